This is an optimization exercise on Yosys and OpenROAD, whose aim is small area, not a production implementation. Where RTL was checked, it was by simulation tests only, not by an equivalence proof against the original. Runs are listed by start time; runs that overlapped did not see each other's results, and the first one shown may already differ from the original design. Not every run is shown, and edits may drop behaviour that the tests do not exercise. The RTL of runs 2 to 6, 15, 16 and 21 was laid out without a check of its function. Power and IR drop assume default switching activity.

$ cat flow/run.sh
#!/bin/bash
# synth_recipe.tcl (not shown) runs the flow's synth.tcl, then flattens the netlist and writes it again
# the make line also repeats each setting of config.mk as NAME=value (left out here)
make -C /OpenROAD-flow-scripts/flow DESIGN_CONFIG=/design/flow/config.mk WORK_HOME=/design/flow/orfs CLKGATE_MAP_FILE= SYNTH_SCRIPT=/design/flow/synth_recipe.tcl finish
$ cat flow/config.mk
export PLATFORM = sky130hd
export DESIGN_NAME = framer
export DESIGN_NICKNAME = framer
export VERILOG_FILES = /design/flow/design.v
export SDC_FILE = /design/flow/constraint.sdc
export NUM_CORES = 4
export LEC_CHECK = 0
export CAP_MARGIN = 20
export CORE_MARGIN = 2
export CORE_UTILIZATION = 40
export SLEW_MARGIN = 20
$ cat flow/constraint.sdc
create_clock -name core_clock -period 5.0 [get_ports {aclk}]
set_input_delay 1.0000 -clock core_clock [delete_from_list [all_inputs] [get_ports {aclk}]]
set_output_delay 1.0000 -clock core_clock [all_outputs]
set_load 0.01 [all_outputs]
$ cat flow/design.v
`timescale 1ns / 1ps
module framer (
    input  wire        aclk,
    input  wire        aresetn,
    input  wire [255:0] s_axis_tdata,
    input  wire         s_axis_tvalid,
    output wire         s_axis_tready,
    output wire [31:0] m_axi_awaddr,
    output wire        m_axi_awvalid,
    input  wire        m_axi_awready,
    output wire [31:0] m_axi_wdata,
    output wire [3:0]  m_axi_wstrb,
    output wire        m_axi_wvalid,
    input  wire        m_axi_wready,
    input  wire [1:0]  m_axi_bresp,
    input  wire        m_axi_bvalid,
    output wire        m_axi_bready,
    output wire [31:0] m_axi_araddr,
    output wire        m_axi_arvalid,
    input  wire        m_axi_arready,
    input  wire [31:0] m_axi_rdata,
    input  wire [1:0]  m_axi_rresp,
    input  wire        m_axi_rvalid,
    output wire        m_axi_rready
);
localparam [2:0]
    STATE_INIT        = 3'd0,
    STATE_IDLE        = 3'd1,
    STATE_WRITE_FRAME = 3'd2,
    STATE_TX_FRAME    = 3'd3,
    STATE_WAIT_DONE   = 3'd4;
reg [255:0] data;
reg [255:0] data_next;
reg  [2:0] state;
reg  [2:0] state_next;
reg         tready_reg;
reg  [31:0] awaddr_reg;
reg         awvalid_reg;
reg  [31:0] wdata_reg;
reg         wvalid_reg;
reg  [31:0] araddr_reg;
reg         arvalid_reg;
reg         rready_reg;
reg         tready_next;
reg  [31:0] awaddr_next; 
reg         awvalid_next;
reg  [31:0] wdata_next;
reg         wvalid_next;
reg  [31:0] araddr_next;
reg         arvalid_next;
reg         rready_next;
always @* begin
    state_next = STATE_IDLE;
    data_next = data;
    tready_next = tready_reg;
    awaddr_next = awaddr_reg;
    awvalid_next = awvalid_reg;
    wdata_next = wdata_reg;
    wvalid_next = wvalid_reg;
    araddr_next = araddr_reg;
    arvalid_next = arvalid_reg;
    rready_next = rready_reg;
    case (state)
        STATE_INIT: begin
            awaddr_next = 32'h40E0_07f4;
            wdata_next = 32'h0062;
            if (m_axi_awready) begin
                if (m_axi_awvalid) begin
                    awvalid_next = 1'b0;
                    wvalid_next = 1'b1;
                end
            end else begin
                if (!m_axi_wvalid) awvalid_next = 1'b1;
            end
            if (m_axi_wready) begin
                if (m_axi_wvalid) begin
                    awaddr_next = 32'h40E0_0000;
                    awvalid_next = 1'b0;
                    wvalid_next = 1'b0;
                    wdata_next = 32'b0;
                    state_next = STATE_IDLE;
                end else begin
                    state_next = STATE_INIT;
                end
            end else begin
                state_next = STATE_INIT;
            end
        end
        STATE_IDLE: begin
            if (s_axis_tready & s_axis_tvalid) begin
                data_next = s_axis_tdata;
                tready_next = 1'b0;
                awaddr_next = 32'h40E0_0000;
                awvalid_next = 1'b1;
                rready_next = 1'b0;
                state_next = STATE_WRITE_FRAME;
            end else begin
                tready_next = 1'b1;
                rready_next = 1'b1;
                state_next = STATE_IDLE;
            end
        end
        STATE_WRITE_FRAME: begin
            state_next = STATE_WRITE_FRAME;
            case (m_axi_awaddr[12:0])
                13'h00: wdata_next = 32'hFFFFFFFF;
                13'h04: wdata_next = 32'h1800FFFF;
                13'h08: wdata_next = 32'h6b4d023e;
                13'h0c: wdata_next = 32'h00450008;
                13'h10: wdata_next = 32'h00005400;
                13'h14: wdata_next = 32'h11ff0000;
                13'h18: wdata_next = 32'h0000eff0;
                13'h1c: wdata_next = 32'ha8c00000;
                13'h20: wdata_next = 32'hc507010a;
                13'h24: wdata_next = 32'h4000c507;
                13'h28: wdata_next = 32'h722f0000;
                13'h2c: wdata_next = 32'h6f696461;
                13'h30: wdata_next = 32'h6d757264;
                13'h34: wdata_next = 32'h692c0000;
                13'h38: wdata_next = 32'h69696969;
                13'h3c: wdata_next = 32'h00696969;
                13'h40: wdata_next = {data[23:16], data[31:24], 16'h0000};
                13'h44: wdata_next = {data[55:48], data[63:56], data[7:0], data[15:8]};
                13'h48: wdata_next = {data[87:80], data[95:88], data[39:32], data[47:40]};
                13'h4c: wdata_next = {data[119:112], data[127:120], data[71:64], data[79:72]};
                13'h50: wdata_next = {data[151:144], data[159:152], data[103:96], data[111:104]};
                13'h54: wdata_next = {data[183:176], data[191:184], data[135:128], data[143:136]};
                13'h58: wdata_next = {data[215:208], data[223:216], data[167:160], data[175:168]};
                13'h5c: wdata_next = {data[247:240], data[255:248], data[199:192], data[207:200]};
                13'h60: wdata_next = {16'h0000, data[231:224], data[239:232]};
            endcase
            if (m_axi_awready) begin
                if (m_axi_awvalid) begin
                    awvalid_next = 1'b0;
                    wvalid_next = 1'b1;
                end
            end
            if (m_axi_wready) begin
                if (m_axi_awaddr <= 32'h40E0_0060) begin
                    awaddr_next = awaddr_reg + 32'h4;
                    awvalid_next = 1'b1;
                    wvalid_next = 1'b0;
                end else begin
                    awaddr_next = 32'h40E0_07fc;
                    awvalid_next = 1'b1;
                    wvalid_next = 1'b0;
                    state_next = STATE_TX_FRAME;
                end
            end else begin
                wvalid_next = 1'b1;
            end
        end
        STATE_TX_FRAME: begin
            wdata_next = 32'h0009;
            if (m_axi_awready) begin
                if (m_axi_awvalid) begin
                    awvalid_next = 1'b0;
                    wvalid_next = 1'b1;
                end
            end else begin
                if (!m_axi_wvalid) awvalid_next = 1'b1;
            end
            if (m_axi_wready) begin
                if (m_axi_wvalid) begin
                    awaddr_next = 32'h40E0_0000;
                    awvalid_next = 1'b0;
                    wvalid_next = 1'b0;
                    wdata_next = 32'b0;
                    state_next = STATE_WAIT_DONE;
                end else begin
                    state_next = STATE_TX_FRAME;
                end
            end else begin
                state_next = STATE_TX_FRAME;
            end
        end
        STATE_WAIT_DONE: begin
            if (m_axi_rvalid) begin
                if (m_axi_rdata == 32'h08) begin
                    arvalid_next = 1'b0;
                    state_next = STATE_IDLE;
                end else begin
                    state_next = STATE_WAIT_DONE;
                end
            end else begin
                araddr_next = 32'h40E0_07fc;
                arvalid_next = 1'b1;
                rready_next = 1'b1;
                state_next = STATE_WAIT_DONE;
            end
        end
    endcase
end
always @(posedge aclk) begin
    if (~aresetn) begin
        state <= STATE_INIT;
        data <= 64'b0;
        tready_reg <= 1'b0;
        awaddr_reg <= 32'b0;
        awvalid_reg <= 1'b0;
        wdata_reg <= 32'b0;
        wvalid_reg <= 1'b0;
        araddr_reg <= 32'b0;
        arvalid_reg <= 1'b0;
        rready_reg <= 1'b0;
    end else begin
        state <= state_next;
        data <= data_next;
        tready_reg <= tready_next;
        awaddr_reg <= awaddr_next;
        awvalid_reg <= awvalid_next;
        wdata_reg <= wdata_next;
        wvalid_reg <= wvalid_next;
        araddr_reg <= araddr_next;
        arvalid_reg <= arvalid_next;
        rready_reg <= rready_next;
    end
end
assign s_axis_tready = tready_reg;
assign m_axi_awaddr = awaddr_reg;
assign m_axi_awvalid = awvalid_reg;
assign m_axi_wdata = wdata_reg;
assign m_axi_wvalid = wvalid_reg;
assign m_axi_wstrb = 4'hF;
assign m_axi_bready = 1'b1;
assign m_axi_araddr = araddr_reg; 
assign m_axi_arvalid = arvalid_reg;
assign m_axi_rready = rready_reg;
endmodule
==> flow_summary.toml, run 1 <==
[logic_synthesis]
seq_total_area_yosys = 0.448
count_of_different_cell_masters_after_synthesis = 83
syn_area_um2 = 14600
yosys_warnings = 1
synth-main-ff-cell = "sky130_fd_sc_hd__dfxtp_1"
synthTopCellsByArea = "sky130_fd_sc_hd__dfxtp_1 45%, sky130_fd_sc_hd__nand2_1 15%, sky130_fd_sc_hd__a21oi_1 10%, sky130_fd_sc_hd__a22oi_1 2.8%, sky130_fd_sc_hd__clkbuf_1 2.6%"
synth-adder-area-share = 0.00342
synthMuxAreaShare = 0.000770
ys_async_sr_fraction = 0
synth-seq-cells = 327
synth_top_area_cell = "sky130_fd_sc_hd__dfxtp_1"
synthXorXnorAreaFrac = 0.0120
synthSimpleGateAreaFrac = 0.247
number_of_enable_type_register_cells_in_the_synthesized_netlist = 0
synth.top_cell.area_share = 0.448
synth.avg_cell_area_um2 = 7.68
syn-instance-count = 1905
synth_compound_area_frac = 0.224
synth_top_family_by_area = "simple AND/OR/NAND/NOR gates"

[detailed_routing]
detail_route.drc_violations = 0
detailedRoute.firstPassIterationCount = 6
detail_route.iter0.violations = 1130
ant_nets = 0
drt-total-wl_um = 54700
vias = 14800
detail_route.wl_per_cell_um = 20.3
viasPerCell = 5.52

[sta]
finalHoldViolCount = 0
max_slew_margin_vs_limit = 0.222
final-setup-viol-count = 0
timing.final.crit_period_ns = 3.48
worst-slew-pin-transition_ns = 1.16
final_report_max_slew_violation_count = 0
fmax_ghz = 0.288
final.setup.tns_ns = 0
period_share = 0.696
fin_worst_skew_ns = 0.0197
rsz_0062_raised_after_global_routing = "false"

[global_route]
grt_start_max_net_pins = 115
antenna_found_initial = 6
first_global_vias = 14200
grt_pass1_wl_um = 82200
groute.usage.overall = 0.278
overflow_after_grt = 0

[cells_and_area]
fill_cells = 3584
layout.cells.non_filler = 2691
finalNetCount = 2504
largest_register_ffs = 256
flow.area_growth_from_synthesis_pct = 34.5
layout-drive-gt1-share = 0.0577

[power_and_ir_drop]
comb_power_share = 0.094
total_switching_power_mw = 1.36
p_int_mw = 4.38
power.static_leakage_nw = 6.64
power_density_nw_per_um2 = 292
p_seq_frac = 0.464
vdd.ir_drop.worst_mv = 0.211
pwr-share-clk = 0.442
switching_fraction_of_total_power = 0.237

[hold_path]
timing.hold.worst.class = "reg -> reg"
whs_endpoint = "data[227]$_SDFFE_PN0P_"
hold_path.startpoint = "data[227]$_SDFFE_PN0P_"
whs_path_depth = 2

[place]
hpwl_um = 39000
numPortBuffers = 373
globalplace.congestion = 0.894
post-place-cells = 2629

[critical_path]
crit_slowest_cell = "sky130_fd_sc_hd__dfxtp_1"
rr_startpoint = "awaddr_reg[4]$_SDFFE_PN0P_"
path_class = "reg -> reg"
timing.critical_path.slowest_cell_delay_ns = 0.70
critical_path_peak_fanout = 18
worst_setup_path_end_kind = "flop"
worstPathRequired_ns = 5.45
rr_worst_depth = 9
cp_cell_sequence = "buf_4, nand4bb_1, nor3_4, buf_4, a22o_1, a211oi_1, nand4_1, o22ai_1, nor3_1"
worst_r2r_endpoint = "wdata_reg[0]$_SDFFE_PN0P_"
reg2reg_slack_ns = 1.52
startpoint_type = "flop"
timing.critical_path.arrival_ns = 3.92
worst_path_most_repeated_cell = "sky130_fd_sc_hd__buf_4"

[die]
fp.dieArea_um2 = 38100
cell_row_count = 70
die_h_um = 195
die_wd_um = 195
design.core.area_um2 = 36300
io-pin-count = 406
floorplan.initialDensity = 0.403

[clocking]
cts_inserted_buffers = 37
postCtsResizedCells = 0
htreeDepth = 2
ctsHoldBuffers = 0
clkTransAtPathRegs_ns = 0.06
clk_path_buf_depth = 3
root_buffer = "sky130_fd_sc_hd__clkbuf_16"
post-cts-setup-buffer-count = 0
clock_tree_from_tritoncts = "built"
clk_sink_count = 327
insertion_delay_ns = 0.53

[run]
max_cap_viol_count = 0

[run_status]
outcome = "complete, no violations"
==> worst max path at each step <==
stage	start	end	slack, ns	cells past startpoint
after floorplan	m_axi_wready	awaddr_reg[26]$_SDFFE_PN0P_	2.24	8
after global placement	m_axi_wready	awaddr_reg[26]$_SDFFE_PN0P_	1.29	8
after detailed placement	m_axi_wready	awaddr_reg[26]$_SDFFE_PN0P_	1.28	8
after CTS	awaddr_reg[4]$_SDFFE_PN0P_	wdata_reg[0]$_SDFFE_PN0P_	1.54	9
after global routing	awaddr_reg[7]$_SDFFE_PN0P_	wdata_reg[19]$_SDFFE_PN0P_	1.36	9
final	awaddr_reg[4]$_SDFFE_PN0P_	wdata_reg[0]$_SDFFE_PN0P_	1.52	9
==> per-stage QoR <==
step / hold WS, ns / worst slack [ns] / cell area, um2 / total power [mW] / util
2_1_floorplan: 0.432 / 2.24 / 14700 / 2.92 / -
3_3_place_gp: 0.441 / 1.29 / 18500 / 3.25 / 0.511
3_5_place_dp: 0.446 / 1.28 / 18500 / 3.26 / 0.511
4_1_cts: 0.454 / 1.54 / 19700 / 5.77 / 0.542
5_1_grt: 0.468 / 1.36 / 19700 / 5.91 / 0.542
6_report: 0.454 / 1.52 / 19700 / 5.74 / 0.542
==> Yosys cell counts, drive strengths merged, types with 12 or more instances <==
cell	count
nand2	598
o2bb2ai	15
clkbuf	101
a21oi	307
inv	15
nor2	70
nand3	28
o21ai	29
xnor2	12
a222oi	24
nand4	23
a221oi	13
nor3	29
buf	81
and3	14
a22oi	54
dfxtp	327
a22o	15
==> cells in the final DEF, fill, tap and decap left out, types with 5 or more instances in the layout <==
cell                              count
sky130_fd_sc_hd__nor2b_1             10
sky130_fd_sc_hd__nand2_1            597
sky130_fd_sc_hd__o21ai_0             21
sky130_fd_sc_hd__o22ai_1              7
sky130_fd_sc_hd__clkbuf_8             5
sky130_fd_sc_hd__a31oi_1              6
sky130_fd_sc_hd__a22oi_1             54
sky130_fd_sc_hd__nor3_2               5
sky130_fd_sc_hd__clkdlybuf4s50_1    373
sky130_fd_sc_hd__buf_4               37
sky130_fd_sc_hd__a222oi_1            24
sky130_fd_sc_hd__dfxtp_1            327
sky130_fd_sc_hd__a22o_1              15
sky130_fd_sc_hd__a221oi_1            13
sky130_fd_sc_hd__inv_1               14
sky130_fd_sc_hd__nand2b_1            11
sky130_fd_sc_hd__xor2_1               8
sky130_fd_sc_hd__a211oi_1            11
sky130_fd_sc_hd__a2111oi_0            7
sky130_fd_sc_hd__o2bb2ai_1           15
sky130_fd_sc_hd__nor2_1              68
sky130_fd_sc_hd__nand4_1             23
sky130_fd_sc_hd__o21ai_1              6
sky130_fd_sc_hd__clkinv_2             9
sky130_fd_sc_hd__clkbuf_16           38
sky130_fd_sc_hd__xnor2_1             12
sky130_fd_sc_hd__a21oi_1            306
sky130_fd_sc_hd__nand3_1             28
sky130_fd_sc_hd__conb_1              26
sky130_fd_sc_hd__and3_1              14
sky130_fd_sc_hd__nor4_1               8
sky130_fd_sc_hd__nor3_1              20
==> critical path: cells and delay by family, from the launching register on <==
family                 cells  cell delay [ns]
and+or+nand+nor            4             1.46
buffers and inverters      2             0.71
DFF                        1             0.70
AOI/OAI and AO/OA          3             0.53
==> cell families after synthesis <==
group / count (synthesis)
mux: 1
compound gates: 523
buf+inv: 197
fa+ha+maj: 4
xor+xnor: 20
other cells: 2
simple gates: 831
flops: 327
==> per-layer routing <==
metal | global-route usage | vias up | wire [um] | share of wire
li1 | - | 7140 | - | -
met1 | 0.359 | 6952 | 22900 | 0.42
met2 | 0.454 | 637 | 25100 | 0.46
met3 | 0.0623 | 114 | 4670 | 0.085
met4 | 0.109 | 6 | 2040 | 0.037
met5 | 0 | - | 41 | 0.00075
==> power groups by stage <==
stage | logic, mW | clock network [mW] | registers [mW]
2_1_floorplan | 0.212 | 0 | 2.70
3_3_place_gp | 0.537 | 0 | 2.72
3_5_place_dp | 0.537 | 0 | 2.72
4_1_cts | 0.540 | 2.57 | 2.66
5_1_grt | 0.577 | 2.67 | 2.66
6_report | 0.542 | 2.53 | 2.66
==> area by class of cell <==
cell class	count	area [um2]	share of cell area
antenna	3	7.51	0.000382
tap	468	586	0.0298
clock buffer	47	1030	0.0526
inverter	15	63.8	0.00325
sequential	327	6550	0.333
clock inverter	12	77.6	0.00395
multi-input combinational	1405	7260	0.369
timing repair buffer	414	4090	0.208
==> inputs of run 2 (changes only) <==
==> flow/design.v (replaced) <==
`timescale 1ns / 1ps
module framer (
    input  wire        aclk,
    input  wire        aresetn,
    input  wire [255:0] s_axis_tdata,
    input  wire         s_axis_tvalid,
    output wire         s_axis_tready,
    output wire [31:0] m_axi_awaddr,
    output wire        m_axi_awvalid,
    input  wire        m_axi_awready,
    output wire [31:0] m_axi_wdata,
    output wire [3:0]  m_axi_wstrb,
    output wire        m_axi_wvalid,
    input  wire        m_axi_wready,
    input  wire [1:0]  m_axi_bresp,
    input  wire        m_axi_bvalid,
    output wire        m_axi_bready,
    output wire [31:0] m_axi_araddr,
    output wire        m_axi_arvalid,
    input  wire        m_axi_arready,
    input  wire [31:0] m_axi_rdata,
    input  wire [1:0]  m_axi_rresp,
    input  wire        m_axi_rvalid,
    output wire        m_axi_rready
);
localparam [2:0]
    S_INIT0 = 3'd0,
    S_INIT  = 3'd1,
    S_IDLE  = 3'd2,
    S_WRITE = 3'd3,
    S_TX    = 3'd4,
    S_WAIT  = 3'd5;
localparam [4:0]
    W_ZERO = 5'd31,
    W_C62  = 5'd29,
    W_C9   = 5'd30;
reg [255:0] data;         
reg   [2:0] state;
reg   [4:0] idx;          
reg   [4:0] wsel;         
reg         tready_reg;
reg         awvalid_reg;
reg         wvalid_reg;
reg         rready_reg;
reg         ar_set;       
wire in_init0 = (state == S_INIT0);
wire in_init  = (state == S_INIT);
wire in_idle  = (state == S_IDLE);
wire in_write = (state == S_WRITE);
wire in_tx    = (state == S_TX);
wire in_wait  = (state == S_WAIT);
wire last_word = (idx == 5'd25);
wire hs_exit   = m_axi_wready & wvalid_reg;       
wire accept    = tready_reg & s_axis_tvalid;      
wire done      = m_axi_rvalid & (m_axi_rdata == 32'h8);
reg   [2:0] state_next;
reg   [4:0] idx_next;
reg   [4:0] wsel_next;
reg         awvalid_next;
reg         wvalid_next;
reg         rready_next;
always @* begin
    state_next   = state;
    idx_next     = 5'd0;
    wsel_next    = W_ZERO;
    awvalid_next = awvalid_reg;
    wvalid_next  = wvalid_reg;
    rready_next  = rready_reg;
    case (state)
        S_INIT0, S_INIT, S_TX: begin
            state_next = (state == S_INIT0) ? S_INIT : state;
            wsel_next  = (state == S_TX) ? W_C9 : W_C62;
            if (m_axi_awready) begin
                awvalid_next = 1'b0;
                if (awvalid_reg) wvalid_next = 1'b1;
            end else if (!wvalid_reg) begin
                awvalid_next = 1'b1;
            end
            if (hs_exit) begin
                awvalid_next = 1'b0;
                wvalid_next  = 1'b0;
                wsel_next    = W_ZERO;
                state_next   = (state == S_TX) ? S_WAIT : S_IDLE;
            end
        end
        S_IDLE: begin
            rready_next = ~accept;
            if (accept) begin
                awvalid_next = 1'b1;
                state_next   = S_WRITE;
            end
        end
        S_WRITE: begin
            wsel_next = {idx[4:1], idx[0] & ~last_word};
            if (m_axi_wready) begin
                awvalid_next = 1'b1;
                wvalid_next  = 1'b0;
                if (last_word) state_next = S_TX;
                else           idx_next   = idx + 5'd1;
            end else begin
                idx_next    = idx;
                wvalid_next = 1'b1;
                if (m_axi_awready) awvalid_next = 1'b0;
            end
        end
        S_WAIT: begin
            if (!m_axi_rvalid) rready_next = 1'b1;
            if (done) state_next = S_IDLE;
        end
        default: ;
    endcase
end
always @(posedge aclk) begin
    if (tready_reg) data <= s_axis_tdata;
end
always @(posedge aclk) begin
    if (~aresetn) begin
        state       <= S_INIT0;
        idx         <= 5'd0;
        wsel        <= W_ZERO;
        tready_reg  <= 1'b0;
        awvalid_reg <= 1'b0;
        wvalid_reg  <= 1'b0;
        rready_reg  <= 1'b0;
        ar_set      <= 1'b0;
    end else begin
        state       <= state_next;
        idx         <= idx_next;
        wsel        <= wsel_next;
        tready_reg  <= in_idle & ~accept;
        awvalid_reg <= awvalid_next;
        wvalid_reg  <= wvalid_next;
        rready_reg  <= rready_next;
        if (in_wait & ~m_axi_rvalid) ar_set <= 1'b1;
    end
end
reg [31:0] wdata;
always @* begin
    case (wsel)
        5'd0:  wdata = 32'hFFFFFFFF;
        5'd1:  wdata = 32'h1800FFFF;
        5'd2:  wdata = 32'h6b4d023e;
        5'd3:  wdata = 32'h00450008;
        5'd4:  wdata = 32'h00005400;
        5'd5:  wdata = 32'h11ff0000;
        5'd6:  wdata = 32'h0000eff0;
        5'd7:  wdata = 32'ha8c00000;
        5'd8:  wdata = 32'hc507010a;
        5'd9:  wdata = 32'h4000c507;
        5'd10: wdata = 32'h722f0000;
        5'd11: wdata = 32'h6f696461;
        5'd12: wdata = 32'h6d757264;
        5'd13: wdata = 32'h692c0000;
        5'd14: wdata = 32'h69696969;
        5'd15: wdata = 32'h00696969;
        5'd16: wdata = {data[23:16], data[31:24], 16'h0000};
        5'd17: wdata = {data[55:48], data[63:56], data[7:0], data[15:8]};
        5'd18: wdata = {data[87:80], data[95:88], data[39:32], data[47:40]};
        5'd19: wdata = {data[119:112], data[127:120], data[71:64], data[79:72]};
        5'd20: wdata = {data[151:144], data[159:152], data[103:96], data[111:104]};
        5'd21: wdata = {data[183:176], data[191:184], data[135:128], data[143:136]};
        5'd22: wdata = {data[215:208], data[223:216], data[167:160], data[175:168]};
        5'd23: wdata = {data[247:240], data[255:248], data[199:192], data[207:200]};
        5'd24: wdata = {16'h0000, data[231:224], data[239:232]};
        W_C62: wdata = 32'h00000062;
        W_C9:  wdata = 32'h00000009;
        default: wdata = 32'h00000000;
    endcase
end
wire base    = ~in_init0;
wire hi_addr = in_init | in_tx;
assign s_axis_tready = tready_reg;
assign m_axi_awaddr  = {1'b0, base, 6'b0, base, base, base, 10'b0,
                        {4{hi_addr}}, idx | {hi_addr, hi_addr, hi_addr, in_tx, hi_addr}, 2'b00};
assign m_axi_awvalid = awvalid_reg;
assign m_axi_wdata   = wdata;
assign m_axi_wvalid  = wvalid_reg;
assign m_axi_wstrb   = 4'hF;
assign m_axi_bready  = 1'b1;
assign m_axi_araddr  = {1'b0, ar_set, 6'b0, ar_set, ar_set, ar_set, 10'b0,
                        {9{ar_set}}, 2'b00};
assign m_axi_arvalid = rready_reg & in_wait;
assign m_axi_rready  = rready_reg;
endmodule
==> run 2 against run 1 <==
Against the previous run: flip-flop and latch count fell by 53; via count shrank 43%; register-to-register slack gained 1.0 ns; hold slack gained 0.11 ns; sequential share of layout area rose by 16 points; first-iteration DRC count fell by 15%; setup slack got worse by 1.2 ns; still clean; largest power group unchanged; largest cell class is now flip-flops and latches; count of clock-buffer cells in the layout fell by 12.
==> flow_summary.toml, run 2 <==
[die]
io-pin-count = 406
floorplan.initialDensity = 0.406
die_wd_um = 175
die_h_um = 175
design.core.area_um2 = 28700
cell_row_count = 62
fp.dieArea_um2 = 30500

[clocking]
clkTransAtPathRegs_ns = 0.06
root_buffer = "sky130_fd_sc_hd__clkbuf_16"
clk_sink_count = 274
htreeDepth = 1
clk_path_buf_depth = 3
post-cts-setup-buffer-count = 0
ctsHoldBuffers = 0
postCtsResizedCells = 0
insertion_delay_ns = 0.56
clock_tree_from_tritoncts = "built"
cts_inserted_buffers = 30

[critical_path]
timing.critical_path.arrival_ns = 3.63
startpoint_type = "flop"
rr_startpoint = "tready_reg$_SDFF_PN0_"
path_class = "reg -> out"
worst_r2r_endpoint = "data[65]$_DFFE_PP_"
critical_path_peak_fanout = 25
rr_worst_depth = 2
worstPathRequired_ns = 4.00
reg2reg_slack_ns = 2.54
worst_setup_path_end_kind = "output pin"

[sta]
final-setup-viol-count = 0
timing.final.crit_period_ns = 4.63
period_share = 0.926
final.setup.tns_ns = 0
final_report_max_slew_violation_count = 0
worst-slew-pin-transition_ns = 1.00
max_slew_margin_vs_limit = 0.329
layout_setup_ws_ns = 0.371
worst_hold_slack_ns = 0.566
fin_worst_skew_ns = 0.00893
fmax_ghz = 0.216
finalHoldViolCount = 0
rsz_0062_raised_after_global_routing = "false"

[logic_synthesis]
synth-main-ff-cell = "sky130_fd_sc_hd__edfxtp_1"
syn_area_um2 = 11700
synth_top_area_cell = "sky130_fd_sc_hd__edfxtp_1"
yosysMostFrequentCell = "sky130_fd_sc_hd__edfxtp_1"
synth.top_cell.area_share = 0.660
count_of_different_cell_masters_after_synthesis = 72
synthTopCellsByArea = "sky130_fd_sc_hd__edfxtp_1 66%, sky130_fd_sc_hd__buf_4 4.5%, sky130_fd_sc_hd__a22oi_1 3.5%, sky130_fd_sc_hd__dfxtp_1 3.1%, sky130_fd_sc_hd__a21oi_1 1.5%"
seq_total_area_yosys = 0.691
yosys_warnings = 1
netlist_top_cells_count = "256 x sky130_fd_sc_hd__edfxtp_1, 70 x sky130_fd_sc_hd__buf_4, 54 x sky130_fd_sc_hd__a22oi_1"
synth-seq-cells = 274
syn-instance-count = 825
ys_async_sr_fraction = 0
number_of_enable_type_register_cells_in_the_synthesized_netlist = 256
synth.avg_cell_area_um2 = 14.1

[power_and_ir_drop]
p_int_mw = 4.09
finalPower_mw = 5.11
p_seq_frac = 0.497
vdd.ir_drop.worst_mv = 0.285
pwr-share-clk = 0.431
switching_fraction_of_total_power = 0.199
comb_power_share = 0.072
power.static_leakage_nw = 5.44
power_density_nw_per_um2 = 314
total_switching_power_mw = 1.02

[cells_and_area]
registers.top_by_ff_count = "data"
finalNetCount = 1465
flow.area_growth_from_synthesis_pct = 39.7
layout-drive-gt1-share = 0.0828
post-route-util = 0.567
largest_register_ffs = 256
final_common_cell = "sky130_fd_sc_hd__clkdlybuf4s50_1"
final_cell_mix = "356 x sky130_fd_sc_hd__clkdlybuf4s50_1, 256 x sky130_fd_sc_hd__edfxtp_1, 54 x sky130_fd_sc_hd__a22oi_1, 43 x sky130_fd_sc_hd__conb_1"

[place]
numPortBuffers = 356
worst_slack_at_placement_ns = 0.958
globalplace.congestion = 0.839
hpwl_um = 26300

[hold_path]
timing.hold.worst.class = "reg -> reg"
whs_path_depth = 2
whs_endpoint = "rready_reg$_SDFFE_PN0P_"
hold_path.startpoint = "rready_reg$_SDFFE_PN0P_"

[global_route]
groute.usage.overall = 0.235
first_global_vias = 8383
overflow_after_grt = 0
grt_start_max_net_pins = 129
antenna_found_initial = 8
grt_pass1_wl_um = 52900

[detailed_routing]
detailedRoute.firstPassIterationCount = 5
detail_route.wl_per_cell_um = 23.6
detail_route.iter0.violations = 964
drt-total-wl_um = 37100
viasPerCell = 5.41
vias = 8508
detail_route.drc_violations = 0
ant_nets = 0

[run]
max_cap_viol_count = 0

[run_status]
outcome = "complete, no violations"
## run 2: cell type report
type	instances	area (um2)
Clock buffer	35	791
Fill cell	2391	12400
Clock inverter	17	174
Antenna cell	6	15.0
Timing Repair Buffer	379	3750
Tap cell	384	480
Multi-Input combinational cell	470	2990
Inverter	8	30.0
Sequential cell	274	8060
## run 2: through the flow
| step | instance area, um2 | cells |
|---|---|---|
| 2_1_floorplan | 11800 | 866 |
| 3_3_place_gp | 15300 | 1515 |
| 3_5_place_dp | 15300 | 1515 |
| 4_1_cts | 16300 | 1567 |
| 5_1_grt | 16300 | 1573 |
| 6_report | 16300 | 1573 |
## run 2: worst max-delay path by stage
stage                     endpoint  cells after the start                   from  slack [ns]
floorplan            s_axis_tready                      0  tready_reg$_SDFF_PN0_        0.70
global placement    m_axi_wdata[7]                      8     wsel[0]$_SDFF_PN1_        0.96
detailed placement  m_axi_wdata[7]                      8     wsel[0]$_SDFF_PN1_        0.96
CTS                 m_axi_wdata[7]                      8     wsel[0]$_SDFF_PN1_        0.34
global route        m_axi_wdata[9]                      8     wsel[0]$_SDFF_PN1_        0.26
finish              m_axi_wdata[7]                      8     wsel[0]$_SDFF_PN1_        0.37
## run 2: routing by layer
layer | global-route usage | share of wire
met5 | 0 | 0.00032
met4 | 0.0823 | 0.035
met3 | 0.0509 | 0.089
met2 | 0.377 | 0.47
met1 | 0.316 | 0.41
## run 2: critical path: stages (launching register included)
cell	delay [ns]
sky130_fd_sc_hd__dfxtp_2	0.51
sky130_fd_sc_hd__buf_4	0.36
sky130_fd_sc_hd__nand3b_1	0.24
sky130_fd_sc_hd__nor2_4	0.67
sky130_fd_sc_hd__buf_4	0.35
sky130_fd_sc_hd__a22o_1	0.19
sky130_fd_sc_hd__a221oi_1	0.05
sky130_fd_sc_hd__nand4_1	0.13
sky130_fd_sc_hd__clkdlybuf4s50_1	0.55
## run 2: power groups by stage
stage,Clock (mW),Sequential [mW],Combinational (mW)
after floorplan,0,2.59,0.114
after global placement,0,2.58,0.361
after detailed placement,0,2.59,0.365
after CTS,2.24,2.54,0.367
after global routing,2.33,2.54,0.389
final,2.20,2.54,0.366
## run 2: cell families after synthesis
group / synth area share
adders and majority gates: 0.00215
AOI/OAI and AO/OA: 0.136
muxes: 0.00354
and+or+nand+nor: 0.0928
DFF: 0.691
xor gates and xnor gates: 0.00526
buffers and inverters: 0.0688
other: 0.000644
==> inputs of run 3 (changes only) <==
==> flow/flow/run.sh (new file) <==
#!/bin/bash
# Standard layout, with every I/O port buffered by a minimum-size buffer.
set -euo pipefail
bash standard.sh BUFFER_PORTS_ARGS="-buffer_cell sky130_fd_sc_hd__buf_1" finish > standard_flow.log 2>&1
==> flow/standard.sh (new file) <==
#!/bin/bash
# synth_recipe.tcl (not shown) runs the flow's synth.tcl, then flattens the netlist and writes it again
# the make line also repeats each setting of config.mk as NAME=value (left out here)
make -C /OpenROAD-flow-scripts/flow DESIGN_CONFIG=/design/flow/config.mk WORK_HOME=/design/flow/orfs CLKGATE_MAP_FILE= SYNTH_SCRIPT=/design/flow/synth_recipe.tcl "${@:-finish}"
--- a/flow/config.mk
+++ b/flow/config.mk
@@ -8,4 +8,5 @@
 export CAP_MARGIN = 20
 export CORE_MARGIN = 2
 export CORE_UTILIZATION = 40
+export CTS_BUF_LIST = sky130_fd_sc_hd__clkbuf_4
 export SLEW_MARGIN = 20
removed: flow/run.sh
==> run 3 against run 2 <==
Against the previous run: largest cell class unchanged; global-route usage shrank 0.22 points; synthesized cell count did not move; setup slack improved by 0.15 ns; still clean on timing, DRC and antenna; critical path depth unchanged; synthesized area unchanged; die area unchanged; count of clock-buffer cells in the layout grew 73; register-to-register slack gained 0.67 ns.
==> flow_summary.toml, run 3 <==
[clocking]
clkTransAtPathRegs_ns = 0.07
clk_path_buf_depth = 3
cts_inserted_buffers = 76
root_buffer = "sky130_fd_sc_hd__clkbuf_4"
postCtsResizedCells = 0
clock_tree_from_tritoncts = "built"
insertion_delay_ns = 0.69
post-cts-setup-buffer-count = 0
clk_sink_count = 274
htreeDepth = 3
ctsHoldBuffers = 0

[logic_synthesis]
synth_top_area_cell = "sky130_fd_sc_hd__edfxtp_1"
synthSimpleGateAreaFrac = 0.0928
number_of_enable_type_register_cells_in_the_synthesized_netlist = 256
syn-instance-count = 825
synth-main-ff-cell = "sky130_fd_sc_hd__edfxtp_1"
netlist_top_cells_count = "256 x sky130_fd_sc_hd__edfxtp_1, 70 x sky130_fd_sc_hd__buf_4, 54 x sky130_fd_sc_hd__a22oi_1"
yosys_warnings = 1
synthXorXnorAreaFrac = 0.00526
synth.avg_cell_area_um2 = 14.1
synthTopCellsByArea = "sky130_fd_sc_hd__edfxtp_1 66%, sky130_fd_sc_hd__buf_4 4.5%, sky130_fd_sc_hd__a22oi_1 3.5%, sky130_fd_sc_hd__dfxtp_1 3.1%, sky130_fd_sc_hd__a21oi_1 1.5%"
synth-seq-cells = 274
synth_top_family_by_area = "compound AO/OA/AOI/OAI gates"
count_of_different_cell_masters_after_synthesis = 72
ys_async_sr_fraction = 0
synth.top_cell.area_share = 0.660
seq_total_area_yosys = 0.691
syn_area_um2 = 11700
synth_compound_area_frac = 0.136
synth-adder-area-share = 0.00215
yosysMostFrequentCell = "sky130_fd_sc_hd__edfxtp_1"
synthMuxAreaShare = 0.00354

[die]
fp.dieArea_um2 = 30500
die_h_um = 175
io-pin-count = 406
cell_row_count = 62
die_wd_um = 175
floorplan.initialDensity = 0.406
design.core.area_um2 = 28700

[detailed_routing]
vias = 8685
viasPerCell = 5.29
ant_nets = 0
detail_route.wl_per_cell_um = 22.1
drt-total-wl_um = 36400
detail_route.iter0.violations = 708
detail_route.drc_violations = 0
detailedRoute.firstPassIterationCount = 5

[global_route]
grt_start_max_net_pins = 136
groute.usage.overall = 0.233
grt_pass1_wl_um = 52300
overflow_after_grt = 0
antenna_found_initial = 3
first_global_vias = 8640

[sta]
rsz_0062_raised_after_global_routing = "false"
fin_worst_skew_ns = 0.0393
timing.final.crit_period_ns = 4.47
final_report_max_slew_violation_count = 0
fmax_ghz = 0.223
worst-slew-pin-transition_ns = 1.13
final.setup.tns_ns = 0
max_slew_margin_vs_limit = 0.248
finalHoldViolCount = 0
period_share = 0.895
final-setup-viol-count = 0

[cells_and_area]
flow.area_growth_from_synthesis_pct = 20.2
finalNetCount = 1507
layout.cells.non_filler = 1643
final_cell_mix = "356 x sky130_fd_sc_hd__buf_1, 256 x sky130_fd_sc_hd__edfxtp_1, 108 x sky130_fd_sc_hd__clkbuf_4, 54 x sky130_fd_sc_hd__a22oi_1, 43 x sky130_fd_sc_hd__conb_1"
final_common_cell = "sky130_fd_sc_hd__buf_1"
registers.top_by_ff_count = "data"
largest_register_ffs = 256
layout-drive-gt1-share = 0.136

[critical_path]
path_class = "reg -> out"
rr_startpoint = "tready_reg$_SDFF_PN0_"
worstPathRequired_ns = 4.00
timing.critical_path.arrival_ns = 3.47
startpoint_type = "flop"
critical_path_peak_fanout = 19
worst_r2r_endpoint = "data[15]$_DFFE_PP_"
worst_setup_path_end_kind = "output pin"
rr_worst_depth = 1
reg2reg_slack_ns = 3.21

[hold_path]
whs_path_depth = 1
whs_endpoint = "data[6]$_DFFE_PP_"
timing.hold.worst.class = "in -> reg"
hold_path.startpoint = "s_axis_tdata[6]"

[place]
post-place-cells = 1510
numPortBuffers = 356
hpwl_um = 25000
globalplace.congestion = 0.852

[power_and_ir_drop]
power_density_nw_per_um2 = 337
power.static_leakage_nw = 4.56
vdd.ir_drop.worst_mv = 0.200

[run_status]
outcome = "complete, no violations"

[run]
max_cap_viol_count = 0
## run 3: cell counts after synthesis
Identical to the previous run, type by type.
## run 3: area by class of cell
class / count / area, um2
Clock buffer: 108 / 811
Sequential cell: 274 / 8060
Tap cell: 384 / 480
Timing Repair Buffer: 375 / 1510
Fill cell: 2674 / 14700
Antenna cell: 5 / 12.5
Multi-Input combinational cell: 470 / 2990
Clock inverter: 19 / 126
Inverter: 8 / 30.0
## run 3: worst max path at each step
stage                                      from               to
after CTS                    wsel[3]$_SDFF_PN1_  m_axi_wdata[15]
after floorplan           tready_reg$_SDFF_PN0_    s_axis_tready
after global placement       wsel[3]$_SDFF_PN1_  m_axi_wdata[15]
after detailed placement     wsel[3]$_SDFF_PN1_  m_axi_wdata[15]
after global routing         wsel[3]$_SDFF_PN1_  m_axi_wdata[31]
final                        wsel[3]$_SDFF_PN1_  m_axi_wdata[31]
## run 3: routing by layer
layer | global-route usage | vias up | part of all wire
li1 | - | 3968 | -
met1 | 0.299 | 4186 | 0.41
met2 | 0.381 | 460 | 0.49
met3 | 0.0516 | 71 | 0.078
met4 | 0.0972 | 0 | 0.028
met5 | 0 | - | 0
## run 3: worst max-delay path, stage by stage, from the launching register on
cell and delay [ns]:
sky130_fd_sc_hd__dfxtp_1 0.55, sky130_fd_sc_hd__nand2b_1 0.44, sky130_fd_sc_hd__nor3_4 0.62, sky130_fd_sc_hd__buf_4 0.38, sky130_fd_sc_hd__buf_4 0.25, sky130_fd_sc_hd__o2bb2ai_1 0.14, sky130_fd_sc_hd__a221oi_1 0.08, sky130_fd_sc_hd__nand3_1 0.13
sky130_fd_sc_hd__buf_1 0.16
## run 3: cell families (layout without fill, tap and decap cells)
family          after synthesis  in the layout
flops                       274            274
other cells                   2             48
xor+xnor                      7              7
buf+inv                     122            510
mux                           4              4
fa+ha+maj                     2              2
simple gates                199            199
compound gates              215            215
## run 3: power breakdown
part / switching [mW] / internal (mW)
Combinational: 0.118 / 0.0832
Sequential: 0.0157 / 2.52
Clock: 0.932 / 1.05
## run 3: through the flow
| stage | hold WS (ns) | worst slack, ns | utilization | instance area, um2 | power [mW] |
|---|---|---|---|---|---|
| finish | 0.467 | 0.525 | 0.488 | 14000 | 4.72 |
| global route | 0.412 | 0.255 | 0.488 | 14000 | 4.92 |
| CTS | 0.411 | 0.364 | 0.487 | 14000 | 4.79 |
| detailed placement | 0.561 | 1.14 | 0.454 | 13000 | 2.79 |
| global placement | 0.551 | 1.01 | 0.454 | 13000 | 2.78 |
| floorplan | 0.428 | 0.699 | - | 11800 | 2.70 |
==> inputs of run 4 (changes only) <==
--- a/flow/config.mk
+++ b/flow/config.mk
@@ -7,6 +7,6 @@
 export LEC_CHECK = 0
 export CAP_MARGIN = 20
 export CORE_MARGIN = 2
-export CORE_UTILIZATION = 40
-export CTS_BUF_LIST = sky130_fd_sc_hd__clkbuf_4
+export CORE_UTILIZATION = 60
+export CTS_BUF_LIST = sky130_fd_sc_hd__clkbuf_8
 export SLEW_MARGIN = 20
==> run 4 against run 3 <==
Against the previous run: cell count shrank 11%; routed wire length fell by 11%; final area shrank 2.3%; global-route usage increased by 7.0 points; setup slack worse by 0.071 ns; non-clock buffer count decreased by 6; largest power group unchanged.
==> flow_summary.toml, run 4 <==
[clocking]
post-cts-setup-buffer-count = 0
clkTransAtPathRegs_ns = 0.06
clk_sink_count = 274
root_buffer = "sky130_fd_sc_hd__clkbuf_8"
ctsHoldBuffers = 0
clk_path_buf_depth = 3
htreeDepth = 2
cts_inserted_buffers = 44
clock_tree_from_tritoncts = "built"
postCtsResizedCells = 0
insertion_delay_ns = 0.55

[hold_path]
hold_path.startpoint = "idx[4]$_SDFFE_PN0P_"
timing.hold.worst.class = "reg -> reg"

[die]
die_wd_um = 143
io-pin-count = 406
cell_row_count = 50
die_h_um = 143
fp.dieArea_um2 = 20600
design.core.area_um2 = 18900
floorplan.initialDensity = 0.617

[logic_synthesis]
ys_async_sr_fraction = 0
synthMuxAreaShare = 0.00354
synth_compound_area_frac = 0.136
synth-seq-cells = 274
synthXorXnorAreaFrac = 0.00526
count_of_different_cell_masters_after_synthesis = 72
synth.top_cell.area_share = 0.660
seq_total_area_yosys = 0.691
synth-main-ff-cell = "sky130_fd_sc_hd__edfxtp_1"
netlist_top_cells_count = "256 x sky130_fd_sc_hd__edfxtp_1, 70 x sky130_fd_sc_hd__buf_4, 54 x sky130_fd_sc_hd__a22oi_1"
syn_area_um2 = 11700
yosysMostFrequentCell = "sky130_fd_sc_hd__edfxtp_1"
synthTopCellsByArea = "sky130_fd_sc_hd__edfxtp_1 66%, sky130_fd_sc_hd__buf_4 4.5%, sky130_fd_sc_hd__a22oi_1 3.5%, sky130_fd_sc_hd__dfxtp_1 3.1%, sky130_fd_sc_hd__a21oi_1 1.5%"
synth-adder-area-share = 0.00215
number_of_enable_type_register_cells_in_the_synthesized_netlist = 256
synth_top_area_cell = "sky130_fd_sc_hd__edfxtp_1"
synthSimpleGateAreaFrac = 0.0928
syn-instance-count = 825
synth_top_family_by_area = "compound AO/OA/AOI/OAI gates"
synth.avg_cell_area_um2 = 14.1
yosys_warnings = 1

[sta]
max_slew_margin_vs_limit = 0.168
final.setup.tns_ns = 0
rsz_0062_raised_after_global_routing = "false"
fmax_ghz = 0.220
fin_worst_skew_ns = 0.0200
final-setup-viol-count = 0
finalHoldViolCount = 0
final_report_max_slew_violation_count = 0
period_share = 0.909
worst-slew-pin-transition_ns = 1.25
timing.final.crit_period_ns = 4.55

[place]
numPortBuffers = 356
globalplace.congestion = 0.869
hpwl_um = 22400

[power_and_ir_drop]
vdd.ir_drop.worst_mv = 0.250
pwr-share-clk = 0.399
p_seq_frac = 0.557
power_density_nw_per_um2 = 333
p_int_mw = 3.57
total_switching_power_mw = 0.989
switching_fraction_of_total_power = 0.217
comb_power_share = 0.044
power.static_leakage_nw = 4.45

[detailed_routing]
detail_route.drc_violations = 0
detailedRoute.firstPassIterationCount = 6
detail_route.iter0.violations = 917
drt-total-wl_um = 32200
detail_route.wl_per_cell_um = 22.0
vias = 8394
viasPerCell = 5.73
ant_nets = 0

[global_route]
antenna_found_initial = 1
grt_start_max_net_pins = 187
grt_pass1_wl_um = 45500
overflow_after_grt = 0
groute.usage.overall = 0.302
first_global_vias = 8041

[critical_path]
worstPathRequired_ns = 4.00
timing.critical_path.arrival_ns = 3.55
worst_setup_path_end_kind = "output pin"
critical_path_peak_fanout = 28
startpoint_type = "flop"
path_class = "reg -> out"
crit_start = "wsel[0]$_SDFF_PN1_"
rr_startpoint = "tready_reg$_SDFF_PN0_"

[cells_and_area]
largest_register_ffs = 256
final_common_cell = "sky130_fd_sc_hd__buf_1"
final_cell_mix = "356 x sky130_fd_sc_hd__buf_1, 256 x sky130_fd_sc_hd__edfxtp_1, 54 x sky130_fd_sc_hd__a22oi_1, 46 x sky130_fd_sc_hd__clkbuf_8, 43 x sky130_fd_sc_hd__conb_1"
post-route-util = 0.725
final-seq-area_um2 = 8060
fill_cells = 1403
layout-drive-gt1-share = 0.0856
flow.area_growth_from_synthesis_pct = 17.5
registers.top_by_ff_count = "data"
footprint_of_the_multi_input_gates_um2 = 2990
finalNetCount = 1469

[run]
max_cap_viol_count = 0

[run_status]
outcome = "complete, no violations"
## run 4: cell counts after synthesis
Identical to the previous run, type by type.
## run 4: final cells by class
| class | instances | area share |
|---|---|---|
| multi-input combinational | 470 | 0.218 |
| antenna | 1 | 0.000183 |
| inverter | 8 | 0.00219 |
| clock buffer | 46 | 0.0462 |
| timing repair buffer | 369 | 0.107 |
| clock inverter | 36 | 0.0146 |
| sequential | 274 | 0.588 |
| tap | 260 | 0.0238 |
## run 4: cells by family (layout without fill, tap and decap cells)
family	Yosys count	in the layout
multiplexers	4	4
AND/OR/NAND/NOR	199	199
buffers and inverters	122	459
other	2	44
AO/OA/AOI/OAI	215	215
flip-flops	274	274
XOR/XNOR	7	7
adder cells (fa/ha/maj)	2	2
## run 4: through the flow
stage	total power, mW	hold slack [ns]	worst slack, ns	instance area (um2)	std cells
2_1_floorplan	2.70	0.428	0.699	11800	866
3_3_place_gp	2.78	0.541	1.12	12900	1381
3_5_place_dp	2.78	0.556	1.14	12900	1381
4_1_cts	4.58	0.568	0.549	13700	1463
5_1_grt	4.70	0.591	0.299	13700	1464
6_report	4.56	0.563	0.454	13700	1464
## run 4: worst paths after layout
kind	end	slack, ns	depth (start not counted)
worst min register to register	wsel[4]$_SDFF_PN1_	0.56	1
worst max-delay path	m_axi_wdata[14]	0.45	7
worst min-delay path	wsel[4]$_SDFF_PN1_	0.56	1
worst max register to register	data[59]$_DFFE_PP_	2.66	1
## run 4: worst max-delay path, stage by stage (launching register included)
cell                       delay, ns
sky130_fd_sc_hd__dfxtp_1        0.95
sky130_fd_sc_hd__nand2b_1       0.39
sky130_fd_sc_hd__nor3_2         0.65
sky130_fd_sc_hd__buf_4          0.42
sky130_fd_sc_hd__a22oi_1        0.11
sky130_fd_sc_hd__and3_1         0.21
sky130_fd_sc_hd__nand3_1        0.09
sky130_fd_sc_hd__buf_1          0.16
## run 4: routing by layer
| metal | track usage | up-vias | routed length [um] |
|---|---|---|---|
| met2 | 0.513 | 495 | 16200 |
| met5 | 0 | - | 0 |
| met3 | 0.0750 | 42 | 3440 |
| met4 | 0.0965 | 0 | 723 |
| met1 | 0.386 | 4015 | 11900 |
| li1 | - | 3842 | - |
## run 4: power by group through the flow
stage | combinational, mW | sequential (mW) | clock, mW
after floorplan | 0.114 | 2.59 | 0
after global placement | 0.193 | 2.58 | 0
after detailed placement | 0.196 | 2.59 | 0
after CTS | 0.198 | 2.54 | 1.84
after global routing | 0.219 | 2.54 | 1.95
final | 0.200 | 2.54 | 1.82
==> inputs of run 5 (changes only) <==
==> flow/flow/run.sh (replaced) <==
#!/bin/bash
# Standard layout, with every I/O port buffered by a minimum-size buffer and
# larger clock-sink clusters without dummy loads.
set -euo pipefail
bash standard.sh BUFFER_PORTS_ARGS="-buffer_cell sky130_fd_sc_hd__buf_1" \
  CTS_ARGS="-sink_clustering_enable -repair_clock_nets -buf_list sky130_fd_sc_hd__clkbuf_8 -sink_clustering_size 20 -sink_clustering_max_diameter 100 -dont_use_dummy_load" \
  finish > standard_flow.log 2>&1
--- a/flow/config.mk
+++ b/flow/config.mk
@@ -8,5 +8,4 @@
 export CAP_MARGIN = 20
 export CORE_MARGIN = 2
 export CORE_UTILIZATION = 60
-export CTS_BUF_LIST = sky130_fd_sc_hd__clkbuf_8
 export SLEW_MARGIN = 20
==> run 5 against run 4 <==
Against the previous run: critical path depth unchanged; cell count shrank 4.3%; final area decreased by 4.3%; still clean on timing, DRC and antenna; global-route usage fell by 0.79 points; synthesized area unchanged; first-iteration DRC count is 9.2% higher; hold slack improved by 0.015 ns; via count is 2.3% lower; sequential share of layout area rose by 2.7 points; register-to-register slack improved by 0.02 ns; die area unchanged; non-clock buffer count stayed put.
==> flow_summary.toml, run 5 <==
[run_status]
outcome = "complete, no violations"

[sta]
worst_hold_slack_ns = 0.577
final_report_max_slew_violation_count = 0
timing.final.crit_period_ns = 4.57
fmax_ghz = 0.219
period_share = 0.914
max_slew_margin_vs_limit = 0.207
final.setup.tns_ns = 0
layout_setup_ws_ns = 0.432
rsz_0062_raised_after_global_routing = "false"
finalHoldViolCount = 0
worst-slew-pin-transition_ns = 1.19
final-setup-viol-count = 0
fin_worst_skew_ns = 0.0200

[logic_synthesis]
yosys_warnings = 1
syn_area_um2 = 11700
yosysMostFrequentCell = "sky130_fd_sc_hd__edfxtp_1"
synthTopCellsByArea = "sky130_fd_sc_hd__edfxtp_1 66%, sky130_fd_sc_hd__buf_4 4.5%, sky130_fd_sc_hd__a22oi_1 3.5%, sky130_fd_sc_hd__dfxtp_1 3.1%, sky130_fd_sc_hd__a21oi_1 1.5%"
netlist_top_cells_count = "256 x sky130_fd_sc_hd__edfxtp_1, 70 x sky130_fd_sc_hd__buf_4, 54 x sky130_fd_sc_hd__a22oi_1"
seq_total_area_yosys = 0.691
syn-instance-count = 825
synth-main-ff-cell = "sky130_fd_sc_hd__edfxtp_1"
synth.top_cell.area_share = 0.660
ys_async_sr_fraction = 0
synthMuxAreaShare = 0.00354
synth_top_area_cell = "sky130_fd_sc_hd__edfxtp_1"
synthSimpleGateAreaFrac = 0.0928
number_of_enable_type_register_cells_in_the_synthesized_netlist = 256
synth-adder-area-share = 0.00215
synthXorXnorAreaFrac = 0.00526
synth-seq-cells = 274
synth_top_family_by_area = "compound AO/OA/AOI/OAI gates"
count_of_different_cell_masters_after_synthesis = 72
synth_compound_area_frac = 0.136
synth.avg_cell_area_um2 = 14.1

[power_and_ir_drop]
comb_power_share = 0.054
p_seq_frac = 0.687
power_density_nw_per_um2 = 282
total_switching_power_mw = 0.776
switching_fraction_of_total_power = 0.210
vdd.ir_drop.worst_mv = 0.289
pwr-share-clk = 0.259
p_int_mw = 2.91
finalPower_mw = 3.69
power.static_leakage_nw = 4.10

[place]
worst_slack_at_placement_ns = 1.14
hpwl_um = 22400
globalplace.congestion = 0.869
numPortBuffers = 356

[die]
fp.dieArea_um2 = 20600
cell_row_count = 50
design.core.area_um2 = 18900
floorplan.initialDensity = 0.617
die_h_um = 143
die_wd_um = 143
io-pin-count = 406

[cells_and_area]
flow.area_growth_from_synthesis_pct = 12.4
registers.top_by_ff_count = "data"
finalNetCount = 1442
final_cell_mix = "356 x sky130_fd_sc_hd__buf_1, 256 x sky130_fd_sc_hd__edfxtp_1, 54 x sky130_fd_sc_hd__a22oi_1, 43 x sky130_fd_sc_hd__conb_1"
largest_register_ffs = 256
final-seq-area_um2 = 8060
layout-drive-gt1-share = 0.0571
post-route-util = 0.693
footprint_of_the_multi_input_gates_um2 = 2990
final_common_cell = "sky130_fd_sc_hd__buf_1"
fill_cells = 1446

[critical_path]
worst_setup_path_end_kind = "output pin"
category_of_cells_accounting_for_the_largest_share_of_critical_path_delay = "simple AND/OR/NAND/NOR gates"
timing.critical_path.arrival_ns = 3.57
reg2reg_slack_ns = 2.68
rr_worst_depth = 1
rr_startpoint = "tready_reg$_SDFF_PN0_"
wp_buf_inv = 2
worstPathRequired_ns = 4.00
cp_cell_sequence = "nand2b_1, nor3_2, buf_4, a22oi_1, and3_1, nand3_1, buf_1"
startpoint_type = "flop"
path_class = "reg -> out"
timing.critical_path.slowest_cell_delay_ns = 0.99
critical_path_peak_fanout = 28
crit_start = "wsel[0]$_SDFF_PN1_"
crit_slowest_cell = "sky130_fd_sc_hd__dfxtp_1"
worst_r2r_endpoint = "data[123]$_DFFE_PP_"

[global_route]
gr-usage-met2 = 0.500
groute.usage.overall = 0.294
grt.met1_usage = 0.385
overflow_after_grt = 0
grt_busiest_layer = "met2"
first_global_vias = 7748
use_met3 = 0.0610
grt_start_max_net_pins = 187
grt_pass1_wl_um = 44400
antenna_found_initial = 2

[detailed_routing]
detailedRoute.firstPassIterationCount = 6
vias = 8204
detail_route.drc_violations = 0
viasPerCell = 5.86
drt-total-wl_um = 31600
detail_route.iter0.violations = 1001
ant_nets = 0
detail_route.wl_per_cell_um = 22.6

[clocking]
clk_path_buf_depth = 3
ctsHoldBuffers = 0
postCtsResizedCells = 0
insertion_delay_ns = 0.54
htreeDepth = 1
post-cts-setup-buffer-count = 0
clk_sink_count = 274
cts_inserted_buffers = 17
clkTransAtPathRegs_ns = 0.12
clock_tree_from_tritoncts = "built"
root_buffer = "sky130_fd_sc_hd__clkbuf_8"

[hold_path]
whs_path_depth = 1
whs_endpoint = "wsel[4]$_SDFF_PN1_"
timing.hold.worst.class = "reg -> reg"
hold_path.startpoint = "idx[4]$_SDFFE_PN0P_"

[run]
max_cap_viol_count = 0
==> run 5: cell counts after synthesis <==
Identical to the previous run, type by type.
==> run 5: layout make-up <==
class	count	area share
diodes	3	0.000573
clock buffers	17	0.0179
inverters	8	0.00229
multi-input cells	470	0.228
flip-flops and latches	274	0.615
well taps	260	0.0248
repair buffers	369	0.111
==> run 5: cell families (layout without fill, tap and decap cells) <==
logic type               after synthesis  count (layout)
XOR/XNOR                               7               7
multiplexers                           4               4
AO/OA/AOI/OAI                        215             215
adder cells (fa/ha/maj)                2               2
flip-flops                           274             274
buffers and inverters                122             394
AND/OR/NAND/NOR                      199             199
other                                  2              46
==> run 5: power groups by stage <==
stage          registers [mW]  logic (mW)  clock network, mW
2_1_floorplan            2.59       0.114                  0
3_3_place_gp             2.58       0.193                  0
3_5_place_dp             2.59       0.196                  0
4_1_cts                  2.53       0.198              0.968
5_1_grt                  2.54       0.219               1.04
6_report                 2.53       0.200              0.956
==> run 5: stage by stage <==
step / instance area (um2) / cells
2_1_floorplan: 11800 / 866
3_3_place_gp: 12900 / 1381
3_5_place_dp: 12900 / 1381
4_1_cts: 13100 / 1398
5_1_grt: 13100 / 1400
6_report: 13100 / 1401
==> run 5: worst max path at each step <==
| stage | end | slack (ns) | cells past startpoint |
|---|---|---|---|
| detailed placement | m_axi_wdata[14] | 1.14 | 7 |
| global route | m_axi_wdata[14] | 0.28 | 7 |
| finish | m_axi_wdata[14] | 0.43 | 7 |
| global placement | m_axi_wdata[7] | 1.12 | 7 |
| CTS | m_axi_wdata[14] | 0.53 | 7 |
| floorplan | s_axis_tready | 0.70 | 0 |
==> run 5: routing by layer <==
layer,up-vias,part of all wire
met1,3929,0.37
met4,0,0.029
met3,52,0.10
met5,-,0
li1,3760,-
met2,463,0.50
==> inputs of run 6 (changes only) <==
==> flow/flow/run.sh (replaced) <==
#!/bin/bash
# Standard layout, with every I/O port buffered by a minimum-size buffer and
# larger clock-sink clusters without dummy loads.
set -euo pipefail
bash standard.sh BUFFER_PORTS_ARGS="-buffer_cell sky130_fd_sc_hd__buf_1" \
  CTS_ARGS="-sink_clustering_enable -repair_clock_nets -buf_list sky130_fd_sc_hd__clkbuf_16 -sink_clustering_size 32 -sink_clustering_max_diameter 120 -dont_use_dummy_load" \
  finish > standard_flow.log 2>&1
==> run 6 against run 5 <==
Against the previous run: synthesized cell count is the same; largest power group unchanged; via count is essentially flat; highest routed layer unchanged; clock skew grew 0.036 ns; routed wire length is the same; still clean.
==> flow_summary.toml, run 6 <==
[sta]
worst-slew-pin-transition_ns = 1.11
final-setup-viol-count = 0
worst_hold_slack_ns = 0.553
fin_worst_skew_ns = 0.0559
rsz_0062_raised_after_global_routing = "false"
final.setup.tns_ns = 0
fmax_ghz = 0.224
period_share = 0.893
finalHoldViolCount = 0
final_report_max_slew_violation_count = 0
max_slew_margin_vs_limit = 0.261
timing.final.crit_period_ns = 4.47

[hold_path]
whs_path_depth = 1
whs_endpoint = "wsel[2]$_SDFF_PN1_"
timing.hold.worst.class = "reg -> reg"
hold_path.startpoint = "idx[2]$_SDFFE_PN0P_"

[run_status]
outcome = "complete, no violations"

[cells_and_area]
flow.area_growth_from_synthesis_pct = 12.9
largest_register_ffs = 256
final_common_cell = "sky130_fd_sc_hd__buf_1"
final_cell_mix = "356 x sky130_fd_sc_hd__buf_1, 256 x sky130_fd_sc_hd__edfxtp_1, 54 x sky130_fd_sc_hd__a22oi_1, 43 x sky130_fd_sc_hd__conb_1"
registers.top_by_ff_count = "data"
fill_cells = 1429
layout-drive-gt1-share = 0.0530
finalNetCount = 1437

[logic_synthesis]
netlist_top_cells_count = "256 x sky130_fd_sc_hd__edfxtp_1, 70 x sky130_fd_sc_hd__buf_4, 54 x sky130_fd_sc_hd__a22oi_1"
number_of_enable_type_register_cells_in_the_synthesized_netlist = 256
seq_total_area_yosys = 0.691
syn_area_um2 = 11700
synth-main-ff-cell = "sky130_fd_sc_hd__edfxtp_1"
yosys_warnings = 1
synth.top_cell.area_share = 0.660
ys_async_sr_fraction = 0
count_of_different_cell_masters_after_synthesis = 72
synthTopCellsByArea = "sky130_fd_sc_hd__edfxtp_1 66%, sky130_fd_sc_hd__buf_4 4.5%, sky130_fd_sc_hd__a22oi_1 3.5%, sky130_fd_sc_hd__dfxtp_1 3.1%, sky130_fd_sc_hd__a21oi_1 1.5%"
synth-seq-cells = 274
yosysMostFrequentCell = "sky130_fd_sc_hd__edfxtp_1"
syn-instance-count = 825
synth.avg_cell_area_um2 = 14.1
synth_top_area_cell = "sky130_fd_sc_hd__edfxtp_1"

[die]
io-pin-count = 406
die_wd_um = 143
cell_row_count = 50
design.core.area_um2 = 18900
floorplan.initialDensity = 0.617
fp.dieArea_um2 = 20600
die_h_um = 143

[critical_path]
startpoint_type = "flop"
worst_r2r_endpoint = "data[75]$_DFFE_PP_"
timing.critical_path.arrival_ns = 3.47
rr_startpoint = "tready_reg$_SDFF_PN0_"
critical_path_peak_fanout = 28
worst_setup_path_end_kind = "output pin"
reg2reg_slack_ns = 2.72
rr_worst_depth = 1
path_class = "reg -> out"
worstPathRequired_ns = 4.00

[detailed_routing]
detail_route.iter0.violations = 887
detail_route.wl_per_cell_um = 22.7
drt-total-wl_um = 31600
ant_nets = 0
vias = 8198
detailedRoute.firstPassIterationCount = 5
detail_route.drc_violations = 0
viasPerCell = 5.88

[global_route]
grt_pass1_wl_um = 44400
antenna_found_initial = 2
overflow_after_grt = 0
groute.usage.overall = 0.294
grt_start_max_net_pins = 187
first_global_vias = 7708

[clocking]
root_buffer = "sky130_fd_sc_hd__clkbuf_16"
clk_path_buf_depth = 3
clock_tree_from_tritoncts = "built"
htreeDepth = 1
insertion_delay_ns = 0.50
ctsHoldBuffers = 0
clkTransAtPathRegs_ns = 0.12
cts_inserted_buffers = 12
post-cts-setup-buffer-count = 0
postCtsResizedCells = 0
clk_sink_count = 274

[place]
hpwl_um = 22400
globalplace.congestion = 0.869
numPortBuffers = 356

[run]
max_cap_viol_count = 0

[power_and_ir_drop]
power.static_leakage_nw = 4.12
power_density_nw_per_um2 = 290
vdd.ir_drop.worst_mv = 0.282
==> run 6: cell counts after synthesis <==
Identical to the previous run, type by type.
==> run 6: per-layer routing <==
layer	wire length (um)	part of all wire	global-route usage
met1	11700	0.37	0.387
met2	16000	0.51	0.503
met3	3210	0.10	0.0606
met4	732	0.023	0.0810
met5	0	0	0
==> run 6: through the flow <==
stage / utilization / power [mW] / setup slack [ns] / instance area [um2] / cells
after floorplan: - / 2.70 / 0.699 / 11800 / 866
after global placement: 0.681 / 2.78 / 1.12 / 12900 / 1381
after detailed placement: 0.681 / 2.78 / 1.14 / 12900 / 1381
after CTS: 0.696 / 3.83 / 0.617 / 13200 / 1393
after global routing: 0.697 / 3.92 / 0.346 / 13200 / 1395
final: 0.697 / 3.82 / 0.533 / 13200 / 1395
==> run 6: how the worst max path moves through the flow <==
stage | cells after the start | from | endpoint | slack, ns
3_3_place_gp | 7 | wsel[0]$_SDFF_PN1_ | m_axi_wdata[7] | 1.12
2_1_floorplan | 0 | tready_reg$_SDFF_PN0_ | s_axis_tready | 0.70
5_1_grt | 7 | wsel[0]$_SDFF_PN1_ | m_axi_wdata[14] | 0.35
4_1_cts | 7 | wsel[0]$_SDFF_PN1_ | m_axi_wdata[14] | 0.62
6_report | 7 | wsel[0]$_SDFF_PN1_ | m_axi_wdata[14] | 0.53
3_5_place_dp | 7 | wsel[0]$_SDFF_PN1_ | m_axi_wdata[14] | 1.14
==> run 6: layout make-up <==
| class | count | area (um2) | share of cell area |
|---|---|---|---|
| repair buffers | 369 | 1460 | 0.111 |
| flip-flops and latches | 274 | 8060 | 0.612 |
| well taps | 260 | 325 | 0.0247 |
| multi-input cells | 470 | 2990 | 0.227 |
| inverters | 8 | 30.0 | 0.00228 |
| clock buffers | 12 | 300 | 0.0228 |
| diodes | 2 | 5.00 | 0.000380 |
==> run 6: cells by family (layout without fill, tap and decap cells) <==
kind of cell	Yosys count	after routing	share of synthesized area
buffers and inverters	122	389	0.0688
xor gates and xnor gates	7	7	0.00526
AOI/OAI and AO/OA	215	215	0.136
muxes	4	4	0.00354
adders and majority gates	2	2	0.00215
and+or+nand+nor	199	199	0.0928
DFF	274	274	0.691
other	2	45	0.000644
==> run 6: worst max-delay path, stage by stage (launching register included) <==
cell and delay [ns]:
sky130_fd_sc_hd__dfxtp_1 0.97, sky130_fd_sc_hd__nand2b_1 0.39, sky130_fd_sc_hd__nor3_2 0.62, sky130_fd_sc_hd__buf_4 0.42
sky130_fd_sc_hd__a22oi_1 0.11, sky130_fd_sc_hd__and3_1 0.21, sky130_fd_sc_hd__nand3_1 0.09, sky130_fd_sc_hd__buf_1 0.16
==> run 6: power by group <==
| group | switching, mW | total (mW) | internal [mW] | leakage [nW] |
|---|---|---|---|---|
| clock network | 0.650 | 1.09 | 0.438 | 0.148 |
| logic | 0.117 | 0.200 | 0.0827 | 1.53 |
| registers | 0.0136 | 2.53 | 2.52 | 2.45 |
| total | 0.780 | 3.82 | 3.04 | 4.12 |
==> inputs of run 7 (changes only) <==
--- a/flow/design.v
+++ b/flow/design.v
@@ -134,38 +134,42 @@
         if (in_wait & ~m_axi_rvalid) ar_set <= 1'b1;
     end
 end
+wire [31:0] hdr =
+    ({32{wsel == 5'd0}} & 32'hFFFFFFFF) |
+    ({32{wsel == 5'd1}} & 32'h1800FFFF) |
+    ({32{wsel == 5'd2}} & 32'h6b4d023e) |
+    ({32{wsel == 5'd3}} & 32'h00450008) |
+    ({32{wsel == 5'd4}} & 32'h00005400) |
+    ({32{wsel == 5'd5}} & 32'h11ff0000) |
+    ({32{wsel == 5'd6}} & 32'h0000eff0) |
+    ({32{wsel == 5'd7}} & 32'ha8c00000) |
+    ({32{wsel == 5'd8}} & 32'hc507010a) |
+    ({32{wsel == 5'd9}} & 32'h4000c507) |
+    ({32{wsel == 5'd10}} & 32'h722f0000) |
+    ({32{wsel == 5'd11}} & 32'h6f696461) |
+    ({32{wsel == 5'd12}} & 32'h6d757264) |
+    ({32{wsel == 5'd13}} & 32'h692c0000) |
+    ({32{wsel == 5'd14}} & 32'h69696969) |
+    ({32{wsel == 5'd15}} & 32'h00696969) |
+    ({32{wsel == W_C62}} & 32'h00000062) |
+    ({32{wsel == W_C9}}  & 32'h00000009);
+wire [8:0] wsel_data;     
+genvar gk;
+generate
+    for (gk = 0; gk < 9; gk = gk + 1) begin : g_sel
+        assign wsel_data[gk] = (wsel == 5'd16 + gk);
+    end
+endgenerate
 reg [31:0] wdata;
+integer k;
 always @* begin
-    case (wsel)
-        5'd0:  wdata = 32'hFFFFFFFF;
-        5'd1:  wdata = 32'h1800FFFF;
-        5'd2:  wdata = 32'h6b4d023e;
-        5'd3:  wdata = 32'h00450008;
-        5'd4:  wdata = 32'h00005400;
-        5'd5:  wdata = 32'h11ff0000;
-        5'd6:  wdata = 32'h0000eff0;
-        5'd7:  wdata = 32'ha8c00000;
-        5'd8:  wdata = 32'hc507010a;
-        5'd9:  wdata = 32'h4000c507;
-        5'd10: wdata = 32'h722f0000;
-        5'd11: wdata = 32'h6f696461;
-        5'd12: wdata = 32'h6d757264;
-        5'd13: wdata = 32'h692c0000;
-        5'd14: wdata = 32'h69696969;
-        5'd15: wdata = 32'h00696969;
-        5'd16: wdata = {data[23:16], data[31:24], 16'h0000};
-        5'd17: wdata = {data[55:48], data[63:56], data[7:0], data[15:8]};
-        5'd18: wdata = {data[87:80], data[95:88], data[39:32], data[47:40]};
-        5'd19: wdata = {data[119:112], data[127:120], data[71:64], data[79:72]};
-        5'd20: wdata = {data[151:144], data[159:152], data[103:96], data[111:104]};
-        5'd21: wdata = {data[183:176], data[191:184], data[135:128], data[143:136]};
-        5'd22: wdata = {data[215:208], data[223:216], data[167:160], data[175:168]};
-        5'd23: wdata = {data[247:240], data[255:248], data[199:192], data[207:200]};
-        5'd24: wdata = {16'h0000, data[231:224], data[239:232]};
-        W_C62: wdata = 32'h00000062;
-        W_C9:  wdata = 32'h00000009;
-        default: wdata = 32'h00000000;
-    endcase
+    wdata = hdr;
+    for (k = 0; k < 8; k = k + 1) begin
+        wdata[31:16] = wdata[31:16] | ({16{wsel_data[k]}} &
+                       {data[32*k+23 -: 8], data[32*k+31 -: 8]});
+        wdata[15:0]  = wdata[15:0]  | ({16{wsel_data[k+1]}} &
+                       {data[32*k+7 -: 8], data[32*k+15 -: 8]});
+    end
 end
 wire base    = ~in_init0;
 wire hi_addr = in_init | in_tx;
==> flow/flow/run.sh (replaced) <==
#!/bin/bash
# Standard layout with three changes to how it is made:
#  - synthesis maps the logic with an area-oriented ABC script (flow/abc.script);
#    the registers come out of the standard synthesis unchanged,
#  - every I/O port is buffered by a minimum-size buffer,
#  - clock sinks are clustered into larger groups, without dummy loads.
set -euo pipefail
here=$(pwd)
cat > "$here/my_synth.tcl" <<EOT
proc abc {args} {
  set i [lsearch \$args -script]
  if {\$i >= 0} { lset args [expr {\$i + 1}] {$here/flow/abc.script} }
  yosys abc {*}\$args
}
source {$here/synth_recipe.tcl}
EOT
bash standard.sh SYNTH_SCRIPT="$here/my_synth.tcl" \
  BUFFER_PORTS_ARGS="-buffer_cell sky130_fd_sc_hd__buf_1" \
  CTS_ARGS="-sink_clustering_enable -repair_clock_nets -buf_list sky130_fd_sc_hd__clkbuf_8 -sink_clustering_size 16 -sink_clustering_max_diameter 80 -dont_use_dummy_load" \
  finish > standard_flow.log 2>&1
==> flow/flow/abc.script (new file) <==
strash
&get -n
&st
&dch
&nf -R 1000
&st
&dch
&nf -R 1000
&put
topo
==> run 7 against run 6 <==
Against the previous run: register-to-register slack gained 0.13 ns; clock power shrank 5%; first-iteration DRC count shrank 22%; critical path depth is the same; global-route usage shrank 1.0 points; synthesized area shrank 8.0%; sequential power grew 13%; setup slack gained 0.14 ns; sequential share of layout area grew 3.2 points; clock skew shrank 0.0019 ns; critical endpoint is now m_axi_wdata[27]; highest routed layer is now met5.
==> flow_summary.toml, run 7 <==
[logic_synthesis]
netlist_top_cells_count = "256 x sky130_fd_sc_hd__edfxtp_1, 64 x sky130_fd_sc_hd__buf_4, 44 x sky130_fd_sc_hd__a222oi_1"
yosysMostFrequentCell = "sky130_fd_sc_hd__edfxtp_1"
ys_async_sr_fraction = 0
synth-seq-cells = 274
syn_area_um2 = 10700
synth-main-ff-cell = "sky130_fd_sc_hd__edfxtp_1"
synthTopCellsByArea = "sky130_fd_sc_hd__edfxtp_1 72%, sky130_fd_sc_hd__buf_4 4.5%, sky130_fd_sc_hd__a222oi_1 4.1%, sky130_fd_sc_hd__dfxtp_1 3.4%, sky130_fd_sc_hd__a221oi_1 1.5%"
count_of_different_cell_masters_after_synthesis = 48
synth.top_cell.area_share = 0.717
synth_top_area_cell = "sky130_fd_sc_hd__edfxtp_1"
number_of_enable_type_register_cells_in_the_synthesized_netlist = 256
seq_total_area_yosys = 0.751
syn-instance-count = 677
synth.avg_cell_area_um2 = 15.8
yosys_warnings = 1

[clocking]
clk_path_buf_depth = 3
clock_tree_from_tritoncts = "built"
htreeDepth = 1
clkTransAtPathRegs_ns = 0.10
insertion_delay_ns = 0.55
ctsHoldBuffers = 0
clk_sink_count = 274
root_buffer = "sky130_fd_sc_hd__clkbuf_8"
post-cts-setup-buffer-count = 0
postCtsResizedCells = 0
cts_inserted_buffers = 21

[cells_and_area]
post-route-util = 0.720
final_cell_mix = "356 x sky130_fd_sc_hd__buf_1, 256 x sky130_fd_sc_hd__edfxtp_1, 44 x sky130_fd_sc_hd__a222oi_1, 43 x sky130_fd_sc_hd__conb_1, 40 x sky130_fd_sc_hd__nand2_1"
largest_register_ffs = 256
layout-drive-gt1-share = 0.0477
final_common_cell = "sky130_fd_sc_hd__buf_1"
registers.top_by_ff_count = "data"
finalNetCount = 1353
flow.area_growth_from_synthesis_pct = 16.6
antenna_cells = 0

[sta]
layout_setup_ws_ns = 0.673
finalHoldViolCount = 0
fin_worst_skew_ns = 0.0540
final_report_max_slew_violation_count = 0
worst-slew-pin-transition_ns = 1.02
max_slew_margin_vs_limit = 0.319
timing.final.crit_period_ns = 4.33
final-setup-viol-count = 0
rsz_0062_raised_after_global_routing = "false"
period_share = 0.865
fmax_ghz = 0.231
final.setup.tns_ns = 0

[place]
hpwl_um = 20000
worst_slack_at_placement_ns = 1.36
numPortBuffers = 356
globalplace.congestion = 0.897

[detailed_routing]
viasPerCell = 5.88
drt-total-wl_um = 28000
vias = 7497
detail_route.wl_per_cell_um = 22.0
detail_route.iter0.violations = 688
detailedRoute.firstPassIterationCount = 5
ant_nets = 0
detail_route.drc_violations = 0

[critical_path]
path_class = "reg -> out"
worstPathRequired_ns = 4.00
timing.critical_path.arrival_ns = 3.33
startpoint_type = "flop"
critical_path_peak_fanout = 18
worst_setup_path_end_kind = "output pin"

[die]
die_wd_um = 138
floorplan.initialDensity = 0.618
design.core.area_um2 = 17400
fp.dieArea_um2 = 18900
cell_row_count = 48
die_h_um = 138
io-pin-count = 406

[run_status]
outcome = "complete, no violations"

[global_route]
antenna_found_initial = 1
grt_start_max_net_pins = 85
first_global_vias = 7110
use_met3 = 0.0758
grt_pass1_wl_um = 39300
groute.usage.overall = 0.284
gr-usage-met2 = 0.475
overflow_after_grt = 0
grt.met1_usage = 0.363
grt_busiest_layer = "met2"

[power_and_ir_drop]
vdd.ir_drop.worst_mv = 0.281
power.static_leakage_nw = 4.01
power_density_nw_per_um2 = 365

[run]
max_cap_viol_count = 0

[hold_path]
timing.hold.worst.class = "reg -> reg"
## run 7: logic make-up after synthesis
group,synth area share
other,0.000701
flip-flops,0.751
buffers and inverters,0.0480
XOR/XNOR,0.00245
AO/OA/AOI/OAI,0.117
AND/OR/NAND/NOR,0.0784
adder cells (fa/ha/maj),0.00233
## run 7: layout make-up
cell class,count,area (um2)
well taps,225,282
inverters,9,33.8
multi-input cells,371,2370
repair buffers,374,1470
flip-flops and latches,274,8050
clock buffers,21,289
fillers,1258,4860
## run 7: worst paths after layout
path	startpoint	to	slack, ns	cells past startpoint
worst min register to register	idx[1]$_SDFFE_PN0P_	idx[1]$_SDFFE_PN0P_	0.55	2
worst max register to register	tready_reg$_SDFF_PN0_	data[16]$_DFFE_PP_	2.85	1
worst min-delay path	idx[1]$_SDFFE_PN0P_	idx[1]$_SDFFE_PN0P_	0.55	2
worst max-delay path	wsel[4]$_SDFF_PN1_	m_axi_wdata[27]	0.67	7
## run 7: layer usage
metal,share of wire,wire (um),up-vias
li1,-,-,3432
met1,0.37,10400,3604
met2,0.49,13800,409
met3,0.11,2970,50
met4,0.028,795,2
met5,0.00036,10,-
## run 7: where the power goes
group,internal (mW),switching [mW]
clock network,0.377,0.659
logic,0.221,0.453
registers,2.73,0.120
## run 7: critical path, stage by stage (launching register included)
cell and delay, ns:
sky130_fd_sc_hd__dfxtp_1 0.74, sky130_fd_sc_hd__nand2_1 0.36, sky130_fd_sc_hd__nor3_2 0.72, sky130_fd_sc_hd__buf_4 0.34, sky130_fd_sc_hd__a222oi_1 0.10, sky130_fd_sc_hd__and3_1 0.25, sky130_fd_sc_hd__nand3_1 0.08, sky130_fd_sc_hd__buf_1 0.18
## run 7: metrics by stage
stage	hold slack (ns)	total power, mW	instance area (um2)	std cells
after floorplan	0.469	3.37	10900	718
after global placement	0.519	3.56	12200	1253
after detailed placement	0.532	3.57	12200	1253
after CTS	0.551	4.57	12500	1274
after global routing	0.587	4.74	12500	1274
final	0.554	4.56	12500	1274
==> inputs of run 8 (changes only) <==
--- a/flow/flow/run.sh
+++ b/flow/flow/run.sh
@@ -16,5 +16,5 @@
 EOT
 bash standard.sh SYNTH_SCRIPT="$here/my_synth.tcl" \
   BUFFER_PORTS_ARGS="-buffer_cell sky130_fd_sc_hd__buf_1" \
-  CTS_ARGS="-sink_clustering_enable -repair_clock_nets -buf_list sky130_fd_sc_hd__clkbuf_8 -sink_clustering_size 16 -sink_clustering_max_diameter 80 -dont_use_dummy_load" \
+  CTS_ARGS="-sink_clustering_enable -repair_clock_nets -buf_list sky130_fd_sc_hd__clkbuf_4 -sink_clustering_size 10 -sink_clustering_max_diameter 60 -dont_use_dummy_load" \
   finish > standard_flow.log 2>&1
==> run 8 against run 7 <==
Against the previous run: still clean; clock skew decreased by 0.022 ns; global-route usage about the same; non-clock buffer count unchanged; core utilization fell by 0.35 points; sequential power barely moved; critical path depth rose by 1; routed wire length about the same; hold slack worse by 0.092 ns; combinational power hardly changed; count of clock-buffer cells in the layout is 10 higher; clock power is 11% lower; setup slack worse by 0.090 ns; critical path type unchanged; critical endpoint is now m_axi_wdata[5]; highest routed layer unchanged.
==> flow_summary.toml, run 8 <==
[cells_and_area]
layout-drive-gt1-share = 0.0557
largest_register_ffs = 256
fill_cells = 1273
final_cell_mix = "356 x sky130_fd_sc_hd__buf_1, 256 x sky130_fd_sc_hd__edfxtp_1, 44 x sky130_fd_sc_hd__a222oi_1, 43 x sky130_fd_sc_hd__conb_1, 40 x sky130_fd_sc_hd__nand2_1"
final_common_cell = "sky130_fd_sc_hd__buf_1"
registers.top_by_ff_count = "data"
flow.area_growth_from_synthesis_pct = 16.1
finalNetCount = 1363

[logic_synthesis]
synthSimpleGateAreaFrac = 0.0784
synth-adder-area-share = 0.00233
count_of_different_cell_masters_after_synthesis = 48
seq_total_area_yosys = 0.751
synth_top_family_by_area = "compound AO/OA/AOI/OAI gates"
synth.avg_cell_area_um2 = 15.8
synthTopCellsByArea = "sky130_fd_sc_hd__edfxtp_1 72%, sky130_fd_sc_hd__buf_4 4.5%, sky130_fd_sc_hd__a222oi_1 4.1%, sky130_fd_sc_hd__dfxtp_1 3.4%, sky130_fd_sc_hd__a221oi_1 1.5%"
number_of_enable_type_register_cells_in_the_synthesized_netlist = 256
yosys_warnings = 1
syn-instance-count = 677
netlist_top_cells_count = "256 x sky130_fd_sc_hd__edfxtp_1, 64 x sky130_fd_sc_hd__buf_4, 44 x sky130_fd_sc_hd__a222oi_1"
synth_compound_area_frac = 0.117
synth-seq-cells = 274
syn_area_um2 = 10700
synthXorXnorAreaFrac = 0.00245
yosysMostFrequentCell = "sky130_fd_sc_hd__edfxtp_1"
synthMuxAreaShare = 0
synth_top_area_cell = "sky130_fd_sc_hd__edfxtp_1"
synth.top_cell.area_share = 0.717
ys_async_sr_fraction = 0
synth-main-ff-cell = "sky130_fd_sc_hd__edfxtp_1"

[sta]
finalHoldViolCount = 0
final_report_max_slew_violation_count = 0
max_slew_margin_vs_limit = 0.242
timing.final.crit_period_ns = 4.42
fin_worst_skew_ns = 0.0318
final.setup.tns_ns = 0
fmax_ghz = 0.226
final-setup-viol-count = 0
worst_hold_slack_ns = 0.462
rsz_0062_raised_after_global_routing = "false"
worst-slew-pin-transition_ns = 1.13
period_share = 0.883

[die]
io-pin-count = 406
die_wd_um = 138
fp.dieArea_um2 = 18900
cell_row_count = 48
design.core.area_um2 = 17400
die_h_um = 138
floorplan.initialDensity = 0.618

[global_route]
overflow_after_grt = 0
grt_start_max_net_pins = 85
grt_pass1_wl_um = 39400
antenna_found_initial = 2
groute.usage.overall = 0.284
first_global_vias = 7179

[power_and_ir_drop]
total_switching_power_mw = 1.22
power_density_nw_per_um2 = 358
p_int_mw = 3.23
switching_fraction_of_total_power = 0.274
pwr-share-clk = 0.209
vdd.ir_drop.worst_mv = 0.224
power.static_leakage_nw = 4.00
p_seq_frac = 0.639
comb_power_share = 0.152

[place]
globalplace.congestion = 0.897
numPortBuffers = 356
hpwl_um = 20000

[hold_path]
timing.hold.worst.class = "in -> reg"
whs_path_depth = 1
whs_endpoint = "data[41]$_DFFE_PP_"
hold_path.startpoint = "s_axis_tdata[41]"

[critical_path]
reg2reg_slack_ns = 2.79
critical_path_peak_fanout = 23
path_class = "reg -> out"
worstPathRequired_ns = 4.00
worst_r2r_endpoint = "data[35]$_DFFE_PP_"
worst_setup_path_end_kind = "output pin"
startpoint_type = "flop"
timing.critical_path.arrival_ns = 3.42
rr_worst_depth = 1
rr_startpoint = "tready_reg$_SDFF_PN0_"

[run]
max_cap_viol_count = 0

[detailed_routing]
detail_route.wl_per_cell_um = 21.8
viasPerCell = 5.88
detailedRoute.firstPassIterationCount = 6
vias = 7562
detail_route.drc_violations = 0
drt-total-wl_um = 28000
ant_nets = 0
detail_route.iter0.violations = 694

[clocking]
htreeDepth = 1
ctsHoldBuffers = 0
cts_inserted_buffers = 31
postCtsResizedCells = 0
clk_path_buf_depth = 3
clkTransAtPathRegs_ns = 0.11
clk_sink_count = 274
root_buffer = "sky130_fd_sc_hd__clkbuf_4"
clock_tree_from_tritoncts = "built"
post-cts-setup-buffer-count = 0
insertion_delay_ns = 0.69

[run_status]
outcome = "complete, no violations"
-- run 8: power groups by stage --
stage                     combinational, mW  sequential [mW]  clock [mW]
final                                 0.676             2.85       0.930
after global routing                  0.744             2.86        1.04
after CTS                             0.677             2.84       0.954
after detailed placement              0.674             2.90           0
after global placement                0.667             2.89           0
after floorplan                       0.417             2.96           0
-- run 8: critical path, stage by stage, from the launching register on --
cell and delay, ns:
sky130_fd_sc_hd__dfxtp_1 0.74, sky130_fd_sc_hd__nand2_1 0.37, sky130_fd_sc_hd__nor2_4 0.68, sky130_fd_sc_hd__buf_4 0.33, sky130_fd_sc_hd__a22oi_1 0.09, sky130_fd_sc_hd__nand2_1 0.11
sky130_fd_sc_hd__a2111oi_0 0.07, sky130_fd_sc_hd__nand4_1 0.13, sky130_fd_sc_hd__buf_1 0.20
-- run 8: per-layer routing --
| metal | wire [um] | part of all wire | GRT usage | vias to the layer above |
|---|---|---|---|---|
| met5 | 8 | 0.00029 | 0 | - |
| met4 | 578 | 0.021 | 0.0842 | 2 |
| met3 | 3310 | 0.12 | 0.0754 | 45 |
| met2 | 14000 | 0.50 | 0.480 | 461 |
| met1 | 10200 | 0.36 | 0.363 | 3590 |
| li1 | - | - | - | 3464 |
-- run 8: layout make-up --
cell class                 instances  area, um2  area share
antenna                            1       2.50    0.000201
clock buffer                      31        233      0.0187
inverter                           9       33.8     0.00272
multi-input combinational        371       2370       0.190
sequential                       274       8050       0.647
tap                              225        282      0.0226
timing repair buffer             374       1470       0.118
-- run 8: metrics by stage --
step                instances  cell area [um2]  setup WS, ns  power (mW)  utilization
floorplan                 718            10900         0.145        3.37            -
global placement         1253            12200          1.41        3.56        0.703
detailed placement       1253            12200          1.36        3.57        0.703
CTS                      1284            12400         0.575        4.47        0.717
global route             1285            12400         0.382        4.65        0.717
finish                   1285            12400         0.583        4.45        0.717
-- run 8: worst max-delay path by stage --
| stage | start | to | slack (ns) |
|---|---|---|---|
| after floorplan | tready_reg$_SDFF_PN0_ | state[0]$_SDFFE_PN0P_ | 0.15 |
| after global placement | wsel[1]$_SDFF_PN1_ | m_axi_wdata[5] | 1.41 |
| after detailed placement | wsel[1]$_SDFF_PN1_ | m_axi_wdata[5] | 1.36 |
| after CTS | wsel[1]$_SDFF_PN1_ | m_axi_wdata[5] | 0.57 |
| after global routing | wsel[4]$_SDFF_PN1_ | m_axi_wdata[5] | 0.38 |
| final | wsel[1]$_SDFF_PN1_ | m_axi_wdata[5] | 0.58 |
-- run 8: cells by family (layout without fill, tap and decap cells) --
kind of cell / count (synthesis) / count (layout)
xor gates and xnor gates: 3 / 3
AOI/OAI and AO/OA: 153 / 153
buffers and inverters: 73 / 414
other: 2 / 44
and+or+nand+nor: 170 / 170
adders and majority gates: 2 / 2
DFF: 274 / 274
==> inputs of run 9 (changes only) <==
--- a/flow/flow/run.sh
+++ b/flow/flow/run.sh
@@ -16,5 +16,5 @@
 EOT
 bash standard.sh SYNTH_SCRIPT="$here/my_synth.tcl" \
   BUFFER_PORTS_ARGS="-buffer_cell sky130_fd_sc_hd__buf_1" \
-  CTS_ARGS="-sink_clustering_enable -repair_clock_nets -buf_list sky130_fd_sc_hd__clkbuf_4 -sink_clustering_size 10 -sink_clustering_max_diameter 60 -dont_use_dummy_load" \
-  finish > standard_flow.log 2>&1
+  CTS_ARGS="-sink_clustering_enable -repair_clock_nets -buf_list sky130_fd_sc_hd__clkbuf_8 -sink_clustering_size 16 -sink_clustering_max_diameter 80 -dont_use_dummy_load" \
+  SKIP_REPAIR_TIE_FANOUT=1 finish > standard_flow.log 2>&1
==> run 9 against run 8 <==
Against the previous run: still clean; setup slack worse by 0.017 ns; maximum frequency fell by 0.37%; core utilization decreased by 0.52 points; die area unchanged; cell count down 3.9%; flip-flop and latch count unchanged; final area decreased by 0.72%; clock skew up 0.034 ns; combinational power hardly changed; via count down 1.4%.
==> flow_summary.toml, run 9 <==
[cells_and_area]
fin_area_um2 = 12300
final_common_cell = "sky130_fd_sc_hd__buf_1"
finalNetCount = 1313
layout.cells.non_filler = 1235
post-route-util = 0.712
flow.area_growth_from_synthesis_pct = 15.2
registers.top_by_ff_count = "data"
layout-drive-gt1-share = 0.0496
final_cell_mix = "356 x sky130_fd_sc_hd__buf_1, 256 x sky130_fd_sc_hd__edfxtp_1, 44 x sky130_fd_sc_hd__a222oi_1, 40 x sky130_fd_sc_hd__nand2_1, 28 x sky130_fd_sc_hd__nor2_1"
largest_register_ffs = 256

[hold_path]
timing.hold.worst.class = "reg -> reg"

[detailed_routing]
detail_route.iter0.violations = 751
vias = 7457
detail_route.drc_violations = 0
drt-total-wl_um = 28100
detailedRoute.firstPassIterationCount = 6
viasPerCell = 6.04
ant_nets = 0
detail_route.wl_per_cell_um = 22.7

[clocking]
cts_inserted_buffers = 21
clk_path_buf_depth = 3
root_buffer = "sky130_fd_sc_hd__clkbuf_8"
ctsHoldBuffers = 0
clock_tree_from_tritoncts = "built"
clk_sink_count = 274
post-cts-setup-buffer-count = 0
htreeDepth = 1
postCtsResizedCells = 0
insertion_delay_ns = 0.55
clkTransAtPathRegs_ns = 0.10

[global_route]
first_global_vias = 7376
overflow_after_grt = 0
grt_pass1_wl_um = 40200
antenna_found_initial = 0
grt_start_max_net_pins = 84
groute.usage.overall = 0.289

[logic_synthesis]
ys_async_sr_fraction = 0
synth.avg_cell_area_um2 = 15.8
count_of_different_cell_masters_after_synthesis = 48
number_of_enable_type_register_cells_in_the_synthesized_netlist = 256
netlist_top_cells_count = "256 x sky130_fd_sc_hd__edfxtp_1, 64 x sky130_fd_sc_hd__buf_4, 44 x sky130_fd_sc_hd__a222oi_1"
yosys_warnings = 1
seq_total_area_yosys = 0.751
synth-main-ff-cell = "sky130_fd_sc_hd__edfxtp_1"
yosysMostFrequentCell = "sky130_fd_sc_hd__edfxtp_1"
synthTopCellsByArea = "sky130_fd_sc_hd__edfxtp_1 72%, sky130_fd_sc_hd__buf_4 4.5%, sky130_fd_sc_hd__a222oi_1 4.1%, sky130_fd_sc_hd__dfxtp_1 3.4%, sky130_fd_sc_hd__a221oi_1 1.5%"
synth-seq-cells = 274
synth.top_cell.area_share = 0.717
syn_area_um2 = 10700
syn-instance-count = 677
synth_top_area_cell = "sky130_fd_sc_hd__edfxtp_1"

[sta]
final-setup-viol-count = 0
final_report_max_slew_violation_count = 0
period_share = 0.887
finalHoldViolCount = 0
worst-slew-pin-transition_ns = 1.14
rsz_0062_raised_after_global_routing = "false"
max_slew_margin_vs_limit = 0.230
timing.final.crit_period_ns = 4.43
fmax_ghz = 0.226
final.setup.tns_ns = 0
fin_worst_skew_ns = 0.0660

[critical_path]
timing.critical_path.arrival_ns = 3.43
startpoint_type = "flop"
critical_path_peak_fanout = 19
timing.critical_path.slowest_cell_delay_ns = 0.73
cp_cell_sequence = "clkinv_1, nor2_1, nand2_1, nor2_4, buf_4, a222oi_1, a21boi_0, nand4_1, buf_1"
wp_buf_inv = 3
crit_slowest_cell = "sky130_fd_sc_hd__dfxtp_1"
worstPathRequired_ns = 4.00
path_class = "reg -> out"
category_of_cells_accounting_for_the_largest_share_of_critical_path_delay = "simple AND/OR/NAND/NOR gates"
worst_setup_path_end_kind = "output pin"

[die]
die_wd_um = 138
cell_row_count = 48
fp.dieArea_um2 = 18900
floorplan.initialDensity = 0.618
die_h_um = 138
io-pin-count = 406
design.core.area_um2 = 17400

[run_status]
outcome = "complete, no violations"

[power_and_ir_drop]
vdd.ir_drop.worst_mv = 0.274
power.static_leakage_nw = 3.88
power_density_nw_per_um2 = 368

[place]
post-place-cells = 1213
postPlaceCellArea_um2 = 12100
hpwl_um = 20200
numPortBuffers = 356
globalplace.congestion = 0.949

[run]
max_cap_viol_count = 0
==> run 9: cell counts after synthesis <==
No cell type changed its count.
==> run 9: through the flow <==
stage | setup slack [ns] | hold WS (ns) | power, mW
final | 0.567 | 0.549 | 4.54
after global placement | 1.33 | 0.522 | 3.54
after floorplan | 0.145 | 0.469 | 3.37
after detailed placement | 1.20 | 0.540 | 3.57
after global routing | 0.328 | 0.578 | 4.72
after CTS | 0.597 | 0.545 | 4.55
==> run 9: where the power goes <==
group          internal, mW  switching, mW
logic                 0.219          0.454
registers              2.73          0.126
clock network         0.378          0.639
total                  3.32           1.22
==> run 9: metal layers <==
metal / share of wire / vias to the layer above / wire length, um / GRT usage
met4: 0.026 / 0 / 733 / 0.0911
met3: 0.12 / 53 / 3360 / 0.0688
met5: 0 / - / 0 / 0
li1: - / 3384 / - / -
met1: 0.36 / 3546 / 10100 / 0.370
met2: 0.49 / 474 / 13800 / 0.490
==> run 9: kinds of logic after synthesis <==
group | synth area share
flops | 0.751
simple gates | 0.0784
compound gates | 0.117
buf+inv | 0.0480
xor+xnor | 0.00245
fa+ha+maj | 0.00233
other cells | 0.000701
==> run 9: final timing paths <==
check / endpoint / cells past startpoint / slack, ns / from
setup / recovery: m_axi_wdata[12] / 9 / 0.57 / wsel[0]$_SDFF_PN1_
hold / removal: idx[1]$_SDFFE_PN0P_ / 2 / 0.55 / idx[1]$_SDFFE_PN0P_
setup reg to reg: state[0]$_SDFFE_PN0P_ / 6 / 2.80 / tready_reg$_SDFF_PN0_
hold reg to reg: idx[1]$_SDFFE_PN0P_ / 2 / 0.55 / idx[1]$_SDFFE_PN0P_
==> run 9: worst reg2reg max path: stages (launching register included) <==
cell and delay, ns:
sky130_fd_sc_hd__dfxtp_4 0.81, sky130_fd_sc_hd__a21oi_1 0.22, sky130_fd_sc_hd__o31ai_1 0.35, sky130_fd_sc_hd__o311a_1 0.30, sky130_fd_sc_hd__o31a_1 0.20, sky130_fd_sc_hd__o21ai_0 0.10, sky130_fd_sc_hd__o211a_1 0.14
==> run 9: layout make-up <==
cell class / count / area, um2
repair buffers: 375 / 1480
well taps: 225 / 282
multi-input cells: 330 / 2210
clock buffers: 21 / 289
flip-flops and latches: 274 / 8050
inverters: 9 / 33.8
fillers: 1229 / 5010
diodes: 1 / 2.50
==> inputs of run 10 (changes only) <==
==> flow/flow/run.sh (replaced) <==
#!/bin/bash
# Standard layout with three changes to how it is made:
#  - synthesis maps the logic with an area-oriented ABC script (flow/abc.script);
#    the registers come out of the standard synthesis unchanged,
#  - every I/O port is buffered by a minimum-size buffer,
#  - clock sinks are clustered by CTS without dummy loads,
#  - each constant output value comes from a single tie cell.
set -euo pipefail
here=$(pwd)
cat > "$here/my_synth.tcl" <<EOT
proc abc {args} {
  set i [lsearch \$args -script]
  if {\$i >= 0} { lset args [expr {\$i + 1}] {$here/flow/abc.script} }
  yosys abc {*}\$args
}
source {$here/synth_recipe.tcl}
EOT
bash standard.sh SYNTH_SCRIPT="$here/my_synth.tcl" \
  BUFFER_PORTS_ARGS="-buffer_cell sky130_fd_sc_hd__buf_1" \
  CTS_ARGS="-sink_clustering_enable -repair_clock_nets -buf_list sky130_fd_sc_hd__clkbuf_4 -sink_clustering_size 10 -sink_clustering_max_diameter 60 -dont_use_dummy_load" \
  SKIP_REPAIR_TIE_FANOUT=1 finish > standard_flow.log 2>&1
==> run 10 against run 9 <==
Against the previous run: still clean; routed wire length rose by 0.82%; sequential power about the same; cell count is 0.89% higher; critical path type unchanged; largest cell class unchanged.
==> flow_summary.toml, run 10 <==
[run_status]
outcome = "complete, no violations"

[die]
floorplan.initialDensity = 0.618
fp.dieArea_um2 = 18900
die_h_um = 138
io-pin-count = 406
design.core.area_um2 = 17400
die_wd_um = 138
cell_row_count = 48

[global_route]
overflow_after_grt = 0
first_global_vias = 7470
groute.usage.overall = 0.290
grt_pass1_wl_um = 40500
grt_start_max_net_pins = 84
antenna_found_initial = 1

[cells_and_area]
final-seq-area_um2 = 8050
finalNetCount = 1324
footprint_of_the_multi_input_gates_um2 = 2210
layout-drive-gt1-share = 0.0598
registers.top_by_ff_count = "data"
final_common_cell = "sky130_fd_sc_hd__buf_1"
largest_register_ffs = 256
flow.area_growth_from_synthesis_pct = 14.7
final_cell_mix = "356 x sky130_fd_sc_hd__buf_1, 256 x sky130_fd_sc_hd__edfxtp_1, 44 x sky130_fd_sc_hd__a222oi_1, 40 x sky130_fd_sc_hd__nand2_1, 31 x sky130_fd_sc_hd__clkbuf_4"
fill_cells = 1246

[detailed_routing]
detailedRoute.firstPassIterationCount = 5
vias = 7496
detail_route.wl_per_cell_um = 22.7
drt-total-wl_um = 28300
detail_route.iter0.violations = 756
ant_nets = 0
detail_route.drc_violations = 0
viasPerCell = 6.02

[clocking]
clk_sink_count = 274
ctsHoldBuffers = 0
insertion_delay_ns = 0.71
cts_inserted_buffers = 31
postCtsResizedCells = 0
htreeDepth = 1
root_buffer = "sky130_fd_sc_hd__clkbuf_4"
clock_tree_from_tritoncts = "built"
clk_path_buf_depth = 3
clkTransAtPathRegs_ns = 0.11
post-cts-setup-buffer-count = 0

[run]
max_cap_viol_count = 0

[logic_synthesis]
yosys_warnings = 1
synth.avg_cell_area_um2 = 15.8
ys_async_sr_fraction = 0
synthTopCellsByArea = "sky130_fd_sc_hd__edfxtp_1 72%, sky130_fd_sc_hd__buf_4 4.5%, sky130_fd_sc_hd__a222oi_1 4.1%, sky130_fd_sc_hd__dfxtp_1 3.4%, sky130_fd_sc_hd__a221oi_1 1.5%"
synth_top_area_cell = "sky130_fd_sc_hd__edfxtp_1"
yosysMostFrequentCell = "sky130_fd_sc_hd__edfxtp_1"
seq_total_area_yosys = 0.751
synth.top_cell.area_share = 0.717
syn_area_um2 = 10700
number_of_enable_type_register_cells_in_the_synthesized_netlist = 256
synth-seq-cells = 274
synth-main-ff-cell = "sky130_fd_sc_hd__edfxtp_1"
syn-instance-count = 677
count_of_different_cell_masters_after_synthesis = 48
netlist_top_cells_count = "256 x sky130_fd_sc_hd__edfxtp_1, 64 x sky130_fd_sc_hd__buf_4, 44 x sky130_fd_sc_hd__a222oi_1"

[critical_path]
wp_buf_inv = 3
path_class = "reg -> out"
cp_cell_sequence = "clkinv_1, nor2_1, nand2_1, nor2_4, buf_4, a222oi_1, a21boi_0, nand4_1, buf_1"
timing.critical_path.slowest_cell_delay_ns = 0.75
worstPathRequired_ns = 4.00
startpoint_type = "flop"
crit_slowest_cell = "sky130_fd_sc_hd__dfxtp_1"
timing.critical_path.arrival_ns = 3.59
category_of_cells_accounting_for_the_largest_share_of_critical_path_delay = "simple AND/OR/NAND/NOR gates"
critical_path_peak_fanout = 19
worst_setup_path_end_kind = "output pin"

[sta]
final-setup-viol-count = 0
final.setup.tns_ns = 0
period_share = 0.919
worst-slew-pin-transition_ns = 1.04
final_report_max_slew_violation_count = 0
finalHoldViolCount = 0
worst_hold_slack_ns = 0.448
fmax_ghz = 0.218
fin_worst_skew_ns = 0.0518
timing.final.crit_period_ns = 4.59
rsz_0062_raised_after_global_routing = "false"
max_slew_margin_vs_limit = 0.309

[place]
globalplace.congestion = 0.949
hpwl_um = 20200
numPortBuffers = 356

[power_and_ir_drop]
power.static_leakage_nw = 3.88
finalPower_mw = 4.46
power_density_nw_per_um2 = 363
vdd.ir_drop.worst_mv = 0.275

[hold_path]
timing.hold.worst.class = "in -> reg"
==> run 10: cell counts after synthesis <==
Identical to the previous run, type by type.
==> run 10: through the flow <==
step / cell area (um2) / worst slack (ns) / utilization / std cells
floorplan: 10700 / 0.145 / - / 677
global placement: 12100 / 1.33 / 0.695 / 1213
detailed placement: 12100 / 1.20 / 0.695 / 1213
CTS: 12300 / 0.448 / 0.708 / 1244
global route: 12300 / 0.188 / 0.709 / 1246
finish: 12300 / 0.406 / 0.709 / 1246
==> run 10: final cells by class <==
class,count,share of cell area
Antenna cell,1,0.000203
Sequential cell,274,0.655
Clock buffer,31,0.0189
Timing Repair Buffer,376,0.121
Tap cell,225,0.0229
Multi-Input combinational cell,330,0.180
Inverter,9,0.00275
==> run 10: logic make-up (layout without fill, tap and decap cells) <==
family	count (synthesis)	after routing	share of synthesized area
other	2	3	0.000701
adder cells (fa/ha/maj)	2	2	0.00233
AND/OR/NAND/NOR	170	170	0.0784
AO/OA/AOI/OAI	153	153	0.117
flip-flops	274	274	0.751
XOR/XNOR	3	3	0.00245
buffers and inverters	73	416	0.0480
==> run 10: worst register-to-register path, cell delays in order (launching register included) <==
cell and delay (ns):
sky130_fd_sc_hd__dfxtp_4 0.81, sky130_fd_sc_hd__a21oi_1 0.21, sky130_fd_sc_hd__o31ai_1 0.35, sky130_fd_sc_hd__o311a_1 0.29
sky130_fd_sc_hd__o31a_1 0.20, sky130_fd_sc_hd__o21ai_0 0.10, sky130_fd_sc_hd__o211a_1 0.14
==> run 10: layer usage <==
metal  up-vias  track usage  wire length [um]
li1       3420            -                 -
met1      3563        0.374             10400
met2       460        0.497             13900
met3        53       0.0666              3340
met4         0       0.0825               671
met5         -            0                 0
==> run 10: report_power, final <==
part | leakage (nW) | switching, mW | internal [mW]
registers | 2.46 | 0.127 | 2.73
clock network | 0.143 | 0.650 | 0.284
logic | 1.28 | 0.456 | 0.219
==> run 10: final timing paths <==
check / start / endpoint / slack [ns] / depth (start not counted)
setup / recovery: wsel[0]$_SDFF_PN1_ / m_axi_wdata[12] / 0.41 / 9
hold / removal: s_axis_tdata[249] / data[249]$_DFFE_PP_ / 0.45 / 1
setup reg to reg: tready_reg$_SDFF_PN0_ / state[0]$_SDFFE_PN0P_ / 2.80 / 6
hold reg to reg: idx[1]$_SDFFE_PN0P_ / idx[1]$_SDFFE_PN0P_ / 0.56 / 2
==> inputs of run 11 (changes only) <==
==> flow/config.mk (replaced) <==
export PLATFORM = sky130hd
export DESIGN_NAME = framer
export DESIGN_NICKNAME = framer
export VERILOG_FILES = /design/flow/design.v
export SDC_FILE = /design/flow/constraint.sdc
export NUM_CORES = 4
export LEC_CHECK = 0
export CAP_MARGIN = 0
export CORE_MARGIN = 2
export CORE_UTILIZATION = 70
export SLEW_MARGIN = 0
==> run 11 against run 10 <==
Against the previous run: via count is 1.9% higher; first-iteration DRC count is 22% higher; total power down 0.61%; final area decreased by 0.56%; sequential share of layout area increased by 0.37 points; hold slack improved by 0.016 ns.
==> flow_summary.toml, run 11 <==
[logic_synthesis]
synth_top_area_cell = "sky130_fd_sc_hd__edfxtp_1"
netlist_top_cells_count = "256 x sky130_fd_sc_hd__edfxtp_1, 64 x sky130_fd_sc_hd__buf_4, 44 x sky130_fd_sc_hd__a222oi_1"
yosys_warnings = 1
yosysMostFrequentCell = "sky130_fd_sc_hd__edfxtp_1"
synth.top_cell.area_share = 0.717
number_of_enable_type_register_cells_in_the_synthesized_netlist = 256
synth-seq-cells = 274
synth-main-ff-cell = "sky130_fd_sc_hd__edfxtp_1"
syn-instance-count = 677
ys_async_sr_fraction = 0
syn_area_um2 = 10700
synthTopCellsByArea = "sky130_fd_sc_hd__edfxtp_1 72%, sky130_fd_sc_hd__buf_4 4.5%, sky130_fd_sc_hd__a222oi_1 4.1%, sky130_fd_sc_hd__dfxtp_1 3.4%, sky130_fd_sc_hd__a221oi_1 1.5%"
count_of_different_cell_masters_after_synthesis = 48
synth.avg_cell_area_um2 = 15.8
seq_total_area_yosys = 0.751

[place]
globalplace.congestion = 0.897
hpwl_um = 19900
numPortBuffers = 356

[clocking]
root_buffer = "sky130_fd_sc_hd__clkbuf_4"
ctsHoldBuffers = 0
post-cts-setup-buffer-count = 0
clock_tree_from_tritoncts = "built"
clkTransAtPathRegs_ns = 0.11
insertion_delay_ns = 0.69
cts_inserted_buffers = 31
clk_sink_count = 274
htreeDepth = 1
postCtsResizedCells = 0
clk_path_buf_depth = 3

[global_route]
grt_start_max_net_pins = 101
overflow_after_grt = 0
antenna_found_initial = 1
grt_pass1_wl_um = 40600
first_global_vias = 7685
groute.usage.overall = 0.332

[detailed_routing]
detail_route.drc_violations = 0
drt-total-wl_um = 27800
vias = 7641
detailedRoute.firstPassIterationCount = 5
detail_route.wl_per_cell_um = 23.1
viasPerCell = 6.33
ant_nets = 0
detail_route.iter0.violations = 924

[critical_path]
worstPathRequired_ns = 4.00
cp_cell_sequence = "clkinv_1, nand2_1, nor3_2, buf_4, a222oi_1, nand4_1, or4_1, buf_1"
crit_slowest_cell = "sky130_fd_sc_hd__dfxtp_1"
startpoint_type = "flop"
rr_startpoint = "tready_reg$_SDFF_PN0_"
crit_start = "wsel[0]$_SDFF_PN1_"
worst_setup_path_end_kind = "output pin"
critical_path_peak_fanout = 22
path_class = "reg -> out"
timing.critical_path.slowest_cell_delay_ns = 0.73
timing.critical_path.arrival_ns = 3.59

[run_status]
outcome = "complete, no violations"

[cells_and_area]
flow.area_growth_from_synthesis_pct = 14.1
layout-drive-gt1-share = 0.0561
largest_register_ffs = 256
finalNetCount = 1320
final_common_cell = "sky130_fd_sc_hd__buf_1"
fill_cells = 908
registers.top_by_ff_count = "data"
final_cell_mix = "356 x sky130_fd_sc_hd__buf_1, 256 x sky130_fd_sc_hd__edfxtp_1, 44 x sky130_fd_sc_hd__a222oi_1, 40 x sky130_fd_sc_hd__nand2_1, 31 x sky130_fd_sc_hd__clkbuf_4"

[die]
floorplan.initialDensity = 0.710
fp.dieArea_um2 = 16300
die_h_um = 128
design.core.area_um2 = 15100
io-pin-count = 406
cell_row_count = 45
die_wd_um = 128

[sta]
fmax_ghz = 0.218
worst-slew-pin-transition_ns = 1.35
worst_hold_slack_ns = 0.464
final-setup-viol-count = 0
max_slew_margin_vs_limit = 0.0940
final.setup.tns_ns = 0
final_report_max_slew_violation_count = 0
fin_worst_skew_ns = 0.0648
timing.final.crit_period_ns = 4.59
rsz_0062_raised_after_global_routing = "false"
period_share = 0.918
finalHoldViolCount = 0

[hold_path]
timing.hold.worst.class = "in -> reg"
hold_path.startpoint = "s_axis_tdata[151]"

[power_and_ir_drop]
power_density_nw_per_um2 = 363
vdd.ir_drop.worst_mv = 0.306
power.static_leakage_nw = 3.86

[run]
max_cap_viol_count = 0
-- run 11: changes by cell type in the layout (fill, tap and decap cells not counted), sizes merged --
cell | before | now
clkbuf | 32 | 31
diode | 1 | 3
buf | 375 | 372
-- run 11: layout make-up --
type	instances	area, um2	share of cell area
multi-input combinational	330	2210	0.181
sequential	274	8050	0.658
antenna	3	7.51	0.000614
timing repair buffer	372	1460	0.119
tap	188	235	0.0192
inverter	9	33.8	0.00276
clock buffer	31	233	0.0190
-- run 11: routing by layer --
layer  global-route usage  vias to the layer above  wire length (um)
li1                     -                     3420                 -
met1                0.409                     3580              9520
met2                0.576                      551             14100
met3               0.0730                       90              3070
met4                0.138                        0              1130
met5                    0                        -                 0
-- run 11: path summary, 6_finish.rpt --
check,slack (ns),cells past startpoint,end
setup / recovery,0.41,8,m_axi_wdata[1]
hold / removal,0.46,1,data[151]$_DFFE_PP_
setup reg to reg,2.41,2,data[195]$_DFFE_PP_
hold reg to reg,0.54,2,idx[1]$_SDFFE_PN0P_
-- run 11: cells by family (layout without fill, tap and decap cells) --
kind of cell | Yosys count | count (layout) | synth area share
xor gates and xnor gates | 3 | 3 | 0.00245
adders and majority gates | 2 | 2 | 0.00233
other | 2 | 5 | 0.000701
and+or+nand+nor | 170 | 170 | 0.0784
DFF | 274 | 274 | 0.751
buffers and inverters | 73 | 412 | 0.0480
AOI/OAI and AO/OA | 153 | 153 | 0.117
-- run 11: where the power goes --
group,internal (mW),switching (mW),leakage (nW),total (mW)
Combinational,0.219,0.444,1.26,0.663
Clock,0.284,0.633,0.143,0.916
Sequential,2.73,0.128,2.46,2.85
Total,3.23,1.20,3.86,4.43
-- run 11: critical path: cells and delay by family (launching register included) --
kind | cells | cell delay, ns
buf+inv | 3 | 0.78
simple gates | 4 | 0.95
flops | 1 | 0.73
compound gates | 1 | 0.42
-- run 11: stage by stage --
step | util | std cells | setup WS, ns | power, mW | cell area, um2
after CTS | 0.810 | 1204 | 0.441 | 4.45 | 12200
after global routing | 0.810 | 1205 | 0.223 | 4.61 | 12200
after global placement | 0.795 | 1173 | 1.33 | 3.53 | 12000
after detailed placement | 0.795 | 1173 | 1.20 | 3.56 | 12000
after floorplan | - | 677 | 0.145 | 3.37 | 10700
final | 0.810 | 1207 | 0.411 | 4.43 | 12200
==> inputs of run 12 (changes only) <==
--- a/flow/flow/run.sh
+++ b/flow/flow/run.sh
@@ -1,5 +1,5 @@
 #!/bin/bash
-# Standard layout with three changes to how it is made:
+# Standard layout with these changes to how it is made:
 #  - synthesis maps the logic with an area-oriented ABC script (flow/abc.script);
 #    the registers come out of the standard synthesis unchanged,
 #  - every I/O port is buffered by a minimum-size buffer,
==> flow/config.mk (replaced) <==
export PLATFORM = sky130hd
export DESIGN_NAME = framer
export DESIGN_NICKNAME = framer
export VERILOG_FILES = /design/flow/design.v
export SDC_FILE = /design/flow/constraint.sdc
export NUM_CORES = 4
export LEC_CHECK = 0
export CAP_MARGIN = 20
export CORE_MARGIN = 2
export CORE_UTILIZATION = 60
export GPL_TIMING_DRIVEN = 0
export SLEW_MARGIN = 20
==> run 12 against run 11 <==
Against the previous run: combinational power is 23% higher; total power is 3.7% higher; count of clock-buffer cells in the layout is the same; sequential power about the same; hold slack worse by 0.012 ns; critical endpoint unchanged; largest cell class unchanged.
==> flow_summary.toml, run 12 <==
[cells_and_area]
final_common_cell = "sky130_fd_sc_hd__buf_1"
layout-drive-gt1-share = 0.119
post-route-util = 0.748
finalNetCount = 1392
final_cell_mix = "356 x sky130_fd_sc_hd__buf_1, 256 x sky130_fd_sc_hd__edfxtp_1, 73 x sky130_fd_sc_hd__buf_4, 44 x sky130_fd_sc_hd__a222oi_1, 40 x sky130_fd_sc_hd__nand2_1"
flow.area_growth_from_synthesis_pct = 21.1
largest_register_ffs = 256
registers.top_by_ff_count = "data"

[die]
floorplan.initialDensity = 0.618
design.core.area_um2 = 17400
die_h_um = 138
io-pin-count = 406
die_wd_um = 138
fp.dieArea_um2 = 18900
cell_row_count = 48

[place]
globalplace.congestion = 0.888
numPortBuffers = 356
hpwl_um = 21100

[clocking]
postCtsResizedCells = 0
ctsHoldBuffers = 0
clk_path_buf_depth = 3
insertion_delay_ns = 0.71
clock_tree_from_tritoncts = "built"
htreeDepth = 1
clk_sink_count = 274
root_buffer = "sky130_fd_sc_hd__clkbuf_4"
clkTransAtPathRegs_ns = 0.11
cts_inserted_buffers = 31
post-cts-setup-buffer-count = 0

[global_route]
groute.usage.overall = 0.292
first_global_vias = 7433
overflow_after_grt = 0
grt_pass1_wl_um = 40700
antenna_found_initial = 0
grt_start_max_net_pins = 63

[logic_synthesis]
number_of_enable_type_register_cells_in_the_synthesized_netlist = 256
synth.top_cell.area_share = 0.717
synth_top_area_cell = "sky130_fd_sc_hd__edfxtp_1"
synth-seq-cells = 274
yosysMostFrequentCell = "sky130_fd_sc_hd__edfxtp_1"
synth-main-ff-cell = "sky130_fd_sc_hd__edfxtp_1"
yosys_warnings = 1
ys_async_sr_fraction = 0
synth.avg_cell_area_um2 = 15.8
count_of_different_cell_masters_after_synthesis = 48
netlist_top_cells_count = "256 x sky130_fd_sc_hd__edfxtp_1, 64 x sky130_fd_sc_hd__buf_4, 44 x sky130_fd_sc_hd__a222oi_1"
syn-instance-count = 677
synthTopCellsByArea = "sky130_fd_sc_hd__edfxtp_1 72%, sky130_fd_sc_hd__buf_4 4.5%, sky130_fd_sc_hd__a222oi_1 4.1%, sky130_fd_sc_hd__dfxtp_1 3.4%, sky130_fd_sc_hd__a221oi_1 1.5%"
syn_area_um2 = 10700
seq_total_area_yosys = 0.751

[detailed_routing]
vias = 7774
viasPerCell = 5.91
detail_route.wl_per_cell_um = 21.7
detail_route.drc_violations = 0
ant_nets = 0
detail_route.iter0.violations = 824
drt-total-wl_um = 28500
detailedRoute.firstPassIterationCount = 8

[power_and_ir_drop]
vdd.ir_drop.worst_mv = 0.258
power_density_nw_per_um2 = 354
power.static_leakage_nw = 4.28

[hold_path]
timing.hold.worst.class = "in -> reg"

[sta]
final_report_max_slew_violation_count = 0
fin_worst_skew_ns = 0.0514
final-setup-viol-count = 0
max_slew_margin_vs_limit = 0.359
worst-slew-pin-transition_ns = 0.952
rsz_0062_raised_after_global_routing = "false"
final.setup.tns_ns = 0
fmax_ghz = 0.218
finalHoldViolCount = 0
period_share = 0.917
timing.final.crit_period_ns = 4.58

[run]
max_cap_viol_count = 0

[critical_path]
timing.critical_path.slowest_cell_delay_ns = 0.71
worst_setup_path_end_kind = "output pin"
category_of_cells_accounting_for_the_largest_share_of_critical_path_delay = "simple AND/OR/NAND/NOR gates"
startpoint_type = "flop"
critical_path_peak_fanout = 15
crit_slowest_cell = "sky130_fd_sc_hd__dfxtp_1"
worstPathRequired_ns = 4.00
cp_cell_sequence = "clkinv_1, nand2_1, nor3_2, buf_4, a222oi_1, nand4_1, or4_1, buf_1"
path_class = "reg -> out"
wp_buf_inv = 3
timing.critical_path.arrival_ns = 3.58

[run_status]
outcome = "complete, no violations"
## run 12: metrics by stage
stage	total power [mW]	worst slack (ns)	instances	instance area (um2)	hold slack [ns]
2_1_floorplan	3.37	0.145	677	10700	0.469
3_3_place_gp	3.68	-2.33	1258	12300	0.532
3_5_place_dp	3.70	1.19	1282	12700	0.542
4_1_cts	4.60	0.433	1313	13000	0.409
5_1_grt	4.78	0.0309	1313	13000	0.416
6_report	4.60	0.416	1315	13000	0.452
## run 12: area by class of cell
class	count	area [um2]
Antenna cell	2	5.00
Timing Repair Buffer	380	1680
Inverter	9	33.8
Tap cell	225	282
Buffer	64	480
Clock buffer	31	233
Fill cell	1177	4380
Sequential cell	274	8050
Multi-Input combinational cell	330	2210
## run 12: final timing paths
path                              start  depth (start not counted)                    end  slack (ns)
setup reg to reg  state[1]$_SDFFE_PN0P_                          8  state[1]$_SDFFE_PN0P_        2.80
setup / recovery     wsel[0]$_SDFF_PN1_                          8         m_axi_wdata[1]        0.42
hold reg to reg     idx[1]$_SDFFE_PN0P_                          2    idx[1]$_SDFFE_PN0P_        0.55
hold / removal        s_axis_tdata[180]                          1    data[180]$_DFFE_PP_        0.45
## run 12: power by group
group	internal, mW	switching (mW)
clock network	0.283	0.658
registers	2.72	0.118
logic	0.330	0.486
total	3.33	1.26
## run 12: logic make-up (layout without fill, tap and decap cells)
family,Yosys count,in the layout,share of synthesized area
XOR/XNOR,3,3,0.00245
buffers and inverters,73,484,0.0480
adder cells (fa/ha/maj),2,2,0.00233
AO/OA/AOI/OAI,153,153,0.117
flip-flops,274,274,0.751
other,2,4,0.000701
AND/OR/NAND/NOR,170,170,0.0784
## run 12: metal layers
layer,GRT usage,wire (um),vias up,share of wire
met2,0.503,14400,472,0.50
li1,-,-,3560,-
met4,0.0899,759,0,0.027
met3,0.0773,3300,59,0.12
met1,0.363,10100,3683,0.35
met5,0,0,-,0
==> inputs of run 13 (changes only) <==
--- a/flow/config.mk
+++ b/flow/config.mk
@@ -7,6 +7,6 @@
 export LEC_CHECK = 0
 export CAP_MARGIN = 20
 export CORE_MARGIN = 2
-export CORE_UTILIZATION = 60
+export CORE_UTILIZATION = 70
 export GPL_TIMING_DRIVEN = 0
 export SLEW_MARGIN = 20
==> run 13 against run 12 <==
Against the previous run: still clean on timing, DRC and antenna; count of clock-buffer cells in the layout is the same; non-clock buffer count decreased by 2; total power is essentially flat; sequential power hardly changed; combinational power increased by 0.9%; flip-flop and latch count unchanged; setup slack worse by 0.13 ns; clock skew decreased by 0.014 ns; cell count fell by 3.0%; critical path type unchanged.
==> flow_summary.toml, run 13 <==
[detailed_routing]
drt-total-wl_um = 28800
viasPerCell = 6.36
detail_route.drc_violations = 0
ant_nets = 0
detail_route.wl_per_cell_um = 22.6
detail_route.iter0.violations = 1044
vias = 8118
detailedRoute.firstPassIterationCount = 8

[logic_synthesis]
syn-instance-count = 677
yosysMostFrequentCell = "sky130_fd_sc_hd__edfxtp_1"
number_of_enable_type_register_cells_in_the_synthesized_netlist = 256
synth-main-ff-cell = "sky130_fd_sc_hd__edfxtp_1"
netlist_top_cells_count = "256 x sky130_fd_sc_hd__edfxtp_1, 64 x sky130_fd_sc_hd__buf_4, 44 x sky130_fd_sc_hd__a222oi_1"
synth-seq-cells = 274
count_of_different_cell_masters_after_synthesis = 48
synth_top_area_cell = "sky130_fd_sc_hd__edfxtp_1"
yosys_warnings = 1
syn_area_um2 = 10700
synthTopCellsByArea = "sky130_fd_sc_hd__edfxtp_1 72%, sky130_fd_sc_hd__buf_4 4.5%, sky130_fd_sc_hd__a222oi_1 4.1%, sky130_fd_sc_hd__dfxtp_1 3.4%, sky130_fd_sc_hd__a221oi_1 1.5%"
ys_async_sr_fraction = 0
synth.top_cell.area_share = 0.717
seq_total_area_yosys = 0.751
synth.avg_cell_area_um2 = 15.8

[cells_and_area]
finalNetCount = 1390
flow.area_growth_from_synthesis_pct = 20.6
footprint_of_the_multi_input_gates_um2 = 2220
final_common_cell = "sky130_fd_sc_hd__buf_1"
layout-drive-gt1-share = 0.119
final-seq-area_um2 = 8050
registers.top_by_ff_count = "data"
fill_cells = 771
final_cell_mix = "356 x sky130_fd_sc_hd__buf_1, 256 x sky130_fd_sc_hd__edfxtp_1, 74 x sky130_fd_sc_hd__buf_4, 44 x sky130_fd_sc_hd__a222oi_1, 40 x sky130_fd_sc_hd__nand2_1"
largest_register_ffs = 256

[clocking]
clock_tree_from_tritoncts = "built"
htreeDepth = 1
clk_path_buf_depth = 3
clkTransAtPathRegs_ns = 0.11
clk_sink_count = 274
post-cts-setup-buffer-count = 0
ctsHoldBuffers = 0
root_buffer = "sky130_fd_sc_hd__clkbuf_4"
cts_inserted_buffers = 31
insertion_delay_ns = 0.69
postCtsResizedCells = 0

[power_and_ir_drop]
vdd.ir_drop.worst_mv = 0.344
power.static_leakage_nw = 4.27
switching_fraction_of_total_power = 0.275
p_int_mw = 3.34
finalPower_mw = 4.60
total_switching_power_mw = 1.26
pwr-share-clk = 0.202
p_seq_frac = 0.619
power_density_nw_per_um2 = 356
comb_power_share = 0.179

[critical_path]
worst_setup_path_end_kind = "output pin"
crit_start = "wsel[0]$_SDFF_PN1_"
critical_path_peak_fanout = 23
rr_startpoint = "tready_reg$_SDFF_PN0_"
path_class = "reg -> out"
startpoint_type = "flop"
worstPathRequired_ns = 4.00
timing.critical_path.arrival_ns = 3.71

[die]
io-pin-count = 406
floorplan.initialDensity = 0.710
die_wd_um = 128
fp.dieArea_um2 = 16300
design.core.area_um2 = 15100
die_h_um = 128
cell_row_count = 45

[run_status]
outcome = "complete, no violations"

[run]
max_cap_viol_count = 0

[global_route]
overflow_after_grt = 0
first_global_vias = 7740
antenna_found_initial = 3
grt_pass1_wl_um = 41700
groute.usage.overall = 0.344
grt_start_max_net_pins = 65

[sta]
rsz_0062_raised_after_global_routing = "false"
timing.final.crit_period_ns = 4.71
fin_worst_skew_ns = 0.0371
period_share = 0.943
max_slew_margin_vs_limit = 0.424
finalHoldViolCount = 0
worst-slew-pin-transition_ns = 0.843
final_report_max_slew_violation_count = 0
final-setup-viol-count = 0
final.setup.tns_ns = 0
fmax_ghz = 0.212

[hold_path]
hold_path.startpoint = "s_axis_tdata[33]"
timing.hold.worst.class = "in -> reg"

[place]
hpwl_um = 21000
numPortBuffers = 356
globalplace.congestion = 0.926
==> run 13: cell types whose count changed in the layout (fill, tap and decap cells not counted), sizes merged <==
cell and change:
buf -2
==> run 13: routing by layer <==
metal	GRT usage	vias to the layer above	part of all wire	routed length, um
met4	0.151	2	0.046	1340
met2	0.595	645	0.50	14400
met5	0	-	0.00038	11
met3	0.0743	98	0.12	3450
li1	-	3565	-	-
met1	0.423	3808	0.33	9560
==> run 13: through the flow <==
step / utilization / setup slack (ns) / instances / hold WS (ns) / instance area (um2)
final: 0.857 / 0.285 / 1276 / 0.464 / 12900
after global routing: 0.857 / 0.0487 / 1276 / 0.443 / 12900
after CTS: 0.856 / 0.366 / 1274 / 0.445 / 12900
after detailed placement: 0.841 / 1.13 / 1243 / 0.548 / 12700
after global placement: 0.815 / -2.07 / 1221 / 0.529 / 12300
after floorplan: - / 0.145 / 677 / 0.469 / 10700
==> run 13: area by class of cell <==
type / instances / area share
Buffer: 64 / 0.0372
Clock buffer: 31 / 0.0180
Tap cell: 188 / 0.0182
Inverter: 9 / 0.00261
Timing Repair Buffer: 378 / 0.129
Multi-Input combinational cell: 330 / 0.172
Antenna cell: 2 / 0.000387
Sequential cell: 274 / 0.623
==> run 13: worst paths after layout <==
| path | cells past startpoint | slack (ns) | endpoint |
|---|---|---|---|
| worst max-delay path | 9 | 0.29 | m_axi_wdata[20] |
| worst min-delay path | 1 | 0.46 | data[33]$_DFFE_PP_ |
| worst min register to register | 2 | 0.57 | idx[1]$_SDFFE_PN0P_ |
| worst max register to register | 7 | 2.73 | state[0]$_SDFFE_PN0P_ |
==> run 13: cells by family (layout without fill, tap and decap cells) <==
logic type | count (synthesis) | in the layout | share of synthesized area
other | 2 | 4 | 0.000701
DFF | 274 | 274 | 0.751
adders and majority gates | 2 | 2 | 0.00233
and+or+nand+nor | 170 | 170 | 0.0784
buffers and inverters | 73 | 482 | 0.0480
xor gates and xnor gates | 3 | 3 | 0.00245
AOI/OAI and AO/OA | 153 | 153 | 0.117
==> run 13: critical path: stages (launching register included) <==
cell and delay [ns]:
sky130_fd_sc_hd__dfxtp_1 0.74, sky130_fd_sc_hd__clkinv_1 0.36, sky130_fd_sc_hd__nand2_1 0.29, sky130_fd_sc_hd__nor2_4 0.14, sky130_fd_sc_hd__buf_12 0.20, sky130_fd_sc_hd__a22o_1 0.24, sky130_fd_sc_hd__a221o_1 0.26, sky130_fd_sc_hd__a2111oi_0 0.50
sky130_fd_sc_hd__nand2_1 0.11, sky130_fd_sc_hd__buf_1 0.16
==> run 13: power by group through the flow <==
stage / sequential [mW] / combinational (mW) / clock (mW)
after floorplan: 2.96 / 0.417 / 0
after global placement: 3.00 / 0.661 / 0
after detailed placement: 2.89 / 0.813 / 0
after CTS: 2.84 / 0.815 / 0.931
after global routing: 2.86 / 0.894 / 1.02
final: 2.85 / 0.823 / 0.930
==> inputs of run 14 (changes only) <==
--- a/flow/flow/run.sh
+++ b/flow/flow/run.sh
@@ -17,5 +17,5 @@
 EOT
 bash standard.sh SYNTH_SCRIPT="$here/my_synth.tcl" \
   BUFFER_PORTS_ARGS="-buffer_cell sky130_fd_sc_hd__buf_1" \
-  CTS_ARGS="-sink_clustering_enable -repair_clock_nets -buf_list sky130_fd_sc_hd__clkbuf_4 -sink_clustering_size 10 -sink_clustering_max_diameter 60 -dont_use_dummy_load" \
+  CTS_ARGS="-sink_clustering_enable -repair_clock_nets -buf_list sky130_fd_sc_hd__clkbuf_2 -sink_clustering_size 6 -sink_clustering_max_diameter 50 -dont_use_dummy_load" \
   SKIP_REPAIR_TIE_FANOUT=1 finish > standard_flow.log 2>&1
--- a/flow/config.mk
+++ b/flow/config.mk
@@ -7,6 +7,5 @@
 export LEC_CHECK = 0
 export CAP_MARGIN = 20
 export CORE_MARGIN = 2
-export CORE_UTILIZATION = 70
-export GPL_TIMING_DRIVEN = 0
+export CORE_UTILIZATION = 60
 export SLEW_MARGIN = 20
==> run 14 against run 13 <==
Against the previous run: core utilization down 15 points; non-clock buffer count down 66; hold slack worse by 0.15 ns.
==> flow_summary.toml, run 14 <==
[sta]
worst-slew-pin-transition_ns = 1.03
final-setup-viol-count = 0
fin_worst_skew_ns = 0.0738
final.setup.tns_ns = 0
final_report_max_slew_violation_count = 0
max_slew_margin_vs_limit = 0.313
timing.final.crit_period_ns = 4.72
fmax_ghz = 0.212
rsz_0062_raised_after_global_routing = "false"
period_share = 0.943
layout_setup_ws_ns = 0.283
finalHoldViolCount = 0

[logic_synthesis]
synth_top_area_cell = "sky130_fd_sc_hd__edfxtp_1"
synth-main-ff-cell = "sky130_fd_sc_hd__edfxtp_1"
synth_compound_area_frac = 0.117
synth-seq-cells = 274
yosys_warnings = 1
yosysMostFrequentCell = "sky130_fd_sc_hd__edfxtp_1"
synthXorXnorAreaFrac = 0.00245
ys_async_sr_fraction = 0
synthMuxAreaShare = 0
syn-instance-count = 677
number_of_enable_type_register_cells_in_the_synthesized_netlist = 256
synth_top_family_by_area = "compound AO/OA/AOI/OAI gates"
synthTopCellsByArea = "sky130_fd_sc_hd__edfxtp_1 72%, sky130_fd_sc_hd__buf_4 4.5%, sky130_fd_sc_hd__a222oi_1 4.1%, sky130_fd_sc_hd__dfxtp_1 3.4%, sky130_fd_sc_hd__a221oi_1 1.5%"
seq_total_area_yosys = 0.751
count_of_different_cell_masters_after_synthesis = 48
netlist_top_cells_count = "256 x sky130_fd_sc_hd__edfxtp_1, 64 x sky130_fd_sc_hd__buf_4, 44 x sky130_fd_sc_hd__a222oi_1"
synth-adder-area-share = 0.00233
synth.top_cell.area_share = 0.717
synthSimpleGateAreaFrac = 0.0784
syn_area_um2 = 10700
synth.avg_cell_area_um2 = 15.8

[detailed_routing]
detail_route.drc_violations = 0
detail_route.wl_per_cell_um = 22.6
ant_nets = 0
viasPerCell = 6.04
drt-total-wl_um = 28600
detail_route.iter0.violations = 694
detailedRoute.firstPassIterationCount = 8
vias = 7644

[critical_path]
critical_path_peak_fanout = 19
worstPathRequired_ns = 4.00
rr_startpoint = "tready_reg$_SDFF_PN0_"
category_of_cells_accounting_for_the_largest_share_of_critical_path_delay = "simple AND/OR/NAND/NOR gates"
timing.critical_path.arrival_ns = 3.72
startpoint_type = "flop"
path_class = "reg -> out"
timing.critical_path.slowest_cell_delay_ns = 0.75
wp_buf_inv = 3
rr_worst_depth = 6
worstSetupPathDepth = 9
cp_cell_sequence = "clkinv_1, nor2_1, nand2_1, nor2_4, buf_4, a222oi_1, a21boi_0, nand4_1, buf_1"
crit_slowest_cell = "sky130_fd_sc_hd__dfxtp_1"
worst_setup_path_end_kind = "output pin"
worst_r2r_endpoint = "state[0]$_SDFFE_PN0P_"
reg2reg_slack_ns = 2.78

[place]
post-place-cells = 1213
numPortBuffers = 356
globalplace.congestion = 0.949
hpwl_um = 20200
worst_slack_at_placement_ns = 1.20

[clocking]
clock_tree_from_tritoncts = "built"
insertion_delay_ns = 0.84
cts_inserted_buffers = 51
clk_path_buf_depth = 3
clk_sink_count = 274
clkTransAtPathRegs_ns = 0.12
postCtsResizedCells = 0
post-cts-setup-buffer-count = 0
htreeDepth = 2
root_buffer = "sky130_fd_sc_hd__clkbuf_2"
ctsHoldBuffers = 0

[cells_and_area]
flow.area_growth_from_synthesis_pct = 15.0
finalNetCount = 1344
layout.cells.non_filler = 1266
final_cell_mix = "356 x sky130_fd_sc_hd__buf_1, 256 x sky130_fd_sc_hd__edfxtp_1, 52 x sky130_fd_sc_hd__clkbuf_2, 44 x sky130_fd_sc_hd__a222oi_1, 40 x sky130_fd_sc_hd__nand2_1"
final_common_cell = "sky130_fd_sc_hd__buf_1"
registers.top_by_ff_count = "data"
largest_register_ffs = 256
fill_cells = 1247
footprint_of_the_multi_input_gates_um2 = 2210
layout-drive-gt1-share = 0.0779
final-seq-area_um2 = 8050

[die]
floorplan.initialDensity = 0.618
die_wd_um = 138
cell_row_count = 48
design.core.area_um2 = 17400
die_h_um = 138
io-pin-count = 406
fp.dieArea_um2 = 18900

[power_and_ir_drop]
power_density_nw_per_um2 = 365
vdd.ir_drop.worst_mv = 0.313
switching_fraction_of_total_power = 0.287
p_int_mw = 3.21
pwr-share-clk = 0.216
comb_power_share = 0.150
power.static_leakage_nw = 3.95
p_seq_frac = 0.634
total_switching_power_mw = 1.29

[global_route]
grt_start_max_net_pins = 84
first_global_vias = 7681
overflow_after_grt = 0
groute.usage.overall = 0.296
antenna_found_initial = 1
grt_pass1_wl_um = 41100

[hold_path]
whs_endpoint = "data[102]$_DFFE_PP_"
whs_path_depth = 1
hold_path.startpoint = "s_axis_tdata[102]"
timing.hold.worst.class = "in -> reg"

[run]
max_cap_viol_count = 0

[run_status]
outcome = "complete, no violations"
==> run 14: cell counts after synthesis <==
No cell type changed its count.
==> run 14: kinds of logic (layout without fill, tap and decap cells) <==
family | after synthesis | count (layout)
flip-flops | 274 | 274
AND/OR/NAND/NOR | 170 | 170
AO/OA/AOI/OAI | 153 | 153
buffers and inverters | 73 | 436
XOR/XNOR | 3 | 3
adder cells (fa/ha/maj) | 2 | 2
other | 2 | 3
==> run 14: worst max path at each step <==
stage / to / from
finish: m_axi_wdata[12] / wsel[0]$_SDFF_PN1_
detailed placement: m_axi_wdata[12] / wsel[0]$_SDFF_PN1_
floorplan: state[0]$_SDFFE_PN0P_ / tready_reg$_SDFF_PN0_
global route: m_axi_wdata[12] / wsel[0]$_SDFF_PN1_
global placement: m_axi_wdata[12] / wsel[0]$_SDFF_PN1_
CTS: m_axi_wdata[12] / wsel[0]$_SDFF_PN1_
==> run 14: through the flow <==
| stage | power [mW] | area, um2 | util | hold slack (ns) |
|---|---|---|---|---|
| final | 4.50 | 12300 | 0.710 | 0.311 |
| after global routing | 4.70 | 12300 | 0.710 | 0.260 |
| after CTS | 4.52 | 12300 | 0.709 | 0.247 |
| after detailed placement | 3.57 | 12100 | 0.695 | 0.540 |
| after global placement | 3.54 | 12100 | 0.695 | 0.522 |
| after floorplan | 3.37 | 10700 | - | 0.469 |
==> run 14: final cells by class <==
type / count / share of cell area
clock buffer: 51 / 0.0207
antenna: 1 / 0.000203
sequential: 274 / 0.653
timing repair buffer: 376 / 0.120
tap: 225 / 0.0228
inverter: 9 / 0.00274
multi-input combinational: 330 / 0.180
==> run 14: worst reg2reg max path: stages, from the launching register on <==
cell and delay (ns):
sky130_fd_sc_hd__dfxtp_4 0.81, sky130_fd_sc_hd__a21oi_1 0.22, sky130_fd_sc_hd__o31ai_1 0.36, sky130_fd_sc_hd__o311a_1 0.30, sky130_fd_sc_hd__o31a_1 0.20, sky130_fd_sc_hd__o21ai_0 0.10, sky130_fd_sc_hd__o211a_1 0.14
==> run 14: power groups by stage <==
stage | registers (mW) | logic (mW) | clock network (mW)
3_3_place_gp | 2.89 | 0.654 | 0
4_1_cts | 2.85 | 0.672 | 0.998
6_report | 2.85 | 0.675 | 0.975
3_5_place_dp | 2.90 | 0.670 | 0
2_1_floorplan | 2.96 | 0.417 | 0
5_1_grt | 2.87 | 0.736 | 1.09
==> run 14: per-layer routing <==
metal / up-vias / track usage / wire (um) / share of wire
met2: 512 / 0.497 / 14100 / 0.49
met5: - / 0 / 0 / 0
li1: 3468 / - / - / -
met3: 60 / 0.0798 / 3350 / 0.12
met1: 3604 / 0.372 / 10400 / 0.36
met4: 0 / 0.108 / 720 / 0.025
==> inputs of run 15 (changes only) <==
--- a/flow/design.v
+++ b/flow/design.v
@@ -36,8 +36,8 @@
     W_C9   = 5'd30;
 reg [255:0] data;         
 reg   [2:0] state;
-reg   [4:0] idx;          
 reg   [4:0] wsel;         
+reg         ahead;        
 reg         tready_reg;
 reg         awvalid_reg;
 reg         wvalid_reg;
@@ -49,20 +49,21 @@
 wire in_write = (state == S_WRITE);
 wire in_tx    = (state == S_TX);
 wire in_wait  = (state == S_WAIT);
-wire last_word = (idx == 5'd25);
-wire hs_exit   = m_axi_wready & wvalid_reg;       
-wire accept    = tready_reg & s_axis_tvalid;      
-wire done      = m_axi_rvalid & (m_axi_rdata == 32'h8);
+wire  [4:0] idx       = wsel + {4'b0, ahead};
+wire        last_word = (wsel == 5'd24) & ahead;    
+wire        hs_exit   = m_axi_wready & wvalid_reg;  
+wire        accept    = tready_reg & s_axis_tvalid;   
+wire        done      = m_axi_rvalid & (m_axi_rdata == 32'h8);
 reg   [2:0] state_next;
-reg   [4:0] idx_next;
 reg   [4:0] wsel_next;
+reg         ahead_next;
 reg         awvalid_next;
 reg         wvalid_next;
 reg         rready_next;
 always @* begin
     state_next   = state;
-    idx_next     = 5'd0;
     wsel_next    = W_ZERO;
+    ahead_next   = 1'b1;
     awvalid_next = awvalid_reg;
     wvalid_next  = wvalid_reg;
     rready_next  = rready_reg;
@@ -91,14 +92,13 @@
             end
         end
         S_WRITE: begin
-            wsel_next = {idx[4:1], idx[0] & ~last_word};
+            wsel_next  = last_word ? 5'd24 : idx;
+            ahead_next = last_word | m_axi_wready;
             if (m_axi_wready) begin
                 awvalid_next = 1'b1;
                 wvalid_next  = 1'b0;
                 if (last_word) state_next = S_TX;
-                else           idx_next   = idx + 5'd1;
             end else begin
-                idx_next    = idx;
                 wvalid_next = 1'b1;
                 if (m_axi_awready) awvalid_next = 1'b0;
             end
@@ -116,8 +116,8 @@
 always @(posedge aclk) begin
     if (~aresetn) begin
         state       <= S_INIT0;
-        idx         <= 5'd0;
         wsel        <= W_ZERO;
+        ahead       <= 1'b1;
         tready_reg  <= 1'b0;
         awvalid_reg <= 1'b0;
         wvalid_reg  <= 1'b0;
@@ -125,8 +125,8 @@
         ar_set      <= 1'b0;
     end else begin
         state       <= state_next;
-        idx         <= idx_next;
         wsel        <= wsel_next;
+        ahead       <= ahead_next;
         tready_reg  <= in_idle & ~accept;
         awvalid_reg <= awvalid_next;
         wvalid_reg  <= wvalid_next;
@@ -175,7 +175,7 @@
 wire hi_addr = in_init | in_tx;
 assign s_axis_tready = tready_reg;
 assign m_axi_awaddr  = {1'b0, base, 6'b0, base, base, base, 10'b0,
-                        {4{hi_addr}}, idx | {hi_addr, hi_addr, hi_addr, in_tx, hi_addr}, 2'b00};
+                        {4{hi_addr}}, ({5{in_write}} & idx) | {hi_addr, hi_addr, hi_addr, in_tx, hi_addr}, 2'b00};
 assign m_axi_awvalid = awvalid_reg;
 assign m_axi_wdata   = wdata;
 assign m_axi_wvalid  = wvalid_reg;
--- a/flow/flow/run.sh
+++ b/flow/flow/run.sh
@@ -17,5 +17,5 @@
 EOT
 bash standard.sh SYNTH_SCRIPT="$here/my_synth.tcl" \
   BUFFER_PORTS_ARGS="-buffer_cell sky130_fd_sc_hd__buf_1" \
-  CTS_ARGS="-sink_clustering_enable -repair_clock_nets -buf_list sky130_fd_sc_hd__clkbuf_2 -sink_clustering_size 6 -sink_clustering_max_diameter 50 -dont_use_dummy_load" \
+  CTS_ARGS="-sink_clustering_enable -repair_clock_nets -buf_list sky130_fd_sc_hd__clkbuf_4 -sink_clustering_size 10 -sink_clustering_max_diameter 60 -dont_use_dummy_load" \
   SKIP_REPAIR_TIE_FANOUT=1 finish > standard_flow.log 2>&1
==> run 15 against run 14 <==
Against the previous run: still clean on timing, DRC and antenna; combinational power grew 8.3%; final area shrank 1.5%; maximum frequency grew 0.74%; global-route usage up 0.32 points; count of clock-buffer cells in the layout is 21 lower; clock skew decreased by 0.041 ns; routed wire length increased by 0.69%; first-iteration DRC count grew 12%; sequential power is essentially flat; core utilization decreased by 0.82 points; synthesized cell count is 1.5% higher; hold slack gained 0.16 ns; highest routed layer unchanged.
==> flow_summary.toml, run 15 <==
[clocking]
clkTransAtPathRegs_ns = 0.11
clk_sink_count = 270
clock_tree_from_tritoncts = "built"
post-cts-setup-buffer-count = 0
clk_path_buf_depth = 3
root_buffer = "sky130_fd_sc_hd__clkbuf_4"
cts_inserted_buffers = 30
htreeDepth = 1
postCtsResizedCells = 0
ctsHoldBuffers = 0
insertion_delay_ns = 0.68

[logic_synthesis]
ys_async_sr_fraction = 0
synthMuxAreaShare = 0
netlist_top_cells_count = "256 x sky130_fd_sc_hd__edfxtp_1, 64 x sky130_fd_sc_hd__buf_4, 57 x sky130_fd_sc_hd__nand2_1"
synth_top_family_by_area = "compound AO/OA/AOI/OAI gates"
syn-instance-count = 687
synthXorXnorAreaFrac = 0.00247
synth-seq-cells = 270
synth-adder-area-share = 0.00235
synthTopCellsByArea = "sky130_fd_sc_hd__edfxtp_1 72%, sky130_fd_sc_hd__buf_4 4.5%, sky130_fd_sc_hd__a222oi_1 3.8%, sky130_fd_sc_hd__dfxtp_1 2.6%, sky130_fd_sc_hd__nand2_1 2.0%"
number_of_enable_type_register_cells_in_the_synthesized_netlist = 256
synthSimpleGateAreaFrac = 0.0809
synth_compound_area_frac = 0.117
synth_top_area_cell = "sky130_fd_sc_hd__edfxtp_1"
count_of_different_cell_masters_after_synthesis = 44
syn_area_um2 = 10600
synth-main-ff-cell = "sky130_fd_sc_hd__edfxtp_1"
yosysMostFrequentCell = "sky130_fd_sc_hd__edfxtp_1"
seq_total_area_yosys = 0.749
yosys_warnings = 1
synth.avg_cell_area_um2 = 15.5
synth.top_cell.area_share = 0.722

[global_route]
overflow_after_grt = 0
gr-usage-met2 = 0.509
use_met3 = 0.0648
antenna_found_initial = 2
first_global_vias = 7494
grt_pass1_wl_um = 40800
grt_start_max_net_pins = 84
groute.usage.overall = 0.299
grt.met1_usage = 0.362
grt_busiest_layer = "met2"

[place]
globalplace.congestion = 0.914
hpwl_um = 20400
numPortBuffers = 356

[die]
die_wd_um = 137
die_h_um = 137
fp.dieArea_um2 = 18800
cell_row_count = 48
design.core.area_um2 = 17300
floorplan.initialDensity = 0.615
io-pin-count = 406

[critical_path]
path_class = "reg -> out"
worst_setup_path_end_kind = "output pin"
timing.critical_path.slowest_cell_delay_ns = 0.58
rr_worst_depth = 8
worst_r2r_endpoint = "state[1]$_SDFFE_PN0P_"
crit_start = "wsel[2]$_SDFF_PN1_"
critical_path_peak_fanout = 11
rr_startpoint = "wsel[4]$_SDFF_PN1_"
timing.critical_path.arrival_ns = 3.68
worstPathRequired_ns = 4.00
crit_slowest_cell = "sky130_fd_sc_hd__nor2_1"
startpoint_type = "flop"
cp_cell_sequence = "nand2_1, nor2_1, nand2_1, a21oi_1, a21oi_1, and3_1, nand3_1, buf_1"
reg2reg_slack_ns = 2.08

[cells_and_area]
footprint_of_the_multi_input_gates_um2 = 2200
final-seq-area_um2 = 7970
post-route-util = 0.702
final_cell_mix = "356 x sky130_fd_sc_hd__buf_1, 256 x sky130_fd_sc_hd__edfxtp_1, 57 x sky130_fd_sc_hd__nand2_1, 40 x sky130_fd_sc_hd__a222oi_1, 30 x sky130_fd_sc_hd__clkbuf_4"
fill_cells = 1280
finalNetCount = 1324
largest_register_ffs = 256
flow.area_growth_from_synthesis_pct = 14.1
final_common_cell = "sky130_fd_sc_hd__buf_1"
registers.top_by_ff_count = "data"
layout-drive-gt1-share = 0.0500

[sta]
final-setup-viol-count = 0
timing.final.crit_period_ns = 4.68
final_report_max_slew_violation_count = 0
worst-slew-pin-transition_ns = 1.07
final.setup.tns_ns = 0
period_share = 0.937
rsz_0062_raised_after_global_routing = "false"
fin_worst_skew_ns = 0.0331
fmax_ghz = 0.214
finalHoldViolCount = 0
max_slew_margin_vs_limit = 0.289

[detailed_routing]
detail_route.wl_per_cell_um = 23.1
detailedRoute.firstPassIterationCount = 6
detail_route.iter0.violations = 780
viasPerCell = 6.09
vias = 7589
drt-total-wl_um = 28800
detail_route.drc_violations = 0
ant_nets = 0

[power_and_ir_drop]
finalPower_mw = 4.49
p_int_mw = 3.23
comb_power_share = 0.163
pwr-share-clk = 0.205
power.static_leakage_nw = 3.81
total_switching_power_mw = 1.26
power_density_nw_per_um2 = 370
p_seq_frac = 0.632
switching_fraction_of_total_power = 0.281
vdd.ir_drop.worst_mv = 0.248

[run]
max_cap_viol_count = 0

[hold_path]
whs_path_depth = 1
hold_path.startpoint = "s_axis_tdata[82]"
timing.hold.worst.class = "in -> reg"
whs_endpoint = "data[82]$_DFFE_PP_"

[run_status]
outcome = "complete, no violations"
## run 15: cell types whose count changed after synthesis, moves of 5 or more
cell and change:
sky130_fd_sc_hd__o21ai_0 +11, sky130_fd_sc_hd__and3_1 +5, sky130_fd_sc_hd__a21oi_1 +6, sky130_fd_sc_hd__or2_0 -5, sky130_fd_sc_hd__nand2_1 +17, sky130_fd_sc_hd__nor3_1 -8, sky130_fd_sc_hd__nor4_1 -5, sky130_fd_sc_hd__a211oi_1 -7
## run 15: worst max-delay path: cells and delay by family (launching register included)
family	cells	cell delay [ns]
and+or+nand+nor	5	1.41
AOI/OAI and AO/OA	2	0.86
DFF	1	0.55
buffers and inverters	1	0.18
## run 15: cell type report
type / instances / share of cell area
multi-input combinational: 345 / 0.182
sequential: 270 / 0.657
inverter: 8 / 0.00247
clock buffer: 30 / 0.0186
timing repair buffer: 367 / 0.117
tap: 225 / 0.0232
antenna: 2 / 0.000412
## run 15: cells by family (layout without fill, tap and decap cells)
kind of cell	count (synthesis)	in the layout
AO/OA/AOI/OAI	158	158
XOR/XNOR	3	3
adder cells (fa/ha/maj)	2	2
buffers and inverters	72	405
flip-flops	270	270
other	2	4
AND/OR/NAND/NOR	180	180
## run 15: per-layer routing
metal	up-vias	wire length, um
met5	-	0
met4	0	1300
met3	82	2810
met2	487	14700
met1	3601	10000
li1	3419	-
## run 15: through the flow
| stage | setup slack, ns | hold WS (ns) | instances | cell area [um2] |
|---|---|---|---|---|
| after floorplan | 0.314 | 0.545 | 687 | 10600 |
| after global placement | 1.20 | 0.509 | 1215 | 11900 |
| after detailed placement | 1.16 | 0.514 | 1215 | 11900 |
| after CTS | 0.417 | 0.441 | 1245 | 12100 |
| after global routing | 0.194 | 0.447 | 1247 | 12100 |
| final | 0.317 | 0.468 | 1247 | 12100 |
## run 15: worst max path at each step
stage / endpoint / slack (ns) / cells past startpoint
detailed placement: m_axi_wdata[6] / 1.16 / 9
finish: m_axi_wdata[16] / 0.32 / 8
CTS: m_axi_wdata[6] / 0.42 / 9
floorplan: state[2]$_SDFFE_PN0P_ / 0.31 / 7
global route: m_axi_wdata[10] / 0.19 / 8
global placement: m_axi_wdata[10] / 1.20 / 8
## run 15: power groups by stage
stage / sequential, mW / combinational (mW) / clock [mW]
after CTS: 2.83 / 0.727 / 0.936
final: 2.84 / 0.731 / 0.918
after floorplan: 2.94 / 0.444 / 0
after global placement: 2.87 / 0.697 / 0
after global routing: 2.86 / 0.812 / 1.02
after detailed placement: 2.89 / 0.723 / 0
==> inputs of run 16 (changes only) <==
--- a/flow/design.v
+++ b/flow/design.v
@@ -29,7 +29,8 @@
     S_IDLE  = 3'd2,
     S_WRITE = 3'd3,
     S_TX    = 3'd4,
-    S_WAIT  = 3'd5;
+    S_WAIT  = 3'd5,
+    S_READY = 3'd6;       
 localparam [4:0]
     W_ZERO = 5'd31,
     W_C62  = 5'd29,
@@ -38,14 +39,13 @@
 reg   [2:0] state;
 reg   [4:0] wsel;         
 reg         ahead;        
-reg         tready_reg;
 reg         awvalid_reg;
 reg         wvalid_reg;
-reg         rready_reg;
 reg         ar_set;       
 wire in_init0 = (state == S_INIT0);
 wire in_init  = (state == S_INIT);
-wire in_idle  = (state == S_IDLE);
+wire in_idle  = (state == S_IDLE) | (state == S_READY);
+wire tready_reg = (state == S_READY);
 wire in_write = (state == S_WRITE);
 wire in_tx    = (state == S_TX);
 wire in_wait  = (state == S_WAIT);
@@ -59,18 +59,17 @@
 reg         ahead_next;
 reg         awvalid_next;
 reg         wvalid_next;
-reg         rready_next;
 always @* begin
     state_next   = state;
     wsel_next    = W_ZERO;
     ahead_next   = 1'b1;
     awvalid_next = awvalid_reg;
     wvalid_next  = wvalid_reg;
-    rready_next  = rready_reg;
     case (state)
         S_INIT0, S_INIT, S_TX: begin
             state_next = (state == S_INIT0) ? S_INIT : state;
             wsel_next  = (state == S_TX) ? W_C9 : W_C62;
+            ahead_next = 1'b0;
             if (m_axi_awready) begin
                 awvalid_next = 1'b0;
                 if (awvalid_reg) wvalid_next = 1'b1;
@@ -84,8 +83,8 @@
                 state_next   = (state == S_TX) ? S_WAIT : S_IDLE;
             end
         end
-        S_IDLE: begin
-            rready_next = ~accept;
+        S_IDLE, S_READY: begin
+            state_next  = S_READY;
             if (accept) begin
                 awvalid_next = 1'b1;
                 state_next   = S_WRITE;
@@ -104,7 +103,7 @@
             end
         end
         S_WAIT: begin
-            if (!m_axi_rvalid) rready_next = 1'b1;
+            ahead_next = ahead | ~m_axi_rvalid;
             if (done) state_next = S_IDLE;
         end
         default: ;
@@ -118,19 +117,15 @@
         state       <= S_INIT0;
         wsel        <= W_ZERO;
         ahead       <= 1'b1;
-        tready_reg  <= 1'b0;
         awvalid_reg <= 1'b0;
         wvalid_reg  <= 1'b0;
-        rready_reg  <= 1'b0;
         ar_set      <= 1'b0;
     end else begin
         state       <= state_next;
         wsel        <= wsel_next;
         ahead       <= ahead_next;
-        tready_reg  <= in_idle & ~accept;
         awvalid_reg <= awvalid_next;
         wvalid_reg  <= wvalid_next;
-        rready_reg  <= rready_next;
         if (in_wait & ~m_axi_rvalid) ar_set <= 1'b1;
     end
 end
@@ -183,6 +178,6 @@
 assign m_axi_bready  = 1'b1;
 assign m_axi_araddr  = {1'b0, ar_set, 6'b0, ar_set, ar_set, ar_set, 10'b0,
                         {9{ar_set}}, 2'b00};
-assign m_axi_arvalid = rready_reg & in_wait;
-assign m_axi_rready  = rready_reg;
+assign m_axi_arvalid = ahead & in_wait;
+assign m_axi_rready  = (ahead & (in_wait | (state == S_IDLE))) | tready_reg;
 endmodule
==> run 16 against run 15 <==
Against the previous run: count of clock-buffer cells in the layout did not move; non-clock buffer count up 1; flip-flop and latch count shrank 2; critical endpoint is now m_axi_wdata[19]; largest power group unchanged; sequential power fell by 7.7%.
==> flow_summary.toml, run 16 <==
[run_status]
outcome = "complete, no violations"

[clocking]
clock_tree_from_tritoncts = "built"
post-cts-setup-buffer-count = 0
cts_inserted_buffers = 30
insertion_delay_ns = 0.68
postCtsResizedCells = 0
root_buffer = "sky130_fd_sc_hd__clkbuf_4"
ctsHoldBuffers = 0
clk_sink_count = 268
htreeDepth = 1
clk_path_buf_depth = 3
clkTransAtPathRegs_ns = 0.11

[global_route]
groute.usage.overall = 0.311
overflow_after_grt = 0
grt_pass1_wl_um = 42400
grt_start_max_net_pins = 162
first_global_vias = 7723
antenna_found_initial = 2

[power_and_ir_drop]
power_density_nw_per_um2 = 336
power.static_leakage_nw = 3.80
vdd.ir_drop.worst_mv = 0.292

[critical_path]
path_class = "reg -> out"
reg2reg_slack_ns = 2.25
wp_buf_inv = 2
worst_setup_path_end_kind = "output pin"
category_of_cells_accounting_for_the_largest_share_of_critical_path_delay = "simple AND/OR/NAND/NOR gates"
timing.critical_path.arrival_ns = 3.61
critical_path_peak_fanout = 12
crit_slowest_cell = "sky130_fd_sc_hd__a2111oi_0"
worstPathRequired_ns = 4.00
timing.critical_path.slowest_cell_delay_ns = 0.75
startpoint_type = "flop"
cp_cell_sequence = "clkinv_1, nand2_1, or2_0, nand2_1, a2111oi_0, nand3_1, buf_1"
worst_path_most_repeated_cell = "sky130_fd_sc_hd__nand2_1"

[detailed_routing]
ant_nets = 0
detailedRoute.firstPassIterationCount = 9
vias = 7668
drt-total-wl_um = 29400
detail_route.drc_violations = 0
viasPerCell = 6.19
detail_route.wl_per_cell_um = 23.7
detail_route.iter0.violations = 775

[sta]
final_report_max_slew_violation_count = 0
period_share = 0.922
max_slew_margin_vs_limit = 0.272
timing.final.crit_period_ns = 4.61
final-setup-viol-count = 0
worst-slew-pin-transition_ns = 1.09
rsz_0062_raised_after_global_routing = "false"
fin_worst_skew_ns = 0.0216
final.setup.tns_ns = 0
fmax_ghz = 0.217
finalHoldViolCount = 0

[cells_and_area]
fin_area_um2 = 12100
final_cell_mix = "356 x sky130_fd_sc_hd__buf_1, 256 x sky130_fd_sc_hd__edfxtp_1, 49 x sky130_fd_sc_hd__nand2_1, 40 x sky130_fd_sc_hd__a222oi_1, 31 x sky130_fd_sc_hd__nand3_1"
finalNetCount = 1315
layout.cells.non_filler = 1238
fill_cells = 1239
registers.top_by_ff_count = "data"
largest_register_ffs = 256
flow.area_growth_from_synthesis_pct = 14.6
layout-drive-gt1-share = 0.0554
final_common_cell = "sky130_fd_sc_hd__buf_1"

[die]
cell_row_count = 48
design.core.area_um2 = 17300
die_wd_um = 137
floorplan.initialDensity = 0.612
io-pin-count = 406
fp.dieArea_um2 = 18700
die_h_um = 137

[logic_synthesis]
synth_top_area_cell = "sky130_fd_sc_hd__edfxtp_1"
synth-adder-area-share = 0.00236
ys_async_sr_fraction = 0
synth_top_family_by_area = "compound AO/OA/AOI/OAI gates"
synthMuxAreaShare = 0.00106
synth_compound_area_frac = 0.120
count_of_different_cell_masters_after_synthesis = 45
seq_total_area_yosys = 0.749
syn-instance-count = 677
yosysMostFrequentCell = "sky130_fd_sc_hd__edfxtp_1"
synth-seq-cells = 268
synth.avg_cell_area_um2 = 15.6
yosys_warnings = 1
synthXorXnorAreaFrac = 0.00166
synthTopCellsByArea = "sky130_fd_sc_hd__edfxtp_1 73%, sky130_fd_sc_hd__buf_4 4.5%, sky130_fd_sc_hd__a222oi_1 3.8%, sky130_fd_sc_hd__dfxtp_1 2.3%, sky130_fd_sc_hd__nand2_1 1.7%"
number_of_enable_type_register_cells_in_the_synthesized_netlist = 256
synth.top_cell.area_share = 0.726
syn_area_um2 = 10600
synth-main-ff-cell = "sky130_fd_sc_hd__edfxtp_1"
netlist_top_cells_count = "256 x sky130_fd_sc_hd__edfxtp_1, 64 x sky130_fd_sc_hd__buf_4, 49 x sky130_fd_sc_hd__nand2_1"
synthSimpleGateAreaFrac = 0.0783

[run]
max_cap_viol_count = 0

[hold_path]
timing.hold.worst.class = "in -> reg"

[place]
postPlaceCellArea_um2 = 11900
post-place-cells = 1206
globalplace.congestion = 0.972
hpwl_um = 20800
numPortBuffers = 356
## run 16: cell count changes after synthesis, sizes merged, moves of 4 or more
cell / delta
a21oi: -9
and3: -8
a211oi: +6
a22oi: +9
nand2: -8
nor3: +4
## run 16: final timing paths
kind	from	to	depth (start not counted)
worst max-delay path	wsel[4]$_SDFF_PN1_	m_axi_wdata[19]	7
worst min-delay path	s_axis_tdata[95]	data[95]$_DFFE_PP_	1
worst max register to register	wsel[1]$_SDFF_PN1_	state[1]$_SDFFE_PN0P_	8
worst min register to register	state[1]$_SDFFE_PN0P_	wsel[1]$_SDFF_PN1_	1
## run 16: cells by family (layout without fill, tap and decap cells)
group,count (synthesis),in the layout
adders and majority gates,2,2
buffers and inverters,69,403
muxes,1,1
xor gates and xnor gates,2,2
and+or+nand+nor,173,173
AOI/OAI and AO/OA,160,160
other,2,4
DFF,268,268
## run 16: cell type report
type / instances / area, um2 / share of cell area
clock buffers: 30 / 225 / 0.0186
repair buffers: 368 / 1440 / 0.119
flip-flops and latches: 268 / 7930 / 0.654
multi-input cells: 340 / 2220 / 0.183
well taps: 225 / 282 / 0.0232
diodes: 2 / 5.00 / 0.000413
inverters: 5 / 20.0 / 0.00165
## run 16: power breakdown
part	leakage, nW	internal (mW)	switching, mW
registers	2.40	2.54	0.0753
clock network	0.138	0.275	0.630
logic	1.26	0.192	0.360
total	3.80	3.01	1.07
## run 16: per-layer routing
layer,share of wire,GRT usage,vias to the layer above
li1,-,-,3402
met1,0.35,0.385,3664
met2,0.51,0.543,527
met3,0.10,0.0663,75
met4,0.035,0.113,0
met5,0,0,-
## run 16: through the flow
step           total power [mW]  setup WS, ns  hold slack, ns  utilization
6_report                   4.07         0.389           0.481        0.701
5_1_grt                    4.25         0.178           0.433        0.701
4_1_cts                    4.09         0.445           0.426        0.701
3_5_place_dp               3.21          1.22           0.551        0.688
3_3_place_gp               3.18          1.29           0.558        0.688
2_1_floorplan              3.04        -0.225           0.515            -
==> inputs of run 17 (changes only) <==
--- a/flow/design.v
+++ b/flow/design.v
@@ -41,6 +41,7 @@
 reg         ahead;        
 reg         awvalid_reg;
 reg         wvalid_reg;
+reg         rready_reg;
 reg         ar_set;       
 wire in_init0 = (state == S_INIT0);
 wire in_init  = (state == S_INIT);
@@ -59,17 +60,18 @@
 reg         ahead_next;
 reg         awvalid_next;
 reg         wvalid_next;
+reg         rready_next;
 always @* begin
     state_next   = state;
     wsel_next    = W_ZERO;
     ahead_next   = 1'b1;
     awvalid_next = awvalid_reg;
     wvalid_next  = wvalid_reg;
+    rready_next  = rready_reg;
     case (state)
         S_INIT0, S_INIT, S_TX: begin
             state_next = (state == S_INIT0) ? S_INIT : state;
             wsel_next  = (state == S_TX) ? W_C9 : W_C62;
-            ahead_next = 1'b0;
             if (m_axi_awready) begin
                 awvalid_next = 1'b0;
                 if (awvalid_reg) wvalid_next = 1'b1;
@@ -84,6 +86,7 @@
             end
         end
         S_IDLE, S_READY: begin
+            rready_next = ~accept;
             state_next  = S_READY;
             if (accept) begin
                 awvalid_next = 1'b1;
@@ -103,7 +106,7 @@
             end
         end
         S_WAIT: begin
-            ahead_next = ahead | ~m_axi_rvalid;
+            if (!m_axi_rvalid) rready_next = 1'b1;
             if (done) state_next = S_IDLE;
         end
         default: ;
@@ -119,6 +122,7 @@
         ahead       <= 1'b1;
         awvalid_reg <= 1'b0;
         wvalid_reg  <= 1'b0;
+        rready_reg  <= 1'b0;
         ar_set      <= 1'b0;
     end else begin
         state       <= state_next;
@@ -126,6 +130,7 @@
         ahead       <= ahead_next;
         awvalid_reg <= awvalid_next;
         wvalid_reg  <= wvalid_next;
+        rready_reg  <= rready_next;
         if (in_wait & ~m_axi_rvalid) ar_set <= 1'b1;
     end
 end
@@ -178,6 +183,6 @@
 assign m_axi_bready  = 1'b1;
 assign m_axi_araddr  = {1'b0, ar_set, 6'b0, ar_set, ar_set, ar_set, 10'b0,
                         {9{ar_set}}, 2'b00};
-assign m_axi_arvalid = ahead & in_wait;
-assign m_axi_rready  = (ahead & (in_wait | (state == S_IDLE))) | tready_reg;
+assign m_axi_arvalid = rready_reg & in_wait;
+assign m_axi_rready  = rready_reg;
 endmodule
==> run 17 against run 16 <==
Against the previous run: total power rose by 0.90%; combinational power rose by 3.8%; register-to-register slack got worse by 0.19 ns; maximum frequency rose by 1.6%; synthesized cell count fell by 0.74%; critical endpoint unchanged; largest cell class unchanged.
==> flow_summary.toml, run 17 <==
[global_route]
groute.usage.overall = 0.301
grt_start_max_net_pins = 138
overflow_after_grt = 0
antenna_found_initial = 2
grt_pass1_wl_um = 41300
first_global_vias = 7601

[detailed_routing]
drt-total-wl_um = 28600
detail_route.iter0.violations = 676
viasPerCell = 6.07
vias = 7499
detail_route.drc_violations = 0
detail_route.wl_per_cell_um = 23.2
ant_nets = 0
detailedRoute.firstPassIterationCount = 7

[cells_and_area]
flow.area_growth_from_synthesis_pct = 14.6
layout.cells.non_filler = 1235
finalNetCount = 1312
final_common_cell = "sky130_fd_sc_hd__buf_1"
largest_register_ffs = 256
final_cell_mix = "356 x sky130_fd_sc_hd__buf_1, 256 x sky130_fd_sc_hd__edfxtp_1, 56 x sky130_fd_sc_hd__nand2_1, 41 x sky130_fd_sc_hd__a222oi_1, 31 x sky130_fd_sc_hd__nand3_1"
post-route-util = 0.702
registers.top_by_ff_count = "data"
layout-drive-gt1-share = 0.0526
fill_cells = 1265

[logic_synthesis]
synth.top_cell.area_share = 0.727
netlist_top_cells_count = "256 x sky130_fd_sc_hd__edfxtp_1, 64 x sky130_fd_sc_hd__buf_4, 56 x sky130_fd_sc_hd__nand2_1"
yosys_warnings = 1
synth-seq-cells = 269
count_of_different_cell_masters_after_synthesis = 47
ys_async_sr_fraction = 0
number_of_enable_type_register_cells_in_the_synthesized_netlist = 256
synthTopCellsByArea = "sky130_fd_sc_hd__edfxtp_1 73%, sky130_fd_sc_hd__buf_4 4.5%, sky130_fd_sc_hd__a222oi_1 3.9%, sky130_fd_sc_hd__dfxtp_1 2.5%, sky130_fd_sc_hd__nand2_1 2.0%"
synth.avg_cell_area_um2 = 15.7
synth_top_area_cell = "sky130_fd_sc_hd__edfxtp_1"
synth-main-ff-cell = "sky130_fd_sc_hd__edfxtp_1"
yosysMostFrequentCell = "sky130_fd_sc_hd__edfxtp_1"
seq_total_area_yosys = 0.752
syn_area_um2 = 10600
syn-instance-count = 672

[clocking]
insertion_delay_ns = 0.72
clk_sink_count = 269
post-cts-setup-buffer-count = 0
htreeDepth = 1
clock_tree_from_tritoncts = "built"
ctsHoldBuffers = 0
cts_inserted_buffers = 30
postCtsResizedCells = 0
root_buffer = "sky130_fd_sc_hd__clkbuf_4"
clk_path_buf_depth = 3
clkTransAtPathRegs_ns = 0.12

[die]
cell_row_count = 48
io-pin-count = 406
floorplan.initialDensity = 0.613
design.core.area_um2 = 17200
die_h_um = 137
fp.dieArea_um2 = 18700
die_wd_um = 137

[critical_path]
timing.critical_path.slowest_cell_delay_ns = 0.88
worstPathRequired_ns = 4.00
worst_setup_path_end_kind = "output pin"
startpoint_type = "flop"
cp_cell_sequence = "clkinv_1, nand2_1, or2_0, nand2_1, a2111oi_0, nand3_1, buf_1"
path_class = "reg -> out"
timing.critical_path.arrival_ns = 3.54
crit_slowest_cell = "sky130_fd_sc_hd__a2111oi_0"
worst_path_most_repeated_cell = "sky130_fd_sc_hd__nand2_1"
reg2reg_slack_ns = 2.06
critical_path_peak_fanout = 12

[sta]
max_slew_margin_vs_limit = 0.293
timing.final.crit_period_ns = 4.54
layout_setup_ws_ns = 0.463
fmax_ghz = 0.220
final_report_max_slew_violation_count = 0
rsz_0062_raised_after_global_routing = "false"
finalHoldViolCount = 0
final-setup-viol-count = 0
fin_worst_skew_ns = 0.0771
period_share = 0.907
final.setup.tns_ns = 0
worst-slew-pin-transition_ns = 1.06

[place]
globalplace.congestion = 0.910
post-place-cells = 1203
worst_slack_at_placement_ns = 1.19
hpwl_um = 20400
numPortBuffers = 356

[power_and_ir_drop]
power_density_nw_per_um2 = 339
power.static_leakage_nw = 3.80
vdd.ir_drop.worst_mv = 0.267
finalPower_mw = 4.11

[run]
max_cap_viol_count = 0

[hold_path]
timing.hold.worst.class = "in -> reg"

[run_status]
outcome = "complete, no violations"
==> run 17: cell types whose count changed after synthesis, sizes merged, moves of 3 or more <==
| cell | before | now |
|---|---|---|
| nor3 | 14 | 11 |
| o21ai | 20 | 9 |
| nand2 | 49 | 56 |
| a22oi | 21 | 10 |
| and3 | 4 | 7 |
| a21oi | 15 | 26 |
| a22o | 12 | 15 |
| nor2 | 35 | 30 |
==> run 17: worst paths after layout <==
| path | startpoint | endpoint | cells after the start |
|---|---|---|---|
| max | wsel[4]$_SDFF_PN1_ | m_axi_wdata[19] | 7 |
| min | s_axis_tdata[115] | data[115]$_DFFE_PP_ | 1 |
| max reg2reg | wsel[1]$_SDFF_PN1_ | state[2]$_SDFFE_PN0P_ | 9 |
| min reg2reg | rready_reg$_SDFFE_PN0P_ | rready_reg$_SDFFE_PN0P_ | 1 |
==> run 17: metrics by stage <==
step	instance area, um2	hold WS, ns
after floorplan	10600	0.534
after global placement	11900	0.517
after detailed placement	11900	0.521
after CTS	12100	0.400
after global routing	12100	0.405
final	12100	0.435
==> run 17: logic make-up (layout without fill, tap and decap cells) <==
group,Yosys count,after routing,synth area share
compound gates,152,152,0.115
simple gates,178,178,0.0816
flops,269,269,0.752
xor+xnor,2,2,0.00166
other cells,2,4,0.000711
fa+ha+maj,2,2,0.00237
buf+inv,67,403,0.0465
==> run 17: worst max-delay path: cells and delay by family (launching register included) <==
| family | cells | cell delay [ns] |
|---|---|---|
| AO/OA/AOI/OAI | 1 | 0.88 |
| buffers and inverters | 2 | 0.54 |
| flip-flops | 1 | 0.59 |
| AND/OR/NAND/NOR | 4 | 0.87 |
==> run 17: area by class of cell <==
class | instances | area, um2 | area share
sequential | 269 | 7950 | 0.657
multi-input combinational | 336 | 2180 | 0.180
timing repair buffer | 370 | 1450 | 0.120
tap | 225 | 282 | 0.0233
clock buffer | 30 | 225 | 0.0186
inverter | 3 | 11.3 | 0.000930
antenna | 2 | 5.00 | 0.000413
==> run 17: power breakdown <==
part           switching [mW]  internal [mW]  leakage (nW)  total (mW)
registers              0.0695           2.54          2.41        2.61
clock network           0.652          0.275         0.138       0.927
logic                   0.374          0.199          1.25       0.573
==> run 17: layer usage <==
layer / track usage / share of wire
met2: 0.535 / 0.51
met3: 0.0737 / 0.099
met1: 0.359 / 0.36
met4: 0.101 / 0.033
met5: 0 / 0
==> inputs of run 18 (changes only) <==
--- a/flow/flow/run.sh
+++ b/flow/flow/run.sh
@@ -17,5 +17,5 @@
 EOT
 bash standard.sh SYNTH_SCRIPT="$here/my_synth.tcl" \
   BUFFER_PORTS_ARGS="-buffer_cell sky130_fd_sc_hd__buf_1" \
-  CTS_ARGS="-sink_clustering_enable -repair_clock_nets -buf_list sky130_fd_sc_hd__clkbuf_4 -sink_clustering_size 10 -sink_clustering_max_diameter 60 -dont_use_dummy_load" \
+  CTS_ARGS="-sink_clustering_enable -repair_clock_nets -buf_list sky130_fd_sc_hd__clkbuf_4 -sink_clustering_size 9 -sink_clustering_max_diameter 50 -dont_use_dummy_load" \
   SKIP_REPAIR_TIE_FANOUT=1 finish > standard_flow.log 2>&1
==> run 18 against run 17 <==
Against the previous run: sequential power about the same; cell count increased by 0.57%; highest routed layer unchanged; routed wire length about the same; core utilization increased by 0.28 points; largest power group unchanged; non-clock buffer count unchanged; synthesized cell count unchanged.
==> flow_summary.toml, run 18 <==
[cells_and_area]
post-route-util = 0.705
flow.area_growth_from_synthesis_pct = 15.0
layout.cells.non_filler = 1242
largest_register_ffs = 256
layout-drive-gt1-share = 0.0582
final_common_cell = "sky130_fd_sc_hd__buf_1"
fill_cells = 1276
registers.top_by_ff_count = "data"
finalNetCount = 1318
final_cell_mix = "356 x sky130_fd_sc_hd__buf_1, 256 x sky130_fd_sc_hd__edfxtp_1, 56 x sky130_fd_sc_hd__nand2_1, 41 x sky130_fd_sc_hd__a222oi_1, 36 x sky130_fd_sc_hd__clkbuf_4"

[clocking]
post-cts-setup-buffer-count = 0
cts_inserted_buffers = 36
clock_tree_from_tritoncts = "built"
ctsHoldBuffers = 0
clk_sink_count = 269
clk_path_buf_depth = 3
root_buffer = "sky130_fd_sc_hd__clkbuf_4"
postCtsResizedCells = 0
insertion_delay_ns = 0.63
htreeDepth = 2
clkTransAtPathRegs_ns = 0.10

[sta]
timing.final.crit_period_ns = 4.37
fin_worst_skew_ns = 0.0488
final.setup.tns_ns = 0
fmax_ghz = 0.229
finalHoldViolCount = 0
final_report_max_slew_violation_count = 0
rsz_0062_raised_after_global_routing = "false"
max_slew_margin_vs_limit = 0.325
final-setup-viol-count = 0
worst_hold_slack_ns = 0.531
period_share = 0.875
worst-slew-pin-transition_ns = 1.01

[global_route]
grt_pass1_wl_um = 41400
first_global_vias = 7665
grt_start_max_net_pins = 138
groute.usage.overall = 0.303
overflow_after_grt = 0
antenna_found_initial = 2

[power_and_ir_drop]
power.static_leakage_nw = 3.83
power_density_nw_per_um2 = 343
vdd.ir_drop.worst_mv = 0.256
finalPower_mw = 4.17

[logic_synthesis]
netlist_top_cells_count = "256 x sky130_fd_sc_hd__edfxtp_1, 64 x sky130_fd_sc_hd__buf_4, 56 x sky130_fd_sc_hd__nand2_1"
number_of_enable_type_register_cells_in_the_synthesized_netlist = 256
yosysMostFrequentCell = "sky130_fd_sc_hd__edfxtp_1"
synth-seq-cells = 269
synth.top_cell.area_share = 0.727
synthTopCellsByArea = "sky130_fd_sc_hd__edfxtp_1 73%, sky130_fd_sc_hd__buf_4 4.5%, sky130_fd_sc_hd__a222oi_1 3.9%, sky130_fd_sc_hd__dfxtp_1 2.5%, sky130_fd_sc_hd__nand2_1 2.0%"
yosys_warnings = 1
synth.avg_cell_area_um2 = 15.7
synth-main-ff-cell = "sky130_fd_sc_hd__edfxtp_1"
ys_async_sr_fraction = 0
seq_total_area_yosys = 0.752
syn_area_um2 = 10600
syn-instance-count = 672
synth_top_area_cell = "sky130_fd_sc_hd__edfxtp_1"
count_of_different_cell_masters_after_synthesis = 47

[critical_path]
timing.critical_path.slowest_cell_delay_ns = 0.81
path_class = "reg -> out"
worstPathRequired_ns = 4.00
crit_slowest_cell = "sky130_fd_sc_hd__a2111oi_0"
worst_path_most_repeated_cell = "sky130_fd_sc_hd__nand2_1"
worst_setup_path_end_kind = "output pin"
timing.critical_path.arrival_ns = 3.37
cp_cell_sequence = "clkinv_1, nand2_1, or2_0, nand2_1, a2111oi_0, nand3_1, buf_1"
startpoint_type = "flop"
critical_path_peak_fanout = 12

[die]
design.core.area_um2 = 17200
cell_row_count = 48
die_h_um = 137
io-pin-count = 406
floorplan.initialDensity = 0.613
die_wd_um = 137
fp.dieArea_um2 = 18700

[detailed_routing]
detail_route.drc_violations = 0
detailedRoute.firstPassIterationCount = 7
vias = 7571
dr.max_layer_used = "met4"
detail_route.iter0.violations = 657
routedLengthMet1_um = 10200
drt-total-wl_um = 28600
detail_route.wl_per_cell_um = 23.0
ant_nets = 0
viasPerCell = 6.10
met3_length_um = 2700
wl_met2_um = 15000

[place]
hpwl_um = 20400
post-place-cells = 1203
globalplace.congestion = 0.910
numPortBuffers = 356

[run]
max_cap_viol_count = 0

[hold_path]
timing.hold.worst.class = "in -> reg"

[run_status]
outcome = "complete, no violations"
[run 18: cell count changes in the layout (fill, tap and decap cells not counted)]
cell,before,now
sky130_fd_sc_hd__clkbuf_4,30,36
sky130_fd_sc_hd__diode_2,2,3
[run 18: metrics by stage]
stage | worst slack [ns] | area (um2)
after global routing | 0.395 | 12100
after floorplan | 0.0569 | 10600
after global placement | 1.29 | 11900
final | 0.626 | 12200
after detailed placement | 1.19 | 11900
after CTS | 0.543 | 12100
[run 18: kinds of logic after synthesis]
kind of cell | count (synthesis) | share of synthesized area
XOR/XNOR | 2 | 0.00166
adder cells (fa/ha/maj) | 2 | 0.00237
other | 2 | 0.000711
AND/OR/NAND/NOR | 178 | 0.0816
buffers and inverters | 67 | 0.0465
flip-flops | 269 | 0.752
AO/OA/AOI/OAI | 152 | 0.115
[run 18: final timing paths]
check                                 end               startpoint  slack, ns  cells after the start
setup / recovery          m_axi_wdata[19]       wsel[4]$_SDFF_PN1_       0.63                      7
hold / removal        data[203]$_DFFE_PP_        s_axis_tdata[203]       0.53                      1
hold reg to reg   rready_reg$_SDFFE_PN0P_  rready_reg$_SDFFE_PN0P_       0.54                      1
setup reg to reg    state[2]$_SDFFE_PN0P_       wsel[1]$_SDFF_PN1_       2.08                      9
[run 18: cell type report]
class	instances	area, um2	share of cell area
diodes	3	7.51	0.000618
clock buffers	36	270	0.0222
inverters	3	11.3	0.000927
multi-input cells	336	2180	0.179
flip-flops and latches	269	7950	0.654
well taps	225	282	0.0232
repair buffers	370	1450	0.120
[run 18: worst max-delay path, delay by kind of cell, from the launching register on]
kind,cells,cell delay [ns]
and+or+nand+nor,4,0.86
AOI/OAI and AO/OA,1,0.81
buffers and inverters,2,0.55
DFF,1,0.59
[run 18: power breakdown]
group / internal, mW / switching, mW
combinational: 0.199 / 0.373
sequential: 2.54 / 0.0689
clock: 0.334 / 0.655
total: 3.07 / 1.10
[run 18: routing by layer]
metal / track usage / vias to the layer above
met1: 0.359 / 3693
met2: 0.538 / 426
li1: - / 3394
met5: 0 / -
met4: 0.103 / 0
met3: 0.0781 / 58
==> inputs of run 19 (changes only) <==
--- a/flow/flow/run.sh
+++ b/flow/flow/run.sh
@@ -17,5 +17,5 @@
 EOT
 bash standard.sh SYNTH_SCRIPT="$here/my_synth.tcl" \
   BUFFER_PORTS_ARGS="-buffer_cell sky130_fd_sc_hd__buf_1" \
-  CTS_ARGS="-sink_clustering_enable -repair_clock_nets -buf_list sky130_fd_sc_hd__clkbuf_4 -sink_clustering_size 9 -sink_clustering_max_diameter 50 -dont_use_dummy_load" \
+  CTS_ARGS="-sink_clustering_enable -repair_clock_nets -buf_list sky130_fd_sc_hd__clkbuf_4 -sink_clustering_size 10 -sink_clustering_max_diameter 60 -dont_use_dummy_load" \
   SKIP_REPAIR_TIE_FANOUT=1 finish > standard_flow.log 2>&1
--- a/flow/config.mk
+++ b/flow/config.mk
@@ -7,5 +7,5 @@
 export LEC_CHECK = 0
 export CAP_MARGIN = 20
 export CORE_MARGIN = 2
-export CORE_UTILIZATION = 60
+export CORE_UTILIZATION = 70
 export SLEW_MARGIN = 20
==> run 19 against run 18 <==
Against the previous run: still clean; synthesized cell count unchanged; die area down 14%; critical path depth unchanged; total power down 2.0%; final area down 0.94%; clock power down 8.8%; non-clock buffer count down 2; core utilization up 12 points; register-to-register slack worse by 0.25 ns; combinational power up 0.7%; synthesized area unchanged.
==> flow_summary.toml, run 19 <==
[critical_path]
startpoint_type = "flop"
rr_worst_depth = 7
path_class = "reg -> out"
crit_slowest_cell = "sky130_fd_sc_hd__nor3_2"
worst_setup_path_end_kind = "output pin"
crit_start = "wsel[2]$_SDFF_PN1_"
rr_startpoint = "state[1]$_SDFFE_PN0P_"
cp_cell_sequence = "nand2b_1, nor3_2, buf_4, a22oi_1, and4_1, nand3_1, buf_1"
timing.critical_path.slowest_cell_delay_ns = 0.71
reg2reg_slack_ns = 1.83
worst_r2r_endpoint = "awvalid_reg$_SDFFE_PN0P_"
critical_path_peak_fanout = 23
worstPathRequired_ns = 4.00
timing.critical_path.arrival_ns = 3.56
cp-endpoint = "m_axi_wdata[27]"

[global_route]
first_global_vias = 7927
grt_start_max_net_pins = 110
groute.usage.overall = 0.355
overflow_after_grt = 0
grt_pass1_wl_um = 42500
antenna_found_initial = 2

[detailed_routing]
drt-total-wl_um = 29100
detail_route.wl_per_cell_um = 24.4
detail_route.drc_violations = 0
viasPerCell = 6.51
vias = 7762
detailedRoute.firstPassIterationCount = 5
ant_nets = 0
detail_route.iter0.violations = 964

[clocking]
clk_path_buf_depth = 3
root_buffer = "sky130_fd_sc_hd__clkbuf_4"
clk_sink_count = 269
clock_tree_from_tritoncts = "built"
clkTransAtPathRegs_ns = 0.11
insertion_delay_ns = 0.69
cts_inserted_buffers = 30
ctsHoldBuffers = 0
post-cts-setup-buffer-count = 0
postCtsResizedCells = 0
htreeDepth = 1

[power_and_ir_drop]
power_density_nw_per_um2 = 339
power.static_leakage_nw = 3.79
vdd.ir_drop.worst_mv = 0.237

[cells_and_area]
fill_cells = 809
layout-drive-gt1-share = 0.0507
final_common_cell = "sky130_fd_sc_hd__buf_1"
finalNetCount = 1310
flow.area_growth_from_synthesis_pct = 13.9
final_cell_mix = "356 x sky130_fd_sc_hd__buf_1, 256 x sky130_fd_sc_hd__edfxtp_1, 56 x sky130_fd_sc_hd__nand2_1, 41 x sky130_fd_sc_hd__a222oi_1, 31 x sky130_fd_sc_hd__nand3_1"
registers.top_by_ff_count = "data"
layout.cells.non_filler = 1192
post-route-util = 0.822
largest_register_ffs = 256

[hold_path]
whs_path_depth = 1
timing.hold.worst.class = "in -> reg"

[logic_synthesis]
syn-instance-count = 672
synth_top_area_cell = "sky130_fd_sc_hd__edfxtp_1"
yosysMostFrequentCell = "sky130_fd_sc_hd__edfxtp_1"
synth-main-ff-cell = "sky130_fd_sc_hd__edfxtp_1"
ys_async_sr_fraction = 0
synth-seq-cells = 269
synth.top_cell.area_share = 0.727
yosys_warnings = 1
netlist_top_cells_count = "256 x sky130_fd_sc_hd__edfxtp_1, 64 x sky130_fd_sc_hd__buf_4, 56 x sky130_fd_sc_hd__nand2_1"
number_of_enable_type_register_cells_in_the_synthesized_netlist = 256
count_of_different_cell_masters_after_synthesis = 47
seq_total_area_yosys = 0.752
syn_area_um2 = 10600
synth.avg_cell_area_um2 = 15.7
synthTopCellsByArea = "sky130_fd_sc_hd__edfxtp_1 73%, sky130_fd_sc_hd__buf_4 4.5%, sky130_fd_sc_hd__a222oi_1 3.9%, sky130_fd_sc_hd__dfxtp_1 2.5%, sky130_fd_sc_hd__nand2_1 2.0%"

[run]
max_cap_viol_count = 0

[place]
hpwl_um = 20900
post-place-cells = 1160
numPortBuffers = 356
globalplace.congestion = 0.912

[sta]
fin_worst_skew_ns = 0.0698
worst-slew-pin-transition_ns = 1.05
finalHoldViolCount = 0
final-setup-viol-count = 0
rsz_0062_raised_after_global_routing = "false"
final_report_max_slew_violation_count = 0
final.setup.tns_ns = 0
fmax_ghz = 0.219
period_share = 0.911
timing.final.crit_period_ns = 4.56
max_slew_margin_vs_limit = 0.297

[die]
cell_row_count = 44
design.core.area_um2 = 14600
fp.dieArea_um2 = 16100
die_wd_um = 127
io-pin-count = 406
die_h_um = 127
floorplan.initialDensity = 0.722

[run_status]
outcome = "complete, no violations"
[run 19: cell types whose count changed in the layout (fill, tap and decap cells not counted)]
cell / change
sky130_fd_sc_hd__buf_4: -2
sky130_fd_sc_hd__clkbuf_4: -6
sky130_fd_sc_hd__diode_2: -1
[run 19: worst min path at each step]
stage / start / end / slack (ns)
after floorplan: state[1]$_SDFFE_PN0P_ / wsel[1]$_SDFF_PN1_ / 0.53
after global placement: awvalid_reg$_SDFFE_PN0P_ / awvalid_reg$_SDFFE_PN0P_ / 0.52
after detailed placement: rready_reg$_SDFFE_PN0P_ / rready_reg$_SDFFE_PN0P_ / 0.53
after CTS: s_axis_tdata[141] / data[141]$_DFFE_PP_ / 0.44
after global routing: s_axis_tdata[215] / data[215]$_DFFE_PP_ / 0.44
final: s_axis_tdata[141] / data[141]$_DFFE_PP_ / 0.47
[run 19: per-layer routing]
layer	GRT usage	routed length, um
met1	0.436	9700
met2	0.617	15000
met3	0.0776	3210
met4	0.151	1200
met5	0	0
[run 19: power breakdown]
| part | switching (mW) | total [mW] | internal [mW] |
|---|---|---|---|
| registers | 0.0692 | 2.61 | 2.54 |
| clock network | 0.627 | 0.902 | 0.275 |
| logic | 0.377 | 0.576 | 0.199 |
[run 19: cell families (layout without fill, tap and decap cells)]
kind of cell | count (synthesis) | in the layout | synth area share
compound gates | 152 | 152 | 0.115
flops | 269 | 269 | 0.752
xor+xnor | 2 | 2 | 0.00166
buf+inv | 67 | 401 | 0.0465
fa+ha+maj | 2 | 2 | 0.00237
simple gates | 178 | 178 | 0.0816
other cells | 2 | 4 | 0.000711
[run 19: cell type report]
cell class | count | area, um2 | share of cell area
diodes | 2 | 5.00 | 0.000416
clock buffers | 30 | 225 | 0.0187
inverters | 3 | 11.3 | 0.000935
multi-input cells | 336 | 2180 | 0.181
flip-flops and latches | 269 | 7950 | 0.660
well taps | 184 | 230 | 0.0191
repair buffers | 368 | 1440 | 0.120
[run 19: worst max-delay path: cells and delay by family, from the launching register on]
kind | cells | cell delay, ns
AO/OA/AOI/OAI | 1 | 0.16
buffers and inverters | 2 | 0.67
flip-flops | 1 | 0.57
AND/OR/NAND/NOR | 4 | 1.46
[run 19: per-stage QoR]
step	instance area, um2	hold slack (ns)	total power [mW]	setup WS (ns)
after detailed placement	11800	0.531	3.22	1.22
after CTS	12000	0.438	4.08	0.459
after global routing	12000	0.435	4.23	0.203
after floorplan	10600	0.534	3.05	0.0569
after global placement	11800	0.524	3.20	1.26
final	12000	0.465	4.09	0.444
==> inputs of run 20 (changes only) <==
--- a/flow/design.v
+++ b/flow/design.v
@@ -160,17 +160,8 @@
         assign wsel_data[gk] = (wsel == 5'd16 + gk);
     end
 endgenerate
-reg [31:0] wdata;
-integer k;
-always @* begin
-    wdata = hdr;
-    for (k = 0; k < 8; k = k + 1) begin
-        wdata[31:16] = wdata[31:16] | ({16{wsel_data[k]}} &
-                       {data[32*k+23 -: 8], data[32*k+31 -: 8]});
-        wdata[15:0]  = wdata[15:0]  | ({16{wsel_data[k+1]}} &
-                       {data[32*k+7 -: 8], data[32*k+15 -: 8]});
-    end
-end
+wire [31:0] wdata;
+framer_wmux u_wmux (.data(data), .sel(wsel_data), .hdr(hdr), .wdata(wdata));
 wire base    = ~in_init0;
 wire hi_addr = in_init | in_tx;
 assign s_axis_tready = tready_reg;
@@ -186,3 +177,20 @@
 assign m_axi_arvalid = rready_reg & in_wait;
 assign m_axi_rready  = rready_reg;
 endmodule
+module framer_wmux (
+    input  wire [255:0] data,
+    input  wire   [8:0] sel,      
+    input  wire  [31:0] hdr,
+    output reg   [31:0] wdata
+);
+integer k;
+always @* begin
+    wdata = hdr;
+    for (k = 0; k < 8; k = k + 1) begin
+        wdata[31:16] = wdata[31:16] | ({16{sel[k]}} &
+                       {data[32*k+23 -: 8], data[32*k+31 -: 8]});
+        wdata[15:0]  = wdata[15:0]  | ({16{sel[k+1]}} &
+                       {data[32*k+7 -: 8], data[32*k+15 -: 8]});
+    end
+end
+endmodule
==> flow/flow/run.sh (replaced) <==
#!/bin/bash
# Standard layout with these changes to how it is made:
#  - the m_axi_wdata multiplexer (module framer_wmux) is laid out from a
#    hand-mapped gate-level version of it (flow/wmux_gates.v); the rest of
#    synthesis maps the logic with an area-oriented ABC script
#    (flow/abc.script); the registers come out of the standard synthesis
#    unchanged,
#  - every I/O port is buffered by a minimum-size buffer,
#  - clock sinks are clustered by CTS without dummy loads,
#  - each constant output value comes from a single tie cell.
set -euo pipefail
here=$(pwd)
awk '/^[ \t]*module[ \t]+framer_wmux[ \t(]/{skip=1} !skip{print} skip && /^[ \t]*endmodule/{skip=0}' \
  design.v > design_mapped.v
cat flow/wmux_gates.v >> design_mapped.v
cat > "$here/my_synth.tcl" <<EOT
proc abc {args} {
  set i [lsearch \$args -script]
  if {\$i >= 0} { lset args [expr {\$i + 1}] {$here/flow/abc.script} }
  yosys abc {*}\$args
}
source {$here/synth_recipe.tcl}
EOT
bash standard.sh SYNTH_SCRIPT="$here/my_synth.tcl" \
  VERILOG_FILES="$here/design_mapped.v" \
  BUFFER_PORTS_ARGS="-buffer_cell sky130_fd_sc_hd__buf_1" \
  CTS_ARGS="-sink_clustering_enable -repair_clock_nets -buf_list sky130_fd_sc_hd__clkbuf_4 -sink_clustering_size 10 -sink_clustering_max_diameter 60 -dont_use_dummy_load" \
  SKIP_REPAIR_TIE_FANOUT=1 finish > standard_flow.log 2>&1
==> flow/flow/wmux_gates.v (new file) <==
// framer_wmux mapped by hand to sky130_fd_sc_hd cells; written by
// gen/wmux_gates.py. Each output bit is nand3 of two a222oi and one
// a221oi: eight (select, data) pairs and the header bit.
module framer_wmux (
    input  wire [255:0] data,
    input  wire   [8:0] sel,
    input  wire  [31:0] hdr,
    output wire  [31:0] wdata
);
wire [2:0] n0;
sky130_fd_sc_hd__a222oi_1 g0_0 (.A1(sel[1]), .A2(data[8]), .B1(sel[2]), .B2(data[40]), .C1(sel[3]), .C2(data[72]), .Y(n0[0]));
sky130_fd_sc_hd__a222oi_1 g0_1 (.A1(sel[4]), .A2(data[104]), .B1(sel[5]), .B2(data[136]), .C1(sel[6]), .C2(data[168]), .Y(n0[1]));
sky130_fd_sc_hd__a221oi_1 g0_2 (.A1(sel[7]), .A2(data[200]), .B1(sel[8]), .B2(data[232]), .C1(hdr[0]), .Y(n0[2]));
sky130_fd_sc_hd__nand3_1 g0_3 (.A(n0[0]), .B(n0[1]), .C(n0[2]), .Y(wdata[0]));
wire [2:0] n1;
sky130_fd_sc_hd__a222oi_1 g1_0 (.A1(sel[1]), .A2(data[9]), .B1(sel[2]), .B2(data[41]), .C1(sel[3]), .C2(data[73]), .Y(n1[0]));
sky130_fd_sc_hd__a222oi_1 g1_1 (.A1(sel[4]), .A2(data[105]), .B1(sel[5]), .B2(data[137]), .C1(sel[6]), .C2(data[169]), .Y(n1[1]));
sky130_fd_sc_hd__a221oi_1 g1_2 (.A1(sel[7]), .A2(data[201]), .B1(sel[8]), .B2(data[233]), .C1(hdr[1]), .Y(n1[2]));
sky130_fd_sc_hd__nand3_1 g1_3 (.A(n1[0]), .B(n1[1]), .C(n1[2]), .Y(wdata[1]));
wire [2:0] n2;
sky130_fd_sc_hd__a222oi_1 g2_0 (.A1(sel[1]), .A2(data[10]), .B1(sel[2]), .B2(data[42]), .C1(sel[3]), .C2(data[74]), .Y(n2[0]));
sky130_fd_sc_hd__a222oi_1 g2_1 (.A1(sel[4]), .A2(data[106]), .B1(sel[5]), .B2(data[138]), .C1(sel[6]), .C2(data[170]), .Y(n2[1]));
sky130_fd_sc_hd__a221oi_1 g2_2 (.A1(sel[7]), .A2(data[202]), .B1(sel[8]), .B2(data[234]), .C1(hdr[2]), .Y(n2[2]));
sky130_fd_sc_hd__nand3_1 g2_3 (.A(n2[0]), .B(n2[1]), .C(n2[2]), .Y(wdata[2]));
wire [2:0] n3;
sky130_fd_sc_hd__a222oi_1 g3_0 (.A1(sel[1]), .A2(data[11]), .B1(sel[2]), .B2(data[43]), .C1(sel[3]), .C2(data[75]), .Y(n3[0]));
sky130_fd_sc_hd__a222oi_1 g3_1 (.A1(sel[4]), .A2(data[107]), .B1(sel[5]), .B2(data[139]), .C1(sel[6]), .C2(data[171]), .Y(n3[1]));
sky130_fd_sc_hd__a221oi_1 g3_2 (.A1(sel[7]), .A2(data[203]), .B1(sel[8]), .B2(data[235]), .C1(hdr[3]), .Y(n3[2]));
sky130_fd_sc_hd__nand3_1 g3_3 (.A(n3[0]), .B(n3[1]), .C(n3[2]), .Y(wdata[3]));
wire [2:0] n4;
sky130_fd_sc_hd__a222oi_1 g4_0 (.A1(sel[1]), .A2(data[12]), .B1(sel[2]), .B2(data[44]), .C1(sel[3]), .C2(data[76]), .Y(n4[0]));
sky130_fd_sc_hd__a222oi_1 g4_1 (.A1(sel[4]), .A2(data[108]), .B1(sel[5]), .B2(data[140]), .C1(sel[6]), .C2(data[172]), .Y(n4[1]));
sky130_fd_sc_hd__a221oi_1 g4_2 (.A1(sel[7]), .A2(data[204]), .B1(sel[8]), .B2(data[236]), .C1(hdr[4]), .Y(n4[2]));
sky130_fd_sc_hd__nand3_1 g4_3 (.A(n4[0]), .B(n4[1]), .C(n4[2]), .Y(wdata[4]));
wire [2:0] n5;
sky130_fd_sc_hd__a222oi_1 g5_0 (.A1(sel[1]), .A2(data[13]), .B1(sel[2]), .B2(data[45]), .C1(sel[3]), .C2(data[77]), .Y(n5[0]));
sky130_fd_sc_hd__a222oi_1 g5_1 (.A1(sel[4]), .A2(data[109]), .B1(sel[5]), .B2(data[141]), .C1(sel[6]), .C2(data[173]), .Y(n5[1]));
sky130_fd_sc_hd__a221oi_1 g5_2 (.A1(sel[7]), .A2(data[205]), .B1(sel[8]), .B2(data[237]), .C1(hdr[5]), .Y(n5[2]));
sky130_fd_sc_hd__nand3_1 g5_3 (.A(n5[0]), .B(n5[1]), .C(n5[2]), .Y(wdata[5]));
wire [2:0] n6;
sky130_fd_sc_hd__a222oi_1 g6_0 (.A1(sel[1]), .A2(data[14]), .B1(sel[2]), .B2(data[46]), .C1(sel[3]), .C2(data[78]), .Y(n6[0]));
sky130_fd_sc_hd__a222oi_1 g6_1 (.A1(sel[4]), .A2(data[110]), .B1(sel[5]), .B2(data[142]), .C1(sel[6]), .C2(data[174]), .Y(n6[1]));
sky130_fd_sc_hd__a221oi_1 g6_2 (.A1(sel[7]), .A2(data[206]), .B1(sel[8]), .B2(data[238]), .C1(hdr[6]), .Y(n6[2]));
sky130_fd_sc_hd__nand3_1 g6_3 (.A(n6[0]), .B(n6[1]), .C(n6[2]), .Y(wdata[6]));
wire [2:0] n7;
sky130_fd_sc_hd__a222oi_1 g7_0 (.A1(sel[1]), .A2(data[15]), .B1(sel[2]), .B2(data[47]), .C1(sel[3]), .C2(data[79]), .Y(n7[0]));
sky130_fd_sc_hd__a222oi_1 g7_1 (.A1(sel[4]), .A2(data[111]), .B1(sel[5]), .B2(data[143]), .C1(sel[6]), .C2(data[175]), .Y(n7[1]));
sky130_fd_sc_hd__a221oi_1 g7_2 (.A1(sel[7]), .A2(data[207]), .B1(sel[8]), .B2(data[239]), .C1(hdr[7]), .Y(n7[2]));
sky130_fd_sc_hd__nand3_1 g7_3 (.A(n7[0]), .B(n7[1]), .C(n7[2]), .Y(wdata[7]));
wire [2:0] n8;
sky130_fd_sc_hd__a222oi_1 g8_0 (.A1(sel[1]), .A2(data[0]), .B1(sel[2]), .B2(data[32]), .C1(sel[3]), .C2(data[64]), .Y(n8[0]));
sky130_fd_sc_hd__a222oi_1 g8_1 (.A1(sel[4]), .A2(data[96]), .B1(sel[5]), .B2(data[128]), .C1(sel[6]), .C2(data[160]), .Y(n8[1]));
sky130_fd_sc_hd__a221oi_1 g8_2 (.A1(sel[7]), .A2(data[192]), .B1(sel[8]), .B2(data[224]), .C1(hdr[8]), .Y(n8[2]));
sky130_fd_sc_hd__nand3_1 g8_3 (.A(n8[0]), .B(n8[1]), .C(n8[2]), .Y(wdata[8]));
wire [2:0] n9;
sky130_fd_sc_hd__a222oi_1 g9_0 (.A1(sel[1]), .A2(data[1]), .B1(sel[2]), .B2(data[33]), .C1(sel[3]), .C2(data[65]), .Y(n9[0]));
sky130_fd_sc_hd__a222oi_1 g9_1 (.A1(sel[4]), .A2(data[97]), .B1(sel[5]), .B2(data[129]), .C1(sel[6]), .C2(data[161]), .Y(n9[1]));
sky130_fd_sc_hd__a221oi_1 g9_2 (.A1(sel[7]), .A2(data[193]), .B1(sel[8]), .B2(data[225]), .C1(hdr[9]), .Y(n9[2]));
sky130_fd_sc_hd__nand3_1 g9_3 (.A(n9[0]), .B(n9[1]), .C(n9[2]), .Y(wdata[9]));
wire [2:0] n10;
sky130_fd_sc_hd__a222oi_1 g10_0 (.A1(sel[1]), .A2(data[2]), .B1(sel[2]), .B2(data[34]), .C1(sel[3]), .C2(data[66]), .Y(n10[0]));
sky130_fd_sc_hd__a222oi_1 g10_1 (.A1(sel[4]), .A2(data[98]), .B1(sel[5]), .B2(data[130]), .C1(sel[6]), .C2(data[162]), .Y(n10[1]));
sky130_fd_sc_hd__a221oi_1 g10_2 (.A1(sel[7]), .A2(data[194]), .B1(sel[8]), .B2(data[226]), .C1(hdr[10]), .Y(n10[2]));
sky130_fd_sc_hd__nand3_1 g10_3 (.A(n10[0]), .B(n10[1]), .C(n10[2]), .Y(wdata[10]));
wire [2:0] n11;
sky130_fd_sc_hd__a222oi_1 g11_0 (.A1(sel[1]), .A2(data[3]), .B1(sel[2]), .B2(data[35]), .C1(sel[3]), .C2(data[67]), .Y(n11[0]));
sky130_fd_sc_hd__a222oi_1 g11_1 (.A1(sel[4]), .A2(data[99]), .B1(sel[5]), .B2(data[131]), .C1(sel[6]), .C2(data[163]), .Y(n11[1]));
sky130_fd_sc_hd__a221oi_1 g11_2 (.A1(sel[7]), .A2(data[195]), .B1(sel[8]), .B2(data[227]), .C1(hdr[11]), .Y(n11[2]));
sky130_fd_sc_hd__nand3_1 g11_3 (.A(n11[0]), .B(n11[1]), .C(n11[2]), .Y(wdata[11]));
wire [2:0] n12;
sky130_fd_sc_hd__a222oi_1 g12_0 (.A1(sel[1]), .A2(data[4]), .B1(sel[2]), .B2(data[36]), .C1(sel[3]), .C2(data[68]), .Y(n12[0]));
sky130_fd_sc_hd__a222oi_1 g12_1 (.A1(sel[4]), .A2(data[100]), .B1(sel[5]), .B2(data[132]), .C1(sel[6]), .C2(data[164]), .Y(n12[1]));
sky130_fd_sc_hd__a221oi_1 g12_2 (.A1(sel[7]), .A2(data[196]), .B1(sel[8]), .B2(data[228]), .C1(hdr[12]), .Y(n12[2]));
sky130_fd_sc_hd__nand3_1 g12_3 (.A(n12[0]), .B(n12[1]), .C(n12[2]), .Y(wdata[12]));
wire [2:0] n13;
sky130_fd_sc_hd__a222oi_1 g13_0 (.A1(sel[1]), .A2(data[5]), .B1(sel[2]), .B2(data[37]), .C1(sel[3]), .C2(data[69]), .Y(n13[0]));
sky130_fd_sc_hd__a222oi_1 g13_1 (.A1(sel[4]), .A2(data[101]), .B1(sel[5]), .B2(data[133]), .C1(sel[6]), .C2(data[165]), .Y(n13[1]));
sky130_fd_sc_hd__a221oi_1 g13_2 (.A1(sel[7]), .A2(data[197]), .B1(sel[8]), .B2(data[229]), .C1(hdr[13]), .Y(n13[2]));
sky130_fd_sc_hd__nand3_1 g13_3 (.A(n13[0]), .B(n13[1]), .C(n13[2]), .Y(wdata[13]));
wire [2:0] n14;
sky130_fd_sc_hd__a222oi_1 g14_0 (.A1(sel[1]), .A2(data[6]), .B1(sel[2]), .B2(data[38]), .C1(sel[3]), .C2(data[70]), .Y(n14[0]));
sky130_fd_sc_hd__a222oi_1 g14_1 (.A1(sel[4]), .A2(data[102]), .B1(sel[5]), .B2(data[134]), .C1(sel[6]), .C2(data[166]), .Y(n14[1]));
sky130_fd_sc_hd__a221oi_1 g14_2 (.A1(sel[7]), .A2(data[198]), .B1(sel[8]), .B2(data[230]), .C1(hdr[14]), .Y(n14[2]));
sky130_fd_sc_hd__nand3_1 g14_3 (.A(n14[0]), .B(n14[1]), .C(n14[2]), .Y(wdata[14]));
wire [2:0] n15;
sky130_fd_sc_hd__a222oi_1 g15_0 (.A1(sel[1]), .A2(data[7]), .B1(sel[2]), .B2(data[39]), .C1(sel[3]), .C2(data[71]), .Y(n15[0]));
sky130_fd_sc_hd__a222oi_1 g15_1 (.A1(sel[4]), .A2(data[103]), .B1(sel[5]), .B2(data[135]), .C1(sel[6]), .C2(data[167]), .Y(n15[1]));
sky130_fd_sc_hd__a221oi_1 g15_2 (.A1(sel[7]), .A2(data[199]), .B1(sel[8]), .B2(data[231]), .C1(hdr[15]), .Y(n15[2]));
sky130_fd_sc_hd__nand3_1 g15_3 (.A(n15[0]), .B(n15[1]), .C(n15[2]), .Y(wdata[15]));
wire [2:0] n16;
sky130_fd_sc_hd__a222oi_1 g16_0 (.A1(sel[0]), .A2(data[24]), .B1(sel[1]), .B2(data[56]), .C1(sel[2]), .C2(data[88]), .Y(n16[0]));
sky130_fd_sc_hd__a222oi_1 g16_1 (.A1(sel[3]), .A2(data[120]), .B1(sel[4]), .B2(data[152]), .C1(sel[5]), .C2(data[184]), .Y(n16[1]));
sky130_fd_sc_hd__a221oi_1 g16_2 (.A1(sel[6]), .A2(data[216]), .B1(sel[7]), .B2(data[248]), .C1(hdr[16]), .Y(n16[2]));
sky130_fd_sc_hd__nand3_1 g16_3 (.A(n16[0]), .B(n16[1]), .C(n16[2]), .Y(wdata[16]));
wire [2:0] n17;
sky130_fd_sc_hd__a222oi_1 g17_0 (.A1(sel[0]), .A2(data[25]), .B1(sel[1]), .B2(data[57]), .C1(sel[2]), .C2(data[89]), .Y(n17[0]));
sky130_fd_sc_hd__a222oi_1 g17_1 (.A1(sel[3]), .A2(data[121]), .B1(sel[4]), .B2(data[153]), .C1(sel[5]), .C2(data[185]), .Y(n17[1]));
sky130_fd_sc_hd__a221oi_1 g17_2 (.A1(sel[6]), .A2(data[217]), .B1(sel[7]), .B2(data[249]), .C1(hdr[17]), .Y(n17[2]));
sky130_fd_sc_hd__nand3_1 g17_3 (.A(n17[0]), .B(n17[1]), .C(n17[2]), .Y(wdata[17]));
wire [2:0] n18;
sky130_fd_sc_hd__a222oi_1 g18_0 (.A1(sel[0]), .A2(data[26]), .B1(sel[1]), .B2(data[58]), .C1(sel[2]), .C2(data[90]), .Y(n18[0]));
sky130_fd_sc_hd__a222oi_1 g18_1 (.A1(sel[3]), .A2(data[122]), .B1(sel[4]), .B2(data[154]), .C1(sel[5]), .C2(data[186]), .Y(n18[1]));
sky130_fd_sc_hd__a221oi_1 g18_2 (.A1(sel[6]), .A2(data[218]), .B1(sel[7]), .B2(data[250]), .C1(hdr[18]), .Y(n18[2]));
sky130_fd_sc_hd__nand3_1 g18_3 (.A(n18[0]), .B(n18[1]), .C(n18[2]), .Y(wdata[18]));
wire [2:0] n19;
sky130_fd_sc_hd__a222oi_1 g19_0 (.A1(sel[0]), .A2(data[27]), .B1(sel[1]), .B2(data[59]), .C1(sel[2]), .C2(data[91]), .Y(n19[0]));
sky130_fd_sc_hd__a222oi_1 g19_1 (.A1(sel[3]), .A2(data[123]), .B1(sel[4]), .B2(data[155]), .C1(sel[5]), .C2(data[187]), .Y(n19[1]));
sky130_fd_sc_hd__a221oi_1 g19_2 (.A1(sel[6]), .A2(data[219]), .B1(sel[7]), .B2(data[251]), .C1(hdr[19]), .Y(n19[2]));
sky130_fd_sc_hd__nand3_1 g19_3 (.A(n19[0]), .B(n19[1]), .C(n19[2]), .Y(wdata[19]));
wire [2:0] n20;
sky130_fd_sc_hd__a222oi_1 g20_0 (.A1(sel[0]), .A2(data[28]), .B1(sel[1]), .B2(data[60]), .C1(sel[2]), .C2(data[92]), .Y(n20[0]));
sky130_fd_sc_hd__a222oi_1 g20_1 (.A1(sel[3]), .A2(data[124]), .B1(sel[4]), .B2(data[156]), .C1(sel[5]), .C2(data[188]), .Y(n20[1]));
sky130_fd_sc_hd__a221oi_1 g20_2 (.A1(sel[6]), .A2(data[220]), .B1(sel[7]), .B2(data[252]), .C1(hdr[20]), .Y(n20[2]));
sky130_fd_sc_hd__nand3_1 g20_3 (.A(n20[0]), .B(n20[1]), .C(n20[2]), .Y(wdata[20]));
wire [2:0] n21;
sky130_fd_sc_hd__a222oi_1 g21_0 (.A1(sel[0]), .A2(data[29]), .B1(sel[1]), .B2(data[61]), .C1(sel[2]), .C2(data[93]), .Y(n21[0]));
sky130_fd_sc_hd__a222oi_1 g21_1 (.A1(sel[3]), .A2(data[125]), .B1(sel[4]), .B2(data[157]), .C1(sel[5]), .C2(data[189]), .Y(n21[1]));
sky130_fd_sc_hd__a221oi_1 g21_2 (.A1(sel[6]), .A2(data[221]), .B1(sel[7]), .B2(data[253]), .C1(hdr[21]), .Y(n21[2]));
sky130_fd_sc_hd__nand3_1 g21_3 (.A(n21[0]), .B(n21[1]), .C(n21[2]), .Y(wdata[21]));
wire [2:0] n22;
sky130_fd_sc_hd__a222oi_1 g22_0 (.A1(sel[0]), .A2(data[30]), .B1(sel[1]), .B2(data[62]), .C1(sel[2]), .C2(data[94]), .Y(n22[0]));
sky130_fd_sc_hd__a222oi_1 g22_1 (.A1(sel[3]), .A2(data[126]), .B1(sel[4]), .B2(data[158]), .C1(sel[5]), .C2(data[190]), .Y(n22[1]));
sky130_fd_sc_hd__a221oi_1 g22_2 (.A1(sel[6]), .A2(data[222]), .B1(sel[7]), .B2(data[254]), .C1(hdr[22]), .Y(n22[2]));
sky130_fd_sc_hd__nand3_1 g22_3 (.A(n22[0]), .B(n22[1]), .C(n22[2]), .Y(wdata[22]));
wire [2:0] n23;
sky130_fd_sc_hd__a222oi_1 g23_0 (.A1(sel[0]), .A2(data[31]), .B1(sel[1]), .B2(data[63]), .C1(sel[2]), .C2(data[95]), .Y(n23[0]));
sky130_fd_sc_hd__a222oi_1 g23_1 (.A1(sel[3]), .A2(data[127]), .B1(sel[4]), .B2(data[159]), .C1(sel[5]), .C2(data[191]), .Y(n23[1]));
sky130_fd_sc_hd__a221oi_1 g23_2 (.A1(sel[6]), .A2(data[223]), .B1(sel[7]), .B2(data[255]), .C1(hdr[23]), .Y(n23[2]));
sky130_fd_sc_hd__nand3_1 g23_3 (.A(n23[0]), .B(n23[1]), .C(n23[2]), .Y(wdata[23]));
wire [2:0] n24;
sky130_fd_sc_hd__a222oi_1 g24_0 (.A1(sel[0]), .A2(data[16]), .B1(sel[1]), .B2(data[48]), .C1(sel[2]), .C2(data[80]), .Y(n24[0]));
sky130_fd_sc_hd__a222oi_1 g24_1 (.A1(sel[3]), .A2(data[112]), .B1(sel[4]), .B2(data[144]), .C1(sel[5]), .C2(data[176]), .Y(n24[1]));
sky130_fd_sc_hd__a221oi_1 g24_2 (.A1(sel[6]), .A2(data[208]), .B1(sel[7]), .B2(data[240]), .C1(hdr[24]), .Y(n24[2]));
sky130_fd_sc_hd__nand3_1 g24_3 (.A(n24[0]), .B(n24[1]), .C(n24[2]), .Y(wdata[24]));
wire [2:0] n25;
sky130_fd_sc_hd__a222oi_1 g25_0 (.A1(sel[0]), .A2(data[17]), .B1(sel[1]), .B2(data[49]), .C1(sel[2]), .C2(data[81]), .Y(n25[0]));
sky130_fd_sc_hd__a222oi_1 g25_1 (.A1(sel[3]), .A2(data[113]), .B1(sel[4]), .B2(data[145]), .C1(sel[5]), .C2(data[177]), .Y(n25[1]));
sky130_fd_sc_hd__a221oi_1 g25_2 (.A1(sel[6]), .A2(data[209]), .B1(sel[7]), .B2(data[241]), .C1(hdr[25]), .Y(n25[2]));
sky130_fd_sc_hd__nand3_1 g25_3 (.A(n25[0]), .B(n25[1]), .C(n25[2]), .Y(wdata[25]));
wire [2:0] n26;
sky130_fd_sc_hd__a222oi_1 g26_0 (.A1(sel[0]), .A2(data[18]), .B1(sel[1]), .B2(data[50]), .C1(sel[2]), .C2(data[82]), .Y(n26[0]));
sky130_fd_sc_hd__a222oi_1 g26_1 (.A1(sel[3]), .A2(data[114]), .B1(sel[4]), .B2(data[146]), .C1(sel[5]), .C2(data[178]), .Y(n26[1]));
sky130_fd_sc_hd__a221oi_1 g26_2 (.A1(sel[6]), .A2(data[210]), .B1(sel[7]), .B2(data[242]), .C1(hdr[26]), .Y(n26[2]));
sky130_fd_sc_hd__nand3_1 g26_3 (.A(n26[0]), .B(n26[1]), .C(n26[2]), .Y(wdata[26]));
wire [2:0] n27;
sky130_fd_sc_hd__a222oi_1 g27_0 (.A1(sel[0]), .A2(data[19]), .B1(sel[1]), .B2(data[51]), .C1(sel[2]), .C2(data[83]), .Y(n27[0]));
sky130_fd_sc_hd__a222oi_1 g27_1 (.A1(sel[3]), .A2(data[115]), .B1(sel[4]), .B2(data[147]), .C1(sel[5]), .C2(data[179]), .Y(n27[1]));
sky130_fd_sc_hd__a221oi_1 g27_2 (.A1(sel[6]), .A2(data[211]), .B1(sel[7]), .B2(data[243]), .C1(hdr[27]), .Y(n27[2]));
sky130_fd_sc_hd__nand3_1 g27_3 (.A(n27[0]), .B(n27[1]), .C(n27[2]), .Y(wdata[27]));
wire [2:0] n28;
sky130_fd_sc_hd__a222oi_1 g28_0 (.A1(sel[0]), .A2(data[20]), .B1(sel[1]), .B2(data[52]), .C1(sel[2]), .C2(data[84]), .Y(n28[0]));
sky130_fd_sc_hd__a222oi_1 g28_1 (.A1(sel[3]), .A2(data[116]), .B1(sel[4]), .B2(data[148]), .C1(sel[5]), .C2(data[180]), .Y(n28[1]));
sky130_fd_sc_hd__a221oi_1 g28_2 (.A1(sel[6]), .A2(data[212]), .B1(sel[7]), .B2(data[244]), .C1(hdr[28]), .Y(n28[2]));
sky130_fd_sc_hd__nand3_1 g28_3 (.A(n28[0]), .B(n28[1]), .C(n28[2]), .Y(wdata[28]));
wire [2:0] n29;
sky130_fd_sc_hd__a222oi_1 g29_0 (.A1(sel[0]), .A2(data[21]), .B1(sel[1]), .B2(data[53]), .C1(sel[2]), .C2(data[85]), .Y(n29[0]));
sky130_fd_sc_hd__a222oi_1 g29_1 (.A1(sel[3]), .A2(data[117]), .B1(sel[4]), .B2(data[149]), .C1(sel[5]), .C2(data[181]), .Y(n29[1]));
sky130_fd_sc_hd__a221oi_1 g29_2 (.A1(sel[6]), .A2(data[213]), .B1(sel[7]), .B2(data[245]), .C1(hdr[29]), .Y(n29[2]));
sky130_fd_sc_hd__nand3_1 g29_3 (.A(n29[0]), .B(n29[1]), .C(n29[2]), .Y(wdata[29]));
wire [2:0] n30;
sky130_fd_sc_hd__a222oi_1 g30_0 (.A1(sel[0]), .A2(data[22]), .B1(sel[1]), .B2(data[54]), .C1(sel[2]), .C2(data[86]), .Y(n30[0]));
sky130_fd_sc_hd__a222oi_1 g30_1 (.A1(sel[3]), .A2(data[118]), .B1(sel[4]), .B2(data[150]), .C1(sel[5]), .C2(data[182]), .Y(n30[1]));
sky130_fd_sc_hd__a221oi_1 g30_2 (.A1(sel[6]), .A2(data[214]), .B1(sel[7]), .B2(data[246]), .C1(hdr[30]), .Y(n30[2]));
sky130_fd_sc_hd__nand3_1 g30_3 (.A(n30[0]), .B(n30[1]), .C(n30[2]), .Y(wdata[30]));
wire [2:0] n31;
sky130_fd_sc_hd__a222oi_1 g31_0 (.A1(sel[0]), .A2(data[23]), .B1(sel[1]), .B2(data[55]), .C1(sel[2]), .C2(data[87]), .Y(n31[0]));
sky130_fd_sc_hd__a222oi_1 g31_1 (.A1(sel[3]), .A2(data[119]), .B1(sel[4]), .B2(data[151]), .C1(sel[5]), .C2(data[183]), .Y(n31[1]));
sky130_fd_sc_hd__a221oi_1 g31_2 (.A1(sel[6]), .A2(data[215]), .B1(sel[7]), .B2(data[247]), .C1(hdr[31]), .Y(n31[2]));
sky130_fd_sc_hd__nand3_1 g31_3 (.A(n31[0]), .B(n31[1]), .C(n31[2]), .Y(wdata[31]));
endmodule
--- a/flow/config.mk
+++ b/flow/config.mk
@@ -7,5 +7,5 @@
 export LEC_CHECK = 0
 export CAP_MARGIN = 20
 export CORE_MARGIN = 2
-export CORE_UTILIZATION = 70
+export CORE_UTILIZATION = 60
 export SLEW_MARGIN = 20
==> run 20 against run 19 <==
Against the previous run: final area is 0.69% lower; clock skew down 0.031 ns; non-clock buffer count is 9 lower; via count shrank 7.0%; still clean on timing, DRC and antenna; highest routed layer unchanged; synthesized cell count down 3.3%; sequential power is essentially flat; register-to-register slack gained 0.28 ns; largest power group unchanged; global-route usage is 7.6 points lower; combinational power shrank 4.7%; synthesized area decreased by 0.65%.
==> flow_summary.toml, run 20 <==
[run_status]
outcome = "complete, no violations"

[sta]
worst_hold_slack_ns = 0.488
fmax_ghz = 0.225
final_report_max_slew_violation_count = 0
max_slew_margin_vs_limit = 0.217
timing.final.crit_period_ns = 4.44
final.setup.tns_ns = 0
rsz_0062_raised_after_global_routing = "false"
finalHoldViolCount = 0
final-setup-viol-count = 0
period_share = 0.888
fin_worst_skew_ns = 0.0388
worst-slew-pin-transition_ns = 1.17

[power_and_ir_drop]
finalPower_mw = 4.04
power_density_nw_per_um2 = 338
power.static_leakage_nw = 3.81
vdd.ir_drop.worst_mv = 0.242

[cells_and_area]
footprint_of_the_multi_input_gates_um2 = 2110
layout-drive-gt1-share = 0.0431
final-seq-area_um2 = 7950
fill_cells = 1287
flow.area_growth_from_synthesis_pct = 13.9
finalNetCount = 1279
final_cell_mix = "356 x sky130_fd_sc_hd__buf_1, 256 x sky130_fd_sc_hd__edfxtp_1, 64 x sky130_fd_sc_hd__a222oi_1, 48 x sky130_fd_sc_hd__nand3_1, 44 x sky130_fd_sc_hd__nand2_1"
final_common_cell = "sky130_fd_sc_hd__buf_1"
layout.cells.non_filler = 1201
fin_area_um2 = 12000
largest_register_ffs = 256
registers.top_by_ff_count = "data"

[critical_path]
critical_path_peak_fanout = 16
cp_cell_sequence = "or3_1, or2_0, and2_0, nand2b_1, a211o_1, or2_0, a221oi_1, nand3_1, buf_1"
worstPathRequired_ns = 4.00
timing.critical_path.arrival_ns = 3.44
worst_setup_path_end_kind = "output pin"
worst_path_most_repeated_cell = "sky130_fd_sc_hd__or2_0"
crit_slowest_cell = "sky130_fd_sc_hd__dfxtp_1"
timing.critical_path.slowest_cell_delay_ns = 0.65
path_class = "reg -> out"
startpoint_type = "flop"

[logic_synthesis]
seq_total_area_yosys = 0.757
synth.top_cell.area_share = 0.732
syn-instance-count = 650
synth_top_area_cell = "sky130_fd_sc_hd__edfxtp_1"
synthTopCellsByArea = "sky130_fd_sc_hd__edfxtp_1 73%, sky130_fd_sc_hd__a222oi_1 6.1%, sky130_fd_sc_hd__buf_4 4.6%, sky130_fd_sc_hd__a221oi_1 2.7%, sky130_fd_sc_hd__dfxtp_1 2.5%"
count_of_different_cell_masters_after_synthesis = 38
netlist_top_cells_count = "256 x sky130_fd_sc_hd__edfxtp_1, 64 x sky130_fd_sc_hd__a222oi_1, 64 x sky130_fd_sc_hd__buf_4"
yosys_warnings = 1
synth.avg_cell_area_um2 = 16.2
yosysMostFrequentCell = "sky130_fd_sc_hd__edfxtp_1"
syn_area_um2 = 10500
ys_async_sr_fraction = 0
number_of_enable_type_register_cells_in_the_synthesized_netlist = 256
synth-main-ff-cell = "sky130_fd_sc_hd__edfxtp_1"
synth-seq-cells = 269

[global_route]
overflow_after_grt = 0
grt_pass1_wl_um = 38500
first_global_vias = 7304
antenna_found_initial = 1
grt_start_max_net_pins = 143
groute.usage.overall = 0.279

[place]
hpwl_um = 18700
postPlaceCellArea_um2 = 11700
numPortBuffers = 356
post-place-cells = 1170
globalplace.congestion = 0.888

[clocking]
cts_inserted_buffers = 30
post-cts-setup-buffer-count = 0
root_buffer = "sky130_fd_sc_hd__clkbuf_4"
clock_tree_from_tritoncts = "built"
clk_path_buf_depth = 3
insertion_delay_ns = 0.67
clkTransAtPathRegs_ns = 0.10
clk_sink_count = 269
postCtsResizedCells = 0
ctsHoldBuffers = 0
htreeDepth = 1

[detailed_routing]
detail_route.iter0.violations = 725
detail_route.drc_violations = 0
drt-total-wl_um = 26800
ant_nets = 0
vias = 7220
viasPerCell = 6.01
detailedRoute.firstPassIterationCount = 6
detail_route.wl_per_cell_um = 22.4

[die]
cell_row_count = 48
io-pin-count = 406
design.core.area_um2 = 17200
die_wd_um = 136
fp.dieArea_um2 = 18600
floorplan.initialDensity = 0.611
die_h_um = 136

[run]
max_cap_viol_count = 0

[hold_path]
timing.hold.worst.class = "in -> reg"
## run 20: final cells by class
cell class / count / share of cell area
Antenna cell: 1 / 0.000209
Timing Repair Buffer: 359 / 0.115
Tap cell: 225 / 0.0235
Inverter: 4 / 0.00126
Sequential cell: 269 / 0.665
Multi-Input combinational cell: 313 / 0.177
Clock buffer: 30 / 0.0188
## run 20: logic make-up after synthesis
logic type | after synthesis | share of synthesized area
flops | 269 | 0.757
xor+xnor | 2 | 0.00167
buf+inv | 68 | 0.0472
fa+ha+maj | 2 | 0.00238
other cells | 2 | 0.000715
simple gates | 176 | 0.0820
compound gates | 131 | 0.109
## run 20: final timing paths
path,from,end,slack (ns),cells past startpoint
setup / recovery,wsel[2]$_SDFF_PN1_,m_axi_wdata[14],0.56,9
hold / removal,s_axis_tdata[112],data[112]$_DFFE_PP_,0.49,1
setup reg to reg,wsel[4]$_SDFF_PN1_,state[2]$_SDFFE_PN0P_,2.11,7
hold reg to reg,rready_reg$_SDFFE_PN0P_,rready_reg$_SDFFE_PN0P_,0.56,1
## run 20: report_power, final
part	switching, mW	internal (mW)	total [mW]
Clock	0.620	0.275	0.895
Sequential	0.0581	2.54	2.60
Combinational	0.351	0.198	0.549
## run 20: worst max-delay path, delay by kind of cell, from the launching register on
kind                   cells  cell delay (ns)
buffers and inverters      1             0.15
AO/OA/AOI/OAI              2             0.53
flip-flops                 1             0.65
AND/OR/NAND/NOR            6             1.47
## run 20: per-stage QoR
| step | util | worst slack [ns] |
|---|---|---|
| after floorplan | - | 1.27 |
| after global placement | 0.683 | 1.34 |
| after detailed placement | 0.683 | 1.30 |
| after CTS | 0.696 | 0.550 |
| after global routing | 0.696 | 0.338 |
| final | 0.696 | 0.560 |
## run 20: per-layer routing
layer / share of wire / wire, um / vias up / global-route usage
li1: - / - / 3310 / -
met1: 0.36 / 9630 / 3462 / 0.336
met2: 0.51 / 13700 / 394 / 0.487
met3: 0.10 / 2770 / 54 / 0.0708
met4: 0.029 / 769 / 0 / 0.106
met5: 0 / 0 / - / 0
==> inputs of run 21 (changes only) <==
--- a/flow/design.v
+++ b/flow/design.v
@@ -41,7 +41,6 @@
 reg         ahead;        
 reg         awvalid_reg;
 reg         wvalid_reg;
-reg         rready_reg;
 reg         ar_set;       
 wire in_init0 = (state == S_INIT0);
 wire in_init  = (state == S_INIT);
@@ -60,18 +59,17 @@
 reg         ahead_next;
 reg         awvalid_next;
 reg         wvalid_next;
-reg         rready_next;
 always @* begin
     state_next   = state;
     wsel_next    = W_ZERO;
     ahead_next   = 1'b1;
     awvalid_next = awvalid_reg;
     wvalid_next  = wvalid_reg;
-    rready_next  = rready_reg;
     case (state)
         S_INIT0, S_INIT, S_TX: begin
             state_next = (state == S_INIT0) ? S_INIT : state;
             wsel_next  = (state == S_TX) ? W_C9 : W_C62;
+            ahead_next = 1'b0;
             if (m_axi_awready) begin
                 awvalid_next = 1'b0;
                 if (awvalid_reg) wvalid_next = 1'b1;
@@ -86,7 +84,6 @@
             end
         end
         S_IDLE, S_READY: begin
-            rready_next = ~accept;
             state_next  = S_READY;
             if (accept) begin
                 awvalid_next = 1'b1;
@@ -106,7 +103,7 @@
             end
         end
         S_WAIT: begin
-            if (!m_axi_rvalid) rready_next = 1'b1;
+            ahead_next = ahead | ~m_axi_rvalid;
             if (done) state_next = S_IDLE;
         end
         default: ;
@@ -122,7 +119,6 @@
         ahead       <= 1'b1;
         awvalid_reg <= 1'b0;
         wvalid_reg  <= 1'b0;
-        rready_reg  <= 1'b0;
         ar_set      <= 1'b0;
     end else begin
         state       <= state_next;
@@ -130,7 +126,6 @@
         ahead       <= ahead_next;
         awvalid_reg <= awvalid_next;
         wvalid_reg  <= wvalid_next;
-        rready_reg  <= rready_next;
         if (in_wait & ~m_axi_rvalid) ar_set <= 1'b1;
     end
 end
@@ -174,8 +169,8 @@
 assign m_axi_bready  = 1'b1;
 assign m_axi_araddr  = {1'b0, ar_set, 6'b0, ar_set, ar_set, ar_set, 10'b0,
                         {9{ar_set}}, 2'b00};
-assign m_axi_arvalid = rready_reg & in_wait;
-assign m_axi_rready  = rready_reg;
+assign m_axi_arvalid = ahead & in_wait;
+assign m_axi_rready  = (ahead & (in_wait | (state == S_IDLE))) | tready_reg;
 endmodule
 module framer_wmux (
     input  wire [255:0] data,
==> run 21 against run 20 <==
Against the previous run: non-clock buffer count rose by 5; first-iteration DRC count increased by 27%; highest routed layer unchanged; flip-flop and latch count is 1 lower; largest power group unchanged; synthesized area is 0.35% lower; cell count is 0.67% higher; critical path depth shrank 2; hold slack worse by 0.031 ns; largest cell class unchanged; clock power is 2% higher; still clean; via count up 2.1%.
==> flow_summary.toml, run 21 <==
[logic_synthesis]
synth_top_family_by_area = "compound AO/OA/AOI/OAI gates"
ys_async_sr_fraction = 0
synth_compound_area_frac = 0.113
synthSimpleGateAreaFrac = 0.0752
seq_total_area_yosys = 0.758
count_of_different_cell_masters_after_synthesis = 33
synthTopCellsByArea = "sky130_fd_sc_hd__edfxtp_1 73%, sky130_fd_sc_hd__a222oi_1 6.1%, sky130_fd_sc_hd__buf_4 4.6%, sky130_fd_sc_hd__nand3_1 2.8%, sky130_fd_sc_hd__a221oi_1 2.7%"
synth-seq-cells = 268
number_of_enable_type_register_cells_in_the_synthesized_netlist = 256
syn-instance-count = 653
synth_top_area_cell = "sky130_fd_sc_hd__edfxtp_1"
synthXorXnorAreaFrac = 0.00167
yosysMostFrequentCell = "sky130_fd_sc_hd__edfxtp_1"
synth-adder-area-share = 0.00239
synth-main-ff-cell = "sky130_fd_sc_hd__edfxtp_1"
syn_area_um2 = 10500
netlist_top_cells_count = "256 x sky130_fd_sc_hd__edfxtp_1, 64 x sky130_fd_sc_hd__a222oi_1, 64 x sky130_fd_sc_hd__buf_4"
synth.avg_cell_area_um2 = 16.0
synth.top_cell.area_share = 0.735
synthMuxAreaShare = 0
yosys_warnings = 1

[detailed_routing]
detail_route.wl_per_cell_um = 22.3
detailedRoute.firstPassIterationCount = 9
vias = 7373
detail_route.iter0.violations = 923
viasPerCell = 6.10
detail_route.drc_violations = 0
ant_nets = 0
drt-total-wl_um = 26900

[clocking]
clk_path_buf_depth = 3
ctsHoldBuffers = 0
postCtsResizedCells = 0
clk_sink_count = 268
root_buffer = "sky130_fd_sc_hd__clkbuf_4"
insertion_delay_ns = 0.70
htreeDepth = 1
cts_inserted_buffers = 30
post-cts-setup-buffer-count = 0
clkTransAtPathRegs_ns = 0.11
clock_tree_from_tritoncts = "built"

[hold_path]
hold_path.startpoint = "s_axis_tdata[226]"
timing.hold.worst.class = "in -> reg"

[cells_and_area]
largest_register_ffs = 256
footprint_of_the_multi_input_gates_um2 = 2090
registers.top_by_ff_count = "data"
layout.cells.non_filler = 1209
final_common_cell = "sky130_fd_sc_hd__buf_1"
layout-drive-gt1-share = 0.0539
flow.area_growth_from_synthesis_pct = 14.5
fill_cells = 1259
finalNetCount = 1287
fin_area_um2 = 12000
final_cell_mix = "356 x sky130_fd_sc_hd__buf_1, 256 x sky130_fd_sc_hd__edfxtp_1, 64 x sky130_fd_sc_hd__a222oi_1, 59 x sky130_fd_sc_hd__nand3_1, 42 x sky130_fd_sc_hd__nand2_1"
final-seq-area_um2 = 7940

[global_route]
first_global_vias = 7480
antenna_found_initial = 1
grt_start_max_net_pins = 157
groute.usage.overall = 0.281
overflow_after_grt = 0
grt_pass1_wl_um = 39400

[sta]
max_slew_margin_vs_limit = 0.201
final_report_max_slew_violation_count = 0
fin_worst_skew_ns = 0.0353
worst_hold_slack_ns = 0.458
timing.final.crit_period_ns = 4.70
rsz_0062_raised_after_global_routing = "false"
finalHoldViolCount = 0
period_share = 0.939
worst-slew-pin-transition_ns = 1.20
fmax_ghz = 0.213
final-setup-viol-count = 0

[critical_path]
reg2reg_slack_ns = 2.00
worst_setup_path_end_kind = "output pin"
startpoint_type = "flop"
worstPathRequired_ns = 4.00
timing.critical_path.arrival_ns = 3.70
rr_startpoint = "wsel[3]$_SDFF_PN1_"
crit_start = "wsel[2]$_SDFF_PN1_"
critical_path_peak_fanout = 32
path_class = "reg -> out"

[die]
die_wd_um = 136
die_h_um = 136
design.core.area_um2 = 17200
floorplan.initialDensity = 0.609
io-pin-count = 406
cell_row_count = 48
fp.dieArea_um2 = 18500

[place]
hpwl_um = 18800
numPortBuffers = 356
globalplace.congestion = 0.930
post-place-cells = 1178
postPlaceCellArea_um2 = 11800

[run_status]
outcome = "complete, no violations"

[power_and_ir_drop]
power_density_nw_per_um2 = 341
finalPower_mw = 4.09
power.static_leakage_nw = 3.81
vdd.ir_drop.worst_mv = 0.246

[run]
max_cap_viol_count = 0
==> run 21: cell types whose count changed after synthesis, moves of 3 or more <==
cell | before | now
sky130_fd_sc_hd__nor2_1 | 28 | 21
sky130_fd_sc_hd__nand3_1 | 48 | 59
sky130_fd_sc_hd__o21ai_0 | 12 | 18
sky130_fd_sc_hd__nor3_1 | 7 | 11
sky130_fd_sc_hd__clkinv_1 | 4 | 9
sky130_fd_sc_hd__nor2b_1 | 8 | 3
sky130_fd_sc_hd__or2_0 | 4 | 0
sky130_fd_sc_hd__a21oi_1 | 8 | 16
sky130_fd_sc_hd__or3_1 | 5 | 2
sky130_fd_sc_hd__and2_0 | 9 | 4
sky130_fd_sc_hd__o22ai_1 | 0 | 3
==> run 21: logic make-up (layout without fill, tap and decap cells) <==
logic type                 Yosys count  count (layout)
AOI/OAI and AO/OA                  142             142
other                                2               3
buffers and inverters               73             403
adders and majority gates            2               2
xor gates and xnor gates             2               2
and+or+nand+nor                    164             164
DFF                                268             268
==> run 21: path summary, 6_finish.rpt <==
| check | depth (start not counted) | end |
|---|---|---|
| worst min-delay path | 1 | data[226]$_DFFE_PP_ |
| worst max-delay path | 7 | m_axi_wdata[18] |
| worst min register to register | 1 | wsel[1]$_SDFF_PN1_ |
| worst max register to register | 7 | state[2]$_SDFFE_PN0P_ |
==> run 21: per-stage QoR <==
| stage | setup TNS, ns | utilization | setup slack (ns) |
|---|---|---|---|
| 2_1_floorplan | -0.636 | - | -0.429 |
| 3_3_place_gp | 0 | 0.684 | 1.17 |
| 3_5_place_dp | 0 | 0.684 | 1.09 |
| 4_1_cts | 0 | 0.697 | 0.333 |
| 5_1_grt | 0 | 0.698 | 0.0786 |
| 6_report | 0 | 0.698 | 0.305 |
==> run 21: routing by layer <==
layer,GRT usage,up-vias,wire length [um]
met1,0.344,3537,9470
met2,0.485,436,13600
met4,0.0920,0,745
met3,0.0787,58,3060
met5,0,-,0
li1,-,3342,-
==> run 21: cell type report <==
| class | count | area share |
|---|---|---|
| well taps | 225 | 0.0235 |
| diodes | 1 | 0.000209 |
| flip-flops and latches | 268 | 0.663 |
| repair buffers | 364 | 0.118 |
| inverters | 9 | 0.00334 |
| multi-input cells | 312 | 0.174 |
| clock buffers | 30 | 0.0188 |
==> run 21: critical path, stage by stage (launching register included) <==
cell and delay (ns):
sky130_fd_sc_hd__dfxtp_1 0.61, sky130_fd_sc_hd__clkinv_1 0.25, sky130_fd_sc_hd__nor2_1 0.42, sky130_fd_sc_hd__nand2_1 0.28, sky130_fd_sc_hd__nor2_4 0.82, sky130_fd_sc_hd__a221oi_1 0.28
sky130_fd_sc_hd__nand3_1 0.15, sky130_fd_sc_hd__buf_1 0.22
==> run 21: power by group <==
group | leakage [nW] | internal [mW] | switching, mW
Sequential | 2.40 | 2.54 | 0.0717
Clock | 0.138 | 0.274 | 0.635
Combinational | 1.27 | 0.198 | 0.371

## re-timing with driven ports
In the flow no input, the clock included, has a driving cell. The finished layouts below were timed again as built, in two steps.
Step 1 assumes that a clkbuf_16 drives the clock port and a buf_2 every other input.
Step 2 also shifts input and output timing later by t, the mid clock arrival at the registers, as if the neighbouring blocks saw the same clock.
Slacks: ideal / step 1 / step 2; pairs: ideal / step 1.
| run | t, ns | setup slack, ns | hold WS [ns] | clock arrival spread, ns | worst register clock-pin slew, ns |
|---|---|---|---|---|---|
| run 1 | 0.569 | 1.522 / 1.522 / 1.231 | 0.454 / 0.454 / 0.454 | 0.026 / 0.026 | 0.06 / 0.06 |
| run 2 | 0.602 | 0.371 / 0.321 / 0.923 | 0.566 / 0.566 / 0.566 | 0.009 / 0.010 | 0.06 / 0.06 |
| run 3 | 0.719 | 0.525 / 0.482 / 1.201 | 0.467 / 0.449 / 0.572 | 0.046 / 0.046 | 0.07 / 0.07 |
| run 4 | 0.581 | 0.454 / 0.408 / 0.989 | 0.563 / 0.563 / 0.563 | 0.021 / 0.021 | 0.07 / 0.07 |
| run 5 | 0.569 | 0.432 / 0.386 / 0.955 | 0.577 / 0.577 / 0.577 | 0.034 / 0.034 | 0.12 / 0.12 |
| run 6 | 0.520 | 0.533 / 0.483 / 1.003 | 0.553 / 0.553 / 0.553 | 0.057 / 0.057 | 0.12 / 0.12 |
| run 7 | 0.562 | 0.673 / 0.634 / 1.196 | 0.554 / 0.554 / 0.554 | 0.060 / 0.061 | 0.10 / 0.10 |
| run 8 | 0.715 | 0.583 / 0.544 / 1.259 | 0.462 / 0.454 / 0.558 | 0.040 / 0.040 | 0.11 / 0.11 |
| run 9 | 0.554 | 0.567 / 0.525 / 1.079 | 0.549 / 0.549 / 0.549 | 0.067 / 0.067 | 0.11 / 0.11 |
| run 10 | 0.713 | 0.406 / 0.362 / 1.075 | 0.448 / 0.428 / 0.558 | 0.088 / 0.088 | 0.11 / 0.11 |
| run 11 | 0.703 | 0.411 / 0.369 / 1.072 | 0.464 / 0.446 / 0.535 | 0.065 / 0.065 | 0.11 / 0.11 |
| run 12 | 0.718 | 0.416 / 0.379 / 1.097 | 0.452 / 0.440 / 0.554 | 0.052 / 0.051 | 0.12 / 0.12 |
| run 13 | 0.720 | 0.285 / 0.240 / 0.960 | 0.464 / 0.445 / 0.569 | 0.038 / 0.038 | 0.11 / 0.11 |
| run 14 | 0.832 | 0.283 / 0.243 / 1.074 | 0.311 / 0.303 / 0.561 | 0.107 / 0.107 | 0.12 / 0.12 |
| run 15 | 0.708 | 0.317 / 0.279 / 0.987 | 0.468 / 0.454 / 0.540 | 0.038 / 0.038 | 0.11 / 0.11 |
| run 16 | 0.710 | 0.389 / 0.350 / 1.060 | 0.481 / 0.470 / 0.580 | 0.027 / 0.028 | 0.12 / 0.12 |
| run 17 | 0.724 | 0.463 / 0.422 / 1.146 | 0.435 / 0.424 / 0.539 | 0.079 / 0.079 | 0.12 / 0.12 |
| run 18 | 0.643 | 0.626 / 0.584 / 1.228 | 0.531 / 0.515 / 0.536 | 0.059 / 0.059 | 0.10 / 0.10 |
| run 19 | 0.696 | 0.444 / 0.403 / 1.099 | 0.465 / 0.453 / 0.560 | 0.073 / 0.073 | 0.11 / 0.11 |
| run 20 | 0.689 | 0.560 / 0.520 / 1.208 | 0.488 / 0.476 / 0.561 | 0.047 / 0.047 | 0.11 / 0.11 |
| run 21 | 0.717 | 0.305 / 0.264 / 0.981 | 0.458 / 0.443 / 0.589 | 0.047 / 0.048 | 0.12 / 0.12 |
After both steps setup and hold are still met in every run listed. For run 1, which loses most, drivers alone change the setup slack by 0.000 ns; drivers and shift together by -0.291 ns.
